Background: an optimization exercise with open tools, aiming at small area. Do not read the settings as production practice. At most, simulation tests tie the RTL to the original design; equivalence was not proved. The runs stand in the order in which they began. Some may have run side by side, so a run need not build on the results above it, and the first need not be the original design. Not every run is shown, and edits may drop behaviour that the tests do not exercise. Only the layout flow was run in runs 5 to 7; the RTL was not checked for function there. Power is estimated from default activity; no workload was simulated. The flow treats the clock pin as an ideal source, which a real chip does not have.

File: flow/run.sh
#!/bin/bash
# synth_recipe.tcl (not shown) runs the flow's synth.tcl, then flattens the netlist and writes it again
# the make line also repeats each setting of config.mk as NAME=value (left out here)
make -C /OpenROAD-flow-scripts/flow DESIGN_CONFIG=/design/flow/config.mk WORK_HOME=/design/flow/orfs CLKGATE_MAP_FILE= SYNTH_SCRIPT=/design/flow/synth_recipe.tcl finish
File: flow/config.mk
export PLATFORM = sky130hd
export DESIGN_NAME = main
export DESIGN_NICKNAME = main
export VERILOG_FILES = /design/flow/design.v
export SDC_FILE = /design/flow/constraint.sdc
export NUM_CORES = 4
export LEC_CHECK = 0
export CAP_MARGIN = 20
export CORE_MARGIN = 2
export CORE_UTILIZATION = 40
export SLEW_MARGIN = 20
File: flow/constraint.sdc
create_clock -name core_clock -period 10.5 [get_ports {clock}]
set_input_delay 2.1000 -clock core_clock [delete_from_list [all_inputs] [get_ports {clock}]]
set_output_delay 2.1000 -clock core_clock [all_outputs]
set_load 0.01 [all_outputs]
File: flow/design.v
`timescale 1ns / 1ps
module pc(
    clock, reset, in_pc, out_pc
    );
    input clock, reset;
    input [7:0] in_pc ;
    output reg [7:0] out_pc;
    always@(posedge clock)
    begin
    if(reset) 
        out_pc<=8'd0;
    else 
        out_pc <= in_pc;
    end
endmodule
`timescale 1ns / 1ps
module Control_Unit (control_opcode, reg_dst, jumpp, branch, mem_read, mem_to_reg, alu_op, mem_write, ALU_src, reg_write);
    input [2:0] control_opcode;
    output reg [1:0] alu_op;
    output reg reg_dst, jumpp, branch, reg_write,  mem_read, mem_to_reg, mem_write, ALU_src;
    parameter  LOAD_WORD_OPCODE = 3'b001,
                STORE_WORD_OPCODE = 3'b010,
                JUMP_OPCODE = 3'b011,
                ADD_OPCODE = 3'b100,
                ADD_IMMEDIATE_OPCODE = 3'b101,
                SUBTRACT_OPCODE = 3'b110;
    always @(*) begin
        reg_dst <= 0;
        reg_write <= 0;
        branch <= 0;
        jumpp <= 0;
        alu_op <= 2'b00;
        mem_read <= 0;
        mem_write <= 0;
        mem_to_reg <= 0;
        ALU_src <= 0;
        case(control_opcode)
            LOAD_WORD_OPCODE:      
                begin
                    reg_dst <= 0;
                    reg_write <= 1;
                    branch <= 0;
                    jumpp <= 0;
                    alu_op <= 2'b00;
                    mem_read <= 1;
                    mem_write <= 0;
                    mem_to_reg <= 1;
                    ALU_src <= 1;
                end
            STORE_WORD_OPCODE:     
                begin
                    reg_dst <= 0;
                    reg_write <= 0;
                    branch <= 0;
                    jumpp <= 0;
                    alu_op <= 2'b00;
                    mem_read <= 0;
                    mem_write <= 1;
                    mem_to_reg <= 0;
                    ALU_src <= 1;                
                end
            JUMP_OPCODE :    
                begin
                    reg_dst <= 0;
                    reg_write <= 0;
                    branch <= 0;
                    jumpp <= 1;
                    alu_op <= 2'b01;
                    mem_read <= 0;
                    mem_write <= 0;
                    mem_to_reg <= 0;
                    ALU_src <= 0;
                end
            ADD_OPCODE:      
                begin
                    reg_dst <= 1;
                    reg_write <= 1;
                    branch <= 0;
                    jumpp <= 0;
                    alu_op <= 2'b10;
                    mem_read <= 0;
                    mem_write <= 0;
                    mem_to_reg <= 0;
                    ALU_src <= 0;
                end
            ADD_IMMEDIATE_OPCODE:     
                begin
                    reg_dst <= 0;
                    reg_write <= 1;
                    branch <= 0;
                    jumpp <= 0;
                    alu_op <= 2'b11;
                    mem_read <= 0;
                    mem_write <= 0;
                    mem_to_reg <= 0;
                    ALU_src <= 1;
                end
            SUBTRACT_OPCODE:      
                begin
                    reg_dst <= 1;
                    reg_write <= 1;
                    branch <= 0;
                    jumpp <= 0;
                    alu_op <= 2'b10;
                    mem_read <= 0;
                    mem_write <= 0;
                    mem_to_reg <= 0;
                    ALU_src <= 0;
                end
            endcase
        end
endmodule
`timescale 1ns / 1ps
module Register_File(clock, reset, read_register1, read_register2, write_enable, write_register, write_data, read_data1, read_data2);
    input clock;
    input reset;
    input read_register1;
    input read_register2;
    input write_enable;
    input write_register;
    input [7:0] write_data;
    output [7:0] read_data1;
    output [7:0] read_data2;
    reg [7:0] register [0:1];
    assign read_data1 = register[read_register1];
    assign read_data2 = register[read_register2];
    always @(posedge clock)
        begin  
        if (reset)
            begin
            register[0]<=8'b00000101;
            register[1]<=8'b00000001;
            end
        else if (write_enable)
                register[write_register] <= write_data;  
        end   
endmodule
`timescale 1ns / 1ps
module ALUControl(function_input, alu_op, alu_control);  
    input [2:0] function_input;
    input [1:0] alu_op;  
    output reg[2:0] alu_control;
    wire [4:0] alu_control_in;  
    assign alu_control_in = {alu_op, function_input};  
    always @(alu_control_in)  
    casex (alu_control_in)  
        5'b00xxx: alu_control = 3'b001;  
        5'b01xxx: alu_control = 3'b010;  
        5'b10000: alu_control = 3'b001;  
        5'b10010: alu_control = 3'b010;
        5'b11xxx: alu_control = 3'b001;  
    default: alu_control = 3'b000;  
  endcase
endmodule
`timescale 1ns / 1ps
module ALU (opperand_1, opperand_2, opcode, alu_out);
    input [7:0] opperand_1, opperand_2;
    input [2:0] opcode;
    output reg [7:0] alu_out;
    always @(*) begin
        case (opcode)
            3'b000 : alu_out = 0;
            3'b001 : alu_out = opperand_1 + opperand_2;
            3'b010 : alu_out = opperand_1 - opperand_2;
            3'b011 : alu_out = opperand_1 & opperand_2;
            3'b100 : alu_out = opperand_1 | opperand_2;
            3'b101 : alu_out = ~ opperand_1;
            3'b110 : alu_out = ~ opperand_2;
            3'b111 : alu_out = 0;
            default : alu_out = 0;
        endcase
    end
endmodule
`timescale 1ns / 1ps
module signextend(
    in_sign, out_sign
    );
    input [2:0] in_sign;
    output reg [7:0] out_sign;
    always@(*)
    begin
    out_sign[7:0] <= {5'b00000,  in_sign[2:0] };
    end
endmodule
`timescale 1ns / 1ps
module mux(input_1, input_2, select_mux, output_mux);
    input [7:0] input_1;
    input [7:0] input_2;
    input select_mux;
    output reg [7:0] output_mux;
    always@(*)
        begin
            if (select_mux==0 )
                output_mux <= input_1;
            else
                output_mux <= input_2;
        end
endmodule
`timescale 1ns / 1ps
module Data_Memory (clock, enable_write, enable_read, ram_addr, write_data, read_data);
    input wire clock;
    input wire enable_write, enable_read;
    input wire [7:0] ram_addr;
    input wire [7:0] write_data;
    output reg [7:0] read_data;
    reg [7:0] ram[255:0];
    always@(posedge clock)
    begin
        if(enable_write)
            ram[ram_addr] <= write_data;
    end
    always@(*)
    begin
        if(enable_read && !enable_write)
            read_data = ram[ram_addr];
        else
            read_data = 8'd0;
    end
endmodule
`timescale 1ns / 1ps
module pc_adder(
    add_pc, pc_add
    ); 
    input [7:0] add_pc;
    output [7:0] pc_add;
    assign pc_add = add_pc + 1;
endmodule
`timescale 1ns / 1ps
module jump(
    jump_addr, jump_j
    );
    input [4:0] jump_addr;
    output reg [7:0] jump_j;
    always@(*)
    begin
       jump_j[7:0] <= {3'b000, jump_addr[4:0]};
    end
endmodule
`timescale 1ns / 1ps
module main(
    clock, reset, instruction, in_pc, out_pc, alu_op, reg_dst, jumpp, branch, reg_write,  mem_read, mem_to_reg, mem_write, ALU_src,
    read_data1, read_data2, alu_control, alu_out, out_sign, out_put_mux, read_data, ram_reg, pc_add, jump_j
    );
    input clock;
    input reset;
    output wire [7:0] in_pc;
    output wire [7:0] out_pc;
    pc pcc(.clock(clock), .reset(reset), .in_pc(in_pc), .out_pc(out_pc));
    input wire [7:0] instruction;
    output wire [1:0] alu_op;
    output wire reg_dst, jumpp, branch, reg_write,  mem_read, mem_to_reg, mem_write, ALU_src;
    Control_Unit control_unit (.control_opcode(instruction[7:5]), .reg_dst(reg_dst), .jumpp(jumpp), .branch(branch), .mem_read(mem_read), .mem_to_reg(mem_to_reg), .alu_op(alu_op), .mem_write(mem_write), .ALU_src(ALU_src), .reg_write(reg_write));
    output wire[7:0] read_data1;
    output wire[7:0] read_data2;
    Register_File register_file(.clock(clock),.reset(reset),.read_register1(instruction[3]), .read_register2(instruction[4]), .write_enable(reg_write), .write_register(instruction[3]), .write_data(ram_reg),.read_data1(read_data1),.read_data2(read_data2));
    output wire [2:0] alu_control;
    ALUControl alucontrol (.function_input(instruction[2:0]), .alu_op(alu_op), .alu_control(alu_control));
    output wire [7:0] alu_out;
    ALU alu (.opperand_1(read_data1), .opperand_2(out_put_mux), .opcode(alu_control),.alu_out(alu_out));
    output wire [7:0] out_sign;
    signextend se1 ( .in_sign(instruction[2:0]), .out_sign(out_sign));
    output wire [7:0] out_put_mux;
    mux mux0 (.input_1(read_data2), .input_2(out_sign), .select_mux(ALU_src), .output_mux(out_put_mux));
    output wire [7:0] read_data;
    Data_Memory ram (.clock(clock), .enable_write(mem_write), .enable_read(mem_read), .ram_addr(alu_out), .write_data(read_data2), .read_data(read_data));
    output wire [7:0] ram_reg;
    mux mux1 (.input_1(alu_out), .input_2(read_data), .select_mux(mem_to_reg), .output_mux(ram_reg));
    output wire [7:0] pc_add;
    pc_adder pcadd (.add_pc(out_pc), .pc_add(pc_add));
    output wire [7:0] jump_j;
    jump jump1 (.jump_addr(instruction[4:0]), .jump_j(jump_j));    
    mux mux2 (.input_1(pc_add), .input_2(jump_j), .select_mux(jumpp), .output_mux(in_pc));
endmodule
==> tab_implementation.tex, run 1 <==
\begin{tabular}{lr}
\hline
Metric & Value \\
\hline
\multicolumn{2}{l}{\textbf{Global routing}} \\
\quad Total Routing Usage GR & 25.21\% \\
\quad Largest net degree at the start of global routing & 151 \\
\quad Total grt overflow & 0 \\
\quad Initial antenna violation count & 10 \\
\quad Vias in the first global route & 54090 \\
\quad Wire length of the first global-routing pass & 397200 um \\
\multicolumn{2}{l}{\textbf{Timing}} \\
\quad Setup TNS Final & 0 ns \\
\quad Number of endpoints with negative hold slack in the final report & 0 \\
\quad Period utilization & 98.42\% \\
\quad Crit path setup slack, layout & 0.1664 ns \\
\quad Measured slew at the worst slew-check pin & 1.312 ns \\
\quad Max Freq & 96.77 MHz \\
\quad Number of max-slew violations in the final report & 0 \\
\quad Hold slack final & 0.6483 ns \\
\quad Skew final & approximately 0.049 ns \\
\quad Remaining max-slew budget at the tightest pin & 12.32\% \\
\quad Min cycle time layout & 10.33 ns \\
\quad Final setup violation count & 0 \\
\multicolumn{2}{l}{\textbf{Detailed routing}} \\
\quad Number of detailed-routing iterations run before antenna repair & 6 \\
\quad Total wire length & 277400 um \\
\quad Count of unresolved DRC violations after routing & 0 \\
\quad Vias after detailed routing & between 50000 and 60000 \\
\quad Remaining antenna violation count & 0 \\
\quad Drt wl/cell & roughly 28 um \\
\quad Detailed router's first-iteration violation count & approximately 8400 \\
\quad Vias per inst & $\sim$5.9 \\
\multicolumn{2}{l}{\textbf{Pwr}} \\
\quad Switch share & between 30\% and 40\% \\
\quad Max IR drop VDD & 0.1508 mV \\
\quad Clock network power share & 30.3\% \\
\quad Power per cell area & 237.7 mW/mm\^{}2 \\
\quad Portion of total power attributed to combinational logic & 29.5\% \\
\quad Total leakage power & 0.03284 uW \\
\quad Internal power of the cells & approximately 15000 uW \\
\quad Net load switching power & around 8000 uW \\
\quad Sequential power share & $\sim$40\% \\
\multicolumn{2}{l}{\textbf{Final layout}} \\
\quad Largest register FFs & $\sim$2000 \\
\quad Commonest non-fill, non-tap cell in the layout & edfxtp\_1 \\
\quad Area delta synth->final & 14.50\% \\
\quad Area of all placed cells without fillers & just under 0.1 mm\^{}2 \\
\quad Layout fillers & 18590 \\
\quad Number of nets in the finished design & about 7000 \\
\quad Number of cells in the finished layout apart from fillers & 9903 \\
\quad Fraction of final layout cells with drive strength greater than 1 & just over 10\% \\
\quad Most frequent cells in the layout & 2064 x edfxtp\_1, 2041 x nand2\_1, 787 x nand3\_1, 308 x buf\_4, 301 x nor2\_1 \\
\multicolumn{2}{l}{\textbf{Logic synthesis}} \\
\quad Mapped Area & around 0.085 mm\^{}2 \\
\quad Count of synthesis-stage warnings from yosys & 9 \\
\quad Syn avg cell area & between 10 and 15 um\^{}2 \\
\quad Distinct cell type count of the synthesized netlist & 83 \\
\quad Synthesized instance count & 6721 \\
\quad Number of flops mapped to enable cells by yosys & approximately 2100 \\
\quad Synth async-reset ratio & 0\% \\
\quad Yosys reg bits & 2072 \\
\quad Leading register cell type out of synthesis & edfxtp\_1 \\
\quad Sequential area share after synthesis & between 70\% and 80\% \\
\multicolumn{2}{l}{\textbf{Clock tree}} \\
\quad Clock tree from TritonCTS & yes \\
\quad Clock input transition at the sequential cells of the worst setup and hold paths & 0.06 ns \\
\quad Root Driver & clkbuf\_16 \\
\quad Max Root-Sink Buffers & 3 \\
\quad H-tree levels & 4 \\
\quad Number of buffers inserted for hold repair after clock tree synthesis & 0 \\
\quad Clock Sink Count & between 2000 and 2500 \\
\quad Number of buffers created by CTS & 202 \\
\quad Insertion delay of the later-clocked pin in the worst-skew pair & about 0.87 ns \\
\multicolumn{2}{l}{\textbf{Floorplan}} \\
\quad Die area & 0.2155 mm\^{}2 \\
\quad Overall die width & approximately 460 um \\
\quad Core footprint & 0.2100 mm\^{}2 \\
\quad Height of the die & around 460 um \\
\quad Number of standard-cell rows in the floorplan & 168 \\
\quad Num ports & 111 \\
\quad Effective utilization at floorplan & 40.34\% \\
\multicolumn{2}{l}{\textbf{Critical path}} \\
\quad Required time worst endpoint & 8.40 ns \\
\quad Critical path arrival & between 8 and 9 ns \\
\quad Delay contributed by the slowest stage of the critical path & 0.49 ns \\
\quad Slowest stage cell, crit path & clkdlybuf4s50\_1 \\
\quad Critical path launch point type & input pin \\
\quad Nature of the critical path endpoint & primary output \\
\quad Critical setup path kind & in2out \\
\quad Critical-path maximum fanout & 12 \\
\multicolumn{2}{l}{\textbf{Placed design}} \\
\quad Worst slack at placement & -0.4071 ns \\
\quad Placed cell area & 0.09058 mm\^{}2 \\
\quad Post-detail-place hpwl & 176900 um \\
\quad PortBufs & 100 \\
\quad Cell count after placement & 9523 \\
\quad Final estimated routing congestion in global placement & approximately 1.0 \\
\multicolumn{2}{l}{\textbf{Hold path}} \\
\quad HP Class & reg2reg \\
\multicolumn{2}{l}{\textbf{Flow run}} \\
\quad Max-capacitance violation count & 0 \\
\multicolumn{2}{l}{\textbf{Run status}} \\
\quad Status & no timing/DRC/antenna violations \\
\hline
\end{tabular}
-- synth_stat cells (22+ instances only) --
library cell / n / area [um^2]
buf_2: 204 / 1021
buf_1: 41 / 153.9
buf_4: 59 / 442.9
nand4_1: 37 / 231.5
clkbuf_1: 159 / 596.8
o21ai_0: 52 / 260.3
inv_1: 31 / 116.4
a31oi_1: 201 / 1257
a32oi_1: 122 / 1069
a21oi_1: 80 / 400.4
nor3_1: 24 / 120.1
nor2_1: 308 / 1156
edfxtp_1: 2064 / 61980
and3_1: 91 / 569.3
nand2_1: 2049 / 7691
nand3_1: 788 / 3944
a22oi_1: 32 / 240.2
a311oi_1: 43 / 376.6
a221oi_1: 22 / 192.7
mux2i_1: 59 / 590.6
-- path summary, 6_finish.rpt --
kind	from	end	slack, ns	depth (start not counted)
setup / recovery	instruction[6]	ram_reg[7]	0.17	27
hold / removal	pcc.out_pc[6]	pcc.out_pc[6]	0.65	2
setup reg to reg	register_file.register[0][1]	ram.ram[22][4]	4.23	19
hold reg to reg	pcc.out_pc[6]	pcc.out_pc[6]	0.65	2
-- power groups by stage --
stage	registers [uW]	clock network (uW)	logic [uW]
6_report	9280	6980	6790
5_1_grt	9280	7370	6990
4_1_cts	9280	7040	6550
3_5_place_dp	9460	0	6520
3_3_place_gp	9450	0	6540
2_1_floorplan	9500	0	3080
-- final cells by class --
type                       instances  area (um^2)  share of cell area [%]
sequential                      2072        62140                   64.06
inverter                          38        206.4                  0.2128
multi-input combinational       4140        20290                   20.91
tap                             2805         3510                   3.618
clock inverter                   114        929.6                  0.9583
timing repair buffer             472         4596                   4.737
antenna                            5        12.51                 0.01290
clock buffer                     257         5325                   5.489
-- worst max-delay path: cells and delay by family --
kind | cells | cell delay (ns)
xor gates and xnor gates | 2 | 0.39
and+or+nand+nor | 7 | 1.44
AOI/OAI and AO/OA | 6 | 1.46
buffers and inverters | 10 | 2.30
adders and majority gates | 2 | 0.52
-- per-layer routing --
layer / GRT usage (%) / part of all wire (%)
met5: 0 / 0.0043
met1: 35.33 / 40
met2: 37.29 / 44
met3: 6.260 / 12
met4: 10.69 / 4.7
-- per-stage QoR --
stage | power, uW | util (%)
6_report | 23060 | 46.20
5_1_grt | 23630 | 46.19
3_5_place_dp | 15970 | 43.13
2_1_floorplan | 12580 | -
4_1_cts | 22880 | 46.13
3_3_place_gp | 15990 | 43.13
-- kinds of logic after synthesis --
family | share of synthesized area [%]
AOI/OAI and AO/OA | 5.665
xor gates and xnor gates | 0.1817
adders and majority gates | 0.2304
buffers and inverters | 3.017
DFF | 73.35
muxes | 0.8566
other | 0.004426
and+or+nand+nor | 16.70
-- what timing repair did --
item / CTS / global route
cloned: 0 / 0
setup buffers: 3 / 0
pin swaps: 1 / 0
gates resized for setup: 3 / 21
setup endpoints to repair: 6 / 14
==> inputs of run 2 (changes only) <==
==> flow/design.v (replaced) <==
`timescale 1ns / 1ps
module main(
    clock, reset, instruction, in_pc, out_pc, alu_op, reg_dst, jumpp, branch, reg_write,  mem_read, mem_to_reg, mem_write, ALU_src,
    read_data1, read_data2, alu_control, alu_out, out_sign, out_put_mux, read_data, ram_reg, pc_add, jump_j
    );
    input clock;
    input reset;
    input wire [7:0] instruction;
    output wire [7:0] in_pc;
    output reg  [7:0] out_pc;
    output wire [1:0] alu_op;
    output wire reg_dst, jumpp, branch, reg_write, mem_read, mem_to_reg, mem_write, ALU_src;
    output wire [7:0] read_data1, read_data2;
    output wire [2:0] alu_control;
    output wire [7:0] alu_out, out_sign, out_put_mux, read_data, ram_reg, pc_add, jump_j;
    wire [2:0] op = instruction[7:5];
    wire b4 = instruction[4];
    wire b3 = instruction[3];
    wire [2:0] f = instruction[2:0];
    wire is_lw   = (op == 3'b001);
    wire is_sw   = (op == 3'b010);
    wire is_j    = (op == 3'b011);
    wire is_rr   = (op == 3'b100) | (op == 3'b110);
    wire is_addi = (op == 3'b101);
    assign reg_dst    = is_rr;
    assign reg_write  = is_lw | is_rr | is_addi;
    assign mem_read   = is_lw;
    assign mem_to_reg = is_lw;
    assign mem_write  = is_sw;
    assign ALU_src    = is_lw | is_sw | is_addi;
    assign jumpp      = is_j;
    assign branch     = 1'b0;
    assign alu_op     = {is_rr | is_addi, is_j | is_addi};
    wire f000 = (f == 3'b000);
    wire f010 = (f == 3'b010);
    assign alu_control = is_rr ? {1'b0, f010, f000} : {1'b0, is_j, ~is_j};
    reg [7:0] r0, r1;
    assign read_data1 = b3 ? r1 : r0;
    assign read_data2 = b4 ? r1 : r0;
    assign out_sign    = {5'b0, f};
    assign out_put_mux = ALU_src ? out_sign : read_data2;
    wire [7:0] sum  = read_data1 + out_put_mux;
    wire [7:0] diff = read_data1 - out_put_mux;
    assign alu_out = alu_control[0] ? sum : alu_control[1] ? diff : 8'd0;
    reg [7:0] mem [0:255];
    wire [3:0] ah = alu_out[7:4];
    wire [3:0] al = alu_out[3:0];
    wire [15:0] hr_n, hw_n, lo_n;    
    genvar i, b;
    generate
        for (i = 0; i < 16; i = i + 1) begin : pd
            assign lo_n[i] = ~(al == i);
            assign hr_n[i] = ~(ah == i);
            assign hw_n[i] = ~((ah == i) & mem_write);
        end
    endgenerate
    wire [255:0] sel, we;
    generate
        for (i = 0; i < 256; i = i + 1) begin : g
            cell_nor2 u_sel (.a(hr_n[i/16]), .b(lo_n[i%16]), .y(sel[i]));
            cell_nor2 u_we  (.a(hw_n[i/16]), .b(lo_n[i%16]), .y(we[i]));
            always @(posedge clock)
                if (we[i]) mem[i] <= read_data2;
        end
    endgenerate
    wire [7:0] rd_hi;   
    wire [7:0] rd;
    generate
        for (b = 0; b < 8; b = b + 1) begin : rb
            wire [85:0] l1_n;
            for (i = 0; i < 85; i = i + 1) begin : l1
                cell_aoi222 u (.a0(sel[3*i]), .b0(mem[3*i][b]), .a1(sel[3*i+1]), .b1(mem[3*i+1][b]),
                               .a2(sel[3*i+2]), .b2(mem[3*i+2][b]), .y(l1_n[i]));
            end
            cell_nand2 u_l1_last (.a(sel[255]), .b(mem[255][b]), .y(l1_n[85]));
            wire [21:0] l2;
            for (i = 0; i < 21; i = i + 1) begin : l2g
                cell_nand4 u (.a(l1_n[4*i]), .b(l1_n[4*i+1]), .c(l1_n[4*i+2]), .d(l1_n[4*i+3]), .y(l2[i]));
            end
            cell_nand2 u_l2_last (.a(l1_n[84]), .b(l1_n[85]), .y(l2[21]));
            wire [10:0] l3_n;
            for (i = 0; i < 11; i = i + 1) begin : l3g
                cell_nor2 u (.a(l2[2*i]), .b(l2[2*i+1]), .y(l3_n[i]));
            end
            wire [2:0] l4;
            cell_nand4 u_l4a (.a(l3_n[0]), .b(l3_n[1]), .c(l3_n[2]), .d(l3_n[3]), .y(l4[0]));
            cell_nand4 u_l4b (.a(l3_n[4]), .b(l3_n[5]), .c(l3_n[6]), .d(l3_n[7]), .y(l4[1]));
            cell_nand3 u_l4c (.a(l3_n[8]), .b(l3_n[9]), .c(l3_n[10]), .y(l4[2]));
            cell_o31a u_out (.a1(l4[0]), .a2(l4[1]), .a3(l4[2]), .b1(mem_read), .x(rd[b]));
        end
    endgenerate
    assign read_data = rd;
    assign ram_reg = mem_to_reg ? read_data : alu_out;
    assign pc_add = out_pc + 8'd1;
    assign jump_j = {3'b000, instruction[4:0]};
    assign in_pc  = jumpp ? jump_j : pc_add;
    always @(posedge clock) begin
        if (reset) begin
            out_pc <= 8'd0;
            r0 <= 8'd5;
            r1 <= 8'd1;
        end else begin
            out_pc <= in_pc;
            if (reg_write) begin
                if (b3) r1 <= ram_reg; else r0 <= ram_reg;
            end
        end
    end
endmodule
module cell_nor2 (input a, input b, output y);
    assign y = ~(a | b);
endmodule
module cell_nand2 (input a, input b, output y);
    assign y = ~(a & b);
endmodule
module cell_nand3 (input a, input b, input c, output y);
    assign y = ~(a & b & c);
endmodule
module cell_nand4 (input a, input b, input c, input d, output y);
    assign y = ~(a & b & c & d);
endmodule
module cell_aoi222 (input a0, input b0, input a1, input b1, input a2, input b2, output y);
    assign y = ~((a0 & b0) | (a1 & b1) | (a2 & b2));
endmodule
module cell_o31a (input a1, input a2, input a3, input b1, output x);
    assign x = (a1 | a2 | a3) & b1;
endmodule
--- a/flow/config.mk
+++ b/flow/config.mk
@@ -10,2 +10,4 @@
 export CORE_UTILIZATION = 40
 export SLEW_MARGIN = 20
+export SYNTH_HIERARCHICAL = 1
+export SYNTH_MINIMUM_KEEP_SIZE = 0
==> tab_implementation.tex, run 2 <==
\begin{tabular}{lr}
\hline
Metric & Value \\
\hline
\multicolumn{2}{l}{\textbf{Global routing}} \\
\quad Initial antenna violation count & 2 (was 10) \\
\quad Largest net degree at the start of global routing & 194 (was 151) \\
\quad Wire length of the first global-routing pass & 306400 um (was 397200 um) \\
\quad Total grt overflow & 0 (unchanged) \\
\quad Total Routing Usage GR & 21.79\% (was 25.21\%) \\
\quad Vias in the first global route & 44670 (was 54090) \\
\multicolumn{2}{l}{\textbf{Floorplan}} \\
\quad Height of the die & 436.0 um (was 464.2 um) \\
\quad Core footprint & 0.1854 mm\^{}2 (was 0.2100 mm\^{}2) \\
\quad Num ports & 111 (unchanged) \\
\quad Die area & 0.1901 mm\^{}2 (was 0.2155 mm\^{}2) \\
\quad Overall die width & 436.0 um (was 464.2 um) \\
\quad Effective utilization at floorplan & 40.25\% (was 40.34\%) \\
\quad Number of standard-cell rows in the floorplan & 158 (was 168) \\
\multicolumn{2}{l}{\textbf{Timing}} \\
\quad Crit path setup slack, layout & -0.002387 ns (was 0.1664 ns) \\
\quad Min cycle time layout & 10.50 ns (was 10.33 ns) \\
\quad Remaining max-slew budget at the tightest pin & 21.25\% (was 12.32\%) \\
\quad Setup TNS Final & -0.002387 ns (was 0 ns) \\
\quad Period utilization & 100.0\% (was 98.42\%) \\
\quad Number of max-slew violations in the final report & 0 (unchanged) \\
\quad RSZ-0062 raised after global routing & true \\
\quad Measured slew at the worst slew-check pin & 1.181 ns (was 1.312 ns) \\
\quad Final setup violation count & 1 (was 0) \\
\quad Skew final & 0.03305 ns (was 0.04856 ns) \\
\quad Max Freq & 95.22 MHz (was 96.77 MHz) \\
\quad Number of endpoints with negative hold slack in the final report & 0 (unchanged) \\
\multicolumn{2}{l}{\textbf{Run status}} \\
\quad Status & complete, but fails checks (was no timing/DRC/antenna violations) \\
\quad Checks that blocked a clean result & negative setup slack \\
\multicolumn{2}{l}{\textbf{Final layout}} \\
\quad Most frequent cells in the layout & 2048 x edfxtp\_1, 680 x a222oi\_1, 665 x buf\_4, 612 x nor2\_1, 204 x clkbuf\_16 (was 2064 x edfxtp\_1, 2041 x nand2\_1, 787 x nand3\_1, 308 x buf\_4, 301 x nor2\_1) \\
\quad Commonest non-fill, non-tap cell in the layout & edfxtp\_1 (unchanged) \\
\quad Fraction of final layout cells with drive strength greater than 1 & 22.07\% (was 10.26\%) \\
\quad Area of all placed cells without fillers & 0.09189 mm\^{}2 (was 0.09701 mm\^{}2) \\
\quad Largest register FFs & 2048 (unchanged) \\
\quad Register containing the most flip-flops in the final layout & mem \\
\quad Layout fillers & 15160 (was 18590) \\
\quad Number of nets in the finished design & 4955 (was 6951) \\
\quad Area delta synth->final & 23.11\% (was 14.50\%) \\
\multicolumn{2}{l}{\textbf{Placed design}} \\
\quad Placed cell area & 0.08496 mm\^{}2 (was 0.09058 mm\^{}2) \\
\quad Post-detail-place hpwl & 134600 um (was 176900 um) \\
\quad Final estimated routing congestion in global placement & 0.9290 (was 1.011) \\
\quad PortBufs & 100 (unchanged) \\
\multicolumn{2}{l}{\textbf{Clock tree}} \\
\quad Number of buffers created by CTS & 203 (was 202) \\
\quad Max Root-Sink Buffers & 3 (unchanged) \\
\quad Clock Sink Count & 2072 (unchanged) \\
\quad H-tree levels & 4 (unchanged) \\
\quad Root Driver & clkbuf\_16 (unchanged) \\
\quad Clock input transition at the sequential cells of the worst setup and hold paths & 0.07 ns (was 0.06 ns) \\
\quad Clock tree from TritonCTS & yes (unchanged) \\
\quad Insertion delay of the later-clocked pin in the worst-skew pair & 0.86 ns (was 0.87 ns) \\
\multicolumn{2}{l}{\textbf{Critical path}} \\
\quad Nature of the critical path endpoint & primary output (unchanged) \\
\quad Combined buffer and inverter count along the critical path & 10 (unchanged) \\
\quad Dominant cell type by count on the critical path & buf\_4 \\
\quad Critical setup path kind & in2out (unchanged) \\
\quad Required time worst endpoint & 8.40 ns (about the same) \\
\quad Slowest stage cell, crit path & a222oi\_1 (was clkdlybuf4s50\_1) \\
\quad Delay contributed by the slowest stage of the critical path & 0.54 ns (was 0.49 ns) \\
\quad Critical path arrival & 8.40 ns (was 8.23 ns) \\
\quad Critical path launch point type & input pin (unchanged) \\
\quad Top delay family on crit path & buffers and inverters (unchanged) \\
\quad Critical-path maximum fanout & 8 (was 12) \\
\multicolumn{2}{l}{\textbf{Logic synthesis}} \\
\quad Top post-synthesis cells by count & 2048 x edfxtp\_1, 680 x a222oi\_1, 638 x nor2\_1 (was 2064 x edfxtp\_1, 2049 x nand2\_1, 788 x nand3\_1) \\
\quad Portion of synthesized cell area occupied by the leading cell type & 82.39\% (was 73.16\%) \\
\quad Cell accounting for the most synthesized area & edfxtp\_1 (unchanged) \\
\quad Adder-cell area share of the yosys netlist & 0.3219\% (was 0.2304\%) \\
\quad Count of synthesis-stage warnings from yosys & 9 (unchanged) \\
\quad Synthesized instance count & 3917 (was 6721) \\
\quad Syn avg cell area & 19.06 um\^{}2 (was 12.61 um\^{}2) \\
\quad Mapped Area & 0.07464 mm\^{}2 (was 0.08472 mm\^{}2) \\
\quad Synth Area in Simple Gates & 5.765\% (was 16.70\%) \\
\quad Xor and xnor fraction of the mapped netlist area & 0.1291\% (was 0.1817\%) \\
\quad Distinct cell type count of the synthesized netlist & 66 (was 83) \\
\quad Sequential area share after synthesis & 83.04\% (was 73.35\%) \\
\quad Synthesized-area fraction occupied by ao, oa, aoi and oai cells & 9.962\% (was 5.665\%) \\
\quad Yosys reg bits & 2072 (unchanged) \\
\quad Number of flops mapped to enable cells by yosys & 2048 (was 2064) \\
\quad Multiplexer fraction of the synthesized cell area & 0.3235\% (was 0.8566\%) \\
\quad Leading register cell type out of synthesis & edfxtp\_1 (unchanged) \\
\quad Synth async-reset ratio & 0\% (unchanged) \\
\quad Top area cells in the synthesized netlist & edfxtp\_1 82\%, a222oi\_1 9.1\%, nor2\_1 3.2\% (was edfxtp\_1 73\%, nand2\_1 9.1\%, nand3\_1 4.7\%) \\
\quad Most common cell in the netlist & edfxtp\_1 (unchanged) \\
\quad Main combinational cell family by area after synthesis & compound AO/OA/AOI/OAI gates (was simple AND/OR/NAND/NOR gates) \\
\multicolumn{2}{l}{\textbf{Detailed routing}} \\
\quad Vias per inst & 6.067 (was 5.864) \\
\quad Detailed router's first-iteration violation count & 7546 (was 8389) \\
\quad Remaining antenna violation count & 0 (unchanged) \\
\quad Count of unresolved DRC violations after routing & 0 (unchanged) \\
\quad Vias after detailed routing & 46000 (was 58070) \\
\quad Number of detailed-routing iterations run before antenna repair & 9 (was 6) \\
\quad Drt wl/cell & 28.07 um (was 28.02 um) \\
\quad Total wire length & 212800 um (was 277400 um) \\
\multicolumn{2}{l}{\textbf{Hold path}} \\
\quad HP Class & reg2reg (unchanged) \\
\multicolumn{2}{l}{\textbf{Pwr}} \\
\quad Max IR drop VDD & 0.1630 mV (was 0.1508 mV) \\
\quad Power per cell area & 197.2 mW/mm\^{}2 (was 237.7 mW/mm\^{}2) \\
\quad Total leakage power & 0.02913 uW (was 0.03284 uW) \\
\multicolumn{2}{l}{\textbf{Flow run}} \\
\quad Max-capacitance violation count & 0 (unchanged) \\
\hline
\end{tabular}
[run 2: cell types whose count changed in the layout (fill, tap and decap cells not counted), sizes merged, moves of 59 or more]
| cell | delta |
|---|---|
| a222oi | +680 |
| nand3 | -751 |
| and3 | -87 |
| a32oi | -122 |
| a21oi | -59 |
| nand4 | +156 |
| nor2 | +330 |
| nand2 | -1995 |
| buf | +362 |
| a31oi | -197 |
[run 2: worst register-to-register path, stage by stage (launching register included)]
cell and delay, ns:
dfxtp_1 0.34, mux2_8 0.32, mux2_2 0.31, ha_1 0.32, nor3_2 0.06, buf_4 0.13
o31ai_1 0.44, nand2_1 0.17, xnor2_2 0.27, a221oi_4 0.12, buf_12 0.16, nand3_1 0.16
buf_12 0.18, nor2_1 0.10, buf_4 0.16, a222oi_1 0.42, buf_4 0.19, nand4_1 0.22
nor2_2 0.23, buf_4 0.14, nand4_1 0.22, buf_4 0.22, o31a_1 0.31, buf_4 0.23
nor3b_1 0.18, a21oi_1 0.20, o41ai_2 0.09
[run 2: kinds of logic (layout without fill, tap and decap cells)]
family / Yosys count / count (layout)
compound gates: 756 / 756
mux: 22 / 22
simple gates: 967 / 967
flops: 2072 / 2072
buf+inv: 70 / 1242
other cells: 1 / 14
fa+ha+maj: 18 / 18
xor+xnor: 11 / 11
[run 2: timing repair]
action,CTS,global route
buffers inserted,2,5
resized for setup,24,41
gates cloned,0,1
pin swaps,17,33
hold endpoints to repair,0,0
hold buffers,0,0
setup endpoints to repair,11,15
[run 2: final cells by class]
cell class              count  area [um^2]  area share, %
multi-input cells        1784        12700          13.82
clock buffers             236         5204          5.663
flip-flops and latches   2072        61980          67.45
repair buffers            834         7362          8.012
diodes                      4        10.01        0.01089
well taps                2480         3103          3.377
clock inverters           140         1406          1.530
inverters                  32        122.6         0.1334
[run 2: per-module statistics from Yosys (local to each module, per instance)]
module / copies in the design / cell area, um^2 / cells inside
cell_nand4: 184 / 6.256 / 1
cell_nand2: 16 / 3.754 / 1
cell_aoi222: 680 / 10.01 / 1
cell_nor2: 600 / 3.754 / 1
cell_o31a: 8 / 8.758 / 1
cell_nand3: 8 / 5.005 / 1
main: 1 / 64260 / 2421
[run 2: stage by stage]
step / utilization [%] / instances / total power [uW] / worst slack, ns / hold WS (ns)
floorplan: - / 3926 / 9925 / 0.06485 / 0.4455
global placement: 45.80 / 7193 / 11050 / -0.2759 / 0.4792
detailed placement: 45.82 / 7195 / 11060 / -0.2536 / 0.4896
CTS: 49.43 / 7572 / 18190 / 0.001362 / 0.4995
global route: 49.55 / 7582 / 18600 / -0.08154 / 0.5305
finish: 49.55 / 7582 / 18120 / -0.002387 / 0.5031
[run 2: path summary, 6_finish.rpt]
check                       from          to  slack (ns)  depth (start not counted)
setup / recovery  instruction[6]  ram_reg[4]      -0.002                         27
hold / removal             r0[1]       r0[1]        0.50                          2
setup reg to reg           r1[1]       r0[7]        4.48                         26
hold reg to reg            r0[1]       r0[1]        0.50                          2
[run 2: power breakdown]
group	internal [uW]	switching [uW]	total (uW)
combinational	594	1140	1730
clock	4060	3120	7180
sequential	9200	9.67	9210
[run 2: metal layers]
layer | track usage, % | wire [um] | vias to the layer above
met2 | 34.50 | 100400 | 2469
li1 | - | - | 19430
met3 | 3.637 | 18310 | 368
met5 | 0 | 0 | -
met4 | 10.17 | 10300 | 0
met1 | 29.52 | 83770 | 23740
==> inputs of run 3 (changes only) <==
--- a/flow/design.v
+++ b/flow/design.v
@@ -40,11 +40,12 @@
     assign out_sign    = {5'b0, f};
     assign out_put_mux = ALU_src ? out_sign : read_data2;
-    wire [7:0] sum  = read_data1 + out_put_mux;
-    wire [7:0] diff = read_data1 - out_put_mux;
-    assign alu_out = alu_control[0] ? sum : alu_control[1] ? diff : 8'd0;
+    wire alu_sub = alu_control[1];
+    wire [7:0] alu_sum = read_data1 + (out_put_mux ^ {8{alu_sub}}) + {7'd0, alu_sub};
+    assign alu_out = (alu_control[0] | alu_control[1]) ? alu_sum : 8'd0;
+    wire [7:0] maddr = read_data1 + {5'd0, f};
     reg [7:0] mem [0:255];
-    wire [3:0] ah = alu_out[7:4];
-    wire [3:0] al = alu_out[3:0];
-    wire [15:0] hr_n, hw_n, lo_n;    
+    wire [3:0] ah = maddr[7:4];
+    wire [3:0] al = maddr[3:0];
+    wire [15:0] hr_n, lo_n;    
     genvar i, b;
     generate
@@ -52,17 +53,16 @@
             assign lo_n[i] = ~(al == i);
             assign hr_n[i] = ~(ah == i);
-            assign hw_n[i] = ~((ah == i) & mem_write);
         end
     endgenerate
-    wire [255:0] sel, we;
+    wire [7:0] mem_q;      
+    wire [7:0] wdata = mem_write ? read_data2 : mem_q;
+    wire [255:0] sel;
     generate
         for (i = 0; i < 256; i = i + 1) begin : g
             cell_nor2 u_sel (.a(hr_n[i/16]), .b(lo_n[i%16]), .y(sel[i]));
-            cell_nor2 u_we  (.a(hw_n[i/16]), .b(lo_n[i%16]), .y(we[i]));
             always @(posedge clock)
-                if (we[i]) mem[i] <= read_data2;
+                if (sel[i]) mem[i] <= wdata;
         end
     endgenerate
-    wire [7:0] rd_hi;   
     wire [7:0] rd;
     generate
@@ -87,5 +87,6 @@
             cell_nand4 u_l4b (.a(l3_n[4]), .b(l3_n[5]), .c(l3_n[6]), .d(l3_n[7]), .y(l4[1]));
             cell_nand3 u_l4c (.a(l3_n[8]), .b(l3_n[9]), .c(l3_n[10]), .y(l4[2]));
-            cell_o31a u_out (.a1(l4[0]), .a2(l4[1]), .a3(l4[2]), .b1(mem_read), .x(rd[b]));
+            assign mem_q[b] = l4[0] | l4[1] | l4[2];
+            assign rd[b] = mem_q[b] & mem_read;
         end
     endgenerate
@@ -123,5 +124,2 @@
     assign y = ~((a0 & b0) | (a1 & b1) | (a2 & b2));
 endmodule
-module cell_o31a (input a1, input a2, input a3, input b1, output x);
-    assign x = (a1 | a2 | a3) & b1;
-endmodule
--- a/flow/config.mk
+++ b/flow/config.mk
@@ -8,5 +8,8 @@
 export CAP_MARGIN = 20
 export CORE_MARGIN = 2
-export CORE_UTILIZATION = 40
+export CORE_UTILIZATION = 55
+export CTS_CLUSTER_DIAMETER = 150
+export CTS_CLUSTER_SIZE = 30
+export SETUP_SLACK_MARGIN = 0.2
 export SLEW_MARGIN = 20
 export SYNTH_HIERARCHICAL = 1
==> tab_implementation.tex, run 3 <==
\begin{tabular}{lr}
\hline
Metric & Value \\
\hline
\multicolumn{2}{l}{\textbf{Logic synthesis}} \\
\quad Leading register cell type out of synthesis & edfxtp\_1 (unchanged) \\
\quad Synthesized instance count & 3642 (was 3917) \\
\quad Distinct cell type count of the synthesized netlist & 49 (was 66) \\
\quad Yosys reg bits & 2072 (unchanged) \\
\quad Most common cell in the netlist & edfxtp\_1 (unchanged) \\
\quad Count of synthesis-stage warnings from yosys & 9 (unchanged) \\
\quad Sequential area share after synthesis & 84.41\% (was 83.04\%) \\
\quad Portion of synthesized cell area occupied by the leading cell type & 83.76\% (was 82.39\%) \\
\quad Mapped Area & 0.07343 mm\^{}2 (was 0.07464 mm\^{}2) \\
\quad Syn avg cell area & 20.16 um\^{}2 (was 19.06 um\^{}2) \\
\quad Number of flops mapped to enable cells by yosys & 2048 (unchanged) \\
\quad Cell accounting for the most synthesized area & edfxtp\_1 (unchanged) \\
\quad Top area cells in the synthesized netlist & edfxtp\_1 84\%, a222oi\_1 9.3\%, nor2\_1 2.0\% (was edfxtp\_1 82\%, a222oi\_1 9.1\%, nor2\_1 3.2\%) \\
\quad Synth async-reset ratio & 0\% (unchanged) \\
\quad Top post-synthesis cells by count & 2048 x edfxtp\_1, 680 x a222oi\_1, 399 x nor2\_1 (was 2048 x edfxtp\_1, 680 x a222oi\_1, 638 x nor2\_1) \\
\multicolumn{2}{l}{\textbf{Detailed routing}} \\
\quad Vias after detailed routing & 41110 (was 46000) \\
\quad Drt wl/cell & 30.50 um (was 28.07 um) \\
\quad Detailed router's first-iteration violation count & 6971 (was 7546) \\
\quad Remaining antenna violation count & 0 (unchanged) \\
\quad Total wire length & 184400 um (was 212800 um) \\
\quad Count of unresolved DRC violations after routing & 0 (unchanged) \\
\quad DR top layer & met5 (was met4) \\
\quad Routed length on met1 & 76630 um (was 83770 um) \\
\quad Metal2 WL & 85690 um (was 100400 um) \\
\quad Number of detailed-routing iterations run before antenna repair & 9 (unchanged) \\
\quad Vias per inst & 6.798 (was 6.067) \\
\quad Detailed route wirelength on metal3 & 18100 um (was 18310 um) \\
\multicolumn{2}{l}{\textbf{Floorplan}} \\
\quad Number of standard-cell rows in the floorplan & 134 (was 158) \\
\quad Core footprint & 0.1330 mm\^{}2 (was 0.1854 mm\^{}2) \\
\quad Overall die width & 369.4 um (was 436.0 um) \\
\quad Num ports & 111 (unchanged) \\
\quad Die area & 0.1364 mm\^{}2 (was 0.1901 mm\^{}2) \\
\quad Height of the die & 369.4 um (was 436.0 um) \\
\quad Effective utilization at floorplan & 55.23\% (was 40.25\%) \\
\multicolumn{2}{l}{\textbf{Timing}} \\
\quad Number of endpoints with negative hold slack in the final report & 0 (unchanged) \\
\quad Setup TNS Final & 0 ns (was -0.002387 ns) \\
\quad Final setup violation count & 0 (was 1) \\
\quad Period utilization & 97.77\% (was 100.0\%) \\
\quad Skew final & 0.05800 ns (was 0.03305 ns) \\
\quad RSZ-0062 raised after global routing & true (unchanged) \\
\quad Hold slack final & 0.5331 ns (was 0.5031 ns) \\
\quad Min cycle time layout & 10.27 ns (was 10.50 ns) \\
\quad Max Freq & 97.41 MHz (was 95.22 MHz) \\
\quad Measured slew at the worst slew-check pin & 1.130 ns (was 1.181 ns) \\
\quad Remaining max-slew budget at the tightest pin & 24.64\% (was 21.25\%) \\
\quad Number of max-slew violations in the final report & 0 (unchanged) \\
\multicolumn{2}{l}{\textbf{Global routing}} \\
\quad Wire length of the first global-routing pass & 265400 um (was 306400 um) \\
\quad Vias in the first global route & 38580 (was 44670) \\
\quad Largest net degree at the start of global routing & 199 (was 194) \\
\quad Initial antenna violation count & 1 (was 2) \\
\quad Total Routing Usage GR & 26.68\% (was 21.79\%) \\
\quad Total grt overflow & 0 (unchanged) \\
\multicolumn{2}{l}{\textbf{Critical path}} \\
\quad Worst-path cell chain & clkdlybuf4s15\_2, mux2\_2, ha\_1, a21o\_1, a21oi\_1, buf\_4, xnor2\_1, nor2\_1, nand2\_1, buf\_4, buf\_4, nor2\_1, buf\_4, a222oi\_1, nand4\_1, nor2\_4, nand4\_1, nor3\_4, buf\_4, nor2\_1, a21oi\_1, inv\_1, clkdlybuf4s50\_1 \\
\quad Top delay family on crit path & buffers and inverters (unchanged) \\
\quad Delay contributed by the slowest stage of the critical path & 0.49 ns (was 0.54 ns) \\
\quad Required time worst endpoint & 8.40 ns (about the same) \\
\quad Critical path arrival & 8.17 ns (was 8.40 ns) \\
\quad Critical-path maximum fanout & 16 (was 8) \\
\quad Dominant cell type by count on the critical path & buf\_4 (unchanged) \\
\quad Critical path launch point type & input pin (unchanged) \\
\quad Slowest stage cell, crit path & clkdlybuf4s50\_1 (was a222oi\_1) \\
\quad Nature of the critical path endpoint & primary output (unchanged) \\
\quad Combined buffer and inverter count along the critical path & 8 (was 10) \\
\quad Critical setup path kind & in2out (unchanged) \\
\multicolumn{2}{l}{\textbf{Hold path}} \\
\quad HP Class & reg2reg (unchanged) \\
\multicolumn{2}{l}{\textbf{Placed design}} \\
\quad Final estimated routing congestion in global placement & 0.9199 (was 0.9290) \\
\quad Post-detail-place hpwl & 116000 um (was 134600 um) \\
\quad PortBufs & 100 (unchanged) \\
\multicolumn{2}{l}{\textbf{Final layout}} \\
\quad Fraction of final layout cells with drive strength greater than 1 & 13.12\% (was 22.07\%) \\
\quad Largest register FFs & 2048 (unchanged) \\
\quad Commonest non-fill, non-tap cell in the layout & edfxtp\_1 (unchanged) \\
\quad Number of nets in the finished design & 4254 (was 4955) \\
\quad Most frequent cells in the layout & 2048 x edfxtp\_1, 680 x a222oi\_1, 407 x buf\_4, 390 x nor2\_1, 184 x nand4\_1 (was 2048 x edfxtp\_1, 680 x a222oi\_1, 665 x buf\_4, 612 x nor2\_1, 204 x clkbuf\_16) \\
\quad Area occupied by multi-input gates & 0.01137 mm\^{}2 (was 0.01270 mm\^{}2) \\
\quad Register containing the most flip-flops in the final layout & mem (unchanged) \\
\quad Area delta synth->final & 12.34\% (was 23.11\%) \\
\quad Layout fillers & 9278 (was 15160) \\
\quad Sequential cell area in the final layout & 0.06198 mm\^{}2 (unchanged) \\
\multicolumn{2}{l}{\textbf{Clock tree}} \\
\quad H-tree levels & 3 (was 4) \\
\quad Number of buffers inserted for hold repair after clock tree synthesis & 0 (unchanged) \\
\quad Post-CTS setup buffer count & 0 (was 2) \\
\quad Number of buffers created by CTS & 79 (was 203) \\
\quad Insertion delay of the later-clocked pin in the worst-skew pair & 0.74 ns (was 0.86 ns) \\
\quad Clock input transition at the sequential cells of the worst setup and hold paths & 0.12 ns (was 0.07 ns) \\
\quad Root Driver & clkbuf\_16 (unchanged) \\
\quad Clock tree from TritonCTS & yes (unchanged) \\
\quad Max Root-Sink Buffers & 3 (unchanged) \\
\quad Clock Sink Count & 2072 (unchanged) \\
\multicolumn{2}{l}{\textbf{Pwr}} \\
\quad Power per cell area & 233.7 mW/mm\^{}2 (was 197.2 mW/mm\^{}2) \\
\quad Total leakage power & 0.02581 uW (was 0.02913 uW) \\
\quad Total power after layout & 19280 uW (was 18120 uW) \\
\quad Max IR drop VDD & 0.4509 mV (was 0.1630 mV) \\
\multicolumn{2}{l}{\textbf{Run status}} \\
\quad Status & no timing/DRC/antenna violations (was complete, but fails checks) \\
\multicolumn{2}{l}{\textbf{Flow run}} \\
\quad Max-capacitance violation count & 0 (unchanged) \\
\hline
\end{tabular}
==> run 3: cell count changes after synthesis, sizes merged, moves of 8 or more <==
| cell | delta |
|---|---|
| mux2 | -13 |
| mux2i | +13 |
| nor2 | -240 |
| xnor2 | +18 |
| o21ai | +8 |
| o31a | -9 |
| nand2 | -10 |
| nand4 | -9 |
==> run 3: final cells by class <==
type | instances | area share [%]
Antenna cell | 4 | 0.01213
Inverter | 31 | 0.1562
Sequential cell | 2072 | 75.14
Multi-Input combinational cell | 1517 | 13.78
Timing Repair Buffer | 531 | 5.479
Clock buffer | 120 | 2.686
Clock inverter | 4 | 0.06826
Tap cell | 1768 | 2.682
==> run 3: per-layer routing <==
layer  up-vias  global-route usage (%)
met1     21450                   40.14
met2      1957                   40.75
met3       202                   5.250
met5         -                       0
met4         2                   6.264
li1      17490                       -
==> run 3: repair_timing <==
action | CTS | global route
setup endpoints to repair | 16 | 12
resized for setup | 14 | 20
hold endpoints to repair | 0 | 0
pin swaps | 3 | 21
==> run 3: worst register-to-register path, cell delays in order (launching register included) <==
cell	delay, ns
dfxtp_1	0.36
mux2_2	0.31
ha_1	0.22
fa_1	0.46
a21oi_2	0.27
nor2_1	0.14
xnor2_1	0.56
nand3_2	0.32
buf_6	0.27
nor2_1	0.48
a222oi_1	0.28
nand4_1	0.24
nor2_1	0.15
nand4_1	0.33
nor3_1	0.13
buf_4	0.17
mux2i_4	0.14
buf_4	0.84
buf_4	0.91
==> run 3: power by group <==
group	internal [uW]	total [uW]	switching, uW
Sequential	11600	11600	31.8
Combinational	573	3870	3300
Clock	1490	3800	2310
Total	13600	19300	5640
==> run 3: kinds of logic (layout without fill, tap and decap cells) <==
group                    after synthesis  in the layout  share of synthesized area, %
flip-flops                          2072           2072                         84.41
XOR/XNOR                              31             31                        0.3885
multiplexers                          22             22                        0.3067
other                                  1             14                      0.005107
AND/OR/NAND/NOR                      704            704                         4.427
adder cells (fa/ha/maj)               12             12                        0.2249
AO/OA/AOI/OAI                        738            738                         9.786
buffers and inverters                 62            686                        0.4499
==> run 3: modules after synthesis, one instance, submodules excluded <==
| module | area (um^2) | times used | cells | flops+latches |
|---|---|---|---|---|
| cell_aoi222 | 10.01 | 680 | 1 | 0 |
| main | 64080 | 1 | 2410 | 2072 |
| cell_nand2 | 3.754 | 16 | 1 | 0 |
| cell_nor2 | 3.754 | 344 | 1 | 0 |
| cell_nand4 | 6.256 | 184 | 1 | 0 |
| cell_nand3 | 5.005 | 8 | 1 | 0 |
==> run 3: path summary, 6_finish.rpt <==
| path | slack [ns] | end | from | cells after the start |
|---|---|---|---|---|
| max | 0.23 | ram_reg[2] | instruction[3] | 23 |
| min | 0.53 | r1[1] | r1[1] | 2 |
| max reg2reg | 3.51 | mem[13][1] | r0[0] | 18 |
| min reg2reg | 0.53 | r1[1] | r1[1] | 2 |
==> run 3: stage by stage <==
step                      area (um^2)  utilization [%]  cells  setup slack [ns]
after global placement          80050            60.21   5918           -0.6961
after global routing            82480            62.04   6043           0.08372
final                           82490            62.04   6047            0.2337
after CTS                       82360            61.95   6042            0.1838
after floorplan                 73540                -   3651           -0.1957
after detailed placement        80050            60.21   5918           -0.6099
==> inputs of run 4 (changes only) <==
--- a/flow/config.mk
+++ b/flow/config.mk
@@ -9,6 +9,4 @@
 export CORE_MARGIN = 2
 export CORE_UTILIZATION = 55
-export CTS_CLUSTER_DIAMETER = 150
-export CTS_CLUSTER_SIZE = 30
 export SETUP_SLACK_MARGIN = 0.2
 export SLEW_MARGIN = 20
==> tab_implementation.tex, run 4 <==
\begin{tabular}{lr}
\hline
Metric & Value \\
\hline
\multicolumn{2}{l}{\textbf{Logic synthesis}} \\
\quad Top post-synthesis cells by count & 2048 x edfxtp\_1, 680 x a222oi\_1, 399 x nor2\_1 (unchanged) \\
\quad Syn avg cell area & 20.16 um\^{}2 (unchanged) \\
\quad Top area cells in the synthesized netlist & edfxtp\_1 84\%, a222oi\_1 9.3\%, nor2\_1 2.0\% (unchanged) \\
\quad Mapped Area & 0.07343 mm\^{}2 (unchanged) \\
\quad Most common cell in the netlist & edfxtp\_1 (unchanged) \\
\quad Portion of synthesized cell area occupied by the leading cell type & 83.76\% (unchanged) \\
\quad Cell accounting for the most synthesized area & edfxtp\_1 (unchanged) \\
\quad Sequential area share after synthesis & 84.41\% (unchanged) \\
\quad Leading register cell type out of synthesis & edfxtp\_1 (unchanged) \\
\quad Count of synthesis-stage warnings from yosys & 9 (unchanged) \\
\quad Number of flops mapped to enable cells by yosys & 2048 (unchanged) \\
\quad Synthesized instance count & 3642 (unchanged) \\
\quad Yosys reg bits & 2072 (unchanged) \\
\quad Distinct cell type count of the synthesized netlist & 49 (unchanged) \\
\quad Synth async-reset ratio & 0\% (unchanged) \\
\multicolumn{2}{l}{\textbf{Hold path}} \\
\quad Cell depth of the worst hold path & 2 (unchanged) \\
\quad Hold Crit Start & r1[1] (unchanged) \\
\quad HP Class & reg2reg (unchanged) \\
\quad Worst Hold Endpoint & r1[1] (unchanged) \\
\multicolumn{2}{l}{\textbf{Critical path}} \\
\quad Critical setup path kind & in2out (unchanged) \\
\quad Worst-path cell chain & clkdlybuf4s18\_2, mux2\_2, ha\_1, a21o\_1, a21oi\_1, nand2b\_1, or3\_1, xnor2\_2, nand3\_1, buf\_6, nor2\_1, buf\_4, a222oi\_1, nand4\_1, nor2\_4, nand4\_1, nor3\_4, buf\_4, nor2\_1, a21oi\_1, inv\_1, clkdlybuf4s50\_1 (was clkdlybuf4s15\_2, mux2\_2, ha\_1, a21o\_1, a21oi\_1, buf\_4, xnor2\_1, nor2\_1, nand2\_1, buf\_4, buf\_4, nor2\_1, buf\_4, a222oi\_1, nand4\_1, nor2\_4, nand4\_1, nor3\_4, buf\_4, nor2\_1, a21oi\_1, inv\_1, clkdlybuf4s50\_1) \\
\quad Critical-path maximum fanout & 16 (unchanged) \\
\quad Slowest stage cell, crit path & a222oi\_1 (was clkdlybuf4s50\_1) \\
\quad Top delay family on crit path & simple AND/OR/NAND/NOR gates (was buffers and inverters) \\
\quad Depth of the worst register-to-register path & 18 (unchanged) \\
\quad Nature of the critical path endpoint & primary output (unchanged) \\
\quad Required time worst endpoint & 8.40 ns (about the same) \\
\quad Critical path arrival & 8.17 ns (about the same) \\
\quad Critical R2R Launch & r1[0] (was r0[0]) \\
\quad Critical path launch point type & input pin (unchanged) \\
\quad Delay contributed by the slowest stage of the critical path & 0.52 ns (was 0.49 ns) \\
\quad Combined buffer and inverter count along the critical path & 6 (was 8) \\
\quad Worst reg2reg path endpoint & mem[36][1] (was mem[13][1]) \\
\quad Register-to-register path setup slack & 3.61 ns (was 3.51 ns) \\
\multicolumn{2}{l}{\textbf{Detailed routing}} \\
\quad Detailed router's first-iteration violation count & 7257 (was 6971) \\
\quad Remaining antenna violation count & 0 (unchanged) \\
\quad Total wire length & 187700 um (was 184400 um) \\
\quad Count of unresolved DRC violations after routing & 0 (unchanged) \\
\quad Vias after detailed routing & 42030 (was 41110) \\
\quad Number of detailed-routing iterations run before antenna repair & 10 (was 9) \\
\quad Vias per inst & 6.679 (was 6.798) \\
\quad Drt wl/cell & 29.82 um (was 30.50 um) \\
\multicolumn{2}{l}{\textbf{Timing}} \\
\quad Skew final & 0.03496 ns (was 0.05800 ns) \\
\quad Number of endpoints with negative hold slack in the final report & 0 (unchanged) \\
\quad Hold slack final & 0.5243 ns (was 0.5331 ns) \\
\quad Measured slew at the worst slew-check pin & 1.132 ns (was 1.130 ns) \\
\quad Final setup violation count & 0 (unchanged) \\
\quad RSZ-0062 raised after global routing & true (unchanged) \\
\quad Max Freq & 97.41 MHz (about the same) \\
\quad Number of max-slew violations in the final report & 0 (unchanged) \\
\quad Period utilization & 97.77\% (about the same) \\
\quad Remaining max-slew budget at the tightest pin & 24.56\% (was 24.64\%) \\
\quad Min cycle time layout & 10.27 ns (about the same) \\
\multicolumn{2}{l}{\textbf{Pwr}} \\
\quad Internal power of the cells & 16140 uW (was 13640 uW) \\
\quad Sequential power share & 51.8\% (was 60.2\%) \\
\quad Net load switching power & 6288 uW (was 5637 uW) \\
\quad Max IR drop VDD & 0.4531 mV (was 0.4509 mV) \\
\quad Total leakage power & 0.02784 uW (was 0.02581 uW) \\
\quad Power per cell area & 259.1 mW/mm\^{}2 (was 233.7 mW/mm\^{}2) \\
\quad Switch share & 28.03\% (was 29.24\%) \\
\quad Portion of total power attributed to combinational logic & 17.3\% (was 20.1\%) \\
\quad Clock network power share & 30.8\% (was 19.7\%) \\
\multicolumn{2}{l}{\textbf{Clock tree}} \\
\quad Max Root-Sink Buffers & 3 (unchanged) \\
\quad Insertion delay of the later-clocked pin in the worst-skew pair & 0.82 ns (was 0.74 ns) \\
\quad Clock tree from TritonCTS & yes (unchanged) \\
\quad Clock input transition at the sequential cells of the worst setup and hold paths & 0.06 ns (was 0.12 ns) \\
\quad Root Driver & clkbuf\_16 (unchanged) \\
\quad Number of buffers created by CTS & 201 (was 79) \\
\quad Clock Sink Count & 2072 (unchanged) \\
\quad H-tree levels & 4 (was 3) \\
\multicolumn{2}{l}{\textbf{Floorplan}} \\
\quad Effective utilization at floorplan & 55.23\% (unchanged) \\
\quad Die area & 0.1364 mm\^{}2 (unchanged) \\
\quad Overall die width & 369.4 um (unchanged) \\
\quad Height of the die & 369.4 um (unchanged) \\
\quad Num ports & 111 (unchanged) \\
\quad Core footprint & 0.1330 mm\^{}2 (unchanged) \\
\quad Number of standard-cell rows in the floorplan & 134 (unchanged) \\
\multicolumn{2}{l}{\textbf{Global routing}} \\
\quad Initial antenna violation count & 6 (was 1) \\
\quad Total Routing Usage GR & 27.26\% (was 26.68\%) \\
\quad Largest net degree at the start of global routing & 199 (unchanged) \\
\quad Vias in the first global route & 39750 (was 38580) \\
\quad Total grt overflow & 0 (unchanged) \\
\quad Wire length of the first global-routing pass & 270200 um (was 265400 um) \\
\multicolumn{2}{l}{\textbf{Final layout}} \\
\quad Area delta synth->final & 17.93\% (was 12.34\%) \\
\quad Layout fillers & 8897 (was 9278) \\
\quad Final core area utilization & 65.13\% (was 62.04\%) \\
\quad Register containing the most flip-flops in the final layout & mem (unchanged) \\
\quad Number of nets in the finished design & 4376 (was 4254) \\
\quad Fraction of final layout cells with drive strength greater than 1 & 16.73\% (was 13.12\%) \\
\quad Number of cells in the finished layout apart from fillers & 6293 (was 6047) \\
\quad Commonest non-fill, non-tap cell in the layout & edfxtp\_1 (unchanged) \\
\quad Largest register FFs & 2048 (unchanged) \\
\quad Most frequent cells in the layout & 2048 x edfxtp\_1, 680 x a222oi\_1, 405 x buf\_4, 388 x nor2\_1, 206 x clkbuf\_16 (was 2048 x edfxtp\_1, 680 x a222oi\_1, 407 x buf\_4, 390 x nor2\_1, 184 x nand4\_1) \\
\multicolumn{2}{l}{\textbf{Flow run}} \\
\quad Max-capacitance violation count & 0 (unchanged) \\
\multicolumn{2}{l}{\textbf{Placed design}} \\
\quad Cell count after placement & 5918 (unchanged) \\
\quad Final estimated routing congestion in global placement & 0.9199 (unchanged) \\
\quad Post-detail-place hpwl & 116000 um (unchanged) \\
\quad PortBufs & 100 (unchanged) \\
\multicolumn{2}{l}{\textbf{Run status}} \\
\quad Status & no timing/DRC/antenna violations (unchanged) \\
\hline
\end{tabular}
==> run 4: cell counts after synthesis <==
Identical to the previous run, type by type.
==> run 4: how the worst max path moves through the flow <==
stage | from | endpoint | depth (start not counted)
floorplan | instruction[3] | mem[0][0] | 16
finish | instruction[3] | ram_reg[2] | 22
CTS | instruction[3] | ram_reg[2] | 22
global route | instruction[3] | ram_reg[3] | 23
global placement | instruction[3] | ram_reg[2] | 21
detailed placement | instruction[3] | ram_reg[2] | 21
==> run 4: cell families (layout without fill, tap and decap cells) <==
| logic type | count (synthesis) | count (layout) | synth area share [%] |
|---|---|---|---|
| AOI/OAI and AO/OA | 738 | 738 | 9.786 |
| xor gates and xnor gates | 31 | 31 | 0.3885 |
| other | 1 | 11 | 0.005107 |
| adders and majority gates | 12 | 12 | 0.2249 |
| and+or+nand+nor | 704 | 704 | 4.427 |
| DFF | 2072 | 2072 | 84.41 |
| buffers and inverters | 62 | 935 | 0.4499 |
| muxes | 22 | 22 | 0.3067 |
==> run 4: through the flow <==
stage / instance area, um^2 / total power [uW] / setup TNS, ns / worst slack (ns)
after floorplan: 73540 / 13640 / -97.74 / -0.1957
after global placement: 80050 / 15450 / -3.041 / -0.6961
after detailed placement: 80050 / 15670 / -3.348 / -0.6099
after CTS: 86460 / 22520 / 0 / 0.1721
after global routing: 86590 / 23100 / 0 / 0.1056
final: 86590 / 22430 / 0 / 0.2344
==> run 4: area by class of cell <==
type | count | area [um^2] | area share [%]
Timing Repair Buffer | 531 | 4526 | 5.227
Clock inverter | 119 | 999.7 | 1.155
Tap cell | 1768 | 2212 | 2.555
Antenna cell | 1 | 2.502 | 0.002890
Sequential cell | 2072 | 61980 | 71.58
Clock buffer | 254 | 5365 | 6.196
Multi-Input combinational cell | 1517 | 11380 | 13.14
Inverter | 31 | 128.9 | 0.1488
==> run 4: what timing repair did <==
action                                  in CTS  in global routing
gates resized for setup                     14                 25
hold buffers                                 0                  0
setup buffers                                0                  0
pin swaps                                    3                 19
endpoints found under the setup margin      16                 10
gates cloned                                 0                  0
==> run 4: metal layers <==
layer,up-vias,track usage [%],wire length [um]
li1,17890,-,-
met1,21790,40.18,77090
met3,243,6.511,19330
met4,10,7.316,4059
met2,2102,41.24,87140
met5,-,0,54
==> run 4: Yosys stat by module (local to each module, per instance) <==
| module | flops+latches | cells inside |
|---|---|---|
| cell_aoi222 | 0 | 1 |
| cell_nor2 | 0 | 1 |
| cell_nand4 | 0 | 1 |
| cell_nand2 | 0 | 1 |
| cell_nand3 | 0 | 1 |
| main | 2072 | 2410 |
==> run 4: worst reg2reg max path, stage by stage, from the launching register on <==
cell	delay (ns)
dfxtp_1	0.34
mux2_2	0.31
ha_1	0.22
fa_1	0.45
a21oi_2	0.26
nor2_1	0.13
xnor2_1	0.56
nand3_2	0.33
buf_6	0.28
nor2_1	0.47
a222oi_1	0.27
nand4_1	0.23
nor2_1	0.15
nand4_1	0.34
nor3_1	0.13
buf_4	0.17
mux2i_4	0.15
buf_4	0.83
buf_4	0.90
==> run 4: power by group through the flow <==
stage	registers (uW)	clock network, uW	logic, uW
floorplan	12100	0	1520
detailed placement	11800	0	3870
CTS	11600	7030	3870
global route	11600	7330	4140
finish	11600	6920	3880
global placement	11800	0	3670
==> inputs of run 5 (changes only) <==
--- a/flow/design.v
+++ b/flow/design.v
@@ -43,16 +43,20 @@
     wire [7:0] alu_sum = read_data1 + (out_put_mux ^ {8{alu_sub}}) + {7'd0, alu_sub};
     assign alu_out = (alu_control[0] | alu_control[1]) ? alu_sum : 8'd0;
-    wire [7:0] maddr = read_data1 + {5'd0, f};
-    reg [7:0] mem [0:255];
-    wire [3:0] ah = maddr[7:4];
-    wire [3:0] al = maddr[3:0];
-    wire [15:0] hr_n, lo_n;    
+    wire [3:0] rlo = b3 ? r1[3:0] : r0[3:0];
+    wire [4:0] lsum = {1'b0, rlo} + {2'b0, f};
+    wire c4 = lsum[4];
+    wire [15:0] hd0, hd1;
+    wire [15:0] lo_n, hr_n;    
     genvar i, b;
     generate
         for (i = 0; i < 16; i = i + 1) begin : pd
-            assign lo_n[i] = ~(al == i);
-            assign hr_n[i] = ~(ah == i);
+            assign hd0[i] = (r0[7:4] == i);
+            assign hd1[i] = (r1[7:4] == i);
+            assign lo_n[i] = ~(lsum[3:0] == i);
+            assign hr_n[i] = ~(c4 ? (b3 ? hd1[(i + 15) % 16] : hd0[(i + 15) % 16])
+                                  : (b3 ? hd1[i] : hd0[i]));
         end
     endgenerate
+    reg [7:0] mem [0:255];
     wire [7:0] mem_q;      
     wire [7:0] wdata = mem_write ? read_data2 : mem_q;
--- a/flow/config.mk
+++ b/flow/config.mk
@@ -9,5 +9,7 @@
 export CORE_MARGIN = 2
 export CORE_UTILIZATION = 55
-export SETUP_SLACK_MARGIN = 0.2
+export CTS_CLUSTER_DIAMETER = 150
+export CTS_CLUSTER_SIZE = 24
+export SETUP_SLACK_MARGIN = 0.1
 export SLEW_MARGIN = 20
 export SYNTH_HIERARCHICAL = 1
==> tab_implementation.tex, run 5 <==
\begin{tabular}{lr}
\hline
Metric & Value \\
\hline
\multicolumn{2}{l}{\textbf{Run status}} \\
\quad Status & no timing/DRC/antenna violations (unchanged) \\
\multicolumn{2}{l}{\textbf{Clock tree}} \\
\quad Number of buffers created by CTS & 96 (was 201) \\
\quad Clock tree from TritonCTS & yes (unchanged) \\
\quad Clock Sink Count & 2072 (unchanged) \\
\quad Root Driver & clkbuf\_16 (unchanged) \\
\quad Max Root-Sink Buffers & 3 (unchanged) \\
\quad Insertion delay of the later-clocked pin in the worst-skew pair & 0.75 ns (was 0.82 ns) \\
\quad H-tree levels & 3 (was 4) \\
\quad Clock input transition at the sequential cells of the worst setup and hold paths & 0.09 ns (was 0.06 ns) \\
\multicolumn{2}{l}{\textbf{Timing}} \\
\quad Number of endpoints with negative hold slack in the final report & 0 (unchanged) \\
\quad Number of max-slew violations in the final report & 0 (unchanged) \\
\quad Period utilization & 98.13\% (was 97.77\%) \\
\quad Hold slack final & 0.5282 ns (was 0.5243 ns) \\
\quad Remaining max-slew budget at the tightest pin & 20.78\% (was 24.56\%) \\
\quad Min cycle time layout & 10.30 ns (was 10.27 ns) \\
\quad Measured slew at the worst slew-check pin & 1.184 ns (was 1.132 ns) \\
\quad Max Freq & 97.05 MHz (was 97.41 MHz) \\
\quad Final setup violation count & 0 (unchanged) \\
\quad Skew final & 0.03951 ns (was 0.03496 ns) \\
\quad RSZ-0062 raised after global routing & true (unchanged) \\
\multicolumn{2}{l}{\textbf{Logic synthesis}} \\
\quad Cell accounting for the most synthesized area & edfxtp\_1 (unchanged) \\
\quad Count of synthesis-stage warnings from yosys & 9 (unchanged) \\
\quad Portion of synthesized cell area occupied by the leading cell type & 83.69\% (was 83.76\%) \\
\quad Most common cell in the netlist & edfxtp\_1 (unchanged) \\
\quad Xor and xnor fraction of the mapped netlist area & 0.2980\% (was 0.3885\%) \\
\quad Leading register cell type out of synthesis & edfxtp\_1 (unchanged) \\
\quad Synthesized instance count & 3660 (was 3642) \\
\quad Synthesized-area fraction occupied by ao, oa, aoi and oai cells & 9.847\% (was 9.786\%) \\
\quad Yosys reg bits & 2072 (unchanged) \\
\quad Sequential area share after synthesis & 84.35\% (was 84.41\%) \\
\quad Mapped Area & 0.07348 mm\^{}2 (was 0.07343 mm\^{}2) \\
\quad Top area cells in the synthesized netlist & edfxtp\_1 84\%, a222oi\_1 9.3\%, nor2\_1 2.1\% (was edfxtp\_1 84\%, a222oi\_1 9.3\%, nor2\_1 2.0\%) \\
\quad Synth async-reset ratio & 0\% (unchanged) \\
\quad Main combinational cell family by area after synthesis & compound AO/OA/AOI/OAI gates (unchanged) \\
\quad Distinct cell type count of the synthesized netlist & 57 (was 49) \\
\quad Number of flops mapped to enable cells by yosys & 2048 (unchanged) \\
\quad Adder-cell area share of the yosys netlist & 0.2248\% (was 0.2249\%) \\
\quad Multiplexer fraction of the synthesized cell area & 0.2946\% (was 0.3067\%) \\
\quad Synth Area in Simple Gates & 4.512\% (was 4.427\%) \\
\quad Top post-synthesis cells by count & 2048 x edfxtp\_1, 680 x a222oi\_1, 404 x nor2\_1 (was 2048 x edfxtp\_1, 680 x a222oi\_1, 399 x nor2\_1) \\
\quad Syn avg cell area & 20.08 um\^{}2 (was 20.16 um\^{}2) \\
\multicolumn{2}{l}{\textbf{Floorplan}} \\
\quad Overall die width & 369.5 um (was 369.4 um) \\
\quad Core footprint & 0.1330 mm\^{}2 (unchanged) \\
\quad Height of the die & 369.5 um (was 369.4 um) \\
\quad Number of standard-cell rows in the floorplan & 134 (unchanged) \\
\quad Num ports & 111 (unchanged) \\
\quad Effective utilization at floorplan & 55.27\% (was 55.23\%) \\
\quad Die area & 0.1365 mm\^{}2 (was 0.1364 mm\^{}2) \\
\multicolumn{2}{l}{\textbf{Pwr}} \\
\quad Portion of total power attributed to combinational logic & 18.8\% (was 17.3\%) \\
\quad Power per cell area & 231.8 mW/mm\^{}2 (was 259.1 mW/mm\^{}2) \\
\quad Sequential power share & 59.6\% (was 51.8\%) \\
\quad Switch share & 28.52\% (was 28.03\%) \\
\quad Net load switching power & 5462 uW (was 6288 uW) \\
\quad Internal power of the cells & 13690 uW (was 16140 uW) \\
\quad Max IR drop VDD & 0.4030 mV (was 0.4531 mV) \\
\quad Clock network power share & 21.6\% (was 30.8\%) \\
\quad Total leakage power & 0.02582 uW (was 0.02784 uW) \\
\multicolumn{2}{l}{\textbf{Detailed routing}} \\
\quad Number of detailed-routing iterations run before antenna repair & 7 (was 10) \\
\quad Detailed router's first-iteration violation count & 7476 (was 7257) \\
\quad Remaining antenna violation count & 0 (unchanged) \\
\quad Drt wl/cell & 30.95 um (was 29.82 um) \\
\quad Count of unresolved DRC violations after routing & 0 (unchanged) \\
\quad Vias per inst & 6.832 (was 6.679) \\
\quad Total wire length & 187200 um (was 187700 um) \\
\quad Vias after detailed routing & 41320 (was 42030) \\
\multicolumn{2}{l}{\textbf{Placed design}} \\
\quad Placed cell area & 0.07984 mm\^{}2 (was 0.08005 mm\^{}2) \\
\quad Final estimated routing congestion in global placement & 0.9129 (was 0.9199) \\
\quad Post-detail-place hpwl & 118000 um (was 116000 um) \\
\quad PortBufs & 100 (unchanged) \\
\multicolumn{2}{l}{\textbf{Global routing}} \\
\quad Met3 track demand over resource & 6.379\% (was 6.511\%) \\
\quad Total grt overflow & 0 (unchanged) \\
\quad Grt met2 use & 40.42\% (was 41.24\%) \\
\quad Initial antenna violation count & 4 (was 6) \\
\quad Global-route met1 utilization & 40.74\% (was 40.18\%) \\
\quad Most Crowded Layer GR & met1 (was met2) \\
\quad Largest net degree at the start of global routing & 203 (was 199) \\
\quad Total Routing Usage GR & 27.02\% (was 27.26\%) \\
\quad Wire length of the first global-routing pass & 268400 um (was 270200 um) \\
\quad Vias in the first global route & 38880 (was 39750) \\
\multicolumn{2}{l}{\textbf{Final layout}} \\
\quad Area delta synth->final & 12.42\% (was 17.93\%) \\
\quad Area of all placed cells without fillers & 0.08261 mm\^{}2 (was 0.08659 mm\^{}2) \\
\quad Most frequent cells in the layout & 2048 x edfxtp\_1, 680 x a222oi\_1, 397 x buf\_4, 391 x nor2\_1, 184 x nand4\_1 (was 2048 x edfxtp\_1, 680 x a222oi\_1, 405 x buf\_4, 388 x nor2\_1, 206 x clkbuf\_16) \\
\quad Largest register FFs & 2048 (unchanged) \\
\quad Commonest non-fill, non-tap cell in the layout & edfxtp\_1 (unchanged) \\
\quad Fraction of final layout cells with drive strength greater than 1 & 12.99\% (was 16.73\%) \\
\quad Register containing the most flip-flops in the final layout & mem (unchanged) \\
\quad Number of nets in the finished design & 4266 (was 4376) \\
\multicolumn{2}{l}{\textbf{Critical path}} \\
\quad Critical setup path kind & in2out (unchanged) \\
\quad Critical path launch point type & input pin (unchanged) \\
\quad Top delay family on crit path & buffers and inverters (was simple AND/OR/NAND/NOR gates) \\
\quad Nature of the critical path endpoint & primary output (unchanged) \\
\quad Required time worst endpoint & 8.40 ns (about the same) \\
\quad Slowest stage cell, crit path & a222oi\_1 (unchanged) \\
\quad Delay contributed by the slowest stage of the critical path & 0.59 ns (was 0.52 ns) \\
\quad Critical-path maximum fanout & 16 (unchanged) \\
\quad Combined buffer and inverter count along the critical path & 7 (was 6) \\
\quad Critical path arrival & 8.20 ns (was 8.17 ns) \\
\quad Register-to-register path setup slack & 3.92 ns (was 3.61 ns) \\
\quad Worst-path cell chain & dlygate4sd2\_1, mux2\_2, ha\_1, fa\_1, a21oi\_1, nor2\_1, mux2i\_1, nand2\_1, buf\_4, nor2\_1, buf\_4, a222oi\_1, nand4\_1, nor2\_4, buf\_4, nand4\_1, buf\_4, nor3\_1, nor2\_1, buf\_4, nor2\_1, nor2\_1, clkdlybuf4s50\_1 (was clkdlybuf4s18\_2, mux2\_2, ha\_1, a21o\_1, a21oi\_1, nand2b\_1, or3\_1, xnor2\_2, nand3\_1, buf\_6, nor2\_1, buf\_4, a222oi\_1, nand4\_1, nor2\_4, nand4\_1, nor3\_4, buf\_4, nor2\_1, a21oi\_1, inv\_1, clkdlybuf4s50\_1) \\
\multicolumn{2}{l}{\textbf{Hold path}} \\
\quad HP Class & reg2reg (unchanged) \\
\multicolumn{2}{l}{\textbf{Flow run}} \\
\quad Max-capacitance violation count & 0 (unchanged) \\
\hline
\end{tabular}
[run 5: final cells by class]
type / count / area (um^2)
diodes: 1 / 2.502
well taps: 1768 / 2212
inverters: 31 / 128.9
fillers: 9275 / 50340
repair buffers: 512 / 4270
flip-flops and latches: 2072 / 61980
clock buffers: 131 / 2640
multi-input cells: 1531 / 11340
clock inverters: 3 / 33.78
[run 5: per-module statistics from Yosys (local to each module, per instance)]
module | copies in the design | cells inside | area [um^2] | flops+latches
main | 1 | 2428 | 64130 | 2072
cell_aoi222 | 680 | 1 | 10.01 | 0
cell_nand4 | 184 | 1 | 6.256 | 0
cell_nand3 | 8 | 1 | 5.005 | 0
cell_nand2 | 16 | 1 | 3.754 | 0
cell_nor2 | 344 | 1 | 3.754 | 0
[run 5: timing repair]
item                       CTS  global route
gates resized for setup      9             3
buffers inserted             1             0
pin swaps                    3             1
setup endpoints to repair    7             6
hold buffers                 0             0
[run 5: power groups by stage]
stage	clock, uW	combinational, uW	sequential, uW
finish	4140	3600	11400
global route	4500	3830	11400
CTS	4220	3590	11400
detailed placement	0	3590	11600
global placement	0	3420	11600
floorplan	0	1410	12100
[run 5: path summary, 6_finish.rpt]
check	to	from	cells after the start
setup / recovery	ram_reg[3]	instruction[3]	23
hold / removal	r1[1]	r1[1]	2
setup reg to reg	mem[246][1]	r1[0]	20
hold reg to reg	r1[1]	r1[1]	2
[run 5: routing by layer]
layer / wire length [um] / vias up
met2: 85170 / 2090
met4: 3546 / 2
li1: - / 17520
met3: 20310 / 195
met1: 77990 / 21510
met5: 191 / -
[run 5: kinds of logic after synthesis]
family / after synthesis
other: 1
AO/OA/AOI/OAI: 745
multiplexers: 21
adder cells (fa/ha/maj): 12
XOR/XNOR: 25
flip-flops: 2072
buffers and inverters: 66
AND/OR/NAND/NOR: 718
[run 5: metrics by stage]
step | worst slack, ns | instances | utilization (%) | power (uW) | TNS (ns)
after CTS | 0.2785 | 6047 | 62.09 | 19230 | 0
after global routing | -0.006569 | 6048 | 62.13 | 19750 | -0.006569
after floorplan | -3.510 | 3669 | - | 13530 | -2686.70
after global placement | -0.1927 | 5912 | 60.05 | 15010 | -0.2889
final | 0.1963 | 6049 | 62.13 | 19150 | 0
after detailed placement | -0.1488 | 5912 | 60.05 | 15190 | -0.1670
[run 5: worst reg2reg max path: cells and delay by family, from the launching register on]
kind | cells | cell delay [ns]
AOI/OAI and AO/OA | 3 | 0.43
buffers and inverters | 5 | 2.15
DFF | 1 | 0.35
and+or+nand+nor | 8 | 1.91
xor gates and xnor gates | 1 | 0.26
muxes | 1 | 0.34
adders and majority gates | 2 | 0.68
==> inputs of run 6 (changes only) <==
--- a/flow/config.mk
+++ b/flow/config.mk
@@ -11,4 +11,5 @@
 export CTS_CLUSTER_DIAMETER = 150
 export CTS_CLUSTER_SIZE = 24
+export GPL_TIMING_DRIVEN = 0
 export SETUP_SLACK_MARGIN = 0.1
 export SLEW_MARGIN = 20
==> tab_implementation.tex, run 6 <==
\begin{tabular}{lr}
\hline
Metric & Value \\
\hline
\multicolumn{2}{l}{\textbf{Logic synthesis}} \\
\quad Top area cells in the synthesized netlist & edfxtp\_1 84\%, a222oi\_1 9.3\%, nor2\_1 2.1\% (unchanged) \\
\quad Number of flops mapped to enable cells by yosys & 2048 (unchanged) \\
\quad Synth async-reset ratio & 0\% (unchanged) \\
\quad Yosys reg bits & 2072 (unchanged) \\
\quad Distinct cell type count of the synthesized netlist & 57 (unchanged) \\
\quad Most common cell in the netlist & edfxtp\_1 (unchanged) \\
\quad Syn avg cell area & 20.08 um\^{}2 (unchanged) \\
\quad Sequential area share after synthesis & 84.35\% (unchanged) \\
\quad Leading register cell type out of synthesis & edfxtp\_1 (unchanged) \\
\quad Portion of synthesized cell area occupied by the leading cell type & 83.69\% (unchanged) \\
\quad Synthesized instance count & 3660 (unchanged) \\
\quad Cell accounting for the most synthesized area & edfxtp\_1 (unchanged) \\
\quad Count of synthesis-stage warnings from yosys & 9 (unchanged) \\
\quad Top post-synthesis cells by count & 2048 x edfxtp\_1, 680 x a222oi\_1, 404 x nor2\_1 (unchanged) \\
\quad Mapped Area & 0.07348 mm\^{}2 (unchanged) \\
\multicolumn{2}{l}{\textbf{Detailed routing}} \\
\quad Remaining antenna violation count & 0 (unchanged) \\
\quad Vias after detailed routing & 40420 (was 41320) \\
\quad Total wire length & 178600 um (was 187200 um) \\
\quad Detailed router's first-iteration violation count & 6623 (was 7476) \\
\quad Vias per inst & 6.933 (was 6.832) \\
\quad Count of unresolved DRC violations after routing & 0 (unchanged) \\
\quad Drt wl/cell & 30.63 um (was 30.95 um) \\
\quad Number of detailed-routing iterations run before antenna repair & 9 (was 7) \\
\multicolumn{2}{l}{\textbf{Global routing}} \\
\quad Wire length of the first global-routing pass & 257200 um (was 268400 um) \\
\quad Largest net degree at the start of global routing & 34 (was 203) \\
\quad Total Routing Usage GR & 25.67\% (was 27.02\%) \\
\quad Total grt overflow & 0 (unchanged) \\
\quad Initial antenna violation count & 4 (unchanged) \\
\quad Vias in the first global route & 38210 (was 38880) \\
\multicolumn{2}{l}{\textbf{Floorplan}} \\
\quad Overall die width & 369.5 um (unchanged) \\
\quad Core footprint & 0.1330 mm\^{}2 (unchanged) \\
\quad Num ports & 111 (unchanged) \\
\quad Height of the die & 369.5 um (unchanged) \\
\quad Die area & 0.1365 mm\^{}2 (unchanged) \\
\quad Number of standard-cell rows in the floorplan & 134 (unchanged) \\
\quad Effective utilization at floorplan & 55.27\% (unchanged) \\
\multicolumn{2}{l}{\textbf{Final layout}} \\
\quad Register containing the most flip-flops in the final layout & mem (unchanged) \\
\quad Number of nets in the finished design & 4038 (was 4266) \\
\quad Commonest non-fill, non-tap cell in the layout & edfxtp\_1 (unchanged) \\
\quad Largest register FFs & 2048 (unchanged) \\
\quad Final core area utilization & 63.87\% (was 62.13\%) \\
\quad Most frequent cells in the layout & 2048 x edfxtp\_1, 680 x a222oi\_1, 243 x nor2\_4, 184 x nand4\_1, 132 x nor2\_1 (was 2048 x edfxtp\_1, 680 x a222oi\_1, 397 x buf\_4, 391 x nor2\_1, 184 x nand4\_1) \\
\quad Fraction of final layout cells with drive strength greater than 1 & 15.34\% (was 12.99\%) \\
\quad Area delta synth->final & 15.56\% (was 12.42\%) \\
\multicolumn{2}{l}{\textbf{Critical path}} \\
\quad Slowest stage cell, crit path & o21ai\_1 (was a222oi\_1) \\
\quad Critical-path maximum fanout & 10 (was 16) \\
\quad Nature of the critical path endpoint & primary output (unchanged) \\
\quad Top delay family on crit path & simple AND/OR/NAND/NOR gates (was buffers and inverters) \\
\quad Worst reg2reg path endpoint & mem[198][6] (was mem[246][1]) \\
\quad Required time worst endpoint & 8.40 ns (about the same) \\
\quad Critical path launch point type & input pin (unchanged) \\
\quad Worst-path cell chain & clkbuf\_2, buf\_4, o21ai\_1, ha\_1, a21oi\_1, xnor2\_1, nor2\_2, nand2\_4, buf\_12, nor2\_4, buf\_12, a222oi\_1, nand4\_1, nor2\_1, nand4\_1, nor3\_2, nor2\_1, a21oi\_4, inv\_1, clkdlybuf4s50\_1 (was dlygate4sd2\_1, mux2\_2, ha\_1, fa\_1, a21oi\_1, nor2\_1, mux2i\_1, nand2\_1, buf\_4, nor2\_1, buf\_4, a222oi\_1, nand4\_1, nor2\_4, buf\_4, nand4\_1, buf\_4, nor3\_1, nor2\_1, buf\_4, nor2\_1, nor2\_1, clkdlybuf4s50\_1) \\
\quad Combined buffer and inverter count along the critical path & 6 (was 7) \\
\quad Critical setup path kind & in2out (unchanged) \\
\quad Delay contributed by the slowest stage of the critical path & 0.66 ns (was 0.59 ns) \\
\quad Depth of the worst register-to-register path & 19 (was 20) \\
\quad Critical path arrival & 8.28 ns (was 8.20 ns) \\
\quad Critical R2R Launch & r0[2] (was r1[0]) \\
\quad Register-to-register path setup slack & 4.09 ns (was 3.92 ns) \\
\multicolumn{2}{l}{\textbf{Pwr}} \\
\quad Total leakage power & 0.02540 uW (was 0.02582 uW) \\
\quad Max IR drop VDD & 0.1863 mV (was 0.4030 mV) \\
\quad Power per cell area & 241.6 mW/mm\^{}2 (was 231.8 mW/mm\^{}2) \\
\multicolumn{2}{l}{\textbf{Timing}} \\
\quad Period utilization & 98.89\% (was 98.13\%) \\
\quad Min cycle time layout & 10.38 ns (was 10.30 ns) \\
\quad Number of max-slew violations in the final report & 0 (unchanged) \\
\quad Measured slew at the worst slew-check pin & 1.255 ns (was 1.184 ns) \\
\quad Setup TNS Final & 0 ns (unchanged) \\
\quad Remaining max-slew budget at the tightest pin & 16.03\% (was 20.78\%) \\
\quad Max Freq & 96.30 MHz (was 97.05 MHz) \\
\quad RSZ-0062 raised after global routing & true (unchanged) \\
\quad Number of endpoints with negative hold slack in the final report & 0 (unchanged) \\
\quad Skew final & 0.03541 ns (was 0.03951 ns) \\
\quad Final setup violation count & 0 (unchanged) \\
\multicolumn{2}{l}{\textbf{Run status}} \\
\quad Status & no timing/DRC/antenna violations (unchanged) \\
\multicolumn{2}{l}{\textbf{Clock tree}} \\
\quad Root Driver & clkbuf\_16 (unchanged) \\
\quad Number of buffers inserted for hold repair after clock tree synthesis & 0 (unchanged) \\
\quad Insertion delay of the later-clocked pin in the worst-skew pair & 0.75 ns (about the same) \\
\quad H-tree levels & 3 (unchanged) \\
\quad Max Root-Sink Buffers & 3 (unchanged) \\
\quad Clock input transition at the sequential cells of the worst setup and hold paths & 0.10 ns (was 0.09 ns) \\
\quad Number of buffers created by CTS & 96 (unchanged) \\
\quad Clock tree from TritonCTS & yes (unchanged) \\
\quad Clock Sink Count & 2072 (unchanged) \\
\multicolumn{2}{l}{\textbf{Flow run}} \\
\quad Max-capacitance violation count & 0 (unchanged) \\
\multicolumn{2}{l}{\textbf{Placed design}} \\
\quad Final estimated routing congestion in global placement & 0.8669 (was 0.9129) \\
\quad PortBufs & 96 (was 100) \\
\quad Post-detail-place hpwl & 117100 um (was 118000 um) \\
\multicolumn{2}{l}{\textbf{Hold path}} \\
\quad Cell depth of the worst hold path & 2 (unchanged) \\
\quad HP Class & reg2reg (unchanged) \\
\quad Worst Hold Endpoint & r1[2] (was r1[1]) \\
\quad Hold Crit Start & r1[2] (was r1[1]) \\
\hline
\end{tabular}
==> run 6: area by class of cell <==
type                    count  area (um^2)
clock inverters             2        32.53
well taps                1768         2212
multi-input cells        1531        13700
diodes                      2        5.005
repair buffers            249         3936
inverters                  31        128.9
clock buffers             140         2695
fillers                  8812        48040
flip-flops and latches   2072        61980
plain buffers              35        222.7
==> run 6: metrics by stage <==
| step | std cells | area (um^2) | hold WS (ns) | total power [uW] | worst slack (ns) |
|---|---|---|---|---|---|
| after floorplan | 3669 | 73570 | 0.4838 | 13530 | -3.510 |
| after global placement | 5533 | 76740 | 0.4976 | 14660 | -14.71 |
| after detailed placement | 5629 | 79370 | 0.5148 | 16310 | -1.350 |
| after CTS | 5795 | 84370 | 0.5284 | 20540 | 0.09268 |
| after global routing | 5828 | 84910 | 0.5775 | 21160 | 0.07543 |
| final | 5830 | 84920 | 0.5391 | 20520 | 0.1163 |
==> run 6: cells by family (layout without fill, tap and decap cells) <==
group	Yosys count	after routing	share of synthesized area, %
fa+ha+maj	12	12	0.2248
compound gates	745	745	9.847
simple gates	718	718	4.512
flops	2072	2072	84.35
mux	21	21	0.2946
other cells	1	12	0.005103
xor+xnor	25	25	0.2980
buf+inv	66	457	0.4733
==> run 6: Yosys stat by module (local to each module, per instance) <==
module / cell area, um^2 / cells
cell_nand3: 5.005 / 1
main: 64130 / 2428
cell_nand2: 3.754 / 1
cell_nor2: 3.754 / 1
cell_aoi222: 10.01 / 1
cell_nand4: 6.256 / 1
==> run 6: worst min-delay path: cells and delay by family, from the launching register on <==
family / cells / cell delay [ns]
AND/OR/NAND/NOR: 1 / 0.10
flip-flops: 1 / 0.34
AO/OA/AOI/OAI: 1 / 0.06
==> run 6: what timing repair did <==
action | 4_1_cts | 5_1_grt
buffers inserted | 24 | 33
gates resized for setup | 501 | 41
setup endpoints to repair | 16 | 9
pin swaps | 10 | 15
==> run 6: where the power goes <==
group | leakage [uW] | internal [uW] | switching [uW]
sequential | 0.0187 | 11300 | 31.7
clock | 0.00132 | 1790 | 2360
combinational | 0.00538 | 1690 | 3350
==> run 6: worst max path at each step <==
stage | from | end | cells past startpoint
final | instruction[3] | ram_reg[4] | 20
after global routing | instruction[0] | ram_reg[3] | 18
after CTS | instruction[3] | ram_reg[4] | 19
after detailed placement | instruction[3] | ram_reg[4] | 19
after global placement | instruction[3] | mem[72][2] | 15
after floorplan | instruction[3] | mem[0][2] | 16
==> run 6: layer usage <==
| metal | wire [um] | track usage (%) |
|---|---|---|
| met5 | 27 | 0 |
| met2 | 81430 | 38.30 |
| met4 | 3948 | 6.405 |
| met1 | 73920 | 38.61 |
| met3 | 19240 | 6.028 |
==> inputs of run 7 (changes only) <==
--- a/flow/config.mk
+++ b/flow/config.mk
@@ -6,12 +6,11 @@
 export NUM_CORES = 4
 export LEC_CHECK = 0
-export CAP_MARGIN = 20
+export CAP_MARGIN = 0
 export CORE_MARGIN = 2
 export CORE_UTILIZATION = 55
 export CTS_CLUSTER_DIAMETER = 150
 export CTS_CLUSTER_SIZE = 24
-export GPL_TIMING_DRIVEN = 0
 export SETUP_SLACK_MARGIN = 0.1
-export SLEW_MARGIN = 20
+export SLEW_MARGIN = 0
 export SYNTH_HIERARCHICAL = 1
 export SYNTH_MINIMUM_KEEP_SIZE = 0
==> tab_implementation.tex, run 7 <==
\begin{tabular}{lr}
\hline
Metric & Value \\
\hline
\multicolumn{2}{l}{\textbf{Run status}} \\
\quad Status & no timing/DRC/antenna violations (unchanged) \\
\multicolumn{2}{l}{\textbf{Placed design}} \\
\quad Final estimated routing congestion in global placement & 0.9129 (was 0.8669) \\
\quad Post-detail-place hpwl & 117900 um (was 117100 um) \\
\quad PortBufs & 100 (was 96) \\
\multicolumn{2}{l}{\textbf{Clock tree}} \\
\quad Root Driver & clkbuf\_16 (unchanged) \\
\quad Clock input transition at the sequential cells of the worst setup and hold paths & 0.09 ns (was 0.10 ns) \\
\quad Number of buffers inserted for hold repair after clock tree synthesis & 0 (unchanged) \\
\quad Clock tree from TritonCTS & yes (unchanged) \\
\quad Clock Sink Count & 2072 (unchanged) \\
\quad Number of buffers created by CTS & 96 (unchanged) \\
\quad Insertion delay of the later-clocked pin in the worst-skew pair & 0.75 ns (about the same) \\
\quad Max Root-Sink Buffers & 3 (unchanged) \\
\quad H-tree levels & 3 (unchanged) \\
\multicolumn{2}{l}{\textbf{Timing}} \\
\quad Max Freq & 97.20 MHz (was 96.30 MHz) \\
\quad Min cycle time layout & 10.29 ns (was 10.38 ns) \\
\quad Number of endpoints with negative hold slack in the final report & 0 (unchanged) \\
\quad Setup TNS Final & 0 ns (unchanged) \\
\quad RSZ-0062 raised after global routing & false (was true) \\
\quad Measured slew at the worst slew-check pin & 1.346 ns (was 1.255 ns) \\
\quad Number of max-slew violations in the final report & 0 (unchanged) \\
\quad Skew final & 0.03892 ns (was 0.03541 ns) \\
\quad Final setup violation count & 0 (unchanged) \\
\quad Period utilization & 97.98\% (was 98.89\%) \\
\quad Remaining max-slew budget at the tightest pin & 10.26\% (was 16.03\%) \\
\multicolumn{2}{l}{\textbf{Logic synthesis}} \\
\quad Mapped Area & 0.07348 mm\^{}2 (unchanged) \\
\quad Count of synthesis-stage warnings from yosys & 9 (unchanged) \\
\quad Number of flops mapped to enable cells by yosys & 2048 (unchanged) \\
\quad Yosys reg bits & 2072 (unchanged) \\
\quad Distinct cell type count of the synthesized netlist & 57 (unchanged) \\
\quad Most common cell in the netlist & edfxtp\_1 (unchanged) \\
\quad Sequential area share after synthesis & 84.35\% (unchanged) \\
\quad Top area cells in the synthesized netlist & edfxtp\_1 84\%, a222oi\_1 9.3\%, nor2\_1 2.1\% (unchanged) \\
\quad Syn avg cell area & 20.08 um\^{}2 (unchanged) \\
\quad Synthesized instance count & 3660 (unchanged) \\
\quad Top post-synthesis cells by count & 2048 x edfxtp\_1, 680 x a222oi\_1, 404 x nor2\_1 (unchanged) \\
\quad Synth async-reset ratio & 0\% (unchanged) \\
\quad Portion of synthesized cell area occupied by the leading cell type & 83.69\% (unchanged) \\
\quad Leading register cell type out of synthesis & edfxtp\_1 (unchanged) \\
\quad Cell accounting for the most synthesized area & edfxtp\_1 (unchanged) \\
\multicolumn{2}{l}{\textbf{Critical path}} \\
\quad Critical setup path kind & in2out (unchanged) \\
\quad Worst-path cell chain & clkdlybuf4s50\_1, ha\_1, fa\_1, a21oi\_1, nor2\_2, mux2i\_1, nand2\_1, buf\_4, nor2\_1, buf\_4, a222oi\_1, nand4\_1, nor2\_2, buf\_4, nand4\_1, buf\_4, nor3\_1, nor2\_1, nor2\_1, nor2\_1, clkdlybuf4s50\_1 (was clkbuf\_2, buf\_4, o21ai\_1, ha\_1, a21oi\_1, xnor2\_1, nor2\_2, nand2\_4, buf\_12, nor2\_4, buf\_12, a222oi\_1, nand4\_1, nor2\_1, nand4\_1, nor3\_2, nor2\_1, a21oi\_4, inv\_1, clkdlybuf4s50\_1) \\
\quad Slowest stage cell, crit path & clkdlybuf4s50\_1 (was o21ai\_1) \\
\quad Required time worst endpoint & 8.40 ns (about the same) \\
\quad Number of stages on the worst setup path & 21 (was 20) \\
\quad Critical path arrival & 8.19 ns (was 8.28 ns) \\
\quad Critical path launch point type & input pin (unchanged) \\
\quad Combined buffer and inverter count along the critical path & 6 (unchanged) \\
\quad Delay contributed by the slowest stage of the critical path & 0.69 ns (was 0.66 ns) \\
\quad Top delay family on crit path & simple AND/OR/NAND/NOR gates (unchanged) \\
\quad Nature of the critical path endpoint & primary output (unchanged) \\
\quad Critical-path maximum fanout & 16 (was 10) \\
\quad Depth of the worst register-to-register path & 19 (unchanged) \\
\multicolumn{2}{l}{\textbf{Final layout}} \\
\quad Layout fillers & 9334 (was 8812) \\
\quad Sequential cell area in the final layout & 0.06198 mm\^{}2 (unchanged) \\
\quad Commonest non-fill, non-tap cell in the layout & edfxtp\_1 (unchanged) \\
\quad Fraction of final layout cells with drive strength greater than 1 & 12.91\% (was 15.34\%) \\
\quad Largest register FFs & 2048 (unchanged) \\
\quad Final core area utilization & 62.06\% (was 63.87\%) \\
\quad Number of nets in the finished design & 4265 (was 4038) \\
\quad Area occupied by multi-input gates & 0.01133 mm\^{}2 (was 0.01370 mm\^{}2) \\
\quad Most frequent cells in the layout & 2048 x edfxtp\_1, 680 x a222oi\_1, 399 x buf\_4, 393 x nor2\_1, 184 x nand4\_1 (was 2048 x edfxtp\_1, 680 x a222oi\_1, 243 x nor2\_4, 184 x nand4\_1, 132 x nor2\_1) \\
\quad Register containing the most flip-flops in the final layout & mem (unchanged) \\
\quad Area delta synth->final & 12.29\% (was 15.56\%) \\
\multicolumn{2}{l}{\textbf{Pwr}} \\
\quad Max IR drop VDD & 0.4211 mV (was 0.1863 mV) \\
\quad Total leakage power & 0.02578 uW (was 0.02540 uW) \\
\quad Power per cell area & 231.3 mW/mm\^{}2 (was 241.6 mW/mm\^{}2) \\
\multicolumn{2}{l}{\textbf{Detailed routing}} \\
\quad Remaining antenna violation count & 0 (unchanged) \\
\quad Vias after detailed routing & 41160 (was 40420) \\
\quad Count of unresolved DRC violations after routing & 0 (unchanged) \\
\quad Detailed router's first-iteration violation count & 7308 (was 6623) \\
\quad Number of detailed-routing iterations run before antenna repair & 10 (was 9) \\
\quad Drt wl/cell & 30.91 um (was 30.63 um) \\
\quad Vias per inst & 6.807 (was 6.933) \\
\quad Total wire length & 186900 um (was 178600 um) \\
\multicolumn{2}{l}{\textbf{Global routing}} \\
\quad Largest net degree at the start of global routing & 203 (was 34) \\
\quad Initial antenna violation count & 4 (unchanged) \\
\quad Wire length of the first global-routing pass & 268000 um (was 257200 um) \\
\quad Vias in the first global route & 39110 (was 38210) \\
\quad Total grt overflow & 0 (unchanged) \\
\quad Total Routing Usage GR & 27.00\% (was 25.67\%) \\
\multicolumn{2}{l}{\textbf{Floorplan}} \\
\quad Effective utilization at floorplan & 55.27\% (unchanged) \\
\quad Height of the die & 369.5 um (unchanged) \\
\quad Overall die width & 369.5 um (unchanged) \\
\quad Die area & 0.1365 mm\^{}2 (unchanged) \\
\quad Core footprint & 0.1330 mm\^{}2 (unchanged) \\
\quad Number of standard-cell rows in the floorplan & 134 (unchanged) \\
\quad Num ports & 111 (unchanged) \\
\multicolumn{2}{l}{\textbf{Hold path}} \\
\quad HP Class & reg2reg (unchanged) \\
\quad Cell depth of the worst hold path & 2 (unchanged) \\
\multicolumn{2}{l}{\textbf{Flow run}} \\
\quad Max-capacitance violation count & 0 (unchanged) \\
\hline
\end{tabular}
-- run 7: cell count changes in the layout (fill, tap and decap cells not counted), moves of 17 or more --
cell	before	now
buf_8	17	0
nand2_8	18	0
buf_16	70	0
nor2_4	243	0
buf_4	62	399
clkbuf_1	44	27
nand2_1	35	57
nor2_2	29	11
nor2_1	132	393
-- run 7: power breakdown --
group / switching [uW] / total [uW] / leakage [uW] / internal (uW)
Combinational: 3050 / 3570 / 0.00580 / 521
Sequential: 30.8 / 11400 / 0.0187 / 11400
Clock: 2370 / 4090 / 0.00127 / 1730
Total: 5440 / 19100 / 0.0258 / 13600
-- run 7: final timing paths --
check	slack [ns]	endpoint	startpoint
worst max register to register	3.91	mem[56][2]	r1[0]
worst min-delay path	0.53	r0[1]	r0[1]
worst min register to register	0.53	r0[1]	r0[1]
worst max-delay path	0.21	ram_reg[3]	instruction[0]
-- run 7: cells by family (layout without fill, tap and decap cells) --
group                    Yosys count  count (layout)  synth area share (%)
flip-flops                      2072            2072                 84.35
buffers and inverters             66             672                0.4733
XOR/XNOR                          25              25                0.2980
AO/OA/AOI/OAI                    745             745                 9.847
other                              1              13              0.005103
multiplexers                      21              21                0.2946
adder cells (fa/ha/maj)           12              12                0.2248
AND/OR/NAND/NOR                  718             718                 4.512
-- run 7: final cells by class --
class                           count  area share [%]
Clock buffer                      126           3.125
Antenna cell                        3        0.009098
Tap cell                         1768           2.681
Sequential cell                  2072           75.12
Timing Repair Buffer              511           5.128
Multi-Input combinational cell   1531           13.73
Clock inverter                      4         0.05156
Inverter                           31          0.1562
-- run 7: timing repair --
item / 4_1_cts / 5_1_grt
endpoints found under the setup margin: 9 / 8
resized for setup: 9 / 9
setup buffers: 1 / 0
pin swaps: 3 / 1
-- run 7: modules after synthesis (local to each module, per instance) --
module / flip-flops and latches / cells / times used
cell_aoi222: 0 / 1 / 680
cell_nand2: 0 / 1 / 16
cell_nand3: 0 / 1 / 8
cell_nand4: 0 / 1 / 184
cell_nor2: 0 / 1 / 344
main: 2072 / 2428 / 1
-- run 7: metrics by stage --
stage | setup slack, ns | power [uW] | hold WS [ns] | cell area (um^2) | cells
3_5_place_dp | -0.1686 | 15190 | 0.5118 | 79840 | 5912
6_report | 0.2119 | 19090 | 0.5280 | 82510 | 6046
2_1_floorplan | -3.510 | 13530 | 0.4838 | 73570 | 3669
3_3_place_gp | -0.1927 | 15010 | 0.5070 | 79840 | 5912
5_1_grt | 0.1602 | 19690 | 0.5612 | 82500 | 6043
4_1_cts | 0.2618 | 19200 | 0.5254 | 82490 | 6043
-- run 7: layer usage --
metal / global-route usage, % / vias to the layer above / wire [um]
li1: - / 17530 / -
met1: 39.86 / 21320 / 77240
met2: 40.15 / 2084 / 84060
met3: 7.375 / 226 / 20700
met5: 0 / - / 19
met4: 7.072 / 2 / 4834
-- run 7: worst min-delay path: stages, from the launching register on --
cell and delay [ns]:
dfxtp_1 0.34, nor2_1 0.10, a211oi_1 0.05
==> inputs of run 8 (changes only) <==
--- a/flow/design.v
+++ b/flow/design.v
@@ -48,5 +48,5 @@
     wire [15:0] hd0, hd1;
     wire [15:0] lo_n, hr_n;    
-    genvar i, b;
+    genvar i, j, b;
     generate
         for (i = 0; i < 16; i = i + 1) begin : pd
@@ -61,35 +61,34 @@
     wire [7:0] mem_q;      
     wire [7:0] wdata = mem_write ? read_data2 : mem_q;
-    wire [255:0] sel;
+    wire [255:0] we;
     generate
         for (i = 0; i < 256; i = i + 1) begin : g
-            cell_nor2 u_sel (.a(hr_n[i/16]), .b(lo_n[i%16]), .y(sel[i]));
+            cell_nor2 u_we (.a(hr_n[i/16]), .b(lo_n[i%16]), .y(we[i]));
             always @(posedge clock)
-                if (sel[i]) mem[i] <= wdata;
+                if (we[i]) mem[i] <= wdata;
         end
     endgenerate
+    wire [15:0] lo = ~lo_n;
     wire [7:0] rd;
     generate
         for (b = 0; b < 8; b = b + 1) begin : rb
-            wire [85:0] l1_n;
-            for (i = 0; i < 85; i = i + 1) begin : l1
-                cell_aoi222 u (.a0(sel[3*i]), .b0(mem[3*i][b]), .a1(sel[3*i+1]), .b1(mem[3*i+1][b]),
-                               .a2(sel[3*i+2]), .b2(mem[3*i+2][b]), .y(l1_n[i]));
+            wire [15:0] grp_n;
+            for (j = 0; j < 16; j = j + 1) begin : gr
+                wire [5:0] l1_n;
+                for (i = 0; i < 5; i = i + 1) begin : l1
+                    cell_aoi222 u (.a0(lo[3*i]), .b0(mem[16*j+3*i][b]), .a1(lo[3*i+1]), .b1(mem[16*j+3*i+1][b]),
+                                   .a2(lo[3*i+2]), .b2(mem[16*j+3*i+2][b]), .y(l1_n[i]));
+                end
+                cell_nand2 u_l1_last (.a(lo[15]), .b(mem[16*j+15][b]), .y(l1_n[5]));
+                wire x, y;
+                cell_nand3 u_x (.a(l1_n[0]), .b(l1_n[1]), .c(l1_n[2]), .y(x));
+                cell_nand3 u_y (.a(l1_n[3]), .b(l1_n[4]), .c(l1_n[5]), .y(y));
+                cell_o21ai u_g (.a1(x), .a2(y), .b1(~hr_n[j]), .y(grp_n[j]));
             end
-            cell_nand2 u_l1_last (.a(sel[255]), .b(mem[255][b]), .y(l1_n[85]));
-            wire [21:0] l2;
-            for (i = 0; i < 21; i = i + 1) begin : l2g
-                cell_nand4 u (.a(l1_n[4*i]), .b(l1_n[4*i+1]), .c(l1_n[4*i+2]), .d(l1_n[4*i+3]), .y(l2[i]));
+            wire [3:0] l3;
+            for (i = 0; i < 4; i = i + 1) begin : l3g
+                cell_nand4 u (.a(grp_n[4*i]), .b(grp_n[4*i+1]), .c(grp_n[4*i+2]), .d(grp_n[4*i+3]), .y(l3[i]));
             end
-            cell_nand2 u_l2_last (.a(l1_n[84]), .b(l1_n[85]), .y(l2[21]));
-            wire [10:0] l3_n;
-            for (i = 0; i < 11; i = i + 1) begin : l3g
-                cell_nor2 u (.a(l2[2*i]), .b(l2[2*i+1]), .y(l3_n[i]));
-            end
-            wire [2:0] l4;
-            cell_nand4 u_l4a (.a(l3_n[0]), .b(l3_n[1]), .c(l3_n[2]), .d(l3_n[3]), .y(l4[0]));
-            cell_nand4 u_l4b (.a(l3_n[4]), .b(l3_n[5]), .c(l3_n[6]), .d(l3_n[7]), .y(l4[1]));
-            cell_nand3 u_l4c (.a(l3_n[8]), .b(l3_n[9]), .c(l3_n[10]), .y(l4[2]));
-            assign mem_q[b] = l4[0] | l4[1] | l4[2];
+            assign mem_q[b] = |l3;
             assign rd[b] = mem_q[b] & mem_read;
         end
@@ -128,2 +127,5 @@
     assign y = ~((a0 & b0) | (a1 & b1) | (a2 & b2));
 endmodule
+module cell_o21ai (input a1, input a2, input b1, output y);
+    assign y = ~((a1 | a2) & b1);
+endmodule
--- a/flow/config.mk
+++ b/flow/config.mk
@@ -6,5 +6,5 @@
 export NUM_CORES = 4
 export LEC_CHECK = 0
-export CAP_MARGIN = 0
+export CAP_MARGIN = 20
 export CORE_MARGIN = 2
 export CORE_UTILIZATION = 55
@@ -12,5 +12,5 @@
 export CTS_CLUSTER_SIZE = 24
 export SETUP_SLACK_MARGIN = 0.1
-export SLEW_MARGIN = 0
+export SLEW_MARGIN = 20
 export SYNTH_HIERARCHICAL = 1
 export SYNTH_MINIMUM_KEEP_SIZE = 0
==> tab_implementation.tex, run 8 <==
\begin{tabular}{lr}
\hline
Metric & Value \\
\hline
\multicolumn{2}{l}{\textbf{Final layout}} \\
\quad Largest register FFs & 2048 (unchanged) \\
\quad Area delta synth->final & 9.845\% (was 12.29\%) \\
\quad Register containing the most flip-flops in the final layout & mem (unchanged) \\
\quad Antenna diodes & 0 (was 3) \\
\quad Area of all placed cells without fillers & 0.08150 mm\^{}2 (was 0.08251 mm\^{}2) \\
\quad Layout fillers & 9675 (was 9334) \\
\quad Number of nets in the finished design & 4229 (was 4265) \\
\quad Fraction of final layout cells with drive strength greater than 1 & 7.021\% (was 12.91\%) \\
\quad Most frequent cells in the layout & 2048 x edfxtp\_1, 640 x a222oi\_1, 331 x nor2\_1, 260 x nand3\_1, 163 x nand2\_1 (was 2048 x edfxtp\_1, 680 x a222oi\_1, 399 x buf\_4, 393 x nor2\_1, 184 x nand4\_1) \\
\quad Number of cells in the finished layout apart from fillers & 5998 (was 6046) \\
\quad Commonest non-fill, non-tap cell in the layout & edfxtp\_1 (unchanged) \\
\multicolumn{2}{l}{\textbf{Timing}} \\
\quad Measured slew at the worst slew-check pin & 1.252 ns (was 1.346 ns) \\
\quad Setup TNS Final & 0 ns (unchanged) \\
\quad Number of max-slew violations in the final report & 0 (unchanged) \\
\quad Number of endpoints with negative hold slack in the final report & 0 (unchanged) \\
\quad Min cycle time layout & 10.09 ns (was 10.29 ns) \\
\quad Period utilization & 96.07\% (was 97.98\%) \\
\quad Crit path setup slack, layout & 0.4127 ns (was 0.2119 ns) \\
\quad RSZ-0062 raised after global routing & false (unchanged) \\
\quad Final setup violation count & 0 (unchanged) \\
\quad Hold slack final & 0.5280 ns (about the same) \\
\quad Remaining max-slew budget at the tightest pin & 16.55\% (was 10.26\%) \\
\quad Skew final & 0.04681 ns (was 0.03892 ns) \\
\quad Max Freq & 99.13 MHz (was 97.20 MHz) \\
\multicolumn{2}{l}{\textbf{Pwr}} \\
\quad Power per cell area & 243.9 mW/mm\^{}2 (was 231.3 mW/mm\^{}2) \\
\quad Max IR drop VDD & 0.3314 mV (was 0.4211 mV) \\
\quad Total leakage power & 0.02510 uW (was 0.02578 uW) \\
\multicolumn{2}{l}{\textbf{Detailed routing}} \\
\quad Detailed router's first-iteration violation count & 7335 (was 7308) \\
\quad Vias per inst & 7.107 (was 6.807) \\
\quad Count of unresolved DRC violations after routing & 0 (unchanged) \\
\quad Drt wl/cell & 34.10 um (was 30.91 um) \\
\quad Total wire length & 204500 um (was 186900 um) \\
\quad Vias after detailed routing & 42630 (was 41160) \\
\quad Remaining antenna violation count & 0 (unchanged) \\
\quad Number of detailed-routing iterations run before antenna repair & 10 (unchanged) \\
\multicolumn{2}{l}{\textbf{Hold path}} \\
\quad HP Class & reg2reg (unchanged) \\
\multicolumn{2}{l}{\textbf{Clock tree}} \\
\quad Insertion delay of the later-clocked pin in the worst-skew pair & 0.77 ns (was 0.75 ns) \\
\quad Root Driver & clkbuf\_16 (unchanged) \\
\quad Max Root-Sink Buffers & 3 (unchanged) \\
\quad H-tree levels & 3 (unchanged) \\
\quad Clock input transition at the sequential cells of the worst setup and hold paths & 0.10 ns (was 0.09 ns) \\
\quad Clock Sink Count & 2072 (unchanged) \\
\quad Number of buffers created by CTS & 96 (unchanged) \\
\quad Clock tree from TritonCTS & yes (unchanged) \\
\multicolumn{2}{l}{\textbf{Logic synthesis}} \\
\quad Synthesized instance count & 3897 (was 3660) \\
\quad Number of flops mapped to enable cells by yosys & 2048 (unchanged) \\
\quad Leading register cell type out of synthesis & edfxtp\_1 (unchanged) \\
\quad Synth async-reset ratio & 0\% (unchanged) \\
\quad Top post-synthesis cells by count & 2048 x edfxtp\_1, 640 x a222oi\_1, 331 x nor2\_1 (was 2048 x edfxtp\_1, 680 x a222oi\_1, 404 x nor2\_1) \\
\quad Top area cells in the synthesized netlist & edfxtp\_1 83\%, a222oi\_1 8.6\%, nand3\_1 1.8\% (was edfxtp\_1 84\%, a222oi\_1 9.3\%, nor2\_1 2.1\%) \\
\quad Distinct cell type count of the synthesized netlist & 51 (was 57) \\
\quad Most common cell in the netlist & edfxtp\_1 (unchanged) \\
\quad Yosys reg bits & 2072 (unchanged) \\
\quad Syn avg cell area & 19.04 um\^{}2 (was 20.08 um\^{}2) \\
\quad Portion of synthesized cell area occupied by the leading cell type & 82.88\% (was 83.69\%) \\
\quad Sequential area share after synthesis & 83.53\% (was 84.35\%) \\
\quad Cell accounting for the most synthesized area & edfxtp\_1 (unchanged) \\
\quad Count of synthesis-stage warnings from yosys & 9 (unchanged) \\
\quad Mapped Area & 0.07420 mm\^{}2 (was 0.07348 mm\^{}2) \\
\multicolumn{2}{l}{\textbf{Critical path}} \\
\quad Critical path launch point type & input pin (unchanged) \\
\quad Required time worst endpoint & 8.40 ns (about the same) \\
\quad Critical setup path kind & in2out (unchanged) \\
\quad Top delay family on crit path & simple AND/OR/NAND/NOR gates (unchanged) \\
\quad Critical path arrival & 7.99 ns (was 8.19 ns) \\
\quad Critical-path maximum fanout & 54 (was 16) \\
\quad Slowest stage cell, crit path & fa\_1 (was clkdlybuf4s50\_1) \\
\quad Nature of the critical path endpoint & primary output (unchanged) \\
\quad Delay contributed by the slowest stage of the critical path & 0.72 ns (was 0.69 ns) \\
\quad Combined buffer and inverter count along the critical path & 6 (unchanged) \\
\quad Worst-path cell chain & dlymetal6s2s\_1, mux2\_2, ha\_1, fa\_1, nor2b\_1, nand2\_2, inv\_4, buf\_12, a222oi\_1, nand3\_1, o21ai\_2, nand4\_1, nor4\_4, buf\_4, nor2\_1, a21oi\_1, inv\_1, clkdlybuf4s50\_1 (was clkdlybuf4s50\_1, ha\_1, fa\_1, a21oi\_1, nor2\_2, mux2i\_1, nand2\_1, buf\_4, nor2\_1, buf\_4, a222oi\_1, nand4\_1, nor2\_2, buf\_4, nand4\_1, buf\_4, nor3\_1, nor2\_1, nor2\_1, nor2\_1, clkdlybuf4s50\_1) \\
\multicolumn{2}{l}{\textbf{Global routing}} \\
\quad Vias in the first global route & 40050 (was 39110) \\
\quad Largest net degree at the start of global routing & 216 (was 203) \\
\quad Total grt overflow & 0 (unchanged) \\
\quad Wire length of the first global-routing pass & 289300 um (was 268000 um) \\
\quad Total Routing Usage GR & 29.38\% (was 27.00\%) \\
\quad Initial antenna violation count & 3 (was 4) \\
\multicolumn{2}{l}{\textbf{Floorplan}} \\
\quad Core footprint & 0.1336 mm\^{}2 (was 0.1330 mm\^{}2) \\
\quad Die area & 0.1379 mm\^{}2 (was 0.1365 mm\^{}2) \\
\quad Overall die width & 371.3 um (was 369.5 um) \\
\quad Effective utilization at floorplan & 55.53\% (was 55.27\%) \\
\quad Num ports & 111 (unchanged) \\
\quad Number of standard-cell rows in the floorplan & 134 (unchanged) \\
\quad Height of the die & 371.3 um (was 369.5 um) \\
\multicolumn{2}{l}{\textbf{Run status}} \\
\quad Status & no timing/DRC/antenna violations (unchanged) \\
\multicolumn{2}{l}{\textbf{Placed design}} \\
\quad PortBufs & 100 (unchanged) \\
\quad Cell count after placement & 5876 (was 5912) \\
\quad Worst slack at placement & -0.3797 ns (was -0.1686 ns) \\
\quad Post-detail-place hpwl & 119600 um (was 117900 um) \\
\quad Final estimated routing congestion in global placement & 0.8856 (was 0.9129) \\
\quad Placed cell area & 0.07883 mm\^{}2 (was 0.07984 mm\^{}2) \\
\multicolumn{2}{l}{\textbf{Flow run}} \\
\quad Max-capacitance violation count & 0 (unchanged) \\
\hline
\end{tabular}
## run 8: path summary, 6_finish.rpt
kind         slack, ns     endpoint  depth (start not counted)           start
max               0.41   ram_reg[0]                         18  instruction[3]
min               0.53        r0[1]                          2           r0[1]
max reg2reg       4.03  mem[229][7]                         15           r1[0]
min reg2reg       0.53        r0[1]                          2           r0[1]
## run 8: per-layer routing
metal	vias up	GRT usage [%]	share of wire, %	wire length, um
met4	0	8.813	3.1	6432
met2	2464	45.89	47	95590
li1	17590	-	-	-
met1	22300	43.05	40	81110
met5	-	0	0	0
met3	271	4.908	10	21410
## run 8: worst reg2reg max path, stage by stage (launching register included)
cell and delay, ns:
dfxtp_1 0.33, mux2_2 0.31, ha_1 0.27, fa_1 0.72
nor2b_1 0.42, nand2_2 0.15, inv_6 0.59, buf_4 0.47
a222oi_1 0.14, nand3_1 0.17, o21ai_1 0.10, nand4_1 0.34
nor4_1 0.20, buf_4 0.18, mux2i_4 0.70, buf_4 0.89
## run 8: Yosys stat by module (local to each module, per instance), a selection
module	area, um^2	cells inside	flops+latches
cell_o21ai	5.005	1	0
cell_nand4	6.256	1	0
cell_nor2	3.754	1	0
cell_nand3	5.005	1	0
cell_nand2	3.754	1	0
cell_aoi222	10.01	1	0
## run 8: what timing repair did
item	4_1_cts	5_1_grt
cloned	0	0
buffers inserted	0	0
gates resized for setup	5	5
pin swaps	0	4
setup endpoints to repair	5	6
hold buffers	0	0
## run 8: power by group
part	switching [uW]	internal [uW]	total (uW)
registers	30.5	11100	11100
clock network	2430	1690	4130
logic	3680	952	4630
total	6150	13700	19900
## run 8: metrics by stage
step	total power (uW)	utilization (%)
floorplan	13650	-
global route	20470	60.99
finish	19880	60.99
CTS	19890	60.96
global placement	15790	59.00
detailed placement	15880	59.00
## run 8: area by class of cell
| type | count | area, um^2 | area share (%) |
|---|---|---|---|
| timing repair buffer | 234 | 2434 | 2.986 |
| multi-input combinational | 1750 | 12030 | 14.76 |
| sequential | 2072 | 61980 | 76.05 |
| inverter | 53 | 259.0 | 0.3178 |
| clock buffer | 114 | 2491 | 3.056 |
| tap | 1768 | 2212 | 2.714 |
| clock inverter | 7 | 97.59 | 0.1197 |
## run 8: cells by family after synthesis
group                    Yosys count  share of synthesized area, %
buffers and inverters             84                        0.5548
adder cells (fa/ha/maj)           12                        0.2226
other                              1                      0.005054
AO/OA/AOI/OAI                    828                         10.02
XOR/XNOR                          25                        0.2951
AND/OR/NAND/NOR                  853                         5.059
flip-flops                      2072                         83.53
multiplexers                      22                        0.3086
==> inputs of run 9 (changes only) <==
--- a/flow/design.v
+++ b/flow/design.v
@@ -48,5 +48,5 @@
     wire [15:0] hd0, hd1;
     wire [15:0] lo_n, hr_n;    
-    genvar i, j, b;
+    genvar i, b;
     generate
         for (i = 0; i < 16; i = i + 1) begin : pd
@@ -61,34 +61,36 @@
     wire [7:0] mem_q;      
     wire [7:0] wdata = mem_write ? read_data2 : mem_q;
-    wire [255:0] we;
+    wire [255:0] sel, sel_w;    
     generate
         for (i = 0; i < 256; i = i + 1) begin : g
-            cell_nor2 u_we (.a(hr_n[i/16]), .b(lo_n[i%16]), .y(we[i]));
+            cell_nor2 u_sel (.a(hr_n[i/16]), .b(lo_n[i%16]), .y(sel[i]));
+            cell_nor2 u_selw (.a(hr_n[i/16]), .b(lo_n[i%16]), .y(sel_w[i]));
             always @(posedge clock)
-                if (we[i]) mem[i] <= wdata;
+                if (sel_w[i]) mem[i] <= wdata;
         end
     endgenerate
-    wire [15:0] lo = ~lo_n;
     wire [7:0] rd;
     generate
         for (b = 0; b < 8; b = b + 1) begin : rb
-            wire [15:0] grp_n;
-            for (j = 0; j < 16; j = j + 1) begin : gr
-                wire [5:0] l1_n;
-                for (i = 0; i < 5; i = i + 1) begin : l1
-                    cell_aoi222 u (.a0(lo[3*i]), .b0(mem[16*j+3*i][b]), .a1(lo[3*i+1]), .b1(mem[16*j+3*i+1][b]),
-                                   .a2(lo[3*i+2]), .b2(mem[16*j+3*i+2][b]), .y(l1_n[i]));
-                end
-                cell_nand2 u_l1_last (.a(lo[15]), .b(mem[16*j+15][b]), .y(l1_n[5]));
-                wire x, y;
-                cell_nand3 u_x (.a(l1_n[0]), .b(l1_n[1]), .c(l1_n[2]), .y(x));
-                cell_nand3 u_y (.a(l1_n[3]), .b(l1_n[4]), .c(l1_n[5]), .y(y));
-                cell_o21ai u_g (.a1(x), .a2(y), .b1(~hr_n[j]), .y(grp_n[j]));
+            wire [85:0] l1_n;
+            for (i = 0; i < 85; i = i + 1) begin : l1
+                cell_aoi222 u (.a0(sel[3*i]), .b0(mem[3*i][b]), .a1(sel[3*i+1]), .b1(mem[3*i+1][b]),
+                               .a2(sel[3*i+2]), .b2(mem[3*i+2][b]), .y(l1_n[i]));
             end
-            wire [3:0] l3;
-            for (i = 0; i < 4; i = i + 1) begin : l3g
-                cell_nand4 u (.a(grp_n[4*i]), .b(grp_n[4*i+1]), .c(grp_n[4*i+2]), .d(grp_n[4*i+3]), .y(l3[i]));
+            cell_nand2 u_l1_last (.a(sel[255]), .b(mem[255][b]), .y(l1_n[85]));
+            wire [21:0] l2;
+            for (i = 0; i < 21; i = i + 1) begin : l2g
+                cell_nand4 u (.a(l1_n[4*i]), .b(l1_n[4*i+1]), .c(l1_n[4*i+2]), .d(l1_n[4*i+3]), .y(l2[i]));
             end
-            assign mem_q[b] = |l3;
+            cell_nand2 u_l2_last (.a(l1_n[84]), .b(l1_n[85]), .y(l2[21]));
+            wire [10:0] l3_n;
+            for (i = 0; i < 11; i = i + 1) begin : l3g
+                cell_nor2 u (.a(l2[2*i]), .b(l2[2*i+1]), .y(l3_n[i]));
+            end
+            wire [2:0] l4;
+            cell_nand4 u_l4a (.a(l3_n[0]), .b(l3_n[1]), .c(l3_n[2]), .d(l3_n[3]), .y(l4[0]));
+            cell_nand4 u_l4b (.a(l3_n[4]), .b(l3_n[5]), .c(l3_n[6]), .d(l3_n[7]), .y(l4[1]));
+            cell_nand3 u_l4c (.a(l3_n[8]), .b(l3_n[9]), .c(l3_n[10]), .y(l4[2]));
+            assign mem_q[b] = l4[0] | l4[1] | l4[2];
             assign rd[b] = mem_q[b] & mem_read;
         end
@@ -127,5 +129,2 @@
     assign y = ~((a0 & b0) | (a1 & b1) | (a2 & b2));
 endmodule
-module cell_o21ai (input a1, input a2, input b1, output y);
-    assign y = ~((a1 | a2) & b1);
-endmodule
==> tab_implementation.tex, run 9 <==
\begin{tabular}{lr}
\hline
Metric & Value \\
\hline
\multicolumn{2}{l}{\textbf{Clock tree}} \\
\quad Clock input transition at the sequential cells of the worst setup and hold paths & 0.11 ns (was 0.10 ns) \\
\quad Insertion delay of the later-clocked pin in the worst-skew pair & 0.74 ns (was 0.77 ns) \\
\quad H-tree levels & 3 (unchanged) \\
\quad Clock tree from TritonCTS & yes (unchanged) \\
\quad Number of buffers created by CTS & 96 (unchanged) \\
\quad Number of buffers inserted for hold repair after clock tree synthesis & 0 (unchanged) \\
\quad Post-CTS setup buffer count & 0 (unchanged) \\
\quad Max Root-Sink Buffers & 3 (unchanged) \\
\quad Clock Sink Count & 2072 (unchanged) \\
\quad Root Driver & clkbuf\_16 (unchanged) \\
\multicolumn{2}{l}{\textbf{Global routing}} \\
\quad Total grt overflow & 0 (unchanged) \\
\quad Wire length of the first global-routing pass & 278000 um (was 289300 um) \\
\quad Initial antenna violation count & 2 (was 3) \\
\quad Largest net degree at the start of global routing & 182 (was 216) \\
\quad Vias in the first global route & 39560 (was 40050) \\
\quad Total Routing Usage GR & 27.91\% (was 29.38\%) \\
\multicolumn{2}{l}{\textbf{Logic synthesis}} \\
\quad Leading register cell type out of synthesis & edfxtp\_1 (unchanged) \\
\quad Synthesized-area fraction occupied by ao, oa, aoi and oai cells & 9.720\% (was 10.02\%) \\
\quad Synth async-reset ratio & 0\% (unchanged) \\
\quad Synth Area in Simple Gates & 5.745\% (was 5.059\%) \\
\quad Main combinational cell family by area after synthesis & compound AO/OA/AOI/OAI gates (unchanged) \\
\quad Sequential area share after synthesis & 83.26\% (was 83.53\%) \\
\quad Number of flops mapped to enable cells by yosys & 2048 (unchanged) \\
\quad Top area cells in the synthesized netlist & edfxtp\_1 83\%, a222oi\_1 9.1\%, nor2\_1 3.3\% (was edfxtp\_1 83\%, a222oi\_1 8.6\%, nand3\_1 1.8\%) \\
\quad Synthesized instance count & 3916 (was 3897) \\
\quad Mapped Area & 0.07444 mm\^{}2 (was 0.07420 mm\^{}2) \\
\quad Xor and xnor fraction of the mapped netlist area & 0.2941\% (was 0.2951\%) \\
\quad Adder-cell area share of the yosys netlist & 0.2219\% (was 0.2226\%) \\
\quad Portion of synthesized cell area occupied by the leading cell type & 82.61\% (was 82.88\%) \\
\quad Count of synthesis-stage warnings from yosys & 9 (unchanged) \\
\quad Yosys reg bits & 2072 (unchanged) \\
\quad Most common cell in the netlist & edfxtp\_1 (unchanged) \\
\quad Distinct cell type count of the synthesized netlist & 57 (was 51) \\
\quad Syn avg cell area & 19.01 um\^{}2 (was 19.04 um\^{}2) \\
\quad Cell accounting for the most synthesized area & edfxtp\_1 (unchanged) \\
\quad Multiplexer fraction of the synthesized cell area & 0.2908\% (was 0.3086\%) \\
\quad Top post-synthesis cells by count & 2048 x edfxtp\_1, 680 x a222oi\_1, 660 x nor2\_1 (was 2048 x edfxtp\_1, 640 x a222oi\_1, 331 x nor2\_1) \\
\multicolumn{2}{l}{\textbf{Timing}} \\
\quad Final setup violation count & 0 (unchanged) \\
\quad RSZ-0062 raised after global routing & true (was false) \\
\quad Min cycle time layout & 10.29 ns (was 10.09 ns) \\
\quad Measured slew at the worst slew-check pin & 1.107 ns (was 1.252 ns) \\
\quad Number of endpoints with negative hold slack in the final report & 0 (unchanged) \\
\quad Max Freq & 97.15 MHz (was 99.13 MHz) \\
\quad Period utilization & 98.03\% (was 96.07\%) \\
\quad Number of max-slew violations in the final report & 0 (unchanged) \\
\quad Skew final & 0.03791 ns (was 0.04681 ns) \\
\quad Setup TNS Final & 0 ns (unchanged) \\
\quad Remaining max-slew budget at the tightest pin & 26.18\% (was 16.55\%) \\
\multicolumn{2}{l}{\textbf{Detailed routing}} \\
\quad Total wire length & 195500 um (was 204500 um) \\
\quad Vias per inst & 7.005 (was 7.107) \\
\quad Remaining antenna violation count & 0 (unchanged) \\
\quad Detailed router's first-iteration violation count & 7681 (was 7335) \\
\quad Number of detailed-routing iterations run before antenna repair & 10 (unchanged) \\
\quad Count of unresolved DRC violations after routing & 0 (unchanged) \\
\quad Drt wl/cell & 32.51 um (was 34.10 um) \\
\quad Vias after detailed routing & 42130 (was 42630) \\
\multicolumn{2}{l}{\textbf{Final layout}} \\
\quad Largest register FFs & 2048 (unchanged) \\
\quad Fraction of final layout cells with drive strength greater than 1 & 6.761\% (was 7.021\%) \\
\quad Sequential cell area in the final layout & 0.06198 mm\^{}2 (unchanged) \\
\quad Area occupied by multi-input gates & 0.01241 mm\^{}2 (was 0.01203 mm\^{}2) \\
\quad Layout fillers & 9728 (was 9675) \\
\quad Register containing the most flip-flops in the final layout & mem (unchanged) \\
\quad Number of nets in the finished design & 4234 (was 4229) \\
\quad Area delta synth->final & 9.615\% (was 9.845\%) \\
\quad Commonest non-fill, non-tap cell in the layout & edfxtp\_1 (unchanged) \\
\quad Most frequent cells in the layout & 2048 x edfxtp\_1, 680 x a222oi\_1, 650 x nor2\_1, 184 x nand4\_1, 99 x clkbuf\_16 (was 2048 x edfxtp\_1, 640 x a222oi\_1, 331 x nor2\_1, 260 x nand3\_1, 163 x nand2\_1) \\
\quad Area of all placed cells without fillers & 0.08160 mm\^{}2 (was 0.08150 mm\^{}2) \\
\quad Number of cells in the finished layout apart from fillers & 6014 (was 5998) \\
\multicolumn{2}{l}{\textbf{Critical path}} \\
\quad Worst reg2reg path endpoint & mem[197][3] (was mem[229][7]) \\
\quad Required time worst endpoint & 8.40 ns (about the same) \\
\quad Critical setup path kind & in2out (unchanged) \\
\quad Register-to-register path setup slack & 3.95 ns (was 4.03 ns) \\
\quad Depth of the worst register-to-register path & 18 (was 15) \\
\quad First element of the critical path & instruction[3] (unchanged) \\
\quad Critical path launch point type & input pin (unchanged) \\
\quad Critical path arrival & 8.19 ns (was 7.99 ns) \\
\quad Nature of the critical path endpoint & primary output (unchanged) \\
\quad Endpoint of the most critical setup path & ram\_reg[3] (was ram\_reg[0]) \\
\quad Critical R2R Launch & r0[0] (was r1[0]) \\
\quad Critical-path maximum fanout & 25 (was 54) \\
\multicolumn{2}{l}{\textbf{Placed design}} \\
\quad PortBufs & 100 (unchanged) \\
\quad Placed cell area & 0.07887 mm\^{}2 (was 0.07883 mm\^{}2) \\
\quad Cell count after placement & 5882 (was 5876) \\
\quad Final estimated routing congestion in global placement & 0.8982 (was 0.8856) \\
\quad Post-detail-place hpwl & 122900 um (was 119600 um) \\
\multicolumn{2}{l}{\textbf{Hold path}} \\
\quad HP Class & reg2reg (unchanged) \\
\multicolumn{2}{l}{\textbf{Floorplan}} \\
\quad Height of the die & 371.9 um (was 371.3 um) \\
\quad Effective utilization at floorplan & 55.57\% (was 55.53\%) \\
\quad Number of standard-cell rows in the floorplan & 134 (unchanged) \\
\quad Die area & 0.1383 mm\^{}2 (was 0.1379 mm\^{}2) \\
\quad Core footprint & 0.1340 mm\^{}2 (was 0.1336 mm\^{}2) \\
\quad Num ports & 111 (unchanged) \\
\quad Overall die width & 371.9 um (was 371.3 um) \\
\multicolumn{2}{l}{\textbf{Flow run}} \\
\quad Max-capacitance violation count & 0 (unchanged) \\
\multicolumn{2}{l}{\textbf{Run status}} \\
\quad Status & no timing/DRC/antenna violations (unchanged) \\
\multicolumn{2}{l}{\textbf{Pwr}} \\
\quad Total power after layout & 19160 uW (was 19880 uW) \\
\quad Max IR drop VDD & 0.3156 mV (was 0.3314 mV) \\
\quad Total leakage power & 0.02457 uW (was 0.02510 uW) \\
\quad Power per cell area & 234.8 mW/mm\^{}2 (was 243.9 mW/mm\^{}2) \\
\hline
\end{tabular}
[run 9: changes by cell type in the layout (fill, tap and decap cells not counted), moves of 6 or more]
cell      previous run  this run
inv_4               13         0
inv_1               35        29
clkbuf_1            17        28
nand4_1             32       184
buf_12              32        23
nand2_1            163        44
nand3_1            260        12
nor2_1             331       650
o21ai_1            127         1
nor2_2               0         8
a222oi_1           640       680
[run 9: critical path, stage by stage]
cell and delay [ns]:
clkdlybuf4s50_1 0.46, buf_4 0.23, mux2_2 0.46, ha_1 0.24
fa_1 0.44, a21oi_1 0.22, nor2_2 0.15, mux2i_1 0.31
nand2_1 0.23, buf_6 0.24, nor2_1 0.18, a222oi_1 0.63
nand4_1 0.30, nor2_1 0.41, nand4_1 0.26, nor3_2 0.25
buf_4 0.21, nor2_1 0.08, nor2_1 0.17, nor2_1 0.06
clkdlybuf4s50_1 0.50
[run 9: what timing repair did]
action | CTS | global route
pin swaps | 1 | 9
gates resized for setup | 10 | 19
endpoints found under the setup margin | 6 | 10
[run 9: layout make-up]
type / count / area share, %
clock inverters: 4 / 0.05213
repair buffers: 224 / 2.752
inverters: 31 / 0.1579
well taps: 1768 / 2.711
clock buffers: 127 / 3.165
diodes: 1 / 0.003067
multi-input cells: 1787 / 15.21
flip-flops and latches: 2072 / 75.95
[run 9: worst min path at each step]
stage	from	to	slack, ns	depth (start not counted)
floorplan	r0[2]	r0[2]	0.48	2
global placement	r1[1]	r1[1]	0.50	2
detailed placement	r0[1]	r0[1]	0.51	2
CTS	r0[1]	r0[1]	0.52	2
global route	r0[2]	r0[2]	0.55	2
finish	r0[2]	r0[2]	0.52	2
[run 9: power by group]
part / switching (uW) / internal (uW) / total, uW
Sequential: 30.9 / 11400 / 11400
Combinational: 3130 / 502 / 3630
Clock: 2380 / 1730 / 4110
Total: 5540 / 13600 / 19200
[run 9: stage by stage]
stage / utilization [%] / hold WS (ns) / worst slack (ns)
after CTS: 60.85 / 0.5196 / 0.1133
final: 60.91 / 0.5196 / 0.2068
after global routing: 60.91 / 0.5512 / 0.07289
after detailed placement: 58.87 / 0.5052 / -0.1445
after floorplan: - / 0.4838 / -3.492
after global placement: 58.87 / 0.5008 / -0.09896
[run 9: cell families after synthesis]
logic type	after synthesis
DFF	2072
and+or+nand+nor	974
AOI/OAI and AO/OA	745
buffers and inverters	66
xor gates and xnor gates	25
muxes	21
adders and majority gates	12
other	1
[run 9: layer usage]
layer / track usage, % / part of all wire [%]
met1: 42.62 / 42
met2: 41.92 / 45
met3: 6.158 / 10
met4: 5.513 / 2.0
met5: 0 / 0.014
[run 9: modules after synthesis (local to each module, per instance)]
module,cell area [um^2],times used,flip-flops and latches,cells inside
cell_nor2,3.754,600,0,1
cell_nand3,5.005,8,0,1
main,64130,1,2072,2428
cell_nand4,6.256,184,0,1
cell_nand2,3.754,16,0,1
cell_aoi222,10.01,680,0,1
==> inputs of run 10 (changes only) <==
==> flow/design.v: back to that of run 8 <==
--- a/flow/config.mk
+++ b/flow/config.mk
@@ -8,7 +8,7 @@
 export CAP_MARGIN = 20
 export CORE_MARGIN = 2
-export CORE_UTILIZATION = 55
-export CTS_CLUSTER_DIAMETER = 150
-export CTS_CLUSTER_SIZE = 24
+export CORE_UTILIZATION = 62
+export CTS_CLUSTER_DIAMETER = 80
+export CTS_CLUSTER_SIZE = 30
 export SETUP_SLACK_MARGIN = 0.1
 export SLEW_MARGIN = 20
==> tab_implementation.tex, run 10 <==
\begin{tabular}{lr}
\hline
Metric & Value \\
\hline
\multicolumn{2}{l}{\textbf{Hold path}} \\
\quad Cell depth of the worst hold path & 2 (unchanged) \\
\quad HP Class & reg2reg (unchanged) \\
\multicolumn{2}{l}{\textbf{Timing}} \\
\quad Min cycle time layout & 9.936 ns (was 10.29 ns) \\
\quad Measured slew at the worst slew-check pin & 1.153 ns (was 1.107 ns) \\
\quad Number of endpoints with negative hold slack in the final report & 0 (unchanged) \\
\quad Skew final & 0.03207 ns (was 0.03791 ns) \\
\quad Period utilization & 94.63\% (was 98.03\%) \\
\quad Number of max-slew violations in the final report & 0 (unchanged) \\
\quad RSZ-0062 raised after global routing & false (was true) \\
\quad Max Freq & 100.6 MHz (was 97.15 MHz) \\
\quad Final setup violation count & 0 (unchanged) \\
\quad Setup TNS Final & 0 ns (unchanged) \\
\quad Remaining max-slew budget at the tightest pin & 23.15\% (was 26.18\%) \\
\multicolumn{2}{l}{\textbf{Floorplan}} \\
\quad Overall die width & 349.9 um (was 371.9 um) \\
\quad Height of the die & 349.9 um (was 371.9 um) \\
\quad Num ports & 111 (unchanged) \\
\quad Die area & 0.1225 mm\^{}2 (was 0.1383 mm\^{}2) \\
\quad Core footprint & 0.1184 mm\^{}2 (was 0.1340 mm\^{}2) \\
\quad Effective utilization at floorplan & 62.67\% (was 55.57\%) \\
\quad Number of standard-cell rows in the floorplan & 126 (was 134) \\
\multicolumn{2}{l}{\textbf{Clock tree}} \\
\quad Max Root-Sink Buffers & 3 (unchanged) \\
\quad Root Driver & clkbuf\_16 (unchanged) \\
\quad H-tree levels & 3 (unchanged) \\
\quad Number of buffers created by CTS & 81 (was 96) \\
\quad Clock input transition at the sequential cells of the worst setup and hold paths & 0.09 ns (was 0.11 ns) \\
\quad Post-CTS setup buffer count & 0 (unchanged) \\
\quad Insertion delay of the later-clocked pin in the worst-skew pair & 0.71 ns (was 0.74 ns) \\
\quad Clock Sink Count & 2072 (unchanged) \\
\quad Clock tree from TritonCTS & yes (unchanged) \\
\multicolumn{2}{l}{\textbf{Critical path}} \\
\quad Slowest stage cell, crit path & a222oi\_1 (unchanged) \\
\quad Critical setup path kind & in2out (unchanged) \\
\quad Worst reg2reg path endpoint & mem[245][2] (was mem[197][3]) \\
\quad First element of the critical path & instruction[3] (unchanged) \\
\quad Number of stages on the worst setup path & 20 (was 21) \\
\quad Critical path arrival & 7.84 ns (was 8.19 ns) \\
\quad Critical-path maximum fanout & 59 (was 25) \\
\quad Delay contributed by the slowest stage of the critical path & 0.68 ns (was 0.63 ns) \\
\quad Critical R2R Launch & r1[1] (was r0[0]) \\
\quad Worst-path cell chain & dlymetal6s2s\_1, mux2\_2, ha\_1, a21o\_1, a21oi\_1, xnor2\_1, nor2\_1, nand2\_1, inv\_4, buf\_4, a222oi\_1, nand3\_1, o21ai\_1, nand4\_1, nor4\_2, buf\_4, nor2\_1, a211oi\_2, inv\_1, clkdlybuf4s50\_1 (was clkdlybuf4s50\_1, buf\_4, mux2\_2, ha\_1, fa\_1, a21oi\_1, nor2\_2, mux2i\_1, nand2\_1, buf\_6, nor2\_1, a222oi\_1, nand4\_1, nor2\_1, nand4\_1, nor3\_2, buf\_4, nor2\_1, nor2\_1, nor2\_1, clkdlybuf4s50\_1) \\
\quad Nature of the critical path endpoint & primary output (unchanged) \\
\quad Top delay family on crit path & compound AO/OA/AOI/OAI gates (was simple AND/OR/NAND/NOR gates) \\
\quad Depth of the worst register-to-register path & 19 (was 18) \\
\quad Required time worst endpoint & 8.40 ns (about the same) \\
\quad Register-to-register path setup slack & 3.83 ns (was 3.95 ns) \\
\quad Combined buffer and inverter count along the critical path & 6 (was 5) \\
\quad Endpoint of the most critical setup path & ram\_reg[7] (was ram\_reg[3]) \\
\quad Critical path launch point type & input pin (unchanged) \\
\multicolumn{2}{l}{\textbf{Global routing}} \\
\quad Largest net degree at the start of global routing & 239 (was 182) \\
\quad Total grt overflow & 0 (unchanged) \\
\quad Wire length of the first global-routing pass & 282200 um (was 278000 um) \\
\quad Vias in the first global route & 39830 (was 39560) \\
\quad Total Routing Usage GR & 32.24\% (was 27.91\%) \\
\quad Initial antenna violation count & 8 (was 2) \\
\multicolumn{2}{l}{\textbf{Final layout}} \\
\quad Area delta synth->final & 8.541\% (was 9.615\%) \\
\quad Largest register FFs & 2048 (unchanged) \\
\quad Number of cells in the finished layout apart from fillers & 5785 (was 6014) \\
\quad Commonest non-fill, non-tap cell in the layout & edfxtp\_1 (unchanged) \\
\quad Fraction of final layout cells with drive strength greater than 1 & 5.816\% (was 6.761\%) \\
\quad Register containing the most flip-flops in the final layout & mem (unchanged) \\
\quad Final core area utilization & 68.02\% (was 60.91\%) \\
\quad Area of all placed cells without fillers & 0.08054 mm\^{}2 (was 0.08160 mm\^{}2) \\
\quad Most frequent cells in the layout & 2048 x edfxtp\_1, 640 x a222oi\_1, 331 x nor2\_1, 259 x nand3\_1, 175 x nand2\_1 (was 2048 x edfxtp\_1, 680 x a222oi\_1, 650 x nor2\_1, 184 x nand4\_1, 99 x clkbuf\_16) \\
\quad Layout fillers & 7708 (was 9728) \\
\quad Number of nets in the finished design & 4178 (was 4234) \\
\multicolumn{2}{l}{\textbf{Detailed routing}} \\
\quad Count of unresolved DRC violations after routing & 0 (unchanged) \\
\quad Vias per inst & 7.357 (was 7.005) \\
\quad Total wire length & 198500 um (was 195500 um) \\
\quad Drt wl/cell & 34.32 um (was 32.51 um) \\
\quad Detailed router's first-iteration violation count & 8538 (was 7681) \\
\quad Remaining antenna violation count & 0 (unchanged) \\
\quad Vias after detailed routing & 42560 (was 42130) \\
\quad Number of detailed-routing iterations run before antenna repair & 11 (was 10) \\
\multicolumn{2}{l}{\textbf{Logic synthesis}} \\
\quad Leading register cell type out of synthesis & edfxtp\_1 (unchanged) \\
\quad Sequential area share after synthesis & 83.53\% (was 83.26\%) \\
\quad Cell accounting for the most synthesized area & edfxtp\_1 (unchanged) \\
\quad Syn avg cell area & 19.04 um\^{}2 (was 19.01 um\^{}2) \\
\quad Synthesized-area fraction occupied by ao, oa, aoi and oai cells & 10.02\% (was 9.720\%) \\
\quad Multiplexer fraction of the synthesized cell area & 0.3086\% (was 0.2908\%) \\
\quad Synth async-reset ratio & 0\% (unchanged) \\
\quad Portion of synthesized cell area occupied by the leading cell type & 82.88\% (was 82.61\%) \\
\quad Number of flops mapped to enable cells by yosys & 2048 (unchanged) \\
\quad Synth Area in Simple Gates & 5.059\% (was 5.745\%) \\
\quad Yosys reg bits & 2072 (unchanged) \\
\quad Count of synthesis-stage warnings from yosys & 9 (unchanged) \\
\quad Most common cell in the netlist & edfxtp\_1 (unchanged) \\
\quad Main combinational cell family by area after synthesis & compound AO/OA/AOI/OAI gates (unchanged) \\
\quad Distinct cell type count of the synthesized netlist & 51 (was 57) \\
\quad Mapped Area & 0.07420 mm\^{}2 (was 0.07444 mm\^{}2) \\
\quad Top post-synthesis cells by count & 2048 x edfxtp\_1, 640 x a222oi\_1, 331 x nor2\_1 (was 2048 x edfxtp\_1, 680 x a222oi\_1, 660 x nor2\_1) \\
\quad Xor and xnor fraction of the mapped netlist area & 0.2951\% (was 0.2941\%) \\
\quad Adder-cell area share of the yosys netlist & 0.2226\% (was 0.2219\%) \\
\quad Top area cells in the synthesized netlist & edfxtp\_1 83\%, a222oi\_1 8.6\%, nand3\_1 1.8\% (was edfxtp\_1 83\%, a222oi\_1 9.1\%, nor2\_1 3.3\%) \\
\quad Synthesized instance count & 3897 (was 3916) \\
\multicolumn{2}{l}{\textbf{Pwr}} \\
\quad Sequential power share & 56.8\% (was 59.6\%) \\
\quad Net load switching power & 6054 uW (was 5537 uW) \\
\quad Clock network power share & 19.7\% (was 21.4\%) \\
\quad Internal power of the cells & 13510 uW (was 13620 uW) \\
\quad Total power after layout & 19560 uW (was 19160 uW) \\
\quad Portion of total power attributed to combinational logic & 23.5\% (was 19.0\%) \\
\quad Total leakage power & 0.02472 uW (was 0.02457 uW) \\
\quad Switch share & 30.95\% (was 28.90\%) \\
\quad Max IR drop VDD & 0.3435 mV (was 0.3156 mV) \\
\quad Power per cell area & 242.9 mW/mm\^{}2 (was 234.8 mW/mm\^{}2) \\
\multicolumn{2}{l}{\textbf{Placed design}} \\
\quad PortBufs & 100 (unchanged) \\
\quad Post-detail-place hpwl & 118300 um (was 122900 um) \\
\quad Final estimated routing congestion in global placement & 0.9033 (was 0.8982) \\
\quad Placed cell area & 0.07811 mm\^{}2 (was 0.07887 mm\^{}2) \\
\quad Cell count after placement & 5671 (was 5882) \\
\multicolumn{2}{l}{\textbf{Run status}} \\
\quad Status & no timing/DRC/antenna violations (unchanged) \\
\multicolumn{2}{l}{\textbf{Flow run}} \\
\quad Max-capacitance violation count & 0 (unchanged) \\
\hline
\end{tabular}
-- run 10: cell types whose count changed after synthesis, moves of 8 or more --
cell,delta
a222oi_1,-40
inv_1,+22
nand2_1,+115
nand3_1,+246
nand4_1,-152
nor2_1,-329
nor4_1,+8
o21ai_1,+127
-- run 10: per-module statistics from Yosys (local to each module, per instance) --
module,flops+latches,cells inside,copies in the design,area [um^2]
cell_nor2,0,1,256,3.754
main,2072,2457,1,64230
cell_o21ai,0,1,128,5.005
cell_nand4,0,1,32,6.256
cell_nand3,0,1,256,5.005
cell_aoi222,0,1,640,10.01
cell_nand2,0,1,128,3.754
-- run 10: cell type report --
type / count / area (um^2) / area share, %
Clock inverter: 13 / 186.4 / 0.2315
Tap cell: 1600 / 2002 / 2.486
Timing Repair Buffer: 198 / 1974 / 2.452
Inverter: 53 / 254.0 / 0.3154
Clock buffer: 92 / 2132 / 2.647
Multi-Input combinational cell: 1750 / 11990 / 14.89
Antenna cell: 7 / 17.52 / 0.02175
Sequential cell: 2072 / 61980 / 76.96
-- run 10: per-stage QoR --
| stage | hold WS (ns) | setup WS [ns] |
|---|---|---|
| 6_report | 0.5311 | 0.5641 |
| 5_1_grt | 0.5488 | 0.4236 |
| 4_1_cts | 0.5253 | 0.1805 |
| 3_5_place_dp | 0.5129 | 0.1015 |
| 3_3_place_gp | 0.5113 | 0.01184 |
| 2_1_floorplan | 0.4743 | -1.168 |
-- run 10: tightest hold or removal path, cell delays in order (launching register included) --
cell and delay, ns:
dfxtp_1 0.33, nor2_1 0.10, a211oi_1 0.06
-- run 10: cell families (layout without fill, tap and decap cells) --
family / Yosys count / count (layout)
compound gates: 828 / 828
xor+xnor: 25 / 25
flops: 2072 / 2072
mux: 22 / 22
other cells: 1 / 17
fa+ha+maj: 12 / 12
buf+inv: 84 / 356
simple gates: 853 / 853
-- run 10: repair_timing --
item                       CTS  global route
setup endpoints to repair    1             7
gates resized for setup      1            11
pin swaps                    2             3
hold buffers                 0             0
-- run 10: how the worst min path moves through the flow --
stage | from | to | slack [ns]
after floorplan | r0[2] | r0[2] | 0.47
after global placement | r1[1] | r1[1] | 0.51
after detailed placement | r0[1] | r0[1] | 0.51
after CTS | r0[1] | r0[1] | 0.53
after global routing | r1[1] | r1[1] | 0.55
final | r0[1] | r0[1] | 0.53
-- run 10: routing by layer --
metal	wire length, um	global-route usage, %	share of wire [%]
met4	5799	9.333	2.9
met1	75250	47.27	38
met3	24600	6.294	12
met5	59	0	0.030
met2	92840	50.21	47
-- run 10: power by group through the flow --
stage,Combinational (uW),Clock (uW),Sequential (uW)
finish,4590,3850,11100
global route,4830,4170,11100
CTS,4520,3900,11100
detailed placement,4510,0,11300
global placement,4330,0,11300
floorplan,2080,0,11600
==> inputs of run 11 (changes only) <==
==> flow/flow/run.sh (new file) <==
#!/bin/bash
# The standard layout (standard.sh, standard synthesis included), with three changes:
#  - the port buffers are the smallest buffer cell instead of clkdlybuf4s50_1;
#  - clock-tree sinks are clustered 24 to a leaf buffer, within 150 um;
#  - the clock tree gets no dummy loads.
# Each tool's full output goes to the ORFS logs under orfs/logs/; make's output to standard.log.
set -euo pipefail
cd "$(dirname "$0")/.."
export BUFFER_PORTS_ARGS="-buffer_cell sky130_fd_sc_hd__buf_1"
export CTS_ARGS="-sink_clustering_enable -repair_clock_nets -sink_clustering_size 24 -sink_clustering_max_diameter 150 -dont_use_dummy_load"
bash standard.sh > standard.log 2>&1
==> flow/standard.sh (new file) <==
#!/bin/bash
# synth_recipe.tcl (not shown) runs the flow's synth.tcl, then flattens the netlist and writes it again
# the make line also repeats each setting of config.mk as NAME=value (left out here)
make -C /OpenROAD-flow-scripts/flow DESIGN_CONFIG=/design/flow/config.mk WORK_HOME=/design/flow/orfs CLKGATE_MAP_FILE= SYNTH_SCRIPT=/design/flow/synth_recipe.tcl "${@:-finish}"
--- a/flow/config.mk
+++ b/flow/config.mk
@@ -8,7 +8,5 @@
 export CAP_MARGIN = 20
 export CORE_MARGIN = 2
-export CORE_UTILIZATION = 62
-export CTS_CLUSTER_DIAMETER = 80
-export CTS_CLUSTER_SIZE = 30
+export CORE_UTILIZATION = 55
 export SETUP_SLACK_MARGIN = 0.1
 export SLEW_MARGIN = 20
removed: flow/run.sh
==> tab_implementation.tex, run 11 <==
\begin{tabular}{lr}
\hline
Metric & Value \\
\hline
\multicolumn{2}{l}{\textbf{Logic synthesis}} \\
\quad Count of synthesis-stage warnings from yosys & 9 (unchanged) \\
\quad Yosys reg bits & 2072 (unchanged) \\
\quad Most common cell in the netlist & edfxtp\_1 (unchanged) \\
\quad Syn avg cell area & 19.04 um\^{}2 (unchanged) \\
\quad Top post-synthesis cells by count & 2048 x edfxtp\_1, 640 x a222oi\_1, 331 x nor2\_1 (unchanged) \\
\quad Number of flops mapped to enable cells by yosys & 2048 (unchanged) \\
\quad Portion of synthesized cell area occupied by the leading cell type & 82.88\% (unchanged) \\
\quad Synth async-reset ratio & 0\% (unchanged) \\
\quad Sequential area share after synthesis & 83.53\% (unchanged) \\
\quad Synthesized instance count & 3897 (unchanged) \\
\quad Top area cells in the synthesized netlist & edfxtp\_1 83\%, a222oi\_1 8.6\%, nand3\_1 1.8\% (unchanged) \\
\quad Distinct cell type count of the synthesized netlist & 51 (unchanged) \\
\quad Leading register cell type out of synthesis & edfxtp\_1 (unchanged) \\
\quad Mapped Area & 0.07420 mm\^{}2 (unchanged) \\
\quad Cell accounting for the most synthesized area & edfxtp\_1 (unchanged) \\
\multicolumn{2}{l}{\textbf{Clock tree}} \\
\quad Clock tree from TritonCTS & yes (unchanged) \\
\quad Clock Sink Count & 2072 (unchanged) \\
\quad Clock input transition at the sequential cells of the worst setup and hold paths & 0.10 ns (was 0.09 ns) \\
\quad Number of buffers created by CTS & 96 (was 81) \\
\quad Post-CTS setup buffer count & 0 (unchanged) \\
\quad Root Driver & clkbuf\_16 (unchanged) \\
\quad H-tree levels & 3 (unchanged) \\
\quad Insertion delay of the later-clocked pin in the worst-skew pair & 0.74 ns (was 0.71 ns) \\
\quad Max Root-Sink Buffers & 3 (unchanged) \\
\multicolumn{2}{l}{\textbf{Detailed routing}} \\
\quad Total wire length & 205100 um (was 198500 um) \\
\quad Detailed router's first-iteration violation count & 7889 (was 8538) \\
\quad Number of detailed-routing iterations run before antenna repair & 14 (was 11) \\
\quad Count of unresolved DRC violations after routing & 0 (unchanged) \\
\quad Vias after detailed routing & 42500 (was 42560) \\
\quad Vias per inst & 7.119 (was 7.357) \\
\quad Remaining antenna violation count & 0 (unchanged) \\
\quad Drt wl/cell & 34.35 um (was 34.32 um) \\
\multicolumn{2}{l}{\textbf{Final layout}} \\
\quad Area occupied by multi-input gates & 0.01200 mm\^{}2 (was 0.01199 mm\^{}2) \\
\quad Final core area utilization & 60.33\% (was 68.02\%) \\
\quad Commonest non-fill, non-tap cell in the layout & edfxtp\_1 (unchanged) \\
\quad Register containing the most flip-flops in the final layout & mem (unchanged) \\
\quad Most frequent cells in the layout & 2048 x edfxtp\_1, 640 x a222oi\_1, 331 x nor2\_1, 260 x nand3\_1, 163 x nand2\_1 (was 2048 x edfxtp\_1, 640 x a222oi\_1, 331 x nor2\_1, 259 x nand3\_1, 175 x nand2\_1) \\
\quad Number of cells in the finished layout apart from fillers & 5970 (was 5785) \\
\quad Layout fillers & 9732 (was 7708) \\
\quad Largest register FFs & 2048 (unchanged) \\
\quad Number of nets in the finished design & 4220 (was 4178) \\
\quad Area delta synth->final & 8.647\% (was 8.541\%) \\
\quad Sequential cell area in the final layout & 0.06198 mm\^{}2 (unchanged) \\
\quad Fraction of final layout cells with drive strength greater than 1 & 6.625\% (was 5.816\%) \\
\multicolumn{2}{l}{\textbf{Timing}} \\
\quad Number of max-slew violations in the final report & 0 (unchanged) \\
\quad Number of endpoints with negative hold slack in the final report & 0 (unchanged) \\
\quad Min cycle time layout & 10.04 ns (was 9.936 ns) \\
\quad Measured slew at the worst slew-check pin & 1.037 ns (was 1.153 ns) \\
\quad Final setup violation count & 0 (unchanged) \\
\quad Skew final & 0.04846 ns (was 0.03207 ns) \\
\quad RSZ-0062 raised after global routing & false (unchanged) \\
\quad Max Freq & 99.57 MHz (was 100.6 MHz) \\
\quad Period utilization & 95.65\% (was 94.63\%) \\
\quad Remaining max-slew budget at the tightest pin & 29.42\% (was 23.15\%) \\
\multicolumn{2}{l}{\textbf{Placed design}} \\
\quad Final estimated routing congestion in global placement & 0.9154 (was 0.9033) \\
\quad Cell count after placement & 5866 (was 5671) \\
\quad Post-detail-place hpwl & 121700 um (was 118300 um) \\
\quad PortBufs & 100 (unchanged) \\
\multicolumn{2}{l}{\textbf{Global routing}} \\
\quad Total Routing Usage GR & 29.38\% (was 32.24\%) \\
\quad Global-route met1 utilization & 43.93\% (was 47.27\%) \\
\quad Vias in the first global route & 39670 (was 39830) \\
\quad Met3 track demand over resource & 4.294\% (was 6.294\%) \\
\quad Initial antenna violation count & 6 (was 8) \\
\quad Largest net degree at the start of global routing & 228 (was 239) \\
\quad Wire length of the first global-routing pass & 289300 um (was 282200 um) \\
\quad Total grt overflow & 0 (unchanged) \\
\quad Grt met2 use & 45.81\% (was 50.21\%) \\
\quad Most Crowded Layer GR & met2 (unchanged) \\
\multicolumn{2}{l}{\textbf{Pwr}} \\
\quad Power per cell area & 244.5 mW/mm\^{}2 (was 242.9 mW/mm\^{}2) \\
\quad Switch share & 30.86\% (was 30.95\%) \\
\quad Portion of total power attributed to combinational logic & 23.5\% (about the same) \\
\quad Total leakage power & 0.02473 uW (was 0.02472 uW) \\
\quad Internal power of the cells & 13630 uW (was 13510 uW) \\
\quad Net load switching power & 6083 uW (was 6054 uW) \\
\quad Clock network power share & 20.2\% (was 19.7\%) \\
\quad Sequential power share & 56.3\% (was 56.8\%) \\
\quad Max IR drop VDD & 0.3818 mV (was 0.3435 mV) \\
\quad Total power after layout & 19710 uW (was 19560 uW) \\
\multicolumn{2}{l}{\textbf{Floorplan}} \\
\quad Number of standard-cell rows in the floorplan & 134 (was 126) \\
\quad Core footprint & 0.1336 mm\^{}2 (was 0.1184 mm\^{}2) \\
\quad Overall die width & 371.3 um (was 349.9 um) \\
\quad Effective utilization at floorplan & 55.53\% (was 62.67\%) \\
\quad Die area & 0.1379 mm\^{}2 (was 0.1225 mm\^{}2) \\
\quad Num ports & 111 (unchanged) \\
\quad Height of the die & 371.3 um (was 349.9 um) \\
\multicolumn{2}{l}{\textbf{Critical path}} \\
\quad Combined buffer and inverter count along the critical path & 6 (unchanged) \\
\quad Critical-path maximum fanout & 80 (was 59) \\
\quad Top delay family on crit path & simple AND/OR/NAND/NOR gates (was compound AO/OA/AOI/OAI gates) \\
\quad Nature of the critical path endpoint & primary output (unchanged) \\
\quad Register-to-register path setup slack & 4.22 ns (was 3.83 ns) \\
\quad Delay contributed by the slowest stage of the critical path & 0.71 ns (was 0.68 ns) \\
\quad Depth of the worst register-to-register path & 18 (was 19) \\
\quad Critical R2R Launch & r1[1] (unchanged) \\
\quad Critical path arrival & 7.94 ns (was 7.84 ns) \\
\quad Critical path launch point type & input pin (unchanged) \\
\quad Slowest stage cell, crit path & fa\_1 (was a222oi\_1) \\
\quad Required time worst endpoint & 8.40 ns (about the same) \\
\quad Worst-path cell chain & clkbuf\_2, mux2\_2, ha\_1, fa\_1, nor2b\_1, nand2\_2, inv\_4, buf\_12, a222oi\_1, nand3\_1, o21ai\_1, nand4\_1, nor4\_2, buf\_4, nor2\_1, a21oi\_1, inv\_1, buf\_1 (was dlymetal6s2s\_1, mux2\_2, ha\_1, a21o\_1, a21oi\_1, xnor2\_1, nor2\_1, nand2\_1, inv\_4, buf\_4, a222oi\_1, nand3\_1, o21ai\_1, nand4\_1, nor4\_2, buf\_4, nor2\_1, a211oi\_2, inv\_1, clkdlybuf4s50\_1) \\
\quad Critical setup path kind & in2out (unchanged) \\
\quad Worst reg2reg path endpoint & mem[158][2] (was mem[245][2]) \\
\multicolumn{2}{l}{\textbf{Hold path}} \\
\quad HP Class & reg2reg (unchanged) \\
\quad Worst Hold Endpoint & r1[1] (was r0[1]) \\
\quad Hold Crit Start & r1[1] (was r0[1]) \\
\quad Cell depth of the worst hold path & 2 (unchanged) \\
\multicolumn{2}{l}{\textbf{Flow run}} \\
\quad Max-capacitance violation count & 0 (unchanged) \\
\multicolumn{2}{l}{\textbf{Run status}} \\
\quad Status & no timing/DRC/antenna violations (unchanged) \\
\hline
\end{tabular}
run 11: cell families (layout without fill, tap and decap cells):
family | after synthesis | count (layout) | synth area share (%)
XOR/XNOR | 25 | 25 | 0.2951
flip-flops | 2072 | 2072 | 83.53
AND/OR/NAND/NOR | 853 | 853 | 5.059
other | 1 | 16 | 0.005054
AO/OA/AOI/OAI | 828 | 828 | 10.02
multiplexers | 22 | 22 | 0.3086
buffers and inverters | 84 | 374 | 0.5548
adder cells (fa/ha/maj) | 12 | 12 | 0.2226
run 11: cell type report:
cell class	count	area share [%]
Tap cell	1768	2.744
Clock buffer	96	2.980
Timing Repair Buffer	225	2.178
Inverter	53	0.3151
Antenna cell	6	0.01862
Multi-Input combinational cell	1750	14.88
Sequential cell	2072	76.88
run 11: worst reg2reg max path: stages, from the launching register on:
cell	delay [ns]
dfxtp_1	0.33
mux2_2	0.35
ha_1	0.29
a21o_1	0.18
a21oi_1	0.25
xnor2_1	0.13
nor2_1	0.35
nand3_2	0.16
inv_4	0.52
buf_12	0.38
buf_4	0.40
a222oi_1	0.15
nand3_1	0.19
o21ai_1	0.15
nand4_1	0.25
nor4_1	0.10
buf_4	0.19
a21oi_4	0.69
buf_4	0.79
run 11: worst max-delay path by stage:
| stage | slack (ns) | depth (start not counted) | startpoint | endpoint |
|---|---|---|---|---|
| after floorplan | -1.17 | 15 | instruction[3] | mem[0][0] |
| after global placement | 0.15 | 20 | instruction[3] | ram_reg[3] |
| after detailed placement | 0.25 | 19 | instruction[3] | ram_reg[3] |
| after CTS | 0.22 | 19 | instruction[3] | ram_reg[3] |
| after global routing | 0.24 | 21 | instruction[3] | ram_reg[3] |
| final | 0.46 | 18 | instruction[3] | ram_reg[3] |
run 11: stage by stage:
stage          hold slack [ns]  instance area [um^2]  setup slack (ns)  TNS, ns
5_1_grt                 0.5433                 80600            0.2448        0
2_1_floorplan           0.4743                 74310            -1.168  -897.07
3_3_place_gp            0.4989                 78130            0.1472        0
3_5_place_dp            0.5031                 78130            0.2466        0
4_1_cts                 0.5266                 80530            0.2156        0
6_report                0.5246                 80610            0.4566        0
run 11: routing by layer:
| metal | vias up | wire length, um |
|---|---|---|
| li1 | 17550 | - |
| met1 | 22190 | 83330 |
| met2 | 2480 | 95850 |
| met3 | 285 | 20060 |
| met4 | 2 | 5830 |
| met5 | - | 13 |
run 11: per-module statistics from Yosys (local to each module, per instance):
| module | cells inside | cell area, um^2 | times used | flops+latches |
|---|---|---|---|---|
| cell_o21ai | 1 | 5.005 | 128 | 0 |
| cell_aoi222 | 1 | 10.01 | 640 | 0 |
| cell_nor2 | 1 | 3.754 | 256 | 0 |
| cell_nand3 | 1 | 5.005 | 256 | 0 |
| cell_nand4 | 1 | 6.256 | 32 | 0 |
| main | 2457 | 64230 | 1 | 2072 |
| cell_nand2 | 1 | 3.754 | 128 | 0 |
run 11: timing repair:
| item | CTS | global route |
|---|---|---|
| resized for setup | 0 | 3 |
| setup endpoints to repair | 0 | 2 |
| hold buffers | 0 | 0 |
run 11: power groups by stage:
| stage | clock [uW] | sequential, uW | combinational [uW] |
|---|---|---|---|
| after floorplan | 0 | 11600 | 2080 |
| final | 3980 | 11100 | 4640 |
| after detailed placement | 0 | 11300 | 4590 |
| after CTS | 4040 | 11100 | 4590 |
| after global routing | 4290 | 11100 | 4900 |
| after global placement | 0 | 11300 | 4520 |
==> inputs of run 12 (changes only) <==
==> flow/flow/run.sh (replaced) <==
#!/bin/bash
# The standard layout (standard.sh, standard synthesis included), with these changes:
#  - the port buffers are the smallest buffer cell instead of clkdlybuf4s50_1;
#  - clock-tree sinks are clustered 30 to a leaf buffer, within 80 um, with no dummy loads;
#  - after global routing, gates off the critical paths are downsized (RECOVER_POWER).
# Each tool's full output goes to the ORFS logs under orfs/logs/; make's output to standard.log.
set -euo pipefail
cd "$(dirname "$0")/.."
export BUFFER_PORTS_ARGS="-buffer_cell sky130_fd_sc_hd__buf_1"
export CTS_ARGS="-sink_clustering_enable -repair_clock_nets -sink_clustering_size 30 -sink_clustering_max_diameter 80 -dont_use_dummy_load"
export RECOVER_POWER=100
bash standard.sh > standard.log 2>&1
--- a/flow/config.mk
+++ b/flow/config.mk
@@ -8,5 +8,5 @@
 export CAP_MARGIN = 20
 export CORE_MARGIN = 2
-export CORE_UTILIZATION = 55
+export CORE_UTILIZATION = 62
 export SETUP_SLACK_MARGIN = 0.1
 export SLEW_MARGIN = 20
==> tab_implementation.tex, run 12 <==
\begin{tabular}{lr}
\hline
Metric & Value \\
\hline
\multicolumn{2}{l}{\textbf{Timing}} \\
\quad Number of max-slew violations in the final report & 1400 (was 0) \\
\quad Final setup violation count & 0 (unchanged) \\
\quad Skew final & 0.08038 ns (was 0.04846 ns) \\
\quad Number of endpoints with negative hold slack in the final report & 0 (unchanged) \\
\quad Measured slew at the worst slew-check pin & 3.280 ns (was 1.037 ns) \\
\quad Max Freq & 96.74 MHz (was 99.57 MHz) \\
\quad Min cycle time layout & 10.34 ns (was 10.04 ns) \\
\quad Hold slack final & 0.5210 ns (was 0.5246 ns) \\
\quad Period utilization & 98.45\% (was 95.65\%) \\
\quad RSZ-0062 raised after global routing & false (unchanged) \\
\quad Remaining max-slew budget at the tightest pin & -118.6\% (was 29.42\%) \\
\multicolumn{2}{l}{\textbf{Critical path}} \\
\quad Nature of the critical path endpoint & primary output (unchanged) \\
\quad Critical path arrival & 8.24 ns (was 7.94 ns) \\
\quad Critical path launch point type & input pin (unchanged) \\
\quad Combined buffer and inverter count along the critical path & 8 (was 6) \\
\quad Required time worst endpoint & 8.40 ns (about the same) \\
\quad Critical-path maximum fanout & 54 (was 80) \\
\quad Slowest stage cell, crit path & nor4\_1 (was fa\_1) \\
\quad Critical setup path kind & in2out (unchanged) \\
\quad Worst-path cell chain & clkbuf\_1, mux2\_1, ha\_1, a21o\_1, a21oi\_1, xnor2\_1, nor2\_1, nand2\_1, inv\_4, buf\_12, buf\_12, buf\_4, a222oi\_1, nand3\_1, o21ai\_0, nand4\_1, nor4\_1, buf\_4, nor2\_1, a21oi\_1, inv\_1, buf\_1 (was clkbuf\_2, mux2\_2, ha\_1, fa\_1, nor2b\_1, nand2\_2, inv\_4, buf\_12, a222oi\_1, nand3\_1, o21ai\_1, nand4\_1, nor4\_2, buf\_4, nor2\_1, a21oi\_1, inv\_1, buf\_1) \\
\quad Delay contributed by the slowest stage of the critical path & 0.64 ns (was 0.71 ns) \\
\quad Top delay family on crit path & buffers and inverters (was simple AND/OR/NAND/NOR gates) \\
\multicolumn{2}{l}{\textbf{Global routing}} \\
\quad Wire length of the first global-routing pass & 282500 um (was 289300 um) \\
\quad Total Routing Usage GR & 32.22\% (was 29.38\%) \\
\quad Total grt overflow & 0 (unchanged) \\
\quad Vias in the first global route & 40080 (was 39670) \\
\quad Initial antenna violation count & 3 (was 6) \\
\quad Largest net degree at the start of global routing & 180 (was 228) \\
\multicolumn{2}{l}{\textbf{Detailed routing}} \\
\quad Count of unresolved DRC violations after routing & 0 (unchanged) \\
\quad Detailed router's first-iteration violation count & 8605 (was 7889) \\
\quad Total wire length & 199300 um (was 205100 um) \\
\quad Drt wl/cell & 34.58 um (was 34.35 um) \\
\quad Number of detailed-routing iterations run before antenna repair & 8 (was 14) \\
\quad Vias per inst & 7.429 (was 7.119) \\
\quad Vias after detailed routing & 42810 (was 42500) \\
\quad Remaining antenna violation count & 0 (unchanged) \\
\multicolumn{2}{l}{\textbf{Logic synthesis}} \\
\quad Most common cell in the netlist & edfxtp\_1 (unchanged) \\
\quad Cell accounting for the most synthesized area & edfxtp\_1 (unchanged) \\
\quad Number of flops mapped to enable cells by yosys & 2048 (unchanged) \\
\quad Leading register cell type out of synthesis & edfxtp\_1 (unchanged) \\
\quad Sequential area share after synthesis & 83.53\% (unchanged) \\
\quad Syn avg cell area & 19.04 um\^{}2 (unchanged) \\
\quad Top post-synthesis cells by count & 2048 x edfxtp\_1, 640 x a222oi\_1, 331 x nor2\_1 (unchanged) \\
\quad Yosys reg bits & 2072 (unchanged) \\
\quad Mapped Area & 0.07420 mm\^{}2 (unchanged) \\
\quad Portion of synthesized cell area occupied by the leading cell type & 82.88\% (unchanged) \\
\quad Distinct cell type count of the synthesized netlist & 51 (unchanged) \\
\quad Synthesized instance count & 3897 (unchanged) \\
\quad Top area cells in the synthesized netlist & edfxtp\_1 83\%, a222oi\_1 8.6\%, nand3\_1 1.8\% (unchanged) \\
\quad Count of synthesis-stage warnings from yosys & 9 (unchanged) \\
\quad Synth async-reset ratio & 0\% (unchanged) \\
\multicolumn{2}{l}{\textbf{Floorplan}} \\
\quad Core footprint & 0.1184 mm\^{}2 (was 0.1336 mm\^{}2) \\
\quad Height of the die & 349.9 um (was 371.3 um) \\
\quad Num ports & 111 (unchanged) \\
\quad Overall die width & 349.9 um (was 371.3 um) \\
\quad Effective utilization at floorplan & 62.67\% (was 55.53\%) \\
\quad Number of standard-cell rows in the floorplan & 126 (was 134) \\
\quad Die area & 0.1225 mm\^{}2 (was 0.1379 mm\^{}2) \\
\multicolumn{2}{l}{\textbf{Placed design}} \\
\quad Cell count after placement & 5675 (was 5866) \\
\quad Final estimated routing congestion in global placement & 0.9206 (was 0.9154) \\
\quad Placed cell area & 0.07753 mm\^{}2 (was 0.07813 mm\^{}2) \\
\quad Post-detail-place hpwl & 118800 um (was 121700 um) \\
\quad PortBufs & 100 (unchanged) \\
\multicolumn{2}{l}{\textbf{Clock tree}} \\
\quad Insertion delay of the later-clocked pin in the worst-skew pair & 0.72 ns (was 0.74 ns) \\
\quad Number of buffers created by CTS & 83 (was 96) \\
\quad Clock Sink Count & 2072 (unchanged) \\
\quad Clock input transition at the sequential cells of the worst setup and hold paths & 0.09 ns (was 0.10 ns) \\
\quad Root Driver & clkbuf\_16 (unchanged) \\
\quad Max Root-Sink Buffers & 3 (unchanged) \\
\quad Clock tree from TritonCTS & yes (unchanged) \\
\quad H-tree levels & 3 (unchanged) \\
\multicolumn{2}{l}{\textbf{Final layout}} \\
\quad Commonest non-fill, non-tap cell in the layout & edfxtp\_1 (unchanged) \\
\quad Area of all placed cells without fillers & 0.07942 mm\^{}2 (was 0.08061 mm\^{}2) \\
\quad Number of cells in the finished layout apart from fillers & 5763 (was 5970) \\
\quad Register containing the most flip-flops in the final layout & mem (unchanged) \\
\quad Number of nets in the finished design & 4184 (was 4220) \\
\quad Area delta synth->final & 7.033\% (was 8.647\%) \\
\quad Largest register FFs & 2048 (unchanged) \\
\quad Fraction of final layout cells with drive strength greater than 1 & 4.928\% (was 6.625\%) \\
\quad Most frequent cells in the layout & 2048 x edfxtp\_1, 640 x a222oi\_1, 331 x nor2\_1, 261 x nand3\_1, 173 x nand2\_1 (was 2048 x edfxtp\_1, 640 x a222oi\_1, 331 x nor2\_1, 260 x nand3\_1, 163 x nand2\_1) \\
\quad Layout fillers & 7791 (was 9732) \\
\multicolumn{2}{l}{\textbf{Run status}} \\
\quad Status & complete, but fails checks (was no timing/DRC/antenna violations) \\
\quad Checks that blocked a clean result & max-capacitance violations, max-slew violations \\
\multicolumn{2}{l}{\textbf{Pwr}} \\
\quad Max IR drop VDD & 0.3306 mV (was 0.3818 mV) \\
\quad Power per cell area & 243.6 mW/mm\^{}2 (was 244.5 mW/mm\^{}2) \\
\quad Total leakage power & 0.02428 uW (was 0.02473 uW) \\
\quad Total power after layout & 19340 uW (was 19710 uW) \\
\multicolumn{2}{l}{\textbf{Hold path}} \\
\quad HP Class & reg2reg (unchanged) \\
\multicolumn{2}{l}{\textbf{Flow run}} \\
\quad Max-capacitance violation count & 17 (was 0) \\
\hline
\end{tabular}
[run 12: routing by layer]
metal  vias to the layer above  part of all wire, %  track usage [%]  wire length [um]
met3                       323                   13            6.352             25300
met5                         -                0.040                0                80
met1                     21970                   38            48.10             76010
li1                      17470                    -                -                 -
met4                        12                  3.6            9.914              7169
met2                      3049                   46            48.95             90740
[run 12: cell type report]
type | instances | area [um^2] | area share [%]
inverter | 53 | 240.2 | 0.3025
multi-input combinational | 1750 | 11870 | 14.95
antenna | 3 | 7.507 | 0.009453
timing repair buffer | 202 | 1240 | 1.561
sequential | 2072 | 61980 | 78.04
clock buffer | 83 | 2077 | 2.615
tap | 1600 | 2002 | 2.521
[run 12: worst min-delay path, delay by kind of cell (launching register included)]
family	cells	cell delay, ns
compound gates	1	0.05
flops	1	0.33
simple gates	1	0.10
[run 12: report_power, final]
part           internal (uW)  leakage (uW)  switching, uW
clock network           1430       0.00102           2260
registers              11200        0.0188           31.5
logic                    705       0.00450           3670
[run 12: timing repair]
action                                 in CTS  in global routing
buffers inserted                            0                  0
setup endpoints to repair                   0                  1
endpoints found under the hold margin       0                  0
gates resized for setup                     0                  1
hold buffers                                0                  0
[run 12: logic make-up after synthesis]
kind of cell | after synthesis | share of synthesized area [%]
buffers and inverters | 84 | 0.5548
and+or+nand+nor | 853 | 5.059
xor gates and xnor gates | 25 | 0.2951
DFF | 2072 | 83.53
muxes | 22 | 0.3086
other | 1 | 0.005054
AOI/OAI and AO/OA | 828 | 10.02
adders and majority gates | 12 | 0.2226
[run 12: path summary, 6_finish.rpt]
path         cells after the start  slack (ns)           to      startpoint
max                             22        0.16   ram_reg[2]  instruction[3]
min reg2reg                      2        0.52        r1[1]           r1[1]
min                              2        0.52        r1[1]           r1[1]
max reg2reg                     17        2.02  mem[130][7]           r1[1]
[run 12: modules after synthesis, one instance, submodules excluded]
module	cells inside	times used	area, um^2	flip-flops and latches
cell_nor2	1	256	3.754	0
cell_o21ai	1	128	5.005	0
cell_aoi222	1	640	10.01	0
cell_nand3	1	256	5.005	0
cell_nand2	1	128	3.754	0
main	2457	1	64230	2072
cell_nand4	1	32	6.256	0
[run 12: through the flow]
step / setup TNS [ns] / setup slack, ns / util, %
floorplan: -897.07 / -1.168 / -
global placement: 0 / 0.5137 / 65.48
detailed placement: 0 / 0.5111 / 65.48
CTS: 0 / 0.4946 / 67.24
global route: 0 / 0.09988 / 67.07
finish: 0 / 0.1628 / 67.08
==> inputs of run 13 (changes only) <==
==> flow/flow/run.sh (replaced) <==
#!/bin/bash
# The standard layout (standard.sh, standard synthesis included), with these changes:
#  - the port buffers are the smallest buffer cell instead of clkdlybuf4s50_1;
#  - clock-tree sinks are clustered 30 to a leaf buffer, within 80 um, with no dummy loads;
# Each tool's full output goes to the ORFS logs under orfs/logs/; make's output to standard.log.
set -euo pipefail
cd "$(dirname "$0")/.."
export BUFFER_PORTS_ARGS="-buffer_cell sky130_fd_sc_hd__buf_1"
export CTS_ARGS="-sink_clustering_enable -repair_clock_nets -sink_clustering_size 30 -sink_clustering_max_diameter 80 -dont_use_dummy_load"
bash standard.sh > standard.log 2>&1
--- a/flow/config.mk
+++ b/flow/config.mk
@@ -8,5 +8,5 @@
 export CAP_MARGIN = 20
 export CORE_MARGIN = 2
-export CORE_UTILIZATION = 62
+export CORE_UTILIZATION = 68
 export SETUP_SLACK_MARGIN = 0.1
 export SLEW_MARGIN = 20
==> tab_implementation.tex, run 13 <==
\begin{tabular}{lr}
\hline
Metric & Value \\
\hline
\multicolumn{2}{l}{\textbf{Logic synthesis}} \\
\quad Yosys reg bits & 2072 (unchanged) \\
\quad Top post-synthesis cells by count & 2048 x edfxtp\_1, 640 x a222oi\_1, 331 x nor2\_1 (unchanged) \\
\quad Synthesized instance count & 3897 (unchanged) \\
\quad Sequential area share after synthesis & 83.53\% (unchanged) \\
\quad Synth async-reset ratio & 0\% (unchanged) \\
\quad Mapped Area & 0.07420 mm\^{}2 (unchanged) \\
\quad Cell accounting for the most synthesized area & edfxtp\_1 (unchanged) \\
\quad Distinct cell type count of the synthesized netlist & 51 (unchanged) \\
\quad Count of synthesis-stage warnings from yosys & 9 (unchanged) \\
\quad Top area cells in the synthesized netlist & edfxtp\_1 83\%, a222oi\_1 8.6\%, nand3\_1 1.8\% (unchanged) \\
\quad Portion of synthesized cell area occupied by the leading cell type & 82.88\% (unchanged) \\
\quad Number of flops mapped to enable cells by yosys & 2048 (unchanged) \\
\quad Syn avg cell area & 19.04 um\^{}2 (unchanged) \\
\quad Most common cell in the netlist & edfxtp\_1 (unchanged) \\
\quad Leading register cell type out of synthesis & edfxtp\_1 (unchanged) \\
\multicolumn{2}{l}{\textbf{Critical path}} \\
\quad Required time worst endpoint & 8.40 ns (about the same) \\
\quad Register-to-register path setup slack & 3.36 ns (was 2.02 ns) \\
\quad Critical R2R Launch & r1[1] (unchanged) \\
\quad Worst-path cell chain & buf\_1, mux2\_2, ha\_1, fa\_1, nor2\_1, nand2\_1, inv\_4, buf\_4, a222oi\_1, nand3\_1, o21ai\_1, nand4\_1, nor4\_2, buf\_4, nor2\_1, a21oi\_1, inv\_1, buf\_1 (was clkbuf\_1, mux2\_1, ha\_1, a21o\_1, a21oi\_1, xnor2\_1, nor2\_1, nand2\_1, inv\_4, buf\_12, buf\_12, buf\_4, a222oi\_1, nand3\_1, o21ai\_0, nand4\_1, nor4\_1, buf\_4, nor2\_1, a21oi\_1, inv\_1, buf\_1) \\
\quad Critical-path maximum fanout & 64 (was 54) \\
\quad Slowest stage cell, crit path & fa\_1 (was nor4\_1) \\
\quad Delay contributed by the slowest stage of the critical path & 0.71 ns (was 0.64 ns) \\
\quad Critical setup path kind & in2out (unchanged) \\
\quad Depth of the worst register-to-register path & 19 (was 17) \\
\quad Top delay family on crit path & buffers and inverters (unchanged) \\
\quad Critical path launch point type & input pin (unchanged) \\
\quad Worst reg2reg path endpoint & mem[180][7] (was mem[130][7]) \\
\quad Combined buffer and inverter count along the critical path & 6 (was 8) \\
\quad Critical path arrival & 8.14 ns (was 8.24 ns) \\
\quad Nature of the critical path endpoint & primary output (unchanged) \\
\multicolumn{2}{l}{\textbf{Global routing}} \\
\quad Most Crowded Layer GR & met2 (unchanged) \\
\quad Wire length of the first global-routing pass & 284400 um (was 282500 um) \\
\quad Met3 track demand over resource & 7.816\% (was 6.352\%) \\
\quad Total Routing Usage GR & 35.48\% (was 32.22\%) \\
\quad Grt met2 use & 53.62\% (was 48.95\%) \\
\quad Total grt overflow & 0 (unchanged) \\
\quad Initial antenna violation count & 7 (was 3) \\
\quad Largest net degree at the start of global routing & 199 (was 180) \\
\quad Vias in the first global route & 40590 (was 40080) \\
\quad Global-route met1 utilization & 52.23\% (was 48.10\%) \\
\multicolumn{2}{l}{\textbf{Run status}} \\
\quad Status & no timing/DRC/antenna violations (was complete, but fails checks) \\
\multicolumn{2}{l}{\textbf{Floorplan}} \\
\quad Num ports & 111 (unchanged) \\
\quad Core footprint & 0.1086 mm\^{}2 (was 0.1184 mm\^{}2) \\
\quad Overall die width & 334.3 um (was 349.9 um) \\
\quad Height of the die & 334.3 um (was 349.9 um) \\
\quad Die area & 0.1118 mm\^{}2 (was 0.1225 mm\^{}2) \\
\quad Number of standard-cell rows in the floorplan & 121 (was 126) \\
\quad Effective utilization at floorplan & 68.35\% (was 62.67\%) \\
\multicolumn{2}{l}{\textbf{Pwr}} \\
\quad Max IR drop VDD & 0.2454 mV (was 0.3306 mV) \\
\quad Total power after layout & 19280 uW (was 19340 uW) \\
\quad Power per cell area & 242.8 mW/mm\^{}2 (was 243.6 mW/mm\^{}2) \\
\quad Total leakage power & 0.02436 uW (was 0.02428 uW) \\
\multicolumn{2}{l}{\textbf{Clock tree}} \\
\quad Post-CTS setup buffer count & 0 (unchanged) \\
\quad Clock Sink Count & 2072 (unchanged) \\
\quad Root Driver & clkbuf\_16 (unchanged) \\
\quad H-tree levels & 3 (unchanged) \\
\quad Clock tree from TritonCTS & yes (unchanged) \\
\quad Insertion delay of the later-clocked pin in the worst-skew pair & 0.71 ns (was 0.72 ns) \\
\quad Max Root-Sink Buffers & 3 (unchanged) \\
\quad Number of buffers inserted for hold repair after clock tree synthesis & 0 (unchanged) \\
\quad Number of instances resized during post-cts repair & 0 (unchanged) \\
\quad Number of buffers created by CTS & 80 (was 83) \\
\quad Clock input transition at the sequential cells of the worst setup and hold paths & 0.07 ns (was 0.09 ns) \\
\multicolumn{2}{l}{\textbf{Hold path}} \\
\quad Hold Crit Start & r1[2] (was r1[1]) \\
\quad Worst Hold Endpoint & r1[2] (was r1[1]) \\
\quad HP Class & reg2reg (unchanged) \\
\quad Cell depth of the worst hold path & 2 (unchanged) \\
\multicolumn{2}{l}{\textbf{Detailed routing}} \\
\quad Remaining antenna violation count & 0 (unchanged) \\
\quad Count of unresolved DRC violations after routing & 0 (unchanged) \\
\quad Vias after detailed routing & 43190 (was 42810) \\
\quad Vias per inst & 7.741 (was 7.429) \\
\quad Total wire length & 198900 um (was 199300 um) \\
\quad Drt wl/cell & 35.64 um (was 34.58 um) \\
\quad Number of detailed-routing iterations run before antenna repair & 10 (was 8) \\
\quad Detailed router's first-iteration violation count & 9629 (was 8605) \\
\multicolumn{2}{l}{\textbf{Timing}} \\
\quad Hold slack final & 0.5504 ns (was 0.5210 ns) \\
\quad Remaining max-slew budget at the tightest pin & 24.81\% (was -118.6\%) \\
\quad Max Freq & 97.63 MHz (was 96.74 MHz) \\
\quad Min cycle time layout & 10.24 ns (was 10.34 ns) \\
\quad Final setup violation count & 0 (unchanged) \\
\quad Measured slew at the worst slew-check pin & 1.128 ns (was 3.280 ns) \\
\quad Number of max-slew violations in the final report & 0 (was 1400) \\
\quad Number of endpoints with negative hold slack in the final report & 0 (unchanged) \\
\quad RSZ-0062 raised after global routing & true (was false) \\
\quad Skew final & 0.05784 ns (was 0.08038 ns) \\
\quad Period utilization & 97.55\% (was 98.45\%) \\
\multicolumn{2}{l}{\textbf{Final layout}} \\
\quad Register containing the most flip-flops in the final layout & mem (unchanged) \\
\quad Commonest non-fill, non-tap cell in the layout & edfxtp\_1 (unchanged) \\
\quad Most frequent cells in the layout & 2048 x edfxtp\_1, 640 x a222oi\_1, 331 x nor2\_1, 260 x nand3\_1, 175 x nand2\_1 (was 2048 x edfxtp\_1, 640 x a222oi\_1, 331 x nor2\_1, 261 x nand3\_1, 173 x nand2\_1) \\
\quad Largest register FFs & 2048 (unchanged) \\
\quad Number of nets in the finished design & 4183 (was 4184) \\
\quad Area of all placed cells without fillers & 0.07940 mm\^{}2 (was 0.07942 mm\^{}2) \\
\quad Area delta synth->final & 7.008\% (was 7.033\%) \\
\quad Fraction of final layout cells with drive strength greater than 1 & 5.530\% (was 4.928\%) \\
\multicolumn{2}{l}{\textbf{Placed design}} \\
\quad Final estimated routing congestion in global placement & 0.9476 (was 0.9206) \\
\quad Placed cell area & 0.07731 mm\^{}2 (was 0.07753 mm\^{}2) \\
\quad PortBufs & 100 (unchanged) \\
\quad Post-detail-place hpwl & 117900 um (was 118800 um) \\
\multicolumn{2}{l}{\textbf{Flow run}} \\
\quad Max-capacitance violation count & 0 (was 17) \\
\hline
\end{tabular}
## run 13: area by class of cell
| class | count | area, um^2 |
|---|---|---|
| diodes | 7 | 17.52 |
| clock buffers | 80 | 2002 |
| fillers | 6396 | 29150 |
| inverters | 53 | 251.5 |
| multi-input cells | 1750 | 11990 |
| flip-flops and latches | 2072 | 61980 |
| well taps | 1414 | 1769 |
| repair buffers | 204 | 1388 |
## run 13: cells by family (layout without fill, tap and decap cells)
| group | count (synthesis) | in the layout | synth area share [%] |
|---|---|---|---|
| AOI/OAI and AO/OA | 828 | 828 | 10.02 |
| xor gates and xnor gates | 25 | 25 | 0.2951 |
| adders and majority gates | 12 | 12 | 0.2226 |
| buffers and inverters | 84 | 337 | 0.5548 |
| DFF | 2072 | 2072 | 83.53 |
| muxes | 22 | 22 | 0.3086 |
| other | 1 | 17 | 0.005054 |
| and+or+nand+nor | 853 | 853 | 5.059 |
## run 13: worst reg2reg max path: stages (launching register included)
cell,delay (ns)
dfxtp_1,0.34
mux2_2,0.37
ha_1,0.31
a21o_1,0.18
a21oi_1,0.26
xnor2_1,0.13
nor2_1,0.33
nand2_1,0.18
inv_4,0.65
buf_4,0.52
buf_4,0.29
a222oi_1,0.12
nand3_1,0.15
o21ai_1,0.11
nand4_1,0.30
nor4_2,0.15
buf_4,0.19
mux2i_4,0.64
buf_4,0.76
buf_4,0.82
## run 13: where the power goes
part / leakage (uW) / internal [uW] / switching, uW
registers: 0.0188 / 11100 / 33.1
clock network: 0.000986 / 1380 / 2240
logic: 0.00461 / 843 / 3710
## run 13: metrics by stage
step	worst slack (ns)	cells	utilization (%)	setup TNS, ns
finish	0.2568	5580	73.14	0
global route	0.06041	5573	73.13	0
CTS	0.3166	5571	73.07	0
detailed placement	0.3274	5491	71.22	0
global placement	0.3930	5491	71.22	0
floorplan	-1.168	3906	-	-897.07
## run 13: worst max-delay path by stage
stage,from,end,cells after the start,slack [ns]
2_1_floorplan,instruction[3],mem[0][0],15,-1.17
3_3_place_gp,instruction[3],ram_reg[7],20,0.39
3_5_place_dp,instruction[3],ram_reg[7],18,0.33
4_1_cts,instruction[3],ram_reg[7],18,0.32
5_1_grt,instruction[3],ram_reg[7],18,0.06
6_report,instruction[3],ram_reg[0],18,0.26
## run 13: per-module statistics from Yosys, one instance, submodules excluded
| module | cells inside | copies in the design | cell area [um^2] | flip-flops and latches |
|---|---|---|---|---|
| cell_aoi222 | 1 | 640 | 10.01 | 0 |
| cell_nor2 | 1 | 256 | 3.754 | 0 |
| cell_nand2 | 1 | 128 | 3.754 | 0 |
| cell_nand3 | 1 | 256 | 5.005 | 0 |
| cell_nand4 | 1 | 32 | 6.256 | 0 |
| main | 2457 | 1 | 64230 | 2072 |
| cell_o21ai | 1 | 128 | 5.005 | 0 |
## run 13: routing by layer
layer | share of wire (%) | vias up
li1 | - | 17460
met1 | 36 | 21870
met2 | 46 | 3442
met3 | 14 | 420
met4 | 4.0 | 4
met5 | 0.013 | -
==> inputs of run 14 (changes only) <==
--- a/flow/config.mk
+++ b/flow/config.mk
@@ -8,5 +8,5 @@
 export CAP_MARGIN = 20
 export CORE_MARGIN = 2
-export CORE_UTILIZATION = 68
+export CORE_UTILIZATION = 62
 export SETUP_SLACK_MARGIN = 0.1
 export SLEW_MARGIN = 20
==> tab_implementation.tex, run 14 <==
\begin{tabular}{lr}
\hline
Metric & Value \\
\hline
\multicolumn{2}{l}{\textbf{Critical path}} \\
\quad Nature of the critical path endpoint & primary output (unchanged) \\
\quad Critical path arrival & 8.13 ns (was 8.14 ns) \\
\quad Critical setup path kind & in2out (unchanged) \\
\quad Number of stages on the worst setup path & 18 (unchanged) \\
\quad Register-to-register path setup slack & 3.39 ns (was 3.36 ns) \\
\quad Worst-path cell chain & buf\_1, mux2\_2, ha\_1, fa\_1, nor2b\_1, nand2\_1, inv\_4, buf\_4, a222oi\_1, nand3\_1, o21ai\_1, nand4\_1, nor4\_1, buf\_4, nor2\_1, a21oi\_1, inv\_1, buf\_1 (was buf\_1, mux2\_2, ha\_1, fa\_1, nor2\_1, nand2\_1, inv\_4, buf\_4, a222oi\_1, nand3\_1, o21ai\_1, nand4\_1, nor4\_2, buf\_4, nor2\_1, a21oi\_1, inv\_1, buf\_1) \\
\quad Critical path launch point type & input pin (unchanged) \\
\quad Critical-path maximum fanout & 54 (was 64) \\
\quad Delay contributed by the slowest stage of the critical path & 0.80 ns (was 0.71 ns) \\
\quad Depth of the worst register-to-register path & 18 (was 19) \\
\quad Slowest stage cell, crit path & nor4\_1 (was fa\_1) \\
\quad Required time worst endpoint & 8.40 ns (about the same) \\
\quad Top delay family on crit path & simple AND/OR/NAND/NOR gates (was buffers and inverters) \\
\quad Combined buffer and inverter count along the critical path & 6 (unchanged) \\
\multicolumn{2}{l}{\textbf{Timing}} \\
\quad Number of max-slew violations in the final report & 0 (unchanged) \\
\quad Skew final & 0.08133 ns (was 0.05784 ns) \\
\quad Min cycle time layout & 10.23 ns (was 10.24 ns) \\
\quad Remaining max-slew budget at the tightest pin & 24.71\% (was 24.81\%) \\
\quad Final setup violation count & 0 (unchanged) \\
\quad Max Freq & 97.78 MHz (was 97.63 MHz) \\
\quad Crit path setup slack, layout & 0.2730 ns (was 0.2568 ns) \\
\quad Number of endpoints with negative hold slack in the final report & 0 (unchanged) \\
\quad RSZ-0062 raised after global routing & false (was true) \\
\quad Measured slew at the worst slew-check pin & 1.119 ns (was 1.128 ns) \\
\quad Hold slack final & 0.5204 ns (was 0.5504 ns) \\
\quad Period utilization & 97.40\% (was 97.55\%) \\
\multicolumn{2}{l}{\textbf{Logic synthesis}} \\
\quad Number of flops mapped to enable cells by yosys & 2048 (unchanged) \\
\quad Top post-synthesis cells by count & 2048 x edfxtp\_1, 640 x a222oi\_1, 331 x nor2\_1 (unchanged) \\
\quad Portion of synthesized cell area occupied by the leading cell type & 82.88\% (unchanged) \\
\quad Count of synthesis-stage warnings from yosys & 9 (unchanged) \\
\quad Synth async-reset ratio & 0\% (unchanged) \\
\quad Sequential area share after synthesis & 83.53\% (unchanged) \\
\quad Distinct cell type count of the synthesized netlist & 51 (unchanged) \\
\quad Cell accounting for the most synthesized area & edfxtp\_1 (unchanged) \\
\quad Most common cell in the netlist & edfxtp\_1 (unchanged) \\
\quad Leading register cell type out of synthesis & edfxtp\_1 (unchanged) \\
\quad Synthesized instance count & 3897 (unchanged) \\
\quad Yosys reg bits & 2072 (unchanged) \\
\quad Syn avg cell area & 19.04 um\^{}2 (unchanged) \\
\quad Top area cells in the synthesized netlist & edfxtp\_1 83\%, a222oi\_1 8.6\%, nand3\_1 1.8\% (unchanged) \\
\quad Mapped Area & 0.07420 mm\^{}2 (unchanged) \\
\multicolumn{2}{l}{\textbf{Final layout}} \\
\quad Commonest non-fill, non-tap cell in the layout & edfxtp\_1 (unchanged) \\
\quad Final core area utilization & 67.30\% (was 73.14\%) \\
\quad Register containing the most flip-flops in the final layout & mem (unchanged) \\
\quad Sequential cell area in the final layout & 0.06198 mm\^{}2 (unchanged) \\
\quad Largest register FFs & 2048 (unchanged) \\
\quad Fraction of final layout cells with drive strength greater than 1 & 5.601\% (was 5.530\%) \\
\quad Number of nets in the finished design & 4184 (was 4183) \\
\quad Area delta synth->final & 7.388\% (was 7.008\%) \\
\quad Most frequent cells in the layout & 2048 x edfxtp\_1, 640 x a222oi\_1, 331 x nor2\_1, 260 x nand3\_1, 173 x nand2\_1 (was 2048 x edfxtp\_1, 640 x a222oi\_1, 331 x nor2\_1, 260 x nand3\_1, 175 x nand2\_1) \\
\quad Area occupied by multi-input gates & 0.01198 mm\^{}2 (was 0.01199 mm\^{}2) \\
\quad Area of all placed cells without fillers & 0.07968 mm\^{}2 (was 0.07940 mm\^{}2) \\
\quad Layout fillers & 7754 (was 6396) \\
\multicolumn{2}{l}{\textbf{Floorplan}} \\
\quad Effective utilization at floorplan & 62.67\% (was 68.35\%) \\
\quad Core footprint & 0.1184 mm\^{}2 (was 0.1086 mm\^{}2) \\
\quad Die area & 0.1225 mm\^{}2 (was 0.1118 mm\^{}2) \\
\quad Num ports & 111 (unchanged) \\
\quad Height of the die & 349.9 um (was 334.3 um) \\
\quad Number of standard-cell rows in the floorplan & 126 (was 121) \\
\quad Overall die width & 349.9 um (was 334.3 um) \\
\multicolumn{2}{l}{\textbf{Global routing}} \\
\quad Wire length of the first global-routing pass & 282500 um (was 284400 um) \\
\quad Largest net degree at the start of global routing & 180 (was 199) \\
\quad Initial antenna violation count & 3 (was 7) \\
\quad Vias in the first global route & 40080 (was 40590) \\
\quad Total grt overflow & 0 (unchanged) \\
\quad Total Routing Usage GR & 32.22\% (was 35.48\%) \\
\multicolumn{2}{l}{\textbf{Pwr}} \\
\quad Max IR drop VDD & 0.3550 mV (was 0.2454 mV) \\
\quad Clock network power share & 19.1\% (was 18.8\%) \\
\quad Internal power of the cells & 13320 uW (was 13300 uW) \\
\quad Switch share & 30.94\% (was 31.03\%) \\
\quad Net load switching power & 5968 uW (was 5984 uW) \\
\quad Portion of total power attributed to combinational logic & 23.2\% (was 23.6\%) \\
\quad Power per cell area & 242.0 mW/mm\^{}2 (was 242.8 mW/mm\^{}2) \\
\quad Total leakage power & 0.02438 uW (was 0.02436 uW) \\
\quad Sequential power share & 57.6\% (about the same) \\
\multicolumn{2}{l}{\textbf{Clock tree}} \\
\quad Clock Sink Count & 2072 (unchanged) \\
\quad Max Root-Sink Buffers & 3 (unchanged) \\
\quad Root Driver & clkbuf\_16 (unchanged) \\
\quad H-tree levels & 3 (unchanged) \\
\quad Clock tree from TritonCTS & yes (unchanged) \\
\quad Insertion delay of the later-clocked pin in the worst-skew pair & 0.72 ns (was 0.71 ns) \\
\quad Number of buffers inserted for hold repair after clock tree synthesis & 0 (unchanged) \\
\quad Number of buffers created by CTS & 83 (was 80) \\
\quad Clock input transition at the sequential cells of the worst setup and hold paths & 0.09 ns (was 0.07 ns) \\
\multicolumn{2}{l}{\textbf{Placed design}} \\
\quad Final estimated routing congestion in global placement & 0.9206 (was 0.9476) \\
\quad PortBufs & 100 (unchanged) \\
\quad Post-detail-place hpwl & 118800 um (was 117900 um) \\
\quad Placed cell area & 0.07753 mm\^{}2 (was 0.07731 mm\^{}2) \\
\quad Worst slack at placement & 0.5111 ns (was 0.3274 ns) \\
\multicolumn{2}{l}{\textbf{Detailed routing}} \\
\quad Vias after detailed routing & 42500 (was 43190) \\
\quad Number of detailed-routing iterations run before antenna repair & 9 (was 10) \\
\quad Drt wl/cell & 34.45 um (was 35.64 um) \\
\quad Detailed router's first-iteration violation count & 8554 (was 9629) \\
\quad Remaining antenna violation count & 0 (unchanged) \\
\quad Vias per inst & 7.373 (was 7.741) \\
\quad Count of unresolved DRC violations after routing & 0 (unchanged) \\
\quad Total wire length & 198600 um (was 198900 um) \\
\multicolumn{2}{l}{\textbf{Run status}} \\
\quad Status & no timing/DRC/antenna violations (unchanged) \\
\multicolumn{2}{l}{\textbf{Hold path}} \\
\quad Cell depth of the worst hold path & 2 (unchanged) \\
\quad HP Class & reg2reg (unchanged) \\
\multicolumn{2}{l}{\textbf{Flow run}} \\
\quad Max-capacitance violation count & 0 (unchanged) \\
\hline
\end{tabular}
-- run 14: worst paths after layout --
check / start / end
worst max-delay path: instruction[3] / ram_reg[1]
worst min-delay path: r1[1] / r1[1]
worst min register to register: r1[1] / r1[1]
worst max register to register: r1[0] / mem[163][6]
-- run 14: layout make-up --
class | count | area share, %
Antenna cell | 4 | 0.01256
Sequential cell | 2072 | 77.79
Tap cell | 1600 | 2.512
Inverter | 53 | 0.3156
Multi-Input combinational cell | 1750 | 15.04
Clock buffer | 83 | 2.607
Timing Repair Buffer | 202 | 1.727
-- run 14: worst register-to-register path, stage by stage (launching register included) --
cell and delay, ns:
dfxtp_1 0.32, mux2_2 0.31, ha_1 0.22, fa_1 0.70
nor2b_1 0.36, nand2_1 0.18, inv_4 0.61, buf_12 0.45
buf_12 0.27, buf_4 0.22, a222oi_1 0.14, nand3_1 0.13
o21ai_1 0.13, nand4_1 0.28, nor4_2 0.08, buf_4 0.20
mux2i_4 0.49, buf_4 0.77, buf_4 0.92
-- run 14: through the flow --
stage,setup TNS [ns],total power [uW],instances
final,0,19290,5764
after global routing,0,19840,5760
after CTS,0,19270,5758
after detailed placement,0,15730,5675
after global placement,0,15530,5675
after floorplan,-897.07,13650,3906
-- run 14: layer usage --
layer	wire (um)	part of all wire, %	vias to the layer above	global-route usage [%]
met5	9	0.0045	-	0
met4	6849	3.4	2	9.914
met3	24590	12	300	6.352
met2	90590	46	2887	48.95
met1	76540	39	21850	48.10
li1	-	-	17460	-
-- run 14: kinds of logic after synthesis --
kind of cell,count (synthesis),share of synthesized area (%)
other,1,0.005054
adders and majority gates,12,0.2226
and+or+nand+nor,853,5.059
DFF,2072,83.53
muxes,22,0.3086
buffers and inverters,84,0.5548
AOI/OAI and AO/OA,828,10.02
xor gates and xnor gates,25,0.2951
-- run 14: timing repair --
action                     CTS  global route
gates resized for setup      0             1
setup endpoints to repair    0             1
buffers inserted             0             0
-- run 14: per-module statistics from Yosys (local to each module, per instance) --
module,flip-flops and latches,cells inside,times used
cell_nand4,0,1,32
cell_nand3,0,1,256
cell_nand2,0,1,128
cell_aoi222,0,1,640
main,2072,2457,1
cell_o21ai,0,1,128
cell_nor2,0,1,256
-- run 14: power by group through the flow --
stage / Clock (uW) / Sequential [uW] / Combinational [uW]
2_1_floorplan: 0 / 11600 / 2080
3_5_place_dp: 0 / 11300 / 4420
3_3_place_gp: 0 / 11300 / 4240
4_1_cts: 3740 / 11100 / 4410
6_report: 3690 / 11100 / 4480
5_1_grt: 4000 / 11100 / 4710
==> inputs of run 15 (changes only) <==
--- a/flow/config.mk
+++ b/flow/config.mk
@@ -9,4 +9,5 @@
 export CORE_MARGIN = 2
 export CORE_UTILIZATION = 62
+export GPL_TIMING_DRIVEN = 0
 export SETUP_SLACK_MARGIN = 0.1
 export SLEW_MARGIN = 20
==> tab_implementation.tex, run 15 <==
\begin{tabular}{lr}
\hline
Metric & Value \\
\hline
\multicolumn{2}{l}{\textbf{Pwr}} \\
\quad Net load switching power & 6211 uW (was 5968 uW) \\
\quad Internal power of the cells & 14340 uW (was 13320 uW) \\
\quad Power per cell area & 250.1 mW/mm\^{}2 (was 242.0 mW/mm\^{}2) \\
\quad Clock network power share & 17.8\% (was 19.1\%) \\
\quad Portion of total power attributed to combinational logic & 28.5\% (was 23.2\%) \\
\quad Switch share & 30.23\% (was 30.94\%) \\
\quad Total leakage power & 0.02536 uW (was 0.02438 uW) \\
\quad Sequential power share & 53.7\% (was 57.6\%) \\
\quad Max IR drop VDD & 0.1646 mV (was 0.3550 mV) \\
\multicolumn{2}{l}{\textbf{Logic synthesis}} \\
\quad Leading register cell type out of synthesis & edfxtp\_1 (unchanged) \\
\quad Sequential area share after synthesis & 83.53\% (unchanged) \\
\quad Top area cells in the synthesized netlist & edfxtp\_1 83\%, a222oi\_1 8.6\%, nand3\_1 1.8\% (unchanged) \\
\quad Cell accounting for the most synthesized area & edfxtp\_1 (unchanged) \\
\quad Syn avg cell area & 19.04 um\^{}2 (unchanged) \\
\quad Synth async-reset ratio & 0\% (unchanged) \\
\quad Top post-synthesis cells by count & 2048 x edfxtp\_1, 640 x a222oi\_1, 331 x nor2\_1 (unchanged) \\
\quad Most common cell in the netlist & edfxtp\_1 (unchanged) \\
\quad Yosys reg bits & 2072 (unchanged) \\
\quad Portion of synthesized cell area occupied by the leading cell type & 82.88\% (unchanged) \\
\quad Count of synthesis-stage warnings from yosys & 9 (unchanged) \\
\quad Synthesized instance count & 3897 (unchanged) \\
\quad Mapped Area & 0.07420 mm\^{}2 (unchanged) \\
\quad Number of flops mapped to enable cells by yosys & 2048 (unchanged) \\
\quad Distinct cell type count of the synthesized netlist & 51 (unchanged) \\
\multicolumn{2}{l}{\textbf{Global routing}} \\
\quad Total grt overflow & 0 (unchanged) \\
\quad Largest net degree at the start of global routing & 97 (was 180) \\
\quad Wire length of the first global-routing pass & 274500 um (was 282500 um) \\
\quad Vias in the first global route & 39180 (was 40080) \\
\quad Initial antenna violation count & 6 (was 3) \\
\quad Total Routing Usage GR & 31.59\% (was 32.22\%) \\
\multicolumn{2}{l}{\textbf{Final layout}} \\
\quad Number of nets in the finished design & 4241 (was 4184) \\
\quad Largest register FFs & 2048 (unchanged) \\
\quad Fraction of final layout cells with drive strength greater than 1 & 7.446\% (was 5.601\%) \\
\quad Commonest non-fill, non-tap cell in the layout & edfxtp\_1 (unchanged) \\
\quad Area delta synth->final & 10.73\% (was 7.388\%) \\
\quad Most frequent cells in the layout & 2048 x edfxtp\_1, 640 x a222oi\_1, 328 x nor2\_1, 260 x nand3\_1, 163 x nand2\_1 (was 2048 x edfxtp\_1, 640 x a222oi\_1, 331 x nor2\_1, 260 x nand3\_1, 173 x nand2\_1) \\
\quad Area of all placed cells without fillers & 0.08216 mm\^{}2 (was 0.07968 mm\^{}2) \\
\quad Register containing the most flip-flops in the final layout & mem (unchanged) \\
\multicolumn{2}{l}{\textbf{Floorplan}} \\
\quad Overall die width & 349.9 um (unchanged) \\
\quad Number of standard-cell rows in the floorplan & 126 (unchanged) \\
\quad Num ports & 111 (unchanged) \\
\quad Effective utilization at floorplan & 62.67\% (unchanged) \\
\quad Height of the die & 349.9 um (unchanged) \\
\quad Die area & 0.1225 mm\^{}2 (unchanged) \\
\quad Core footprint & 0.1184 mm\^{}2 (unchanged) \\
\multicolumn{2}{l}{\textbf{Critical path}} \\
\quad Combined buffer and inverter count along the critical path & 7 (was 6) \\
\quad Critical path arrival & 8.28 ns (was 8.13 ns) \\
\quad Nature of the critical path endpoint & primary output (unchanged) \\
\quad Endpoint of the most critical setup path & ram\_reg[4] (was ram\_reg[1]) \\
\quad Critical R2R Launch & r1[1] (was r1[0]) \\
\quad Critical setup path kind & in2out (unchanged) \\
\quad Register-to-register path setup slack & 3.54 ns (was 3.39 ns) \\
\quad Top delay family on crit path & simple AND/OR/NAND/NOR gates (unchanged) \\
\quad Critical path launch point type & input pin (unchanged) \\
\quad Required time worst endpoint & 8.40 ns (about the same) \\
\quad Dominant cell type by count on the critical path & nor2\_1 \\
\quad Delay contributed by the slowest stage of the critical path & 0.62 ns (was 0.80 ns) \\
\quad Critical-path maximum fanout & 96 (was 54) \\
\quad Number of stages on the worst setup path & 21 (was 18) \\
\quad First element of the critical path & instruction[3] (unchanged) \\
\quad Worst reg2reg path endpoint & mem[39][5] (was mem[163][6]) \\
\quad Slowest stage cell, crit path & nor4\_4 (was nor4\_1) \\
\quad Worst-path cell chain & clkbuf\_2, clkbuf\_4, mux2\_2, ha\_1, a21o\_1, a21oi\_1, xnor2\_1, nor2\_1, nand2\_4, buf\_12, inv\_8, buf\_16, a222oi\_1, nand3\_1, o21ai\_1, nand4\_1, nor4\_4, nor2\_1, a21oi\_2, inv\_1, buf\_1 (was buf\_1, mux2\_2, ha\_1, fa\_1, nor2b\_1, nand2\_1, inv\_4, buf\_4, a222oi\_1, nand3\_1, o21ai\_1, nand4\_1, nor4\_1, buf\_4, nor2\_1, a21oi\_1, inv\_1, buf\_1) \\
\quad Depth of the worst register-to-register path & 22 (was 18) \\
\multicolumn{2}{l}{\textbf{Timing}} \\
\quad Number of endpoints with negative hold slack in the final report & 0 (unchanged) \\
\quad Max Freq & 96.31 MHz (was 97.78 MHz) \\
\quad Setup TNS Final & 0 ns (unchanged) \\
\quad Min cycle time layout & 10.38 ns (was 10.23 ns) \\
\quad Number of max-slew violations in the final report & 0 (unchanged) \\
\quad Remaining max-slew budget at the tightest pin & 16.03\% (was 24.71\%) \\
\quad Measured slew at the worst slew-check pin & 1.255 ns (was 1.119 ns) \\
\quad RSZ-0062 raised after global routing & false (unchanged) \\
\quad Period utilization & 98.88\% (was 97.40\%) \\
\quad Skew final & 0.04954 ns (was 0.08133 ns) \\
\quad Final setup violation count & 0 (unchanged) \\
\multicolumn{2}{l}{\textbf{Placed design}} \\
\quad Final estimated routing congestion in global placement & 0.8771 (was 0.9206) \\
\quad PortBufs & 98 (was 100) \\
\quad Placed cell area & 0.07975 mm\^{}2 (was 0.07753 mm\^{}2) \\
\quad Post-detail-place hpwl & 119700 um (was 118800 um) \\
\multicolumn{2}{l}{\textbf{Detailed routing}} \\
\quad Number of detailed-routing iterations run before antenna repair & 10 (was 9) \\
\quad Count of unresolved DRC violations after routing & 0 (unchanged) \\
\quad Vias per inst & 7.226 (was 7.373) \\
\quad Drt wl/cell & 33.42 um (was 34.45 um) \\
\quad Vias after detailed routing & 42060 (was 42500) \\
\quad Total wire length & 194500 um (was 198600 um) \\
\quad Remaining antenna violation count & 0 (unchanged) \\
\quad Detailed router's first-iteration violation count & 8072 (was 8554) \\
\multicolumn{2}{l}{\textbf{Flow run}} \\
\quad Max-capacitance violation count & 0 (unchanged) \\
\multicolumn{2}{l}{\textbf{Clock tree}} \\
\quad Clock tree from TritonCTS & yes (unchanged) \\
\quad Max Root-Sink Buffers & 3 (unchanged) \\
\quad Root Driver & clkbuf\_16 (unchanged) \\
\quad Number of buffers created by CTS & 81 (was 83) \\
\quad Number of buffers inserted for hold repair after clock tree synthesis & 0 (unchanged) \\
\quad H-tree levels & 3 (unchanged) \\
\quad Clock Sink Count & 2072 (unchanged) \\
\quad Insertion delay of the later-clocked pin in the worst-skew pair & 0.70 ns (was 0.72 ns) \\
\quad Clock input transition at the sequential cells of the worst setup and hold paths & 0.06 ns (was 0.09 ns) \\
\multicolumn{2}{l}{\textbf{Run status}} \\
\quad Status & no timing/DRC/antenna violations (unchanged) \\
\multicolumn{2}{l}{\textbf{Hold path}} \\
\quad HP Class & reg2reg (unchanged) \\
\hline
\end{tabular}
[run 15: cell types whose count changed in the layout (fill, tap and decap cells not counted), moves of 9 or more]
cell | before | now
buf_12 | 16 | 7
buf_16 | 1 | 84
buf_4 | 82 | 40
buf_8 | 1 | 21
inv_4 | 16 | 0
inv_8 | 0 | 16
nand2_1 | 173 | 163
[run 15: final cells by class]
| cell class | count | area, um^2 |
|---|---|---|
| sequential | 2072 | 61980 |
| tap | 1600 | 2002 |
| multi-input combinational | 1750 | 12320 |
| timing repair buffer | 230 | 3287 |
| clock buffer | 81 | 2027 |
| fill | 7597 | 36240 |
| buffer | 31 | 203.9 |
| inverter | 53 | 331.6 |
| antenna | 4 | 10.01 |
[run 15: tightest hold or removal path: cells and delay by family (launching register included)]
family / cells / cell delay [ns]
AOI/OAI and AO/OA: 1 / 0.05
and+or+nand+nor: 1 / 0.10
DFF: 1 / 0.32
[run 15: per-module statistics from Yosys, one instance, submodules excluded]
module	cells inside	flip-flops and latches	copies in the design
cell_aoi222	1	0	640
cell_nand2	1	0	128
cell_nand3	1	0	256
cell_nand4	1	0	32
cell_nor2	1	0	256
cell_o21ai	1	0	128
main	2457	2072	1
[run 15: metal layers]
layer	global-route usage, %	up-vias	share of wire, %
met5	0	-	0.032
met4	9.017	4	3.0
li1	-	17630	-
met2	47.82	2529	46
met3	5.991	269	12
met1	47.80	21630	39
[run 15: power by group through the flow]
| stage | sequential [uW] | clock (uW) | combinational, uW |
|---|---|---|---|
| after global routing | 11000 | 3970 | 6120 |
| after global placement | 12100 | 0 | 4000 |
| after detailed placement | 11200 | 0 | 5670 |
| after floorplan | 11600 | 0 | 2080 |
| final | 11000 | 3660 | 5850 |
| after CTS | 11000 | 3710 | 5760 |
[run 15: per-stage QoR]
stage / total power [uW] / utilization, % / setup WS, ns / cells / hold slack (ns)
global route: 21130 / 69.38 / 0.1190 / 5817 / 0.5275
global placement: 16070 / 64.76 / -12.63 / 5604 / 0.4915
detailed placement: 16900 / 67.36 / -0.9522 / 5716 / 0.5046
floorplan: 13650 / - / -1.168 / 3906 / 0.4743
finish: 20550 / 69.39 / 0.1173 / 5821 / 0.5148
CTS: 20500 / 69.29 / 0.05182 / 5805 / 0.5149
[run 15: cells by family (layout without fill, tap and decap cells)]
kind of cell	after synthesis	in the layout	share of synthesized area, %
AOI/OAI and AO/OA	828	828	10.02
xor gates and xnor gates	25	25	0.2951
adders and majority gates	12	12	0.2226
buffers and inverters	84	395	0.5548
DFF	2072	2072	83.53
muxes	22	22	0.3086
other	1	14	0.005054
and+or+nand+nor	853	853	5.059
[run 15: worst min path at each step]
stage | end | slack (ns) | start | depth (start not counted)
3_5_place_dp | r1[1] | 0.50 | r1[1] | 2
3_3_place_gp | r0[2] | 0.49 | r0[2] | 2
6_report | r0[1] | 0.51 | r0[1] | 2
2_1_floorplan | r0[2] | 0.47 | r0[2] | 2
5_1_grt | r0[1] | 0.53 | r0[1] | 2
4_1_cts | r1[1] | 0.51 | r1[1] | 2
[run 15: repair_timing]
action	CTS	global route
setup buffers	8	12
endpoints found under the setup margin	16	9
gates resized for setup	32	5
endpoints found under the hold margin	0	0
pin swaps	8	10
==> inputs of run 16 (changes only) <==
--- a/flow/config.mk
+++ b/flow/config.mk
@@ -9,5 +9,5 @@
 export CORE_MARGIN = 2
 export CORE_UTILIZATION = 62
-export GPL_TIMING_DRIVEN = 0
+export PLACE_DENSITY = 0.75
 export SETUP_SLACK_MARGIN = 0.1
 export SLEW_MARGIN = 20
==> tab_implementation.tex, run 16 <==
\begin{tabular}{lr}
\hline
Metric & Value \\
\hline
\multicolumn{2}{l}{\textbf{Run status}} \\
\quad Status & no timing/DRC/antenna violations (unchanged) \\
\multicolumn{2}{l}{\textbf{Critical path}} \\
\quad Critical-path maximum fanout & 55 (was 96) \\
\quad Slowest stage cell, crit path & nor4\_1 (was nor4\_4) \\
\quad Critical path launch point type & input pin (unchanged) \\
\quad Nature of the critical path endpoint & primary output (unchanged) \\
\quad Critical path arrival & 8.04 ns (was 8.28 ns) \\
\quad Delay contributed by the slowest stage of the critical path & 0.98 ns (was 0.62 ns) \\
\quad Combined buffer and inverter count along the critical path & 5 (was 7) \\
\quad Worst-path cell chain & buf\_1, mux2\_2, ha\_1, fa\_1, nor2\_1, nand2\_2, inv\_4, buf\_4, a222oi\_1, nand3\_1, o21ai\_1, nand4\_1, nor4\_1, nor2\_1, a21oi\_1, inv\_1, buf\_1 (was clkbuf\_2, clkbuf\_4, mux2\_2, ha\_1, a21o\_1, a21oi\_1, xnor2\_1, nor2\_1, nand2\_4, buf\_12, inv\_8, buf\_16, a222oi\_1, nand3\_1, o21ai\_1, nand4\_1, nor4\_4, nor2\_1, a21oi\_2, inv\_1, buf\_1) \\
\quad Register-to-register path setup slack & 3.58 ns (was 3.54 ns) \\
\quad Critical setup path kind & in2out (unchanged) \\
\quad Top delay family on crit path & simple AND/OR/NAND/NOR gates (unchanged) \\
\quad Required time worst endpoint & 8.40 ns (about the same) \\
\multicolumn{2}{l}{\textbf{Pwr}} \\
\quad Power per cell area & 240.5 mW/mm\^{}2 (was 250.1 mW/mm\^{}2) \\
\quad Net load switching power & 5843 uW (was 6211 uW) \\
\quad Max IR drop VDD & 0.4017 mV (was 0.1646 mV) \\
\quad Sequential power share & 57.8\% (was 53.7\%) \\
\quad Clock network power share & 18.9\% (was 17.8\%) \\
\quad Total leakage power & 0.02444 uW (was 0.02536 uW) \\
\quad Portion of total power attributed to combinational logic & 23.3\% (was 28.5\%) \\
\quad Internal power of the cells & 13360 uW (was 14340 uW) \\
\quad Switch share & 30.43\% (was 30.23\%) \\
\multicolumn{2}{l}{\textbf{Clock tree}} \\
\quad Clock Sink Count & 2072 (unchanged) \\
\quad Number of buffers inserted for hold repair after clock tree synthesis & 0 (unchanged) \\
\quad Clock tree from TritonCTS & yes (unchanged) \\
\quad Max Root-Sink Buffers & 3 (unchanged) \\
\quad Insertion delay of the later-clocked pin in the worst-skew pair & 0.71 ns (was 0.70 ns) \\
\quad Number of instances resized during post-cts repair & 0 (was 32) \\
\quad Root Driver & clkbuf\_16 (unchanged) \\
\quad H-tree levels & 3 (unchanged) \\
\quad Clock input transition at the sequential cells of the worst setup and hold paths & 0.06 ns (about the same) \\
\quad Post-CTS setup buffer count & 0 (was 8) \\
\quad Number of buffers created by CTS & 81 (unchanged) \\
\multicolumn{2}{l}{\textbf{Final layout}} \\
\quad Most frequent cells in the layout & 2048 x edfxtp\_1, 640 x a222oi\_1, 331 x nor2\_1, 260 x nand3\_1, 163 x nand2\_1 (was 2048 x edfxtp\_1, 640 x a222oi\_1, 328 x nor2\_1, 260 x nand3\_1, 163 x nand2\_1) \\
\quad Commonest non-fill, non-tap cell in the layout & edfxtp\_1 (unchanged) \\
\quad Fraction of final layout cells with drive strength greater than 1 & 5.929\% (was 7.446\%) \\
\quad Number of nets in the finished design & 4190 (was 4241) \\
\quad Area delta synth->final & 7.583\% (was 10.73\%) \\
\quad Register containing the most flip-flops in the final layout & mem (unchanged) \\
\quad Largest register FFs & 2048 (unchanged) \\
\quad Layout fillers & 7490 (was 7597) \\
\quad Number of cells in the finished layout apart from fillers & 5770 (was 5821) \\
\multicolumn{2}{l}{\textbf{Detailed routing}} \\
\quad Number of detailed-routing iterations run before antenna repair & 10 (unchanged) \\
\quad Vias after detailed routing & 42790 (was 42060) \\
\quad Total wire length & 189100 um (was 194500 um) \\
\quad Drt wl/cell & 32.78 um (was 33.42 um) \\
\quad Remaining antenna violation count & 0 (unchanged) \\
\quad Count of unresolved DRC violations after routing & 0 (unchanged) \\
\quad Vias per inst & 7.415 (was 7.226) \\
\quad Detailed router's first-iteration violation count & 8667 (was 8072) \\
\multicolumn{2}{l}{\textbf{Logic synthesis}} \\
\quad Leading register cell type out of synthesis & edfxtp\_1 (unchanged) \\
\quad Yosys reg bits & 2072 (unchanged) \\
\quad Sequential area share after synthesis & 83.53\% (unchanged) \\
\quad Top post-synthesis cells by count & 2048 x edfxtp\_1, 640 x a222oi\_1, 331 x nor2\_1 (unchanged) \\
\quad Syn avg cell area & 19.04 um\^{}2 (unchanged) \\
\quad Cell accounting for the most synthesized area & edfxtp\_1 (unchanged) \\
\quad Synth async-reset ratio & 0\% (unchanged) \\
\quad Mapped Area & 0.07420 mm\^{}2 (unchanged) \\
\quad Distinct cell type count of the synthesized netlist & 51 (unchanged) \\
\quad Number of flops mapped to enable cells by yosys & 2048 (unchanged) \\
\quad Synthesized instance count & 3897 (unchanged) \\
\quad Most common cell in the netlist & edfxtp\_1 (unchanged) \\
\quad Top area cells in the synthesized netlist & edfxtp\_1 83\%, a222oi\_1 8.6\%, nand3\_1 1.8\% (unchanged) \\
\quad Portion of synthesized cell area occupied by the leading cell type & 82.88\% (unchanged) \\
\quad Count of synthesis-stage warnings from yosys & 9 (unchanged) \\
\multicolumn{2}{l}{\textbf{Global routing}} \\
\quad Vias in the first global route & 40180 (was 39180) \\
\quad Wire length of the first global-routing pass & 273200 um (was 274500 um) \\
\quad Largest net degree at the start of global routing & 239 (was 97) \\
\quad Total Routing Usage GR & 30.65\% (was 31.59\%) \\
\quad Initial antenna violation count & 1 (was 6) \\
\quad Total grt overflow & 0 (unchanged) \\
\multicolumn{2}{l}{\textbf{Placed design}} \\
\quad Cell count after placement & 5682 (was 5716) \\
\quad Post-detail-place hpwl & 112200 um (was 119700 um) \\
\quad PortBufs & 100 (was 98) \\
\quad Final estimated routing congestion in global placement & 0.9413 (was 0.8771) \\
\multicolumn{2}{l}{\textbf{Timing}} \\
\quad RSZ-0062 raised after global routing & false (unchanged) \\
\quad Final setup violation count & 0 (unchanged) \\
\quad Measured slew at the worst slew-check pin & 1.110 ns (was 1.255 ns) \\
\quad Remaining max-slew budget at the tightest pin & 25.87\% (was 16.03\%) \\
\quad Number of endpoints with negative hold slack in the final report & 0 (unchanged) \\
\quad Skew final & 0.08673 ns (was 0.04954 ns) \\
\quad Number of max-slew violations in the final report & 0 (unchanged) \\
\quad Max Freq & 98.66 MHz (was 96.31 MHz) \\
\quad Min cycle time layout & 10.14 ns (was 10.38 ns) \\
\quad Period utilization & 96.53\% (was 98.88\%) \\
\quad Setup TNS Final & 0 ns (unchanged) \\
\multicolumn{2}{l}{\textbf{Floorplan}} \\
\quad Die area & 0.1225 mm\^{}2 (unchanged) \\
\quad Num ports & 111 (unchanged) \\
\quad Height of the die & 349.9 um (unchanged) \\
\quad Effective utilization at floorplan & 62.67\% (unchanged) \\
\quad Core footprint & 0.1184 mm\^{}2 (unchanged) \\
\quad Overall die width & 349.9 um (unchanged) \\
\quad Number of standard-cell rows in the floorplan & 126 (unchanged) \\
\multicolumn{2}{l}{\textbf{Hold path}} \\
\quad HP Class & reg2reg (unchanged) \\
\multicolumn{2}{l}{\textbf{Flow run}} \\
\quad Max-capacitance violation count & 0 (unchanged) \\
\hline
\end{tabular}
run 16: cell counts after synthesis:
Identical to the previous run, type by type.
run 16: layout make-up:
type / instances / area, um^2 / area share (%)
sequential: 2072 / 61980 / 77.64
multi-input combinational: 1750 / 12000 / 15.03
clock buffer: 81 / 2027 / 2.539
tap: 1600 / 2002 / 2.508
timing repair buffer: 210 / 1555 / 1.948
inverter: 53 / 251.5 / 0.3151
antenna: 4 / 10.01 / 0.01254
run 16: metal layers:
metal | global-route usage, % | vias up | routed length, um
met5 | 0 | - | 0
met4 | 10.97 | 0 | 7606
met3 | 7.086 | 355 | 26770
met2 | 46.52 | 3412 | 86540
met1 | 44.32 | 21560 | 68230
li1 | - | 17460 | -
run 16: path summary, 6_finish.rpt:
kind | startpoint | to | cells after the start
setup reg to reg | r1[0] | mem[129][3] | 15
setup / recovery | instruction[3] | ram_reg[3] | 17
hold reg to reg | r0[1] | r0[1] | 2
hold / removal | r0[1] | r0[1] | 2
run 16: power by group through the flow:
stage / clock [uW] / combinational, uW / sequential, uW
2_1_floorplan: 0 / 2080 / 11600
3_3_place_gp: 0 / 4120 / 11300
3_5_place_dp: 0 / 4320 / 11300
4_1_cts: 3640 / 4310 / 11100
5_1_grt: 3900 / 4690 / 11100
6_report: 3620 / 4480 / 11100
run 16: kinds of logic (layout without fill, tap and decap cells):
kind of cell | Yosys count | in the layout | share of synthesized area, %
fa+ha+maj | 12 | 12 | 0.2226
mux | 22 | 22 | 0.3086
simple gates | 853 | 853 | 5.059
other cells | 1 | 14 | 0.005054
buf+inv | 84 | 344 | 0.5548
compound gates | 828 | 828 | 10.02
flops | 2072 | 2072 | 83.53
xor+xnor | 25 | 25 | 0.2951
run 16: Yosys stat by module, one instance, submodules excluded:
module       flops+latches  cell area, um^2
cell_nand3               0            5.005
main                  2072            64230
cell_nand2               0            3.754
cell_o21ai               0            5.005
cell_nor2                0            3.754
cell_nand4               0            6.256
cell_aoi222              0            10.01
run 16: stage by stage:
stage	cell area [um^2]	utilization, %	power, uW	hold WS, ns	setup slack, ns
3_3_place_gp	77610	65.55	15410	0.4996	0.7957
4_1_cts	79710	67.33	19060	0.5150	0.5225
2_1_floorplan	74310	-	13650	0.4743	-1.168
3_5_place_dp	77680	65.61	15620	0.5050	0.5730
6_report	79830	67.42	19200	0.5211	0.3640
5_1_grt	79820	67.41	19700	0.5566	0.4508
run 16: worst register-to-register path, cell delays in order (launching register included):
cell      delay (ns)
dfxtp_1         0.34
mux2_2          0.30
ha_1            0.30
fa_1            0.74
nor2_1          0.21
nand2_2         0.16
inv_4           0.30
buf_4           0.34
a222oi_1        0.58
nand3_1         0.14
o21ai_1         0.46
nand4_1         0.39
nor4_1          0.98
mux2i_4         0.30
buf_4           0.44
buf_4           0.50

[separate check: timing with driven ports]
The results above use ideal ports. As a check the final layouts listed here were re-extracted and re-timed, cells and wires unchanged.
Step 1 assumes that a clkbuf_16 drives the clock port and a buf_2 every other input.
Step 2, shift: input delay + t, output delay - t, t = (earliest + latest rising clock arrival at the registers) / 2. This alone moves slack from input paths to output paths.
a / b / c = no drivers / after step 1 / after step 2; a / b = the first two.
run | t, ns | slack for setup (ns) | latest minus earliest clock arrival (ns) | worst data-port slew with drivers (ns) | cell pins on the clock port's net
run 1 | 0.946 | 0.166 / 0.134 / 0.134 | 0.055 / 0.055 | 0.04 | 1
run 2 | 0.927 | -0.002 / -0.029 / -0.029 | 0.040 / 0.040 | 0.04 | 1
run 3 | 0.796 | 0.234 / 0.209 / 0.209 | 0.058 / 0.058 | 0.13 | 1
run 4 | 0.887 | 0.234 / 0.209 / 0.209 | 0.035 / 0.035 | 0.12 | 1
run 5 | 0.810 | 0.196 / 0.169 / 0.169 | 0.041 / 0.041 | 0.04 | 1
run 6 | 0.818 | 0.116 / -0.008 / -0.008 | 0.035 / 0.035 | 0.18 | 1
run 7 | 0.810 | 0.212 / 0.187 / 0.187 | 0.039 / 0.039 | 0.03 | 1
run 8 | 0.824 | 0.413 / 0.389 / 0.389 | 0.047 / 0.047 | 0.04 | 1
run 9 | 0.807 | 0.207 / 0.183 / 0.183 | 0.038 / 0.038 | 0.04 | 1
run 10 | 0.762 | 0.564 / 0.539 / 0.539 | 0.032 / 0.032 | 0.03 | 1
run 11 | 0.796 | 0.457 / 0.429 / 0.429 | 0.049 / 0.049 | 0.03 | 1
run 12 | 0.757 | 0.163 / 0.141 / -0.198 | 0.080 / 0.080 | 0.03 | 1
run 13 | 0.762 | 0.257 / 0.229 / 0.229 | 0.058 / 0.058 | 0.04 | 1
run 14 | 0.758 | 0.273 / 0.250 / 0.250 | 0.082 / 0.082 | 0.03 | 1
run 15 | 0.756 | 0.117 / 0.091 / 0.091 | 0.050 / 0.050 | 0.04 | 1
run 16 | 0.740 | 0.364 / 0.340 / 0.340 | 0.086 / 0.087 | 0.03 | 1
For run 12, which loses most, drivers alone change the setup slack by -0.022 ns; drivers and shift together by -0.361 ns.
